From an optimization exercise on the open Yosys and OpenROAD flow, aimed at small area; shortcuts taken in it are not production practice.
Only simulation tests tie the RTL to the original design; equivalence was not proved.
Order is by start time. A run may have started before the one above it ended, and the first run may already hold edits.
Some runs may be left out. An edit can pass the tests and still lose a function that they never use.

==> design.v <==
module vec_quad_check(
        input clk,
        input nreset,
        input enable,
        input x_in_MSB,
        input y_in_MSB,
        output [1:0] quad_out
    );
    reg [1:0] quad;    
    always @(posedge clk or negedge nreset) begin
        if (~nreset)
            quad <= 2'b00;
        else if (enable)
            quad <= {y_in_MSB,x_in_MSB};
    end
    assign quad_out = enable ? {y_in_MSB,x_in_MSB} : quad;
endmodule
module absolute_value #(
        parameter DATA_WIDTH = 16
    ) (
        input signed [DATA_WIDTH-1:0] x_in,
        input signed [DATA_WIDTH-1:0] y_in,
        output reg [DATA_WIDTH-1:0] x_out,
        output reg [DATA_WIDTH-1:0] y_out
    );
    always @* begin
        x_out = x_in[DATA_WIDTH-1] ? {1'b0,~x_in[DATA_WIDTH-2:0]+1'b1} : x_in;
        y_out = y_in[DATA_WIDTH-1] ? {1'b0,~y_in[DATA_WIDTH-2:0]+1'b1} : y_in;
    end
endmodule
module ip_upscale #(
        parameter DATA_WIDTH = 16,
        parameter CORDIC_WIDTH = 22
    ) (
	    input [DATA_WIDTH-1:0] x_in,
        input [DATA_WIDTH-1:0] y_in,
        output [CORDIC_WIDTH-1:0] x_out,
        output [CORDIC_WIDTH-1:0] y_out
    );
    assign x_out = {x_in,{CORDIC_WIDTH-DATA_WIDTH{1'b0}}};
    assign y_out = {y_in,{CORDIC_WIDTH-DATA_WIDTH{1'b0}}};
endmodule
module vec_block_first_stage #(
        parameter CORDIC_WIDTH = 22
    ) (
        input clk,
        input nreset,
        input enable,
        input signed [CORDIC_WIDTH-1:0] x_in,
        input signed [CORDIC_WIDTH-1:0] y_in,
		output signed [CORDIC_WIDTH-1:0] x_out,
		output signed [CORDIC_WIDTH-1:0] y_out,
        output reg micro_rot_o,
        output reg enable_next_stage,
        output reg vec_microRot_out_start         
    );
    reg signed [CORDIC_WIDTH-1:0] x_temp_out;
    reg signed [CORDIC_WIDTH-1:0] y_temp_out;
    assign x_out = x_temp_out;
    assign y_out = y_temp_out;
    always @(posedge clk or negedge nreset) begin
        if (~nreset) begin
            x_temp_out <= {CORDIC_WIDTH{1'b0}};
            y_temp_out <= {CORDIC_WIDTH{1'b0}};
            micro_rot_o <= 1'b0;
            enable_next_stage <= 1'b0;
            vec_microRot_out_start <= 1'b0;
        end
        else begin
            if (enable) begin
                x_temp_out <= x_in + y_in;   
                y_temp_out <= y_in - x_in;   
                micro_rot_o <= 1'b0;
                enable_next_stage <= 1'b1;
                vec_microRot_out_start <= 1'b1;
            end
            else begin
                enable_next_stage <= 1'b0;
                vec_microRot_out_start <= 1'b0;
            end
        end
    end    
endmodule
module vec_block #(
        parameter CORDIC_WIDTH = 22,
        parameter MICRO_ROT_STAGE = 1
    ) (
        input clk,
        input nreset,
        input enable,
        input signed [CORDIC_WIDTH-1:0] x_in,
        input signed [CORDIC_WIDTH-1:0] y_in,
        output signed [CORDIC_WIDTH-1:0] x_out,
        output signed [CORDIC_WIDTH-1:0] y_out,
        output reg micro_rot_o,
        output reg enable_next_stage
    );
	reg signed [CORDIC_WIDTH-1:0]	x_temp_out;
	reg signed [CORDIC_WIDTH-1:0]	y_temp_out;
	assign x_out = x_temp_out;
	assign y_out = y_temp_out;
	always @(posedge clk or negedge nreset) begin
	    if (~nreset) begin
		    x_temp_out <= {CORDIC_WIDTH{1'b0}};
			y_temp_out <= {CORDIC_WIDTH{1'b0}};
			micro_rot_o <= 1'b0;
			enable_next_stage <= 1'b0;
		end
		else begin
			if (enable) begin
			    enable_next_stage <= 1'b1;
			    if (!(y_in[CORDIC_WIDTH-1])) begin
				    x_temp_out <= x_in + {{MICRO_ROT_STAGE{y_in[CORDIC_WIDTH-1]}}, y_in[CORDIC_WIDTH-1:MICRO_ROT_STAGE]};  
					y_temp_out <= y_in - {{MICRO_ROT_STAGE{x_in[CORDIC_WIDTH-1]}}, x_in[CORDIC_WIDTH-1:MICRO_ROT_STAGE]};  
					micro_rot_o <= 1'b0;
				end
				else begin
					x_temp_out <= x_in - {{MICRO_ROT_STAGE{y_in[CORDIC_WIDTH-1]}}, y_in[CORDIC_WIDTH-1:MICRO_ROT_STAGE]}; 
					y_temp_out <= y_in + {{MICRO_ROT_STAGE{x_in[CORDIC_WIDTH-1]}}, x_in[CORDIC_WIDTH-1:MICRO_ROT_STAGE]};  
					micro_rot_o <= 1'b1;
				end
			end
			else 
				enable_next_stage <= 1'b0;
		end
	end	
endmodule
module vec_block_last_stage #(
        parameter CORDIC_WIDTH = 22,
        parameter MICRO_ROT_STAGE = 15
    ) (
        input clk,
        input nreset,
        input enable,
        input signed [CORDIC_WIDTH-1:0] x_in,
        input signed [CORDIC_WIDTH-1:0] y_in,
        output signed [CORDIC_WIDTH-1:0] x_out,
        output reg micro_rot_o,
        output reg op_valid
    );
	reg signed [CORDIC_WIDTH-1:0]	x_temp_out;
    assign x_out = x_temp_out;
    always @(posedge clk or negedge nreset) begin
        if (~nreset) begin
            x_temp_out <= {CORDIC_WIDTH{1'b0}};
            micro_rot_o <= 1'b0;
            op_valid <= 1'b0;
        end
        else begin
            if (enable) begin
                op_valid <= 1'b1;
                if (!(y_in [CORDIC_WIDTH-1])) begin
                    x_temp_out <= x_in + {{MICRO_ROT_STAGE{y_in[CORDIC_WIDTH-1]}}, y_in [CORDIC_WIDTH-1:MICRO_ROT_STAGE]};   
                    micro_rot_o <= 1'b0;
                end
                else begin
                    x_temp_out <= x_in - {{MICRO_ROT_STAGE{y_in[CORDIC_WIDTH-1]}}, y_in [CORDIC_WIDTH-1:MICRO_ROT_STAGE]};   
                    micro_rot_o <= 1'b1;
                end
            end
            else 
                op_valid <= 1'b0;
        end
    end    
endmodule
module vec_scaling #(
        parameter CORDIC_WIDTH = 22
    ) (
		input signed [CORDIC_WIDTH-1:0] x_in,
		input en,
		output reg signed [CORDIC_WIDTH-1:0] scale_out
    );
    always @* begin
	    if (en)
            scale_out = {x_in[CORDIC_WIDTH-1],x_in[CORDIC_WIDTH-1:1]} + {{4{x_in[CORDIC_WIDTH-1]}},x_in[CORDIC_WIDTH-1:4]} +
                        {{5{x_in[CORDIC_WIDTH-1]}},x_in[CORDIC_WIDTH-1:5]} + {{7{x_in[CORDIC_WIDTH-1]}},x_in[CORDIC_WIDTH-1:7]} +
                        {{8{x_in[CORDIC_WIDTH-1]}},x_in[CORDIC_WIDTH-1:8]} + {{10{x_in[CORDIC_WIDTH-1]}},x_in[CORDIC_WIDTH-1:10]} +
                        {{11{x_in[CORDIC_WIDTH-1]}},x_in[CORDIC_WIDTH-1:11]} + {{12{x_in[CORDIC_WIDTH-1]}},x_in[CORDIC_WIDTH-1:12]} +
                        {{14{x_in[CORDIC_WIDTH-1]}},x_in[CORDIC_WIDTH-1:14]};                                 
        else
            scale_out = {CORDIC_WIDTH{1'b0}};
    end
endmodule
module vec_op_downscale #(
        parameter CORDIC_WIDTH = 22,
        parameter DATA_WIDTH = 16
   ) (  
        input clk,
        input nreset,
        input enable,
	    input signed [CORDIC_WIDTH-1:0] x_in,
        output signed [DATA_WIDTH-1:0] x_out,
        output op_vld
    );
	reg signed [DATA_WIDTH-1:0] x_downscaled;
	reg enable_r;
	always @(posedge clk or negedge nreset) begin
	    if (~nreset) begin
	        x_downscaled <= {DATA_WIDTH{1'b0}};
	        enable_r <= 1'b0;
	    end
	    else begin
	        if (enable) begin   
			    x_downscaled <= x_in [CORDIC_WIDTH-1:CORDIC_WIDTH-DATA_WIDTH];
                enable_r <= 1'b1;
            end
            else
                enable_r <= 1'b0;
        end
    end
    assign x_out = x_downscaled;
    assign op_vld = enable_r;
endmodule
module vec_angle_calc #(
        parameter ANGLE_WIDTH = 16,
        parameter CORDIC_STAGES = 16
    ) (
        input clk,
        input nreset,
        input [CORDIC_STAGES-1:0] enable_in,
        input [CORDIC_STAGES-1:0] micro_rot_dir_in,
        input [1:0] quad_in,
        input quad_vld_in,
        output reg signed [ANGLE_WIDTH-1:0] angle_out
    );
    reg [ANGLE_WIDTH-1:0] atan [CORDIC_STAGES-1:0];
    always @(posedge clk) begin
        atan[0] <= 16'h2000;
        atan[1] <= 16'h12E4;
        atan[2] <= 16'h09FB;
        atan[3] <= 16'h0511;
        atan[4] <= 16'h028B;
        atan[5] <= 16'h0145;
        atan[6] <= 16'h00A2;
        atan[7] <= 16'h0051;
        atan[8] <= 16'h0028;
        atan[9] <= 16'h0014;
        atan[10] <= 16'h000A;
        atan[11] <= 16'h0005;
        atan[12] <= 16'h0002;
        atan[13] <= 16'h0001;
        atan[14] <= 16'h0000;
        atan[15] <= 16'h0000;
    end
    genvar i;
    reg signed [ANGLE_WIDTH-1:0] angle_temp [CORDIC_STAGES-2:0];  
    always @(posedge clk or negedge nreset) begin
        if (~nreset)
            angle_temp[0] <= {ANGLE_WIDTH{1'b0}};
        else if (enable_in[0])
            angle_temp[0] <= micro_rot_dir_in[0] ? -atan[0] : atan[0];
    end
    generate 
        for (i=1;i<CORDIC_STAGES-1;i=i+1) begin: gen_CVM_angle_add
            always @(posedge clk or negedge nreset) begin
                if (~nreset)
                    angle_temp[i] <= {ANGLE_WIDTH{1'b0}};
                else if (enable_in[i])
                    angle_temp[i] <= micro_rot_dir_in[i] ? angle_temp[i-1]-atan[i] :
                                                                                angle_temp[i-1]+atan[i];
            end
        end
    endgenerate
    wire signed [ANGLE_WIDTH-1:0] angle_final; 
    assign angle_final = enable_in[CORDIC_STAGES-1] && micro_rot_dir_in[CORDIC_STAGES-1] ?
                                                  angle_temp[CORDIC_STAGES-2] - atan[CORDIC_STAGES-1] :
                                                  angle_temp[CORDIC_STAGES-2] + atan[CORDIC_STAGES-1];
    wire signed [ANGLE_WIDTH-1:0] angle_final_neg;  
    assign angle_final_neg = ~angle_final[ANGLE_WIDTH-1:0] + 1'b1;
    reg [1:0] quad_r [CORDIC_STAGES-1:0];
    integer k;
    always @(posedge clk or negedge nreset) begin
        if (~nreset) 
            for (k=0;k<CORDIC_STAGES;k=k+1)
                quad_r[k] <= 2'b00;
        else begin
            if (quad_vld_in) 
                quad_r[0] <= quad_in;
            for (k=1;k<CORDIC_STAGES;k=k+1)
                quad_r[k] <= enable_in[k-1] ? quad_r[k-1] : quad_r[k];
        end
    end
    always @(posedge clk or negedge nreset) begin
        if (~nreset)
            angle_out <= {ANGLE_WIDTH{1'b0}};
        else if (enable_in[CORDIC_STAGES-1]) begin
            case (quad_r[CORDIC_STAGES-1])
                2'b00: angle_out <= angle_final;
                2'b01: angle_out <= {1'b0,angle_final_neg[ANGLE_WIDTH-2:0]}; 
                2'b11: angle_out <= {1'b1,angle_final[ANGLE_WIDTH-2:0]};
                2'b10: angle_out <= {1'b1,angle_final_neg[ANGLE_WIDTH-2:0]};            
            endcase
        end
    end
endmodule
module CORDIC_Vectoring_top1 #(
        parameter DATA_WIDTH = 16,
        parameter CORDIC_WIDTH = 22,
        parameter CORDIC_STAGES = 16,
        parameter ANGLE_WIDTH = 16
    ) (        
        input clk,
        input nreset,
        input vec_en,
        input signed [DATA_WIDTH-1:0] x_vec_in,
        input signed [DATA_WIDTH-1:0] y_vec_in,
        input angle_calc_enable_in,    
        output signed [DATA_WIDTH-1:0] x_vec_out,
        output output_valid_o,
        output [CORDIC_STAGES-1:0] micro_angle_o,
        output [1:0] quad_out,
        output vec_microRot_out_start,
        output signed [ANGLE_WIDTH-1:0] angle_out
    );
    wire [DATA_WIDTH-1:0] x_abs;	
    wire [DATA_WIDTH-1:0] y_abs;    
	wire [CORDIC_WIDTH-1:0] x_upscaled;
    wire [CORDIC_WIDTH-1:0] y_upscaled;
	wire upscaled_opvld;
	wire [CORDIC_STAGES*CORDIC_WIDTH-1:0] vect_stage_xin;   
    wire [CORDIC_STAGES*CORDIC_WIDTH-1:0] vect_stage_yin;   
    wire [CORDIC_STAGES-1:0] vect_stage_enable;             
	wire signed [CORDIC_WIDTH-1:0] x_last_stage_out;      
	wire vec_op_vld;    
	wire signed [CORDIC_WIDTH-1:0] x_scaled_o;            
    wire signed [DATA_WIDTH-1:0] x_downscale; 
    wire downscale_vld;   
    wire [CORDIC_STAGES-1:0] angle_calc_enable;
    wire angle_calc_quad_vld;    
    vec_quad_check Vec_Quad_chk(
        .clk (clk),
        .nreset (nreset),
        .enable (vec_en),
        .x_in_MSB (x_vec_in[DATA_WIDTH-1]),            
        .y_in_MSB (y_vec_in[DATA_WIDTH-1]),            
	    .quad_out (quad_out)
	);
	absolute_value #(
	   .DATA_WIDTH (DATA_WIDTH)
    ) abs (
        .x_in (x_vec_in),
        .y_in (y_vec_in),
	    .x_out (x_abs),
	    .y_out (y_abs)
	);
	ip_upscale #(
        .DATA_WIDTH (DATA_WIDTH),
        .CORDIC_WIDTH (CORDIC_WIDTH)
    ) ip_up(
        .x_in (x_abs),
        .y_in (y_abs),
        .x_out (x_upscaled),
        .y_out (y_upscaled)
    );
    assign vect_stage_enable[0] = vec_en;
    assign vect_stage_xin[CORDIC_WIDTH-1:0] = x_upscaled;
    assign vect_stage_yin[CORDIC_WIDTH-1:0] = y_upscaled;
	vec_block_first_stage #(
	    .CORDIC_WIDTH (CORDIC_WIDTH)
    ) Vec_Stage_0(
		.clk (clk),
        .nreset (nreset),
        .enable (vect_stage_enable[0]),
        .x_in (vect_stage_xin[CORDIC_WIDTH-1:0]),
        .y_in (vect_stage_yin[CORDIC_WIDTH-1:0]),
        .x_out (vect_stage_xin[2*CORDIC_WIDTH-1:CORDIC_WIDTH]),
        .y_out (vect_stage_yin[2*CORDIC_WIDTH-1:CORDIC_WIDTH]),
        .micro_rot_o (micro_angle_o[0]),
        .enable_next_stage (vect_stage_enable[1]),
        .vec_microRot_out_start (vec_microRot_out_start)
    );    	   
	genvar i;
	generate
        for (i=1;i<CORDIC_STAGES-1;i=i+1) begin: genblk_Vec_Stage_inst
	        vec_block #(
	            .CORDIC_WIDTH (CORDIC_WIDTH),
	            .MICRO_ROT_STAGE (i)
	        ) Vect_Block (
		        .clk (clk),
                .nreset (nreset),
                .enable (vect_stage_enable[i]),
                .x_in (vect_stage_xin[CORDIC_WIDTH*(i+1)-1:CORDIC_WIDTH*i]),
                .y_in (vect_stage_yin[CORDIC_WIDTH*(i+1)-1:CORDIC_WIDTH*i]),
                .x_out (vect_stage_xin[CORDIC_WIDTH*(i+2)-1:CORDIC_WIDTH*(i+1)]),
                .y_out (vect_stage_yin[CORDIC_WIDTH*(i+2)-1:CORDIC_WIDTH*(i+1)]),
                .micro_rot_o (micro_angle_o[i]),
                .enable_next_stage (vect_stage_enable[i+1])
            );
	    end
    endgenerate    
	vec_block_last_stage #(
        .CORDIC_WIDTH (CORDIC_WIDTH),
        .MICRO_ROT_STAGE (CORDIC_STAGES-1)
    ) Vec_Stage_Last(
        .clk (clk),
        .nreset (nreset),
        .enable (vect_stage_enable[CORDIC_STAGES-1]),
        .x_in (vect_stage_xin[CORDIC_WIDTH*(CORDIC_STAGES)-1:CORDIC_WIDTH*(CORDIC_STAGES-1)]),
        .y_in (vect_stage_yin[CORDIC_WIDTH*(CORDIC_STAGES)-1:CORDIC_WIDTH*(CORDIC_STAGES-1)]),
        .x_out (x_last_stage_out),
        .micro_rot_o (micro_angle_o[CORDIC_STAGES-1]),
        .op_valid (vec_op_vld)
    );           
	vec_scaling #(
        .CORDIC_WIDTH (CORDIC_WIDTH)
    ) scaling (
		.en (vec_op_vld),
		.x_in (x_last_stage_out),
		.scale_out (x_scaled_o)
	);
	vec_op_downscale #(
        .DATA_WIDTH (DATA_WIDTH),
        .CORDIC_WIDTH (CORDIC_WIDTH)
    ) op_down(
        .clk (clk),
        .nreset (nreset),
        .enable (vec_op_vld),
        .x_in (x_scaled_o),
        .x_out (x_downscale),
        .op_vld (downscale_vld)
    );
	assign angle_calc_enable = angle_calc_enable_in ? 
	           {vec_op_vld,vect_stage_enable[CORDIC_STAGES-1:1]} : {CORDIC_STAGES{1'b0}};
	assign angle_calc_quad_vld = angle_calc_enable_in ? vect_stage_enable[0] : 2'b00;
	vec_angle_calc #(
	   .ANGLE_WIDTH (ANGLE_WIDTH),
	   .CORDIC_STAGES (CORDIC_STAGES)
	) angle_calculation (
	   .clk (clk),
	   .nreset (nreset),
       .enable_in (angle_calc_enable),
       .micro_rot_dir_in (micro_angle_o),
       .quad_in (quad_out),
       .quad_vld_in (angle_calc_quad_vld),
       .angle_out (angle_out)
	);
	assign x_vec_out = x_downscale;
	assign output_valid_o = downscale_vld;		
endmodule
==> run.sh <==
#!/bin/bash
# synth_recipe.tcl (not shown) runs the flow's synth.tcl, then flattens the netlist and writes it again
# the make line also repeats each setting of config.mk as NAME=value (left out here)
make -C /OpenROAD-flow-scripts/flow DESIGN_CONFIG=/design/flow/config.mk WORK_HOME=/design/flow/orfs CLKGATE_MAP_FILE= SYNTH_SCRIPT=/design/flow/synth_recipe.tcl finish
==> config.mk <==
export PLATFORM = sky130hd
export DESIGN_NAME = CORDIC_Vectoring_top1
export DESIGN_NICKNAME = CORDIC_Vectoring_top1
export VERILOG_FILES = /design/flow/design.v
export SDC_FILE = /design/flow/constraint.sdc
export NUM_CORES = 4
export LEC_CHECK = 0
export CAP_MARGIN = 20
export CORE_MARGIN = 2
export CORE_UTILIZATION = 40
export PLACE_DENSITY = 0.6
export SLEW_MARGIN = 20
==> constraint.sdc <==
create_clock -name core_clock -period 10.0 [get_ports {clk}]
set_input_delay 2.0000 -clock core_clock [delete_from_list [all_inputs] [get_ports {clk}]]
set_output_delay 2.0000 -clock core_clock [all_outputs]
set_load 0.01 [all_outputs]
==> run notes, run 1 <==
- Cell count after placement: ~12,000
- Register clock-pin slew on the reported worst setup and hold paths: about 0.06 ns
- Largest family of logic cells by synthesized area: compound AO/OA/AOI/OAI gates
- Register bit total from synthesis: around 950
- Largest net degree at the start of global routing: about 160
- Most frequent cells in the layout: 932 x dfrtp_1, 845 x ha_1, 734 x a21oi_1
- Die area: between 200,000 and 250,000 µm²
- Fin. Hold Viols: 0
- Post-DRT Antenna Nets: 0
- Global-route wire length before repair: between 300,000 and 400,000 µm
- DRC: 0
- Final Setup Violations: 0
- Number of buffers created by CTS: between 100 and 150
- Total GRT Usage: 20.1%
- CTS tree: done
- Status: no timing/DRC/antenna violations
- Complex-gate fraction of the synthesized area: between 10% and 20%
- Layout cells sized above 1: just under 9%
- Syn_area_per_cell: about 8.9 µm²
- Clk latency of the worst-skew pair: 0.78 ns
- Initial antenna violation count: 2
- Worst Skew: roughly 0.044 ns
- Input/output buffers: 86
- Synth Cell Area: approximately 80,000 µm²
- # hold bufs at CTS: 0
- Top cells by area, synth: dfrtp_1 29%, ha_1 13%, xnor2_1 7.0%
- Max-slew violation count: 0
- Max-Slew Margin vs Limit: 30.4%
- Crit share post-route: between 50% and 60%
- Dpl hpwl: ~160,000 µm
- CP Data Required Time: roughly 8.0 ns
- Clk buf depth: 3
- Syn nets: 10,100
- Most common cell after layout, fill and taps aside: dfrtp_1
- Vias: roughly 66,000
- Synth Instances: roughly 9,100
- DRT iter0 DRCs: around 4,500
- Rows: between 150 and 200
- RSZ-0062 raised after global routing: false
- Minimum clock period: between 5 and 6 ns
- Fraction of registers with async set/reset: 100%
- Core area: about 200,000 µm²
- Layout Area Growth over Synthesis: 9.21%
- Worst Path Arrival: between 3 and 4 ns
- Htree depth: 3
- Main synth FF type: dfrtp_1
- Setup ws final: between 4 and 5 ns
- Vias in the first global route: around 64,000
- Post-Route WL: approximately 210,000 µm
- GP Congestion: 0.899
- Fin Setup TNS: 0 ns
- Clock root buffer: clkbuf_16
- I/O Pins: a little under 90
- Final Net Count: about 10,000
- Initial Util: 40.1%
- Post-CTS Resized: 0
- Die W: about 450 µm
- Mean routed wirelength per cell: 17.7 µm
- EDFF count, synth: 0
- Worst-Margin Slew: 1.03 ns
- Highest clock rate: 178 MHz
- Die span in y: approximately 450 µm
- Share of the synthesized area in the top cell type: approximately 30%
- Crit. End Element: output port
- Via density: ~5.5
- Setup Crit Path Kind: primary input to output port
- Post-CTS Setup Inserts: 0
- Ys Warns: 24
- Crit start category: primary input
- DR pass1 iterations: 6
- Setup WS pre-CTS: 3.76 ns
- Post-Synth Simple-Gate Area: ~15%
- Max_cap viols: 0
- Adder-cell share of the synthesized area: 15.9%
- Worst min-delay path category: register to register
- Mux contribution to synthesized area: under 10%
- Distinct cells, synth: a little over 80
- Post-synthesis sequential area ratio: between 20% and 30%
- CP Max Fanout: 17
- Overflow after GRT: 0
- Non-filler cells, final: around 12,000
- Cell type with the highest aggregate area in the netlist: dfrtp_1
- Post-Synth XOR/XNOR Area: 10.6%
- CTS sink count: between 900 and 1,000
final timing paths:
check	cells after the start	start	slack, ns	end
worst min-delay path	0	register	0.40	register
worst min register to register	0	register	0.40	register
min in group asynchronous	1	nreset	1.31	angle_calculation.angle_out[14]$_DFFE_PN0P_
worst max-delay path	3	y_vec_in[15]	4.37	quad_out[1]
max in group asynchronous	3	nreset	6.59	async pin
worst max register to register	17	Vec_Stage_Last.x_temp_out[14]$_DFFE_PN0P_	4.85	op_down.x_downscaled[6]$_DFFE_PN0P_
area by class of cell:
type / instances / area (µm²)
antenna: 1 / 2.50
clock buffer: 157 / 3280
clock inverter: 56 / 589
fill: 19800 / 113000
inverter: 520 / 1950
multi-input combinational: 7379 / 54200
sequential: 946 / 23700
tap: 2672 / 3340
timing repair buffer: 131 / 1240
metrics by stage:
stage                     hold WS (ns)  utilization [%]  area, µm²
after floorplan                  0.352                -      80800
after global placement           0.391             41.9      84400
after detailed placement         0.386             41.9      84400
after CTS                        0.403             43.8      88200
after global routing             0.416             43.8      88300
final                            0.404             43.8      88300
cells by family after synthesis:
logic type	count (synthesis)
compound gates	2397
xor+xnor	982
fa+ha+maj	960
buf+inv	784
flops	946
mux	519
other cells	1
simple gates	2520
metal layers:
| metal | routed length (µm) | up-vias | GRT usage, % |
|---|---|---|---|
| met5 | 0 | - | 0 |
| met3 | 7470 | 301 | 2.32 |
| met2 | 99400 | 1171 | 34.2 |
| li1 | - | 32600 | - |
| met1 | 96700 | 31500 | 26.8 |
| met4 | 6220 | 0 | 5.95 |
synth_stat cells, types with 18 or more instances:
library cell	number
a211o_1	32
a211oi_1	84
a21boi_0	34
a21o_1	266
a21oi_1	734
a31o_2	31
a31oi_1	107
and2_1	32
and3_1	100
buf_1	38
clkbuf_1	210
dfrtp_1	946
fa_1	115
ha_1	845
inv_1	517
mux2_2	452
mux2i_1	66
nand2_1	681
nand2b_1	110
nand3_1	149
nand3b_1	23
nand4_1	57
nor2_1	703
nor2b_1	111
nor3_1	297
nor3b_1	21
nor4_1	56
o211ai_1	36
o21a_1	86
o21ai_0	596
o21bai_1	84
o22ai_1	19
o31ai_1	82
o41ai_1	24
or2_2	40
or3_1	59
or4_1	18
xnor2_1	649
xor2_1	333
critical path: stages:
cell and delay (ns):
clkdlybuf4s50_1 0.81, mux2_2 0.27, clkdlybuf4s50_1 0.54
sequential cells by signal, summed over array words and instances (netlist names):
name,cells
Vec_Stage_Last.op_valid,1
angle_calculation.quad_r,32
genblk_Vec_Stage_inst.Vect_Block.y_temp_out,285
genblk_Vec_Stage_inst.Vect_Block.x_temp_out,297
op_down.enable_r,1
Vec_Stage_0.y_temp_out,15
Vec_Quad_chk.quad,2
angle_calculation.angle_out,16
Vec_Stage_0.x_temp_out,16
Vec_Stage_Last.micro_rot_o,1
genblk_Vec_Stage_inst.Vect_Block.micro_rot_o,14
op_down.x_downscaled,16
Vec_Stage_Last.x_temp_out,21
angle_calculation.angle_temp,214
genblk_Vec_Stage_inst.Vect_Block.enable_next_stage,14
Vec_Stage_0.vec_microRot_out_start,1
Power of run 1 is left out: the tool's default activity adds up to more than one toggle a clock period on the data nets, which glitch-free logic cannot reach.
==> inputs of run 2 (changes only) <==
==> design.v (replaced) <==
module CORDIC_Vectoring_top1 #(
        parameter DATA_WIDTH = 16,
        parameter CORDIC_WIDTH = 22,
        parameter CORDIC_STAGES = 16,
        parameter ANGLE_WIDTH = 16
    ) (
        input clk,
        input nreset,
        input vec_en,
        input signed [DATA_WIDTH-1:0] x_vec_in,
        input signed [DATA_WIDTH-1:0] y_vec_in,
        input angle_calc_enable_in,
        output signed [DATA_WIDTH-1:0] x_vec_out,
        output output_valid_o,
        output [CORDIC_STAGES-1:0] micro_angle_o,
        output [1:0] quad_out,
        output vec_microRot_out_start,
        output signed [ANGLE_WIDTH-1:0] angle_out
    );
    reg [17:1] vld;
    always @(posedge clk or negedge nreset)
        if (~nreset) vld <= 17'd0;
        else         vld <= {vld[16:1], vec_en};
    assign vec_microRot_out_start = vld[1];
    assign output_valid_o = vld[17];
    reg [1:0] quad;
    wire [1:0] quad_in = {y_vec_in[15], x_vec_in[15]};
    always @(posedge clk or negedge nreset)
        if (~nreset)     quad <= 2'b00;
        else if (vec_en) quad <= quad_in;
    assign quad_out = vec_en ? quad_in : quad;
    wire [14:0] xa = x_vec_in[15] ? (~x_vec_in[14:0] + 15'd1) : x_vec_in[14:0];
    wire [14:0] ya = y_vec_in[15] ? (~y_vec_in[14:0] + 15'd1) : y_vec_in[14:0];
    reg [15:0] x1h, z1h;    
    always @(posedge clk) begin
        x1h <= {1'b0, xa} + {1'b0, ya};
        z1h <= {1'b0, ya} - {1'b0, xa};
    end
    reg  [15:1] mr;                  
    wire [15:0] dprev = {mr, 1'b0};  
    wire [21:0] xs [1:16];
    wire [21:0] zs [1:15];
    assign xs[1] = {x1h, 6'd0};
    assign zs[1] = {z1h, 6'd0};
    wire [15:1] d;
    genvar k;
    generate
        for (k = 1; k <= 14; k = k + 1) begin : g_stage
            wire        dk = zs[k][21] ^ dprev[k-1];
            wire [21:0] v  = zs[k] ^ {22{zs[k][21]}};    
            wire [21:0] xsh = {{k{xs[k][21]}}, xs[k][21:k]};
            reg  [21:0] xr, zr;
            assign d[k] = dk;
            always @(posedge clk) begin
                xr <= xs[k] + (v >> k) + {21'd0, dk};
                zr <= v - xsh;
            end
            assign xs[k+1] = xr;
            assign zs[k+1] = zr;
        end
    endgenerate
    wire        d15 = zs[15][21] ^ mr[14];
    wire [21:0] v15 = zs[15] ^ {22{zs[15][21]}};
    assign d[15] = d15;
    reg [21:0] x16;
    always @(posedge clk)
        x16 <= xs[15] + (v15 >> 15) + {21'd0, d15};
    assign xs[16] = x16;
    always @(posedge clk or negedge nreset)
        if (~nreset) mr <= 15'd0;
        else begin : upd_mr
            integer i;
            for (i = 1; i <= 15; i = i + 1)
                if (vld[i]) mr[i] <= d[i];
        end
    assign micro_angle_o = {mr, 1'b0};
    wire [21:0] sc = (x16 >> 1) + (x16 >> 4) + (x16 >> 5) + (x16 >> 7) + (x16 >> 8) +
                     (x16 >> 10) + (x16 >> 11) + (x16 >> 12) + (x16 >> 14) +
                     (x16[21] ? 22'h192300 : 22'd0);
    reg [15:0] xo;
    always @(posedge clk or negedge nreset)
        if (~nreset)       xo <= 16'd0;
        else if (vld[16])  xo <= sc[21:6];
    assign x_vec_out = xo;
    wire ace = angle_calc_enable_in;
    wire [15:0] ei = ace ? vld[16:1] : 16'd0;    
    reg [1:0] qr [0:15];
    always @(posedge clk or negedge nreset)
        if (~nreset) qr[0] <= 2'b00;
        else if (ace & vec_en) qr[0] <= quad_in;
    generate
        for (k = 1; k <= 15; k = k + 1) begin : g_qr
            always @(posedge clk or negedge nreset)
                if (~nreset) qr[k] <= 2'b00;
                else if (ei[k-1]) qr[k] <= qr[k-1];
        end
    endgenerate
    reg [1:0] w0;
    always @(posedge clk or negedge nreset)
        if (~nreset) w0 <= 2'b01;
        else if (ei[0]) w0 <= {1'b1, qr[0][1] ^ qr[0][0]};
    wire [15:0] wq [0:14];
    assign wq[0] = {14'd0, w0};
    generate
        for (k = 1; k <= 13; k = k + 1) begin : g_w
            reg [k+1:0] w;
            always @(posedge clk or negedge nreset)
                if (~nreset) w <= 1;
                else if (ei[k]) w <= {wq[k-1][k:0], mr[k] ^ qr[k][1] ^ qr[k][0]};
            assign wq[k] = w;
        end
    endgenerate
    reg [14:0] w14;
    always @(posedge clk or negedge nreset)
        if (~nreset) w14 <= 15'd1;
        else if (ei[14]) w14 <= wq[13][14:0];
    localparam [16*14-1:0] ATAN = {16'h0001, 16'h0002, 16'h0005, 16'h000A, 16'h0014, 16'h0028,
                                   16'h0051, 16'h00A2, 16'h0145, 16'h028B, 16'h0511, 16'h09FB,
                                   16'h12E4, 16'h2000};
    reg [15:0] phi;
    always @* begin : dec
        integer j;
        reg p;
        phi = 16'd0;
        p = 1'b0;
        for (j = 0; j <= 13; j = j + 1) begin
            p = p | w14[14-j];
            if (p)
                phi = w14[13-j] ? phi - ATAN[16*j +: 16] : phi + ATAN[16*j +: 16];
        end
    end
    wire [1:0] qf = qr[15];
    reg [15:0] ao;
    always @(posedge clk or negedge nreset)
        if (~nreset) ao <= 16'd0;
        else if (ei[15]) ao <= {(qf == 2'b00) ? phi[15] : qf[1], phi[14:0]};
    assign angle_out = ao;
endmodule
==> run notes, run 2 <==
- Status: finished with violations
- Failing Checks: setup timing
- Cell type with the highest aggregate area in the netlist: dfxtp_1
- Crit start category: register
- Post-synthesis sequential area ratio: 32.0% (+2.7 points)
- Most common cell after layout, fill and taps aside: ha_1
- Max_cap viols: 0 (unchanged)
- Dpl hpwl: 103,000 µm (-38%)
- Share of the synthesized area in the top cell type: 22.0% (-7.3 points)
- Setup Crit Path Kind: register to register
- Most frequent cells in the layout: 678 x ha_1, 671 x inv_1, 641 x dfxtp_1
- Clk latency of the worst-skew pair: 0.70 ns (-0.08 ns)
- DRT iter0 DRCs: 1,561 (-65%)
- Largest regs: g_stage.xr: 302 flops, g_stage.zr: 287 flops, g_w.w: 117 flops
- CP Max Fanout: 5 (-12)
- Core area: 145,000 µm² (-28%)
- Slowest cell delay on critical path: 0.49 ns (-0.32 ns)
- Util after Layout: 46.8% (+3.0 points)
- Count leader, synth: ha_1
- Max-Slew Margin vs Limit: 35.1% (+4.6 points)
- RSZ-0062 raised after global routing: true
- Number of buffers created by CTS: 92 (-21%)
- Register clock-pin slew on the reported worst setup and hold paths: 0.07 ns (about the same)
- Die W: 386 µm (-15%)
- Filler cells: 13,700 (-31%)
- CTS sink count: 873 (-7.7%)
- Worst min-delay path category: register to register
- Minimum clock period: 11.74 ns (+6.11 ns)
- Hold Slack: 0.420 ns (+0.0167 ns)
- Distinct cells, synth: 85 (+2.4%)
- Layout cells sized above 1: 13.0% (+4.3 points)
- Top cells by area, synth: dfxtp_1 22%, ha_1 15%, dfrtp_1 9.3%
- Die area: 149,000 µm² (-28%)
- Worst-Margin Slew: 0.974 ns (-0.0551 ns)
- Via density: 4.93 (-11%)
- Rows: 140 (-15%)
- Initial Util: 40.1% (about the same)
- Synth Instances: 6,382 (-30%)
- Mean routed wirelength per cell: 14.2 µm (-20%)
- Max-slew violation count: 0 (unchanged)
- Input/output buffers: 86 (unchanged)
- EDFF count, synth: 0 (unchanged)
- Top cells by count, synth: 693 x ha_1, 684 x inv_1, 641 x dfxtp_1
- Highest clock rate: 85.2 MHz (-52%)
- Overflow after GRT: 0 (unchanged)
- Worst Path Arrival: 12.29 ns (+8.66 ns)
- DR pass1 iterations: 5 (-1)
- Clock root buffer: clkbuf_16
- Crit. End Element: register
- Initial antenna violation count: 1 (-1)
- Crit share post-route: 117% (+61 points)
- Fraction of registers with async set/reset: 26.6% (-73 points)
- Largest net degree at the start of global routing: 129 (-17%)
- Die span in y: 386 µm (-15%)
- Htree depth: 3 (unchanged)
- Vias: 43,400 (-34%)
- I/O Pins: 88 (unchanged)
- Main synth FF type: dfxtp_1
- Synth Cell Area: 58,300 µm² (-28%)
- Largest register FFs: 302 (+1.7%)
- Multi-input gate area: 37,700 µm² (-30%)
- Ant diodes: 0 (-1)
- Syn nets: 7,236 (-28%)
- Global-route wire length before repair: 207,000 µm (-39%)
- CTS tree: done
- Post-DRT Antenna Nets: 0 (unchanged)
- Clk buf depth: 3 (unchanged)
- Vias in the first global route: 43,200 (-33%)
- Final Net Count: 7,680 (-24%)
- Fin area: 68,000 µm² (-23%)
- Ys Warns: 2 (-92%)
- Post-Route WL: 126,000 µm (-40%)
- Register bit total from synthesis: 873 (-7.7%)
- Layout Area Growth over Synthesis: 16.7%
- Fin Setup TNS: -4.56 ns (-4.56 ns)
- Register area: 18,700 µm² (-21%)
- DP Area: 63,700 µm² (-25%)
- Reg with most FFs: g_stage.xr
- Fin. Hold Viols: 0 (unchanged)
- Total GRT Usage: 16.7% (-3.4 points)
- GP Congestion: 0.846 (-5.8%)
- Worst Skew: 0.0388 ns (-0.00487 ns)
- # hold bufs at CTS: 0 (unchanged)
- DRC: 0 (unchanged)
- Setup ws final: -1.74 ns (-6.11 ns)
- Final Setup Violations: 6 (+6)
- Syn_area_per_cell: 9.13 µm² (+2.9%)
- CP Data Required Time: 10.56 ns (+2.56 ns)
- Worst path slowest cell: or4_4
## run 2: cell types whose count changed in the layout (fill, tap and decap cells not counted), sizes merged, moves of 153 or more
cell	delta
a21oi	-397
buf	+297
dfrtp	-729
dfxtp	+641
inv	+169
mux2	-284
nand2	-339
nor2	-153
nor3	-170
o21ai	-262
xnor2	-172
## run 2: cell type report
cell class,count,share of cell area (%)
flip-flops and latches,873,27.4
multi-input cells,4743,55.5
repair buffers,430,5.15
well taps,1917,3.53
clock inverters,31,0.497
clock buffers,137,4.16
inverters,686,3.79
## run 2: worst paths after layout
check | depth (start not counted) | from | slack [ns] | endpoint
max in group asynchronous | 2 | nreset | 7.21 | qr[0][1]$_DFFE_PN0P_
min in group asynchronous | 1 | nreset | 1.40 | ao[15]$_DFFE_PN0P_
setup / recovery | 65 | w14[14]$_DFFE_PN0P_ | -1.74 | ao[15]$_DFFE_PN0P_
hold / removal | 0 | vld[7]$_DFF_PN0_ | 0.42 | vld[8]$_DFF_PN0_
hold reg to reg | 0 | vld[7]$_DFF_PN0_ | 0.42 | vld[8]$_DFF_PN0_
setup reg to reg | 65 | w14[14]$_DFFE_PN0P_ | -1.74 | ao[15]$_DFFE_PN0P_
## run 2: cells by family after synthesis
logic type / count (synthesis) / synth area share (%)
xor+xnor: 918 / 13.9
other cells: 1 / 0.00643
flops: 873 / 32.0
compound gates: 1333 / 14.7
mux: 176 / 3.39
simple gates: 1497 / 11.9
fa+ha+maj: 818 / 19.2
buf+inv: 766 / 4.94
## run 2: metal layers
metal  global-route usage, %  part of all wire [%]  vias up
met3                    2.67                   3.1      179
li1                        -                     -    22600
met2                    31.4                    51      465
met5                       0                 0.010        -
met4                    4.08                   2.2        2
met1                    19.7                    44    20200
## run 2: stage by stage
step	cells	setup slack (ns)
6_report	8817	-1.74
5_1_grt	8817	-2.37
4_1_cts	8804	-1.65
3_5_place_dp	8610	-1.86
3_3_place_gp	8610	-1.69
2_1_floorplan	6382	-1.28
## run 2: critical path, delay by kind of cell (launching register included)
family                   cells  cell delay (ns)
buffers and inverters        9             1.07
AO/OA/AOI/OAI               12             2.09
XOR/XNOR                    11             1.81
adder cells (fa/ha/maj)     11             2.96
AND/OR/NAND/NOR             20             2.73
flip-flops                   1             0.40
multiplexers                 2             0.48
## run 2: what timing repair did
action	CTS	global route
endpoints found under the hold margin	0	0
resized for setup	90	124
pin swaps	84	103
buffers inserted	26	14
setup endpoints to repair	7	10
Power of run 2 is left out for the same reason.
==> inputs of run 3 (changes only) <==
==> design.v (replaced) <==
module absolute_value (
        input [15:0] x,
        input [15:0] y,
        output [15:0] xh,
        output [15:0] zh
    );
    wire sx = x[15], sy = y[15];
    wire [14:0] ax = x[14:0] ^ {15{sx}};
    wire [14:0] ay = y[14:0] ^ {15{sy}};
    wire fix = (x == 16'h8000) ^ (y == 16'h8000);
    wire s0x_s0 = ax[0] ^ ay[0];
    wire s0x_c0 = ax[0] & ay[0];
    wire s0x_s1 = s0x_s0 ^ sx;
    wire s0x_c1 = s0x_s0 & sx;
    wire s0x_s2 = ax[1] ^ ay[1] ^ s0x_c0;
    wire s0x_c2 = (ax[1] & ay[1]) | (ax[1] & s0x_c0) | (ay[1] & s0x_c0);
    wire s0x_s3 = ax[2] ^ ay[2];
    wire s0x_c3 = ax[2] & ay[2];
    wire s0x_s4 = ax[3] ^ ay[3];
    wire s0x_c4 = ax[3] & ay[3];
    wire s0x_s5 = ax[4] ^ ay[4];
    wire s0x_c5 = ax[4] & ay[4];
    wire s0x_s6 = ax[5] ^ ay[5];
    wire s0x_c6 = ax[5] & ay[5];
    wire s0x_s7 = ax[6] ^ ay[6];
    wire s0x_c7 = ax[6] & ay[6];
    wire s0x_s8 = ax[7] ^ ay[7];
    wire s0x_c8 = ax[7] & ay[7];
    wire s0x_s9 = ax[8] ^ ay[8];
    wire s0x_c9 = ax[8] & ay[8];
    wire s0x_s10 = ax[9] ^ ay[9];
    wire s0x_c10 = ax[9] & ay[9];
    wire s0x_s11 = ax[10] ^ ay[10];
    wire s0x_c11 = ax[10] & ay[10];
    wire s0x_s12 = ax[11] ^ ay[11];
    wire s0x_c12 = ax[11] & ay[11];
    wire s0x_s13 = ax[12] ^ ay[12];
    wire s0x_c13 = ax[12] & ay[12];
    wire s0x_s14 = ax[13] ^ ay[13];
    wire s0x_c14 = ax[13] & ay[13];
    wire s0x_s15 = ax[14] ^ ay[14];
    wire s0x_c15 = ax[14] & ay[14];
    wire [15:0] xra = {s0x_c15, s0x_s15, s0x_s14, s0x_s13, s0x_s12, s0x_s11, s0x_s10, s0x_s9, s0x_s8, s0x_s7, s0x_s6, s0x_s5, s0x_s4, s0x_s3, s0x_s2, s0x_s1};
    wire [15:0] xrb = {1'b0, s0x_c14, s0x_c13, s0x_c12, s0x_c11, s0x_c10, s0x_c9, s0x_c8, s0x_c7, s0x_c6, s0x_c5, s0x_c4, s0x_c3, s0x_c2, s0x_c1, sy};
    wire [15:0] xsum = xra + xrb;
    assign xh = xsum ^ {fix, 15'd0};
    wire s0z_s0 = ay[0] ^ ~ax[0];
    wire s0z_c0 = ay[0] & ~ax[0];
    wire s0z_s1 = s0z_s0 ^ sy;
    wire s0z_c1 = s0z_s0 & sy;
    wire s0z_s2 = ay[1] ^ ~ax[1] ^ s0z_c0;
    wire s0z_c2 = (ay[1] & ~ax[1]) | (ay[1] & s0z_c0) | (~ax[1] & s0z_c0);
    wire s0z_s3 = ay[2] ^ ~ax[2];
    wire s0z_c3 = ay[2] & ~ax[2];
    wire s0z_s4 = ay[3] ^ ~ax[3];
    wire s0z_c4 = ay[3] & ~ax[3];
    wire s0z_s5 = ay[4] ^ ~ax[4];
    wire s0z_c5 = ay[4] & ~ax[4];
    wire s0z_s6 = ay[5] ^ ~ax[5];
    wire s0z_c6 = ay[5] & ~ax[5];
    wire s0z_s7 = ay[6] ^ ~ax[6];
    wire s0z_c7 = ay[6] & ~ax[6];
    wire s0z_s8 = ay[7] ^ ~ax[7];
    wire s0z_c8 = ay[7] & ~ax[7];
    wire s0z_s9 = ay[8] ^ ~ax[8];
    wire s0z_c9 = ay[8] & ~ax[8];
    wire s0z_s10 = ay[9] ^ ~ax[9];
    wire s0z_c10 = ay[9] & ~ax[9];
    wire s0z_s11 = ay[10] ^ ~ax[10];
    wire s0z_c11 = ay[10] & ~ax[10];
    wire s0z_s12 = ay[11] ^ ~ax[11];
    wire s0z_c12 = ay[11] & ~ax[11];
    wire s0z_s13 = ay[12] ^ ~ax[12];
    wire s0z_c13 = ay[12] & ~ax[12];
    wire s0z_s14 = ay[13] ^ ~ax[13];
    wire s0z_c14 = ay[13] & ~ax[13];
    wire s0z_s15 = ay[14] ^ ~ax[14];
    wire s0z_c15 = ay[14] & ~ax[14];
    wire [15:0] zra = {1'b1, s0z_s15, s0z_s14, s0z_s13, s0z_s12, s0z_s11, s0z_s10, s0z_s9, s0z_s8, s0z_s7, s0z_s6, s0z_s5, s0z_s4, s0z_s3, s0z_s2, s0z_s1};
    wire [15:0] zrb = {s0z_c15, s0z_c14, s0z_c13, s0z_c12, s0z_c11, s0z_c10, s0z_c9, s0z_c8, s0z_c7, s0z_c6, s0z_c5, s0z_c4, s0z_c3, s0z_c2, s0z_c1, ~sx};
    wire [15:0] zsum = zra + zrb;
    assign zh = zsum ^ {fix, 15'd0};
endmodule
module vec_block #(
        parameter K = 1
    ) (
        input clk,
        input [21:0] x_in,
        input [21:0] z_in,
        input dprev,
        output d,
        output reg [21:0] x_out,
        output reg [21:0] z_out
    );
    function [21:0] radd(input [21:0] a, input [21:0] b, input cin);
        integer i;
        reg c;
        begin
            c = cin;
            for (i = 0; i < 22; i = i + 1) begin
                radd[i] = a[i] ^ b[i] ^ c;
                c = (a[i] & b[i]) | (c & (a[i] ^ b[i]));
            end
        end
    endfunction
    assign d = z_in[21] ^ dprev;
    wire [21:0] v   = z_in ^ {22{z_in[21]}};
    wire [21:0] xsh = {{K{x_in[21]}}, x_in[21:K]};
    always @(posedge clk) begin
        x_out <= radd(x_in, v >> K, d);
        z_out <= radd(v, ~xsh, 1'b1);
    end
endmodule
module vec_scaling (
        input [21:0] x,
        output [15:0] y
    );
    wire sc_s0 = x[1] ^ x[4] ^ x[5];
    wire sc_c0 = (x[1] & x[4]) | (x[1] & x[5]) | (x[4] & x[5]);
    wire sc_s1 = x[7] ^ x[8];
    wire sc_c1 = x[7] & x[8];
    wire sc_s2 = x[2] ^ x[5] ^ x[6];
    wire sc_c2 = (x[2] & x[5]) | (x[2] & x[6]) | (x[5] & x[6]);
    wire sc_s3 = x[8] ^ x[9] ^ x[11];
    wire sc_c3 = (x[8] & x[9]) | (x[8] & x[11]) | (x[9] & x[11]);
    wire sc_s4 = x[12] ^ x[13];
    wire sc_c4 = x[12] & x[13];
    wire sc_s5 = x[3] ^ x[6] ^ x[7];
    wire sc_c5 = (x[3] & x[6]) | (x[3] & x[7]) | (x[6] & x[7]);
    wire sc_s6 = x[9] ^ x[10] ^ x[12];
    wire sc_c6 = (x[9] & x[10]) | (x[9] & x[12]) | (x[10] & x[12]);
    wire sc_s7 = x[13] ^ x[14] ^ x[16];
    wire sc_c7 = (x[13] & x[14]) | (x[13] & x[16]) | (x[14] & x[16]);
    wire sc_s8 = x[4] ^ x[7] ^ x[8];
    wire sc_c8 = (x[4] & x[7]) | (x[4] & x[8]) | (x[7] & x[8]);
    wire sc_s9 = x[10] ^ x[11] ^ x[13];
    wire sc_c9 = (x[10] & x[11]) | (x[10] & x[13]) | (x[11] & x[13]);
    wire sc_s10 = x[14] ^ x[15] ^ x[17];
    wire sc_c10 = (x[14] & x[15]) | (x[14] & x[17]) | (x[15] & x[17]);
    wire sc_s11 = x[5] ^ x[8] ^ x[9];
    wire sc_c11 = (x[5] & x[8]) | (x[5] & x[9]) | (x[8] & x[9]);
    wire sc_s12 = x[11] ^ x[12] ^ x[14];
    wire sc_c12 = (x[11] & x[12]) | (x[11] & x[14]) | (x[12] & x[14]);
    wire sc_s13 = x[15] ^ x[16] ^ x[18];
    wire sc_c13 = (x[15] & x[16]) | (x[15] & x[18]) | (x[16] & x[18]);
    wire sc_s14 = x[6] ^ x[9] ^ x[10];
    wire sc_c14 = (x[6] & x[9]) | (x[6] & x[10]) | (x[9] & x[10]);
    wire sc_s15 = x[12] ^ x[13] ^ x[15];
    wire sc_c15 = (x[12] & x[13]) | (x[12] & x[15]) | (x[13] & x[15]);
    wire sc_s16 = x[16] ^ x[17] ^ x[19];
    wire sc_c16 = (x[16] & x[17]) | (x[16] & x[19]) | (x[17] & x[19]);
    wire sc_s17 = x[7] ^ x[10] ^ x[11];
    wire sc_c17 = (x[7] & x[10]) | (x[7] & x[11]) | (x[10] & x[11]);
    wire sc_s18 = x[13] ^ x[14] ^ x[16];
    wire sc_c18 = (x[13] & x[14]) | (x[13] & x[16]) | (x[14] & x[16]);
    wire sc_s19 = x[17] ^ x[18] ^ x[20];
    wire sc_c19 = (x[17] & x[18]) | (x[17] & x[20]) | (x[18] & x[20]);
    wire sc_s20 = x[8] ^ x[11] ^ x[12];
    wire sc_c20 = (x[8] & x[11]) | (x[8] & x[12]) | (x[11] & x[12]);
    wire sc_s21 = x[14] ^ x[15] ^ x[17];
    wire sc_c21 = (x[14] & x[15]) | (x[14] & x[17]) | (x[15] & x[17]);
    wire sc_s22 = x[18] ^ x[19] ^ x[21];
    wire sc_c22 = (x[18] & x[19]) | (x[18] & x[21]) | (x[19] & x[21]);
    wire sc_s23 = x[9] ^ x[12] ^ x[13];
    wire sc_c23 = (x[9] & x[12]) | (x[9] & x[13]) | (x[12] & x[13]);
    wire sc_s24 = x[15] ^ x[16] ^ x[18];
    wire sc_c24 = (x[15] & x[16]) | (x[15] & x[18]) | (x[16] & x[18]);
    wire sc_s25 = x[19] ^ x[20] ^ x[21];
    wire sc_c25 = (x[19] & x[20]) | (x[19] & x[21]) | (x[20] & x[21]);
    wire sc_s26 = x[10] ^ x[13] ^ x[14];
    wire sc_c26 = (x[10] & x[13]) | (x[10] & x[14]) | (x[13] & x[14]);
    wire sc_s27 = x[16] ^ x[17] ^ x[19];
    wire sc_c27 = (x[16] & x[17]) | (x[16] & x[19]) | (x[17] & x[19]);
    wire sc_s28 = x[20] ^ x[21] ^ x[21];
    wire sc_c28 = (x[20] & x[21]) | (x[20] & x[21]) | (x[21] & x[21]);
    wire sc_s29 = x[11] ^ x[14] ^ x[15];
    wire sc_c29 = (x[11] & x[14]) | (x[11] & x[15]) | (x[14] & x[15]);
    wire sc_s30 = x[17] ^ x[18] ^ x[20];
    wire sc_c30 = (x[17] & x[18]) | (x[17] & x[20]) | (x[18] & x[20]);
    wire sc_s31 = x[12] ^ x[15] ^ x[16];
    wire sc_c31 = (x[12] & x[15]) | (x[12] & x[16]) | (x[15] & x[16]);
    wire sc_s32 = sc_s0 ^ sc_s1 ^ x[10];
    wire sc_c32 = (sc_s0 & sc_s1) | (sc_s0 & x[10]) | (sc_s1 & x[10]);
    wire sc_s33 = sc_s2 ^ sc_s3 ^ sc_s4;
    wire sc_c33 = (sc_s2 & sc_s3) | (sc_s2 & sc_s4) | (sc_s3 & sc_s4);
    wire sc_s34 = x[15] ^ sc_c0;
    wire sc_c34 = x[15] & sc_c0;
    wire sc_s35 = sc_s5 ^ sc_s6 ^ sc_s7;
    wire sc_c35 = (sc_s5 & sc_s6) | (sc_s5 & sc_s7) | (sc_s6 & sc_s7);
    wire sc_s36 = sc_c2 ^ sc_c3 ^ sc_c4;
    wire sc_c36 = (sc_c2 & sc_c3) | (sc_c2 & sc_c4) | (sc_c3 & sc_c4);
    wire sc_s37 = sc_s8 ^ sc_s9 ^ sc_s10;
    wire sc_c37 = (sc_s8 & sc_s9) | (sc_s8 & sc_s10) | (sc_s9 & sc_s10);
    wire sc_s38 = sc_c5 ^ sc_c6 ^ sc_c7;
    wire sc_c38 = (sc_c5 & sc_c6) | (sc_c5 & sc_c7) | (sc_c6 & sc_c7);
    wire sc_s39 = sc_s11 ^ sc_s12 ^ sc_s13;
    wire sc_c39 = (sc_s11 & sc_s12) | (sc_s11 & sc_s13) | (sc_s12 & sc_s13);
    wire sc_s40 = sc_c8 ^ sc_c9 ^ sc_c10;
    wire sc_c40 = (sc_c8 & sc_c9) | (sc_c8 & sc_c10) | (sc_c9 & sc_c10);
    wire sc_s41 = sc_s14 ^ sc_s15 ^ sc_s16;
    wire sc_c41 = (sc_s14 & sc_s15) | (sc_s14 & sc_s16) | (sc_s15 & sc_s16);
    wire sc_s42 = sc_c11 ^ sc_c12 ^ sc_c13;
    wire sc_c42 = (sc_c11 & sc_c12) | (sc_c11 & sc_c13) | (sc_c12 & sc_c13);
    wire sc_s43 = sc_s17 ^ sc_s18 ^ sc_s19;
    wire sc_c43 = (sc_s17 & sc_s18) | (sc_s17 & sc_s19) | (sc_s18 & sc_s19);
    wire sc_s44 = sc_c14 ^ sc_c15 ^ sc_c16;
    wire sc_c44 = (sc_c14 & sc_c15) | (sc_c14 & sc_c16) | (sc_c15 & sc_c16);
    wire sc_s45 = sc_s20 ^ sc_s21 ^ sc_s22;
    wire sc_c45 = (sc_s20 & sc_s21) | (sc_s20 & sc_s22) | (sc_s21 & sc_s22);
    wire sc_s46 = sc_c17 ^ sc_c18 ^ sc_c19;
    wire sc_c46 = (sc_c17 & sc_c18) | (sc_c17 & sc_c19) | (sc_c18 & sc_c19);
    wire sc_s47 = sc_s23 ^ sc_s24 ^ sc_s25;
    wire sc_c47 = (sc_s23 & sc_s24) | (sc_s23 & sc_s25) | (sc_s24 & sc_s25);
    wire sc_s48 = sc_c20 ^ sc_c21 ^ sc_c22;
    wire sc_c48 = (sc_c20 & sc_c21) | (sc_c20 & sc_c22) | (sc_c21 & sc_c22);
    wire sc_s49 = sc_s26 ^ sc_s27 ^ sc_s28;
    wire sc_c49 = (sc_s26 & sc_s27) | (sc_s26 & sc_s28) | (sc_s27 & sc_s28);
    wire sc_s50 = sc_c23 ^ sc_c24 ^ sc_c25;
    wire sc_c50 = (sc_c23 & sc_c24) | (sc_c23 & sc_c25) | (sc_c24 & sc_c25);
    wire sc_s51 = sc_s29 ^ sc_s30 ^ x[21];
    wire sc_c51 = (sc_s29 & sc_s30) | (sc_s29 & x[21]) | (sc_s30 & x[21]);
    wire sc_s52 = sc_c26 ^ sc_c27 ^ sc_c28;
    wire sc_c52 = (sc_c26 & sc_c27) | (sc_c26 & sc_c28) | (sc_c27 & sc_c28);
    wire sc_s53 = sc_s31 ^ x[18] ^ x[19];
    wire sc_c53 = (sc_s31 & x[18]) | (sc_s31 & x[19]) | (x[18] & x[19]);
    wire sc_s54 = x[21] ^ sc_c29 ^ sc_c30;
    wire sc_c54 = (x[21] & sc_c29) | (x[21] & sc_c30) | (sc_c29 & sc_c30);
    wire sc_s55 = x[13] ^ x[16] ^ x[17];
    wire sc_c55 = (x[13] & x[16]) | (x[13] & x[17]) | (x[16] & x[17]);
    wire sc_s56 = x[19] ^ x[20] ^ sc_c31;
    wire sc_c56 = (x[19] & x[20]) | (x[19] & sc_c31) | (x[20] & sc_c31);
    wire sc_s57 = x[14] ^ x[17] ^ x[18];
    wire sc_c57 = (x[14] & x[17]) | (x[14] & x[18]) | (x[17] & x[18]);
    wire sc_s58 = x[20] ^ x[21] ^ x[21];
    wire sc_c58 = (x[20] & x[21]) | (x[20] & x[21]) | (x[21] & x[21]);
    wire sc_s59 = x[15] ^ x[18] ^ x[19];
    wire sc_c59 = (x[15] & x[18]) | (x[15] & x[19]) | (x[18] & x[19]);
    wire sc_s60 = sc_s32 ^ x[11];
    wire sc_c60 = sc_s32 & x[11];
    wire sc_s61 = sc_s33 ^ sc_s34 ^ sc_c1;
    wire sc_c61 = (sc_s33 & sc_s34) | (sc_s33 & sc_c1) | (sc_s34 & sc_c1);
    wire sc_s62 = sc_s35 ^ sc_s36 ^ sc_c33;
    wire sc_c62 = (sc_s35 & sc_s36) | (sc_s35 & sc_c33) | (sc_s36 & sc_c33);
    wire sc_s63 = sc_s37 ^ sc_s38 ^ sc_c35;
    wire sc_c63 = (sc_s37 & sc_s38) | (sc_s37 & sc_c35) | (sc_s38 & sc_c35);
    wire sc_s64 = sc_s39 ^ sc_s40 ^ sc_c37;
    wire sc_c64 = (sc_s39 & sc_s40) | (sc_s39 & sc_c37) | (sc_s40 & sc_c37);
    wire sc_s65 = sc_s41 ^ sc_s42 ^ sc_c39;
    wire sc_c65 = (sc_s41 & sc_s42) | (sc_s41 & sc_c39) | (sc_s42 & sc_c39);
    wire sc_s66 = sc_s43 ^ sc_s44 ^ sc_c41;
    wire sc_c66 = (sc_s43 & sc_s44) | (sc_s43 & sc_c41) | (sc_s44 & sc_c41);
    wire sc_s67 = sc_s45 ^ sc_s46 ^ sc_c43;
    wire sc_c67 = (sc_s45 & sc_s46) | (sc_s45 & sc_c43) | (sc_s46 & sc_c43);
    wire sc_s68 = sc_s47 ^ sc_s48 ^ sc_c45;
    wire sc_c68 = (sc_s47 & sc_s48) | (sc_s47 & sc_c45) | (sc_s48 & sc_c45);
    wire sc_s69 = sc_s49 ^ sc_s50 ^ sc_c47;
    wire sc_c69 = (sc_s49 & sc_s50) | (sc_s49 & sc_c47) | (sc_s50 & sc_c47);
    wire sc_s70 = sc_s51 ^ sc_s52 ^ sc_c49;
    wire sc_c70 = (sc_s51 & sc_s52) | (sc_s51 & sc_c49) | (sc_s52 & sc_c49);
    wire sc_s71 = sc_s53 ^ sc_s54 ^ sc_c51;
    wire sc_c71 = (sc_s53 & sc_s54) | (sc_s53 & sc_c51) | (sc_s54 & sc_c51);
    wire sc_s72 = sc_s55 ^ sc_s56 ^ sc_c53;
    wire sc_c72 = (sc_s55 & sc_s56) | (sc_s55 & sc_c53) | (sc_s56 & sc_c53);
    wire sc_s73 = sc_s57 ^ sc_s58 ^ sc_c55;
    wire sc_c73 = (sc_s57 & sc_s58) | (sc_s57 & sc_c55) | (sc_s58 & sc_c55);
    wire sc_s74 = sc_s59 ^ x[21] ^ sc_c57;
    wire sc_c74 = (sc_s59 & x[21]) | (sc_s59 & sc_c57) | (x[21] & sc_c57);
    wire sc_s75 = x[16] ^ x[19] ^ x[20];
    wire sc_c75 = (x[16] & x[19]) | (x[16] & x[20]) | (x[19] & x[20]);
    wire sc_s76 = x[17] ^ x[20] ^ x[21];
    wire sc_c76 = (x[17] & x[20]) | (x[17] & x[21]) | (x[20] & x[21]);
    wire sc_s77 = sc_s60 ^ x[12];
    wire sc_c77 = sc_s60 & x[12];
    wire sc_s78 = sc_s61 ^ sc_c32 ^ sc_c60;
    wire sc_c78 = (sc_s61 & sc_c32) | (sc_s61 & sc_c60) | (sc_c32 & sc_c60);
    wire sc_s79 = sc_s62 ^ sc_c34 ^ sc_c61;
    wire sc_c79 = (sc_s62 & sc_c34) | (sc_s62 & sc_c61) | (sc_c34 & sc_c61);
    wire sc_s80 = sc_s63 ^ sc_c36 ^ sc_c62;
    wire sc_c80 = (sc_s63 & sc_c36) | (sc_s63 & sc_c62) | (sc_c36 & sc_c62);
    wire sc_s81 = sc_s64 ^ sc_c38 ^ sc_c63;
    wire sc_c81 = (sc_s64 & sc_c38) | (sc_s64 & sc_c63) | (sc_c38 & sc_c63);
    wire sc_s82 = sc_s65 ^ sc_c40 ^ sc_c64;
    wire sc_c82 = (sc_s65 & sc_c40) | (sc_s65 & sc_c64) | (sc_c40 & sc_c64);
    wire sc_s83 = sc_s66 ^ sc_c42 ^ sc_c65;
    wire sc_c83 = (sc_s66 & sc_c42) | (sc_s66 & sc_c65) | (sc_c42 & sc_c65);
    wire sc_s84 = sc_s67 ^ sc_c44 ^ sc_c66;
    wire sc_c84 = (sc_s67 & sc_c44) | (sc_s67 & sc_c66) | (sc_c44 & sc_c66);
    wire sc_s85 = sc_s68 ^ sc_c46 ^ sc_c67;
    wire sc_c85 = (sc_s68 & sc_c46) | (sc_s68 & sc_c67) | (sc_c46 & sc_c67);
    wire sc_s86 = sc_s69 ^ sc_c48 ^ sc_c68;
    wire sc_c86 = (sc_s69 & sc_c48) | (sc_s69 & sc_c68) | (sc_c48 & sc_c68);
    wire sc_s87 = sc_s70 ^ sc_c50 ^ sc_c69;
    wire sc_c87 = (sc_s70 & sc_c50) | (sc_s70 & sc_c69) | (sc_c50 & sc_c69);
    wire sc_s88 = sc_s71 ^ sc_c52 ^ sc_c70;
    wire sc_c88 = (sc_s71 & sc_c52) | (sc_s71 & sc_c70) | (sc_c52 & sc_c70);
    wire sc_s89 = sc_s72 ^ sc_c54 ^ sc_c71;
    wire sc_c89 = (sc_s72 & sc_c54) | (sc_s72 & sc_c71) | (sc_c54 & sc_c71);
    wire sc_s90 = sc_s73 ^ sc_c56 ^ sc_c72;
    wire sc_c90 = (sc_s73 & sc_c56) | (sc_s73 & sc_c72) | (sc_c56 & sc_c72);
    wire sc_s91 = sc_s74 ^ sc_c58 ^ sc_c73;
    wire sc_c91 = (sc_s74 & sc_c58) | (sc_s74 & sc_c73) | (sc_c58 & sc_c73);
    wire sc_s92 = sc_s75 ^ sc_c59 ^ sc_c74;
    wire sc_c92 = (sc_s75 & sc_c59) | (sc_s75 & sc_c74) | (sc_c59 & sc_c74);
    wire sc_s93 = sc_s76 ^ x[21] ^ sc_c75;
    wire sc_c93 = (sc_s76 & x[21]) | (sc_s76 & sc_c75) | (x[21] & sc_c75);
    wire sc_s94 = x[18] ^ x[21] ^ sc_c76;
    wire sc_c94 = (x[18] & x[21]) | (x[18] & sc_c76) | (x[21] & sc_c76);
    wire [21:0] ra = {1'b0, x[21], x[20], x[19], sc_s94, sc_s93, sc_s92, sc_s91, sc_s90, sc_s89, sc_s88, sc_s87, sc_s86, sc_s85, sc_s84, sc_s83, sc_s82, sc_s81, sc_s80, sc_s79, sc_s78, sc_s77};
    wire [21:0] rb = {1'b0, x[21], x[21], sc_c94, sc_c93, sc_c92, sc_c91, sc_c90, sc_c89, sc_c88, sc_c87, sc_c86, sc_c85, sc_c84, sc_c83, sc_c82, sc_c81, sc_c80, sc_c79, sc_c78, sc_c77, x[14]};
    wire [21:0] sum = ra + rb;
    assign y = sum[21:6];
endmodule
module vec_angle_calc (
        input clk,
        input nreset,
        input [15:0] ei,           
        input qvld,                
        input [1:0] quad_in,
        input [15:1] dir,          
        output reg [15:0] angle_out
    );
    genvar k;
    reg [1:0] qr [0:15];
    always @(posedge clk or negedge nreset)
        if (~nreset) qr[0] <= 2'b00;
        else if (qvld) qr[0] <= quad_in;
    generate
        for (k = 1; k <= 15; k = k + 1) begin : g_qr
            always @(posedge clk or negedge nreset)
                if (~nreset) qr[k] <= 2'b00;
                else if (ei[k-1]) qr[k] <= qr[k-1];
        end
    endgenerate
    reg [1:0] w0;
    always @(posedge clk or negedge nreset)
        if (~nreset) w0 <= 2'b01;
        else if (ei[0]) w0 <= {1'b1, qr[0][1] ^ qr[0][0]};
    wire [15:0] wq [0:13];
    assign wq[0] = {14'd0, w0};
    generate
        for (k = 1; k <= 13; k = k + 1) begin : g_w
            reg [k+1:0] w;
            always @(posedge clk or negedge nreset)
                if (~nreset) w <= 1;
                else if (ei[k]) w <= {wq[k-1][k:0], dir[k] ^ qr[k][1] ^ qr[k][0]};
            assign wq[k] = w;
        end
    endgenerate
    reg [14:0] w14;
    always @(posedge clk or negedge nreset)
        if (~nreset) w14 <= 15'd1;
        else if (ei[14]) w14 <= wq[13][14:0];
    wire [15:0] phi;
    vec_angle_decode dec (.w(w14), .phi(phi));
    wire [1:0] qf = qr[15];
    always @(posedge clk or negedge nreset)
        if (~nreset) angle_out <= 16'd0;
        else if (ei[15]) angle_out <= {(qf == 2'b00) ? phi[15] : qf[1], phi[14:0]};
endmodule
module vec_angle_decode (
        input [14:0] w,
        output [15:0] phi
    );
    wire [13:0] p, e, f;
    assign p[0] = w[14];
    assign f[0] = w[14];
    assign e[0] = p[0] & w[13];
    assign p[1] = p[0] | w[13];
    assign f[1] = ~p[0] & w[13];
    assign e[1] = p[1] & w[12];
    assign p[2] = p[1] | w[12];
    assign f[2] = ~p[1] & w[12];
    assign e[2] = p[2] & w[11];
    assign p[3] = p[2] | w[11];
    assign f[3] = ~p[2] & w[11];
    assign e[3] = p[3] & w[10];
    assign p[4] = p[3] | w[10];
    assign f[4] = ~p[3] & w[10];
    assign e[4] = p[4] & w[9];
    assign p[5] = p[4] | w[9];
    assign f[5] = ~p[4] & w[9];
    assign e[5] = p[5] & w[8];
    assign p[6] = p[5] | w[8];
    assign f[6] = ~p[5] & w[8];
    assign e[6] = p[6] & w[7];
    assign p[7] = p[6] | w[7];
    assign f[7] = ~p[6] & w[7];
    assign e[7] = p[7] & w[6];
    assign p[8] = p[7] | w[6];
    assign f[8] = ~p[7] & w[6];
    assign e[8] = p[8] & w[5];
    assign p[9] = p[8] | w[5];
    assign f[9] = ~p[8] & w[5];
    assign e[9] = p[9] & w[4];
    assign p[10] = p[9] | w[4];
    assign f[10] = ~p[9] & w[4];
    assign e[10] = p[10] & w[3];
    assign p[11] = p[10] | w[3];
    assign f[11] = ~p[10] & w[3];
    assign e[11] = p[11] & w[2];
    assign p[12] = p[11] | w[2];
    assign f[12] = ~p[11] & w[2];
    assign e[12] = p[12] & w[1];
    assign p[13] = p[12] | w[1];
    assign f[13] = ~p[12] & w[1];
    assign e[13] = p[13] & w[0];
    wire cb0 = f[0] | f[1] | f[2] | f[4] | f[6] | f[7] | f[12] | f[13];
    wire cb1 = f[3] | f[5] | f[7] | f[8] | f[9] | f[10] | f[12];
    wire cb2 = f[2] | f[5] | f[7] | f[8] | f[9];
    wire cb3 = f[2] | f[7] | f[8] | f[11];
    wire cb4 = f[2] | f[4] | f[7] | f[10];
    wire cb5 = f[3] | f[9];
    wire cb6 = f[6] | f[8];
    wire cb7 = f[5] | f[7];
    wire cb8 = f[0] | f[1] | f[4] | f[6];
    wire cb9 = f[0] | f[1] | f[3] | f[5];
    wire cb10 = f[0] | f[1] | f[2] | f[4];
    wire cb11 = f[3];
    wire cb12 = f[2];
    wire cb13 = f[1];
    wire cb14 = f[0];
    wire dc_s0 = cb1 ^ ~e[2] ^ ~e[3];
    wire dc_c0 = (cb1 & ~e[2]) | (cb1 & ~e[3]) | (~e[2] & ~e[3]);
    wire dc_s1 = ~e[4] ^ ~e[5];
    wire dc_c1 = ~e[4] & ~e[5];
    wire dc_s2 = cb2 ^ ~e[2] ^ ~e[4];
    wire dc_c2 = (cb2 & ~e[2]) | (cb2 & ~e[4]) | (~e[2] & ~e[4]);
    wire dc_s3 = ~e[6] ^ ~e[10];
    wire dc_c3 = ~e[6] & ~e[10];
    wire dc_s4 = cb3 ^ ~e[1] ^ ~e[5];
    wire dc_c4 = (cb3 & ~e[1]) | (cb3 & ~e[5]) | (~e[1] & ~e[5]);
    wire dc_s5 = cb4 ^ ~e[2];
    wire dc_c5 = cb4 & ~e[2];
    wire dc_s6 = cb5 ^ ~e[2];
    wire dc_c6 = cb5 & ~e[2];
    wire dc_s7 = cb6 ^ ~e[1];
    wire dc_c7 = cb6 & ~e[1];
    wire dc_s8 = cb7 ^ ~e[1];
    wire dc_c8 = cb7 & ~e[1];
    wire dc_s9 = cb8 ^ ~e[1];
    wire dc_c9 = cb8 & ~e[1];
    wire dc_s10 = dc_s0 ^ dc_s1 ^ ~e[7];
    wire dc_c10 = (dc_s0 & dc_s1) | (dc_s0 & ~e[7]) | (dc_s1 & ~e[7]);
    wire dc_s11 = dc_s2 ^ dc_s3 ^ ~e[12];
    wire dc_c11 = (dc_s2 & dc_s3) | (dc_s2 & ~e[12]) | (dc_s3 & ~e[12]);
    wire dc_s12 = 1'b1 ^ dc_c0;
    wire dc_c12 = 1'b1 & dc_c0;
    wire dc_s13 = dc_s4 ^ ~e[9] ^ ~e[11];
    wire dc_c13 = (dc_s4 & ~e[9]) | (dc_s4 & ~e[11]) | (~e[9] & ~e[11]);
    wire dc_s14 = 1'b1 ^ dc_c2 ^ dc_c3;
    wire dc_c14 = (1'b1 & dc_c2) | (1'b1 & dc_c3) | (dc_c2 & dc_c3);
    wire dc_s15 = dc_s5 ^ ~e[4] ^ ~e[8];
    wire dc_c15 = (dc_s5 & ~e[4]) | (dc_s5 & ~e[8]) | (~e[4] & ~e[8]);
    wire dc_s16 = ~e[10] ^ 1'b1 ^ dc_c4;
    wire dc_c16 = (~e[10] & 1'b1) | (~e[10] & dc_c4) | (1'b1 & dc_c4);
    wire dc_s17 = dc_s6 ^ ~e[3] ^ ~e[7];
    wire dc_c17 = (dc_s6 & ~e[3]) | (dc_s6 & ~e[7]) | (~e[3] & ~e[7]);
    wire dc_s18 = ~e[9] ^ 1'b1 ^ dc_c5;
    wire dc_c18 = (~e[9] & 1'b1) | (~e[9] & dc_c5) | (1'b1 & dc_c5);
    wire dc_s19 = dc_s7 ^ ~e[2] ^ ~e[6];
    wire dc_c19 = (dc_s7 & ~e[2]) | (dc_s7 & ~e[6]) | (~e[2] & ~e[6]);
    wire dc_s20 = ~e[8] ^ 1'b1 ^ dc_c6;
    wire dc_c20 = (~e[8] & 1'b1) | (~e[8] & dc_c6) | (1'b1 & dc_c6);
    wire dc_s21 = dc_s8 ^ ~e[2] ^ ~e[5];
    wire dc_c21 = (dc_s8 & ~e[2]) | (dc_s8 & ~e[5]) | (~e[2] & ~e[5]);
    wire dc_s22 = ~e[7] ^ 1'b1 ^ dc_c7;
    wire dc_c22 = (~e[7] & 1'b1) | (~e[7] & dc_c7) | (1'b1 & dc_c7);
    wire dc_s23 = dc_s9 ^ ~e[2] ^ ~e[4];
    wire dc_c23 = (dc_s9 & ~e[2]) | (dc_s9 & ~e[4]) | (~e[2] & ~e[4]);
    wire dc_s24 = ~e[6] ^ 1'b1 ^ dc_c8;
    wire dc_c24 = (~e[6] & 1'b1) | (~e[6] & dc_c8) | (1'b1 & dc_c8);
    wire dc_s25 = cb9 ^ ~e[2] ^ ~e[3];
    wire dc_c25 = (cb9 & ~e[2]) | (cb9 & ~e[3]) | (~e[2] & ~e[3]);
    wire dc_s26 = ~e[5] ^ dc_c9;
    wire dc_c26 = ~e[5] & dc_c9;
    wire dc_s27 = cb10 ^ ~e[1];
    wire dc_c27 = cb10 & ~e[1];
    wire dc_s28 = dc_s10 ^ ~e[11];
    wire dc_c28 = dc_s10 & ~e[11];
    wire dc_s29 = dc_s11 ^ dc_s12 ^ dc_c1;
    wire dc_c29 = (dc_s11 & dc_s12) | (dc_s11 & dc_c1) | (dc_s12 & dc_c1);
    wire dc_s30 = dc_s13 ^ dc_s14 ^ dc_c11;
    wire dc_c30 = (dc_s13 & dc_s14) | (dc_s13 & dc_c11) | (dc_s14 & dc_c11);
    wire dc_s31 = dc_s15 ^ dc_s16 ^ dc_c13;
    wire dc_c31 = (dc_s15 & dc_s16) | (dc_s15 & dc_c13) | (dc_s16 & dc_c13);
    wire dc_s32 = dc_s17 ^ dc_s18 ^ dc_c15;
    wire dc_c32 = (dc_s17 & dc_s18) | (dc_s17 & dc_c15) | (dc_s18 & dc_c15);
    wire dc_s33 = dc_s19 ^ dc_s20 ^ dc_c17;
    wire dc_c33 = (dc_s19 & dc_s20) | (dc_s19 & dc_c17) | (dc_s20 & dc_c17);
    wire dc_s34 = dc_s21 ^ dc_s22 ^ dc_c19;
    wire dc_c34 = (dc_s21 & dc_s22) | (dc_s21 & dc_c19) | (dc_s22 & dc_c19);
    wire dc_s35 = dc_s23 ^ dc_s24 ^ dc_c21;
    wire dc_c35 = (dc_s23 & dc_s24) | (dc_s23 & dc_c21) | (dc_s24 & dc_c21);
    wire dc_s36 = dc_s25 ^ dc_s26 ^ dc_c23;
    wire dc_c36 = (dc_s25 & dc_s26) | (dc_s25 & dc_c23) | (dc_s26 & dc_c23);
    wire dc_s37 = dc_s27 ^ ~e[4] ^ dc_c25;
    wire dc_c37 = (dc_s27 & ~e[4]) | (dc_s27 & dc_c25) | (~e[4] & dc_c25);
    wire dc_s38 = cb11 ^ ~e[3];
    wire dc_c38 = cb11 & ~e[3];
    wire dc_s39 = cb12 ^ ~e[2];
    wire dc_c39 = cb12 & ~e[2];
    wire dc_s40 = cb13 ^ ~e[1];
    wire dc_c40 = cb13 & ~e[1];
    wire dc_s41 = cb14 ^ ~e[0];
    wire dc_c41 = cb14 & ~e[0];
    wire dc_s42 = dc_s28 ^ ~e[13];
    wire dc_c42 = dc_s28 & ~e[13];
    wire dc_s43 = dc_s29 ^ dc_c10 ^ dc_c28;
    wire dc_c43 = (dc_s29 & dc_c10) | (dc_s29 & dc_c28) | (dc_c10 & dc_c28);
    wire dc_s44 = dc_s30 ^ dc_c12 ^ dc_c29;
    wire dc_c44 = (dc_s30 & dc_c12) | (dc_s30 & dc_c29) | (dc_c12 & dc_c29);
    wire dc_s45 = dc_s31 ^ dc_c14 ^ dc_c30;
    wire dc_c45 = (dc_s31 & dc_c14) | (dc_s31 & dc_c30) | (dc_c14 & dc_c30);
    wire dc_s46 = dc_s32 ^ dc_c16 ^ dc_c31;
    wire dc_c46 = (dc_s32 & dc_c16) | (dc_s32 & dc_c31) | (dc_c16 & dc_c31);
    wire dc_s47 = dc_s33 ^ dc_c18 ^ dc_c32;
    wire dc_c47 = (dc_s33 & dc_c18) | (dc_s33 & dc_c32) | (dc_c18 & dc_c32);
    wire dc_s48 = dc_s34 ^ dc_c20 ^ dc_c33;
    wire dc_c48 = (dc_s34 & dc_c20) | (dc_s34 & dc_c33) | (dc_c20 & dc_c33);
    wire dc_s49 = dc_s35 ^ dc_c22 ^ dc_c34;
    wire dc_c49 = (dc_s35 & dc_c22) | (dc_s35 & dc_c34) | (dc_c22 & dc_c34);
    wire dc_s50 = dc_s36 ^ dc_c24 ^ dc_c35;
    wire dc_c50 = (dc_s36 & dc_c24) | (dc_s36 & dc_c35) | (dc_c24 & dc_c35);
    wire dc_s51 = dc_s37 ^ dc_c26 ^ dc_c36;
    wire dc_c51 = (dc_s37 & dc_c26) | (dc_s37 & dc_c36) | (dc_c26 & dc_c36);
    wire dc_s52 = dc_s38 ^ dc_c27 ^ dc_c37;
    wire dc_c52 = (dc_s38 & dc_c27) | (dc_s38 & dc_c37) | (dc_c27 & dc_c37);
    wire dc_s53 = dc_s39 ^ 1'b1 ^ dc_c38;
    wire dc_c53 = (dc_s39 & 1'b1) | (dc_s39 & dc_c38) | (1'b1 & dc_c38);
    wire dc_s54 = dc_s40 ^ 1'b1 ^ dc_c39;
    wire dc_c54 = (dc_s40 & 1'b1) | (dc_s40 & dc_c39) | (1'b1 & dc_c39);
    wire dc_s55 = dc_s41 ^ 1'b1 ^ dc_c40;
    wire dc_c55 = (dc_s41 & 1'b1) | (dc_s41 & dc_c40) | (1'b1 & dc_c40);
    wire [15:0] ra = {dc_c41, dc_s55, dc_s54, dc_s53, dc_s52, dc_s51, dc_s50, dc_s49, dc_s48, dc_s47, dc_s46, dc_s45, dc_s44, dc_s43, dc_s42, cb0};
    wire [15:0] rb = {dc_c55, dc_c54, dc_c53, dc_c52, dc_c51, dc_c50, dc_c49, dc_c48, dc_c47, dc_c46, dc_c45, dc_c44, dc_c43, dc_c42, 1'b1, 1'b0};
    assign phi = ra + rb;
endmodule
module CORDIC_Vectoring_top1 #(
        parameter DATA_WIDTH = 16,
        parameter CORDIC_WIDTH = 22,
        parameter CORDIC_STAGES = 16,
        parameter ANGLE_WIDTH = 16
    ) (
        input clk,
        input nreset,
        input vec_en,
        input signed [DATA_WIDTH-1:0] x_vec_in,
        input signed [DATA_WIDTH-1:0] y_vec_in,
        input angle_calc_enable_in,
        output signed [DATA_WIDTH-1:0] x_vec_out,
        output output_valid_o,
        output [CORDIC_STAGES-1:0] micro_angle_o,
        output [1:0] quad_out,
        output vec_microRot_out_start,
        output signed [ANGLE_WIDTH-1:0] angle_out
    );
    function [21:0] radd(input [21:0] a, input [21:0] b, input cin);
        integer i;
        reg c;
        begin
            c = cin;
            for (i = 0; i < 22; i = i + 1) begin
                radd[i] = a[i] ^ b[i] ^ c;
                c = (a[i] & b[i]) | (c & (a[i] ^ b[i]));
            end
        end
    endfunction
    reg [17:1] vld;
    always @(posedge clk or negedge nreset)
        if (~nreset) vld <= 17'd0;
        else         vld <= {vld[16:1], vec_en};
    assign vec_microRot_out_start = vld[1];
    assign output_valid_o = vld[17];
    reg [1:0] quad;
    wire [1:0] quad_in = {y_vec_in[15], x_vec_in[15]};
    always @(posedge clk or negedge nreset)
        if (~nreset)     quad <= 2'b00;
        else if (vec_en) quad <= quad_in;
    assign quad_out = vec_en ? quad_in : quad;
    wire [15:0] x1n, z1n;
    absolute_value stage0 (.x(x_vec_in), .y(y_vec_in), .xh(x1n), .zh(z1n));
    reg [15:0] x1h, z1h;
    always @(posedge clk) begin
        x1h <= x1n;
        z1h <= z1n;
    end
    reg  [15:1] mr;                  
    wire [15:0] dprev = {mr, 1'b0};  
    wire [21:0] xs [1:15];
    wire [21:0] zs [1:15];
    wire [15:1] d;
    assign xs[1] = {x1h, 6'd0};
    assign zs[1] = {z1h, 6'd0};
    genvar k;
    generate
        for (k = 1; k <= 14; k = k + 1) begin : g_stage
            vec_block #(.K(k)) stage (
                .clk(clk), .x_in(xs[k]), .z_in(zs[k]), .dprev(dprev[k-1]),
                .d(d[k]), .x_out(xs[k+1]), .z_out(zs[k+1]));
        end
    endgenerate
    wire [21:0] v15 = zs[15] ^ {22{zs[15][21]}};
    assign d[15] = zs[15][21] ^ mr[14];
    reg [21:0] x16;
    always @(posedge clk)
        x16 <= radd(xs[15], v15 >> 15, d[15]);
    always @(posedge clk or negedge nreset)
        if (~nreset) mr <= 15'd0;
        else begin : upd_mr
            integer i;
            for (i = 1; i <= 15; i = i + 1)
                if (vld[i]) mr[i] <= d[i];
        end
    assign micro_angle_o = {mr, 1'b0};
    wire [15:0] xsc;
    vec_scaling scale (.x(x16), .y(xsc));
    reg [15:0] xo;
    always @(posedge clk or negedge nreset)
        if (~nreset)      xo <= 16'd0;
        else if (vld[16]) xo <= xsc;
    assign x_vec_out = xo;
    wire ace = angle_calc_enable_in;
    vec_angle_calc angle (
        .clk(clk), .nreset(nreset), .ei(ace ? vld[16:1] : 16'd0), .qvld(ace & vec_en),
        .quad_in(quad_in), .dir(mr), .angle_out(angle_out));
endmodule
==> run notes, run 3 <==
- Status: no timing/DRC/antenna violations
- Fin area: 50,900 µm² (-25%)
- Crit. End Element: register
- Crit start category: register
- Worst Skew: 0.0213 ns (-0.0175 ns)
- Die area: 115,000 µm² (-22%)
- Die span in y: 340 µm (-12%)
- Fin. Hold Viols: 0 (unchanged)
- Worst-Margin Slew: 0.972 ns (-0.00247 ns)
- Syn_area_per_cell: 12.2 µm² (+34%)
- Most frequent cells in the layout: 893 x inv_1, 640 x dfxtp_1, 550 x fa_1
- CTS sink count: 874 (+0.11%)
- Clock root buffer: clkbuf_16
- Highest clock rate: 104 MHz (+22%)
- Main synth FF type: dfxtp_1
- Core area: 112,000 µm² (-23%)
- Number of buffers created by CTS: 95 (+3.3%)
- Rows: 123 (-12%)
- Largest regs: g_stage.stage.x_out: 302 flops, g_stage.stage.z_out: 287 flops, angle.g_w.w: 117 flops
- Initial antenna violation count: 0 (-1)
- Crit share post-route: 96.5% (-21 points)
- Overflow after GRT: 0 (unchanged)
- Ys Warns: 17 (+15)
- Post-DRT Antenna Nets: 0 (unchanged)
- Worst r2r path cells: 23 (-65%)
- Max-slew violation count: 0 (unchanged)
- CP Max Fanout: 8 (+3)
- Input/output buffers: 86 (unchanged)
- Total GRT Usage: 13.5% (-3.3 points)
- GP Congestion: 0.827 (-2.2%)
- Largest register FFs: 302 (unchanged)
- Ant diodes: 0 (unchanged)
- Count leader, synth: inv_1
- Synth Instances: 3,690 (-42%)
- EDFF count, synth: 0 (unchanged)
- Synth Cell Area: 45,000 µm² (-23%)
- Clk buf depth: 3 (unchanged)
- Max-Slew Margin vs Limit: 34.5% (-0.52 points)
- Layout cells sized above 1: 10.1% (-2.9 points)
- Reg with most FFs: g_stage.stage.x_out
- Htree depth: 3 (unchanged)
- Non-filler cells, final: 5,396 (-39%)
- Fraction of registers with async set/reset: 26.5% (-0.030 points)
- Distinct cells, synth: 72 (-15%)
- Die W: 340 µm (-12%)
- Max_cap viols: 0 (unchanged)
- Setup Crit Path Kind: register to register
- Via density: 4.25 (-14%)
- DP Area: 47,600 µm² (-25%)
- Register clock-pin slew on the reported worst setup and hold paths: 0.06 ns (about the same)
- # hold bufs at CTS: 0 (unchanged)
- Layout Area Growth over Synthesis: 13.0%
- Share of the synthesized area in the top cell type: 28.5% (+6.5 points)
- Dpl hpwl: 59,700 µm (-42%)
- Hold depth: 0 (unchanged)
- DRC: 0 (unchanged)
- Worst Path Arrival: 10.17 ns (-2.12 ns)
- Largest net degree at the start of global routing: 110 (-15%)
- Filler cells: 10,500 (-24%)
- Minimum clock period: 9.65 ns (-2.09 ns)
- Register bit total from synthesis: 874 (+0.11%)
- Worst min-delay path category: register to register
- Post-Route WL: 73,200 µm (-42%)
- Final Net Count: 4,691 (-39%)
- Top cells by count, synth: 893 x inv_1, 642 x dfxtp_1, 559 x fa_1
- Slowest cell delay on critical path: 0.45 ns (-0.04 ns)
- DRT iter0 DRCs: 791 (-49%)
- Global-route wire length before repair: 127,000 µm (-39%)
- Most common cell after layout, fill and taps aside: inv_1
- Post-synthesis sequential area ratio: 41.5% (+9.5 points)
- Vias: 22,900 (-47%)
- Vias in the first global route: 25,700 (-41%)
- CP Data Required Time: 10.52 ns (-0.04 ns)
- Mean routed wirelength per cell: 13.6 µm (-4.7%)
- Top cells by area, synth: dfxtp_1 29%, fa_1 25%, dfrtp_1 12%
- Cell type with the highest aggregate area in the netlist: dfxtp_1
- Clk latency of the worst-skew pair: 0.65 ns (-0.05 ns)
- Multi-input gate area: 22,700 µm² (-40%)
- Worst path slowest cell: fa_1
- DR pass1 iterations: 5 (unchanged)
- Cell count after placement: 5,224 (-39%)
- Register area: 18,700 µm² (+0.11%)
- Most used cell, CP: fa_1
- RSZ-0062 raised after global routing: false
- CTS tree: done
- Crit-path cells: buf_4 -> xor2_1 -> fa_1 -> fa_1 -> fa_1 -> fa_1 -> fa_1 -> fa_1 -> fa_1 -> fa_2 -> fa_1 -> fa_1 -> fa_1 -> fa_1 -> fa_1 -> fa_1 -> fa_1 -> fa_1 -> fa_1 -> fa_1 -> fa_2 -> fa_1 -> xnor2_2
- Initial Util: 40.2% (+0.069 points)
- I/O Pins: 88 (unchanged)
- Syn nets: 4,560 (-37%)
- Final Setup Violations: 0 (-6)
==> run 3: worst max-delay path: cells and delay by family, from the launching register on <==
| kind | cells | cell delay (ns) |
|---|---|---|
| xor+xnor | 2 | 0.34 |
| fa+ha+maj | 20 | 8.65 |
| buf+inv | 1 | 0.18 |
| flops | 1 | 0.33 |
==> run 3: final cells by class <==
class                           instances  area share (%)
Inverter                              894            6.59
Clock inverter                         31           0.848
Timing Repair Buffer                  109            2.05
Tap cell                             1500            3.69
Multi-Input combinational cell       1847            44.6
Sequential cell                       874            36.7
Clock buffer                          141            5.51
==> run 3: worst paths after layout <==
| kind | startpoint | endpoint | slack (ns) |
|---|---|---|---|
| setup / recovery | g_stage[10].stage.z_out[21]$_DFF_P_ | g_stage[11].stage.z_out[21]$_DFF_P_ | 0.35 |
| hold / removal | vld[13]$_DFF_PN0_ | vld[14]$_DFF_PN0_ | 0.41 |
| setup reg to reg | g_stage[10].stage.z_out[21]$_DFF_P_ | g_stage[11].stage.z_out[21]$_DFF_P_ | 0.35 |
| hold reg to reg | vld[13]$_DFF_PN0_ | vld[14]$_DFF_PN0_ | 0.41 |
| max in group asynchronous | nreset | quad[0]$_DFF_PN0_ | 7.07 |
| min in group asynchronous | nreset | angle.angle_out[6]$_DFFE_PN0P_ | 1.38 |
==> run 3: per-stage QoR <==
step                      TNS [ns]  hold WS (ns)  setup WS (ns)  util (%)
final                            0         0.409          0.353      45.4
after global placement           0         0.402         0.0143      42.5
after detailed placement   -0.0452         0.409        -0.0452      42.5
after floorplan                  0         0.354         0.0303         -
after CTS                        0         0.413         0.0564      45.4
after global routing             0         0.433        0.00228      45.4
==> run 3: layer usage <==
layer	GRT usage, %	up-vias	part of all wire (%)
met5	0	-	0
met4	3.91	0	2.4
met3	2.58	124	3.8
met2	24.6	279	52
met1	16.1	11200	42
li1	-	11300	-
==> run 3: cell families after synthesis <==
family          Yosys count  share of synthesized area, %
mux                     169                          4.23
fa+ha+maj               834                          32.5
other cells               1                       0.00833
flops                   874                          41.5
xor+xnor                434                          8.44
compound gates          186                          2.74
buf+inv                 969                          8.20
simple gates            223                          2.43
==> run 3: what timing repair did <==
item,4_1_cts,5_1_grt
endpoints found under the setup margin,1,6
buffers inserted,0,0
gates cloned,0,0
gates resized for setup,2,12
Power of run 3 is left out for the same reason.
==> inputs of run 4 (changes only) <==
--- a/config.mk
+++ b/config.mk
@@ -5,8 +5,10 @@
 export SDC_FILE = /design/flow/constraint.sdc
 export NUM_CORES = 4
 export LEC_CHECK = 0
+export ABC_AREA = 1
 export CAP_MARGIN = 20
 export CORE_MARGIN = 2
 export CORE_UTILIZATION = 40
+export CTS_BUF_LIST = sky130_fd_sc_hd__clkbuf_8 sky130_fd_sc_hd__clkbuf_4
 export PLACE_DENSITY = 0.6
 export SLEW_MARGIN = 20
==> run notes, run 4 <==
- Highest clock rate: 103 MHz (-0.44%)
- Fin Setup TNS: 0 ns (unchanged)
- Post-synthesis sequential area ratio: 41.6% (+0.18 points)
- Worst Path Arrival: 10.34 ns (+0.17 ns)
- Initial antenna violation count: 2 (+2)
- Largest net degree at the start of global routing: 87 (-21%)
- Worst min-delay path category: register to register
- Global-route wire length before repair: 127,000 µm (+0.45%)
- Die span in y: 339 µm (-0.21%)
- Util after Layout: 45.6% (+0.18 points)
- Cell type with the highest aggregate area in the netlist: dfxtp_1
- Max-slew violation count: 0 (unchanged)
- Mean routed wirelength per cell: 12.7 µm (-6.4%)
- Crit share post-route: 96.9% (+0.43 points)
- Die W: 339 µm (-0.21%)
- Final Net Count: 5,051 (+7.7%)
- Setup Crit Path Kind: register to register
- Setup ws final: 0.310 ns (-0.0430 ns)
- Crit start category: register
- Overflow after GRT: 0 (unchanged)
- Most frequent cells in the layout: 1,028 x inv_1, 639 x dfxtp_1, 551 x fa_1
- CP Max Fanout: 2 (-6)
- Vias: 24,100 (+5.3%)
- Main synth FF type: dfxtp_1
- Htree depth: 4 (+1)
- Clk buf depth: 3 (unchanged)
- Syn nets: 4,870 (+6.8%)
- I/O Pins: 88 (unchanged)
- RSZ-0062 raised after global routing: false
- Via density: 4.17 (-1.9%)
- Total GRT Usage: 13.7% (+0.16 points)
- Register clock-pin slew on the reported worst setup and hold paths: 0.06 ns (about the same)
- Dpl hpwl: 59,100 µm (-0.94%)
- Ys Warns: 17 (unchanged)
- Input/output buffers: 86 (unchanged)
- EDFF count, synth: 0 (unchanged)
- GP Congestion: 0.828 (about the same)
- Status: no timing/DRC/antenna violations
- Syn_area_per_cell: 11.2 µm² (-8.1%)
- Layout cells sized above 1: 8.47% (-1.6 points)
- Most common cell after layout, fill and taps aside: inv_1
- Rows: 122 (-0.81%)
- Distinct cells, synth: 42 (-42%)
- Core area: 111,000 µm² (-0.95%)
- DRC: 0 (unchanged)
- Worst-Margin Slew: 0.958 ns (-0.0137 ns)
- Top cells by count, synth: 1,028 x inv_1, 642 x dfxtp_1, 559 x fa_1
- Fraction of registers with async set/reset: 26.5% (unchanged)
- Top cells by area, synth: dfxtp_1 29%, fa_1 25%, dfrtp_1 12%
- Clk latency of the worst-skew pair: 0.78 ns (+0.13 ns)
- CTS tree: done
- Max_cap viols: 0 (unchanged)
- Post-CTS Setup Inserts: 0 (unchanged)
- Clock root buffer: clkbuf_8
- Largest regs: g_stage.stage.x_out: 302 flops, g_stage.stage.z_out: 287 flops, angle.g_w.w: 117 flops
- Post-DRT Antenna Nets: 0 (unchanged)
- Minimum clock period: 9.69 ns (+0.0430 ns)
- Initial Util: 40.4% (+0.21 points)
- Final Setup Violations: 0 (unchanged)
- CP Data Required Time: 10.65 ns (+0.13 ns)
- Max-Slew Margin vs Limit: 35.9% (+1.4 points)
- Die area: 115,000 µm² (-0.42%)
- Count leader, synth: inv_1
- Share of the synthesized area in the top cell type: 28.7% (+0.12 points)
- Post-Route WL: 73,500 µm (+0.40%)
- Vias in the first global route: 26,700 (+3.8%)
- Crit. End Element: register
- Setup WS pre-CTS: -0.0735 ns (-0.0282 ns)
- Register bit total from synthesis: 874 (unchanged)
- DRT iter0 DRCs: 726 (-8.2%)
- DR pass1 iterations: 5 (unchanged)
- Number of buffers created by CTS: 147 (+55%)
- Synth Instances: 4,000 (+8.4%)
- Largest register FFs: 302 (unchanged)
- Fin. Hold Viols: 0 (unchanged)
- Worst Skew: 0.0403 ns (+0.0191 ns)
- CTS sink count: 874 (unchanged)
- Reg with most FFs: g_stage.stage.x_out
- Layout Area Growth over Synthesis: 12.9%
- Synth Cell Area: 44,800 µm² (-0.43%)
## run 4: metrics by stage
stage | hold slack, ns | instance area [µm²] | std cells
6_report | 0.416 | 50600 | 5789
5_1_grt | 0.431 | 50600 | 5788
4_1_cts | 0.418 | 50500 | 5785
3_5_place_dp | 0.411 | 47400 | 5518
3_3_place_gp | 0.409 | 47400 | 5518
2_1_floorplan | 0.352 | 44900 | 4000
## run 4: repair_timing
item	4_1_cts	5_1_grt
gates resized for setup	2	9
endpoints found under the setup margin	1	6
gates cloned	0	1
hold buffers	0	0
## run 4: critical path, stage by stage (launching register included)
cell,delay [ns]
dfxtp_1,0.32
xnor2_1,0.16
ha_1,0.16
inv_1,0.05
fa_1,0.41
fa_1,0.43
fa_1,0.43
fa_1,0.43
fa_1,0.44
fa_2,0.39
fa_2,0.39
fa_2,0.42
fa_1,0.45
fa_1,0.47
fa_1,0.46
fa_1,0.47
fa_2,0.41
fa_1,0.45
fa_1,0.46
fa_1,0.48
fa_2,0.41
fa_1,0.45
fa_1,0.46
fa_1,0.45
xnor2_1,0.13
## run 4: cell families after synthesis
logic type      count (synthesis)  share of synthesized area, %
buf+inv                      1122                          9.51
other cells                     1                       0.00836
flops                         874                          41.6
compound gates                287                          3.50
xor+xnor                      424                          8.28
simple gates                  445                          4.11
mux                            13                         0.326
fa+ha+maj                     834                          32.6
## run 4: final timing paths
path / startpoint / endpoint / slack [ns] / depth (start not counted)
worst max-delay path: g_stage[7].stage.z_out[21]$_DFF_P_ / g_stage[8].stage.z_out[21]$_DFF_P_ / 0.31 / 24
worst min-delay path: vld[3]$_DFF_PN0_ / vld[4]$_DFF_PN0_ / 0.42 / 0
worst max register to register: g_stage[7].stage.z_out[21]$_DFF_P_ / g_stage[8].stage.z_out[21]$_DFF_P_ / 0.31 / 24
worst min register to register: vld[3]$_DFF_PN0_ / vld[4]$_DFF_PN0_ / 0.42 / 0
max in group asynchronous: nreset / mr[1]$_DFFE_PN0P_ / 7.41 / 2
min in group asynchronous: nreset / angle.angle_out[6]$_DFFE_PN0P_ / 1.20 / 1
## run 4: cell type report
cell class | instances | area (µm²)
Tap cell | 1488 | 1860
Clock inverter | 22 | 153
Antenna cell | 2 | 5.00
Inverter | 1043 | 3920
Fill cell | 10300 | 60400
Clock buffer | 245 | 2970
Multi-Input combinational cell | 2004 | 21900
Sequential cell | 874 | 18700
Timing Repair Buffer | 111 | 1100
## run 4: routing by layer
metal / GRT usage, % / share of wire [%] / vias to the layer above
met5: 0 / 0 / -
met4: 4.55 / 2.2 / 0
met1: 15.9 / 43 / 11600
met3: 3.21 / 4.1 / 129
met2: 24.6 / 51 / 308
li1: - / - / 12100
Power of run 4 is left out for the same reason.
==> inputs of run 5 (changes only) <==
--- a/config.mk
+++ b/config.mk
@@ -9,6 +9,8 @@
 export CAP_MARGIN = 20
 export CORE_MARGIN = 2
 export CORE_UTILIZATION = 40
-export CTS_BUF_LIST = sky130_fd_sc_hd__clkbuf_8 sky130_fd_sc_hd__clkbuf_4
+export CTS_BUF_LIST = sky130_fd_sc_hd__clkbuf_4
+export CTS_CLUSTER_DIAMETER = 40
+export CTS_CLUSTER_SIZE = 10
 export PLACE_DENSITY = 0.6
 export SLEW_MARGIN = 20
==> run notes, run 5 <==
- Global-route track usage on met3: 3.36% (+0.16 points)
- Top cells by count, synth: 1,028 x inv_1, 642 x dfxtp_1, 559 x fa_1
- Ys Warns: 17 (unchanged)
- Most used cell, CP: fa_1
- DRT iter0 DRCs: 754 (+3.9%)
- Number of buffers created by CTS: 130 (-12%)
- Crit start category: register
- Main synth FF type: dfxtp_1
- Max-Slew Margin vs Limit: 34.3% (-1.6 points)
- Synth Instances: 4,000 (unchanged)
- Final Setup Violations: 0 (unchanged)
- Top delay family on crit path: adder cells
- Max-slew violation count: 0 (unchanged)
- Share of the synthesized area in the top cell type: 28.7% (unchanged)
- Top cells by area, synth: dfxtp_1 29%, fa_1 25%, dfrtp_1 12%
- Non-filler cells, final: 5,755 (-0.59%)
- Htree depth: 4 (unchanged)
- Layout Area Growth over Synthesis: 10.3%
- Die area: 115,000 µm² (unchanged)
- Die W: 339 µm (unchanged)
- CTS sink count: 874 (unchanged)
- Total GRT Usage: 13.6% (-0.060 points)
- Crit. End Element: register
- Status: no timing/DRC/antenna violations
- Worst-Margin Slew: 0.982 ns (+0.0240 ns)
- Synth Cell Area: 44,800 µm² (unchanged)
- Dpl hpwl: 59,100 µm (unchanged)
- Met1 usage: 15.8% (-0.15 points)
- Worst Path Arrival: 10.58 ns (+0.24 ns)
- Count leader, synth: inv_1
- Global route hottest layer: met2
- Setup Crit Path Kind: register to register
- Most frequent cells in the layout: 1,028 x inv_1, 638 x dfxtp_1, 552 x fa_1
- Input/output buffers: 86 (unchanged)
- CP bufs+invs: 1 (unchanged)
- Distinct cells, synth: 42 (unchanged)
- Crit share post-route: 96.8% (-0.14 points)
- GP Congestion: 0.828 (unchanged)
- Overflow after GRT: 0 (unchanged)
- Cell type with the highest aggregate area in the netlist: dfxtp_1
- Largest register FFs: 302 (unchanged)
- Vias in the first global route: 26,400 (-1.2%)
- Final Net Count: 5,034 (-0.34%)
- CP Max Fanout: 1 (-1)
- Die span in y: 339 µm (unchanged)
- Register bit total from synthesis: 874 (unchanged)
- Clk buf depth: 3 (unchanged)
- Max_cap viols: 0 (unchanged)
- Highest clock rate: 103 MHz (+0.14%)
- Fin Setup TNS: 0 ns (unchanged)
- Initial antenna violation count: 3 (+1)
- Fraction of registers with async set/reset: 26.5% (unchanged)
- Worst path slowest cell: fa_1
- Via density: 4.18 (+0.22%)
- Syn nets: 4,870 (unchanged)
- Worst min-delay path category: register to register
- Met2 usage: 24.5% (-0.12 points)
- Most common cell after layout, fill and taps aside: inv_1
- Slowest cell delay on critical path: 0.48 ns (about the same)
- Crit-path cells: xnor2_1 -> ha_1 -> inv_1 -> fa_1 -> fa_1 -> fa_1 -> fa_1 -> fa_1 -> fa_2 -> fa_2 -> fa_2 -> fa_1 -> fa_1 -> fa_1 -> fa_1 -> fa_2 -> fa_1 -> fa_1 -> fa_1 -> fa_2 -> fa_1 -> fa_1 -> fa_1 -> xnor2_1
- Core area: 111,000 µm² (unchanged)
- Worst Skew: 0.0745 ns (+0.0342 ns)
- Post-synthesis sequential area ratio: 41.6% (unchanged)
- CP Data Required Time: 10.90 ns (+0.25 ns)
- Post-DRT Antenna Nets: 0 (unchanged)
- Layout cells sized above 1: 7.14% (-1.3 points)
- Global-route wire length before repair: 126,000 µm (-0.76%)
- CTS tree: done
- Reg with most FFs: g_stage.stage.x_out
- I/O Pins: 88 (unchanged)
- DRC: 0 (unchanged)
- Vias: 24,000 (-0.37%)
- Syn_area_per_cell: 11.2 µm² (unchanged)
- Post-Route WL: 72,800 µm (-0.95%)
- Clk latency of the worst-skew pair: 1.04 ns (+0.26 ns)
- EDFF count, synth: 0 (unchanged)
- Post-CTS Setup Inserts: 0 (unchanged)
- Minimum clock period: 9.68 ns (-0.0139 ns)
- Mean routed wirelength per cell: 12.7 µm (-0.37%)
- Rows: 122 (unchanged)
- Largest net degree at the start of global routing: 87 (unchanged)
- Cell count after placement: 5,518 (unchanged)
- Initial Util: 40.4% (unchanged)
- Largest regs: g_stage.stage.x_out: 302 flops, g_stage.stage.z_out: 287 flops, angle.g_w.w: 117 flops
- DR pass1 iterations: 5 (unchanged)
- Fin. Hold Viols: 0 (unchanged)
- Clock root buffer: clkbuf_4
- Register clock-pin slew on the reported worst setup and hold paths: 0.12 ns (+0.06 ns)
-- run 5: per-layer routing --
metal  vias to the layer above  share of wire, %
met3                       117               4.2
met4                         0               2.1
met5                         -                 0
li1                      12100                 -
met2                       273                51
met1                     11600                42
-- run 5: logic make-up (layout without fill, tap and decap cells) --
group | count (synthesis) | after routing | share of synthesized area [%]
and+or+nand+nor | 445 | 445 | 4.11
other | 1 | 9 | 0.00836
buffers and inverters | 1122 | 1381 | 9.51
muxes | 13 | 13 | 0.326
xor gates and xnor gates | 424 | 424 | 8.28
AOI/OAI and AO/OA | 287 | 287 | 3.50
adders and majority gates | 834 | 834 | 32.6
DFF | 874 | 874 | 41.6
-- run 5: worst paths after layout --
check                                                   from                                 end  slack (ns)  cells past startpoint
max                        g_stage[7].stage.z_out[0]$_DFF_P_  g_stage[8].stage.z_out[21]$_DFF_P_        0.32                     24
min                                         vld[4]$_DFF_PN0_                    vld[5]$_DFF_PN0_        0.38                      0
max reg2reg                g_stage[7].stage.z_out[0]$_DFF_P_  g_stage[8].stage.z_out[21]$_DFF_P_        0.32                     24
min reg2reg                                 vld[4]$_DFF_PN0_                    vld[5]$_DFF_PN0_        0.38                      0
max in group asynchronous                             nreset       angle.g_w[4].w[4]$_DFFE_PN0P_        7.68                      2
min in group asynchronous                             nreset                   xo[7]$_DFFE_PN0P_        0.97                      1
-- run 5: through the flow --
step / utilization (%) / cell area (µm²) / setup WS (ns) / hold WS, ns
2_1_floorplan: - / 44900 / 0.0542 / 0.352
3_3_place_gp: 42.7 / 47400 / -0.00185 / 0.409
3_5_place_dp: 42.7 / 47400 / -0.0735 / 0.411
4_1_cts: 44.5 / 49400 / 0.00526 / 0.374
5_1_grt: 44.6 / 49500 / -0.0212 / 0.407
6_report: 44.6 / 49500 / 0.324 / 0.379
-- run 5: worst reg2reg max path, cell delays in order, from the launching register on --
cell and delay (ns):
dfxtp_1 0.32, xnor2_1 0.14, ha_1 0.16, inv_1 0.05, fa_1 0.41, fa_1 0.43
fa_1 0.44, fa_1 0.43, fa_1 0.44, fa_2 0.39, fa_2 0.39, fa_2 0.41
fa_1 0.45, fa_1 0.47, fa_1 0.46, fa_1 0.48, fa_2 0.41, fa_1 0.45
fa_1 0.46, fa_1 0.48, fa_2 0.41, fa_1 0.45, fa_1 0.46, fa_1 0.45
xnor2_1 0.13
-- run 5: area by class of cell --
class,count,area [µm²]
multi-input cells,2004,21900
clock buffers,155,1160
repair buffers,111,1100
clock inverters,72,807
fillers,10500,61500
inverters,1043,3920
diodes,8,20.0
flip-flops and latches,874,18700
well taps,1488,1860
-- run 5: timing repair --
| action | in CTS | in global routing |
|---|---|---|
| setup endpoints to repair | 1 | 7 |
| cloned | 0 | 1 |
| hold buffers | 0 | 0 |
| resized for setup | 1 | 11 |
| hold endpoints to repair | 0 | 0 |
Power of run 5 is left out for the same reason.
==> inputs of run 6 (changes only) <==
--- a/config.mk
+++ b/config.mk
@@ -9,8 +9,8 @@
 export CAP_MARGIN = 20
 export CORE_MARGIN = 2
 export CORE_UTILIZATION = 40
-export CTS_BUF_LIST = sky130_fd_sc_hd__clkbuf_4
-export CTS_CLUSTER_DIAMETER = 40
-export CTS_CLUSTER_SIZE = 10
+export CTS_BUF_LIST = sky130_fd_sc_hd__clkbuf_8
+export CTS_CLUSTER_DIAMETER = 50
+export CTS_CLUSTER_SIZE = 18
 export PLACE_DENSITY = 0.6
 export SLEW_MARGIN = 20
==> run notes, run 6 <==
- Register bit total from synthesis: 874 (unchanged)
- Fraction of registers with async set/reset: 26.5% (unchanged)
- # hold bufs at CTS: 0 (unchanged)
- Main synth FF type: dfxtp_1
- R2R setup slack: 0.30 ns (-0.02 ns)
- CP Data Required Time: 10.60 ns (-0.30 ns)
- DRC: 0 (unchanged)
- Total GRT Usage: 13.4% (-0.24 points)
- Hold depth: 0 (unchanged)
- Crit share post-route: 97.0% (+0.20 points)
- DRT iter0 DRCs: 781 (+3.6%)
- Register clock-pin slew on the reported worst setup and hold paths: 0.11 ns (about the same)
- Minimum clock period: 9.70 ns (+0.0197 ns)
- Crit. End Element: register
- Initial Util: 40.4% (unchanged)
- Top cells by count, synth: 1,028 x inv_1, 642 x dfxtp_1, 559 x fa_1
- Max-slew violation count: 0 (unchanged)
- Largest regs: g_stage.stage.x_out: 302 flops, g_stage.stage.z_out: 287 flops, angle.g_w.w: 117 flops
- Crit start category: register
- Worst Skew: 0.0402 ns (-0.0343 ns)
- Number of buffers created by CTS: 91 (-30%)
- Core area: 111,000 µm² (unchanged)
- Most frequent cells in the layout: 1,029 x inv_1, 638 x dfxtp_1, 551 x fa_1
- Ys Warns: 17 (unchanged)
- Fin. Hold Viols: 0 (unchanged)
- GP Congestion: 0.828 (unchanged)
- Dpl hpwl: 59,100 µm (unchanged)
- Syn_area_per_cell: 11.2 µm² (unchanged)
- Distinct cells, synth: 42 (unchanged)
- Final Net Count: 4,995 (-0.77%)
- Clk latency of the worst-skew pair: 0.73 ns (-0.31 ns)
- DR pass1 iterations: 5 (unchanged)
- Rows: 122 (unchanged)
- Input/output buffers: 86 (unchanged)
- Global-route wire length before repair: 126,000 µm (-0.64%)
- EDFF count, synth: 0 (unchanged)
- Synth Instances: 4,000 (unchanged)
- Worst r2r src: g_stage[7].stage.z_out[21]$_DFF_P_
- Vias in the first global route: 26,100 (-1.1%)
- Overflow after GRT: 0 (unchanged)
- Die area: 115,000 µm² (unchanged)
- Post-synthesis sequential area ratio: 41.6% (unchanged)
- Layout cells sized above 1: 6.38% (-0.76 points)
- Layout Area Growth over Synthesis: 10.9%
- Worst hold path startpoint: vld[13]$_DFF_PN0_
- Htree depth: 3 (-1)
- CTS tree: done
- Post-DRT Antenna Nets: 0 (unchanged)
- Post-Route WL: 72,300 µm (-0.64%)
- Post-CTS Setup Inserts: 0 (unchanged)
- Share of the synthesized area in the top cell type: 28.7% (unchanged)
- Syn nets: 4,870 (unchanged)
- Worst min-delay path category: register to register
- Clk buf depth: 3 (unchanged)
- Final Setup Violations: 0 (unchanged)
- Mean routed wirelength per cell: 12.7 µm (+0.46%)
- RSZ-0062 raised after global routing: false
- Top cells by area, synth: dfxtp_1 29%, fa_1 25%, dfrtp_1 12%
- Via density: 4.17 (about the same)
- Most common cell after layout, fill and taps aside: inv_1
- Setup Crit Path Kind: register to register
- Die span in y: 339 µm (unchanged)
- Largest net degree at the start of global routing: 87 (unchanged)
- Worst r2r path cells: 24 (unchanged)
- Fin Setup TNS: 0 ns (unchanged)
- I/O Pins: 88 (unchanged)
- Worst Path Arrival: 10.30 ns (-0.28 ns)
- CTS sink count: 874 (unchanged)
- Clock root buffer: clkbuf_8
- Status: no timing/DRC/antenna violations
- Max-Slew Margin vs Limit: 35.1% (+0.74 points)
- Max_cap viols: 0 (unchanged)
- Initial antenna violation count: 2 (-1)
- Worst-Margin Slew: 0.971 ns (-0.0110 ns)
- Die W: 339 µm (unchanged)
- Worst reg2reg endpoint: g_stage[8].stage.z_out[21]$_DFF_P_
- Count leader, synth: inv_1
- Cell type with the highest aggregate area in the netlist: dfxtp_1
- Highest clock rate: 103 MHz (-0.20%)
- Reg with most FFs: g_stage.stage.x_out
- CP Max Fanout: 2 (+1)
- Vias: 23,800 (-1.1%)
- Synth Cell Area: 44,800 µm² (unchanged)
- Largest register FFs: 302 (unchanged)
- Worst Hold Path EP: vld[14]$_DFF_PN0_
## run 6: worst max-delay path by stage
| stage | from | end | slack [ns] |
|---|---|---|---|
| floorplan | g_stage[7].stage.z_out[21]$_DFF_P_ | g_stage[8].stage.z_out[21]$_DFF_P_ | 0.05 |
| global placement | g_stage[7].stage.z_out[21]$_DFF_P_ | g_stage[8].stage.z_out[21]$_DFF_P_ | -0.002 |
| detailed placement | g_stage[7].stage.z_out[21]$_DFF_P_ | g_stage[8].stage.z_out[21]$_DFF_P_ | -0.07 |
| CTS | g_stage[7].stage.z_out[21]$_DFF_P_ | g_stage[8].stage.z_out[21]$_DFF_P_ | 0.05 |
| global route | g_stage[3].stage.z_out[21]$_DFF_P_ | g_stage[4].stage.z_out[21]$_DFF_P_ | 0.007 |
| finish | g_stage[7].stage.z_out[21]$_DFF_P_ | g_stage[8].stage.z_out[21]$_DFF_P_ | 0.30 |
## run 6: metrics by stage
step / hold slack [ns] / cell area, µm² / utilization, % / setup slack, ns / cells
floorplan: 0.352 / 44900 / - / 0.0542 / 4000
global placement: 0.409 / 47400 / 42.7 / -0.00185 / 5518
detailed placement: 0.411 / 47400 / 42.7 / -0.0735 / 5518
CTS: 0.396 / 49600 / 44.7 / 0.0516 / 5689
global route: 0.437 / 49700 / 44.8 / 0.00655 / 5692
finish: 0.413 / 49700 / 44.8 / 0.304 / 5692
## run 6: final cells by class
| type | instances | area, µm² |
|---|---|---|
| fill | 10400 | 61300 |
| multi-input combinational | 2004 | 21900 |
| sequential | 874 | 18700 |
| inverter | 1043 | 3920 |
| tap | 1488 | 1860 |
| clock buffer | 96 | 1320 |
| timing repair buffer | 111 | 1100 |
| clock inverter | 75 | 907 |
| antenna | 1 | 2.50 |
## run 6: worst max-delay path: stages, from the launching register on
cell	delay, ns
dfxtp_1	0.34
xnor2_1	0.16
ha_1	0.16
inv_1	0.05
fa_1	0.41
fa_1	0.44
fa_1	0.43
fa_1	0.43
fa_1	0.44
fa_2	0.39
fa_2	0.39
fa_2	0.42
fa_1	0.45
fa_1	0.47
fa_1	0.47
fa_2	0.42
fa_2	0.40
fa_1	0.45
fa_1	0.46
fa_1	0.47
fa_2	0.41
fa_1	0.45
fa_1	0.46
fa_1	0.45
xnor2_1	0.13
## run 6: repair_timing
item / in CTS / in global routing
endpoints found under the setup margin: 2 / 7
gates resized for setup: 3 / 10
cloned: 0 / 1
## run 6: cells by family after synthesis
| group | Yosys count | share of synthesized area, % |
|---|---|---|
| simple gates | 445 | 4.11 |
| flops | 874 | 41.6 |
| other cells | 1 | 0.00836 |
| mux | 13 | 0.326 |
| compound gates | 287 | 3.50 |
| fa+ha+maj | 834 | 32.6 |
| buf+inv | 1122 | 9.51 |
| xor+xnor | 424 | 8.28 |
## run 6: layer usage
metal | wire [µm] | track usage, % | vias up
met4 | 1650 | 3.51 | 0
met1 | 31000 | 15.9 | 11500
met2 | 37200 | 24.5 | 216
met3 | 2470 | 2.59 | 110
met5 | 0 | 0 | -
li1 | - | - | 11900
Power of run 6 is left out for the same reason.
==> inputs of run 7 (changes only) <==
==> flow/run.sh (new file) <==
#!/bin/bash
# Standard synthesis, then a re-optimisation of its combinational logic around the
# full adders (netopt.py + resynth.ys), then the standard layout flow.
set -euo pipefail
LIB=$FLOW_HOME/platforms/sky130hd/lib/sky130_fd_sc_hd__tt_025C_1v80.lib
R=orfs/results/sky130hd/CORDIC_Vectoring_top1/base
bash standard.sh synth > standard_synth.log 2>&1
cp $R/1_2_yosys.v standard_1_2_yosys.v
python3 flow/netopt.py $LIB standard_1_2_yosys.v netopt.v > netopt.log 2>&1
sed -e "s#LIBFILE#$LIB#g" -e "s#FLOWHOME#$FLOW_HOME#g" flow/resynth.ys > resynth.ys
yosys -s resynth.ys > resynth.log 2>&1
cp resynth.v $R/1_2_yosys.v
touch $R/1_2_yosys.v
rm -f $R/1_synth.odb
bash standard.sh synth > standard_synth2.log 2>&1
bash standard.sh > standard_finish.log 2>&1
==> flow/netopt.py (new file) <==
#!/usr/bin/env python3
"""Rewrite a mapped Yosys netlist for re-synthesis of its combinational glue:
keeps flip-flops, full/half adders and tie cells as instances, turns every other
cell into an assign from its liberty function, and flips the polarity of full
adders (FA(~a,~b,~c) = ~FA(a,b,c)) where that removes inverters between adders,
flip-flops and ports.  Usage: netopt.py LIB IN.v OUT.v"""
import re, sys, collections

lib_path, in_path, out_path = sys.argv[1:4]

# ---- liberty: output pin functions
lib = open(lib_path).read()
funcs = {}
for m in re.finditer(r'\n\s*cell\s*\(\s*"?(\w+)"?\s*\)\s*\{', lib):
    start = m.end(); depth = 1; i = start
    while depth:
        c = lib[i]
        if c == '{': depth += 1
        elif c == '}': depth -= 1
        i += 1
    body = lib[start:i]
    outs = {}
    for pm in re.finditer(r'\n\s*pin\s*\(\s*"?(\w+)"?\s*\)\s*\{', body):
        s2 = pm.end(); d = 1; j = s2
        while d:
            c = body[j]
            if c == '{': d += 1
            elif c == '}': d -= 1
            j += 1
        pb = body[s2:j]
        if re.search(r'direction\s*:\s*"?output', pb):
            f = re.search(r'\n\s*function\s*:\s*"([^"]*)"', pb)
            if f: outs[pm.group(1)] = f.group(1)
    funcs[m.group(1)] = outs

KEEP = re.compile(r'sky130_fd_sc_hd__(df|edf|sdf|fa_|ha_|conb|dl)')

txt = open(in_path).read()
mod_start = txt.index('module ')
hdr_end = txt.index(';', mod_start) + 1
header = txt[mod_start:hdr_end]
body = txt[hdr_end:txt.rindex('endmodule')]

port_decl = []
for m in re.finditer(r'^\s*(input|output|inout)\b[^;]*;', body, re.M):
    port_decl.append(m.group(0).strip())

NET = r'(\\\S+\s|[A-Za-z_][\w$]*(?:\s*\[\d+\])?|\d+\'[bh][0-9a-fA-Fxz]+)'
insts = []
for m in re.finditer(r'^\s*(sky130_fd_sc_hd__\w+)\s+(\\\S+\s|\S+)\s*\((.*?)\);', body, re.M | re.S):
    pins = {p: n.strip() for p, n in re.findall(r'\.(\w+)\(\s*' + NET + r'\s*\)', m.group(3))}
    insts.append([m.group(1), m.group(2).strip(), pins])
assigns = re.findall(r'^\s*assign\s+(.*?)\s*=\s*(.*?);', body, re.M)

def norm(n):
    n = n.strip()
    return n

# drivers / loads
driver = {}
loads = collections.defaultdict(list)
for idx, (t, name, pins) in enumerate(insts):
    outs = funcs.get(t, {})
    for p, n in pins.items():
        if p in outs or p in ('Q', 'Q_N', 'HI', 'LO', 'SUM', 'COUT'):
            driver[n] = (idx, p)
        else:
            loads[n].append((idx, p))

def is_inv(t):
    return re.match(r'sky130_fd_sc_hd__(clk)?inv_\d+$', t) is not None
def is_fa(t):
    return t.startswith('sky130_fd_sc_hd__fa_')
def kept(t):
    return KEEP.match(t) is not None

# ---- FA flip optimisation
# edges between kept cells / ports through inverter-only chains: (drv, load, parity)
edges = []
def walk(net, parity, src):
    for (li, lp) in loads.get(net, []):
        t = insts[li][0]
        if is_inv(t):
            walk(insts[li][2]['Y'], parity ^ 1, src)
        elif kept(t):
            edges.append((src, li, parity))
for idx, (t, name, pins) in enumerate(insts):
    if kept(t):
        for p in ('Q', 'SUM', 'COUT'):
            if p in pins:
                walk(pins[p], 0, idx)
flip = collections.defaultdict(int)
fa_ids = [i for i, x in enumerate(insts) if is_fa(x[0])]
adj = collections.defaultdict(list)
for (a, b, p) in edges:
    adj[a].append((b, p)); adj[b].append((a, p))
def cost_local(i):
    return sum((p ^ flip[i] ^ flip[j]) for (j, p) in adj[i] if j != i)
changed = True; it = 0
while changed and it < 50:
    changed = False; it += 1
    for i in fa_ids:
        c0 = cost_local(i); flip[i] ^= 1; c1 = cost_local(i)
        if c1 < c0: changed = True
        else: flip[i] ^= 1
tot = sum((p ^ flip[a] ^ flip[b]) for (a, b, p) in edges)
sys.stderr.write("netopt: %d FA, %d flipped, %d edges, inverting edges %d -> %d\n" % (
    len(fa_ids), sum(flip[i] for i in fa_ids), len(edges), sum(p for (_, _, p) in edges), tot))

# ---- write
out = [header]
out += ['  ' + d for d in port_decl]
nets = set()
for t, name, pins in insts:
    nets.update(pins.values())
for a, b in assigns:
    nets.add(a.strip()); nets.add(b.strip())
portnames = set()
for d in port_decl:
    for w in re.sub(r'^(input|output|inout)\s*(\[\d+:\d+\])?', '', d).rstrip(';').split(','):
        portnames.add(w.strip())
def base(n):
    return re.sub(r'\s*\[\d+\]$', '', n) if not n.startswith('\\') else n
decl = set()
for n in nets:
    if "'" in n: continue
    b = base(n)
    if b in portnames: continue
    decl.add(n if n.startswith('\\') else b)
for n in sorted(decl):
    out.append('  wire %s ;' % n if n.startswith('\\') else '  wire %s;' % n)
k = 0
def tok_sub(fn, pins):
    def rep(m):
        return '(' + pins[m.group(0)] + ' )'
    e = re.sub(r'[A-Za-z_]\w*', rep, fn)
    return e.replace('!', '~')
for idx, (t, name, pins) in enumerate(insts):
    if kept(t):
        pins = dict(pins)
        if is_fa(t) and flip[idx]:
            for p in ('A', 'B', 'CIN'):
                nn = '\\nopt_i%d ' % k; k += 1
                out.append('  wire %s;' % nn)
                out.append('  assign %s = ~%s ;' % (nn, pins[p]))
                pins[p] = nn
            for p in ('SUM', 'COUT'):
                nn = '\\nopt_o%d ' % k; k += 1
                out.append('  wire %s;' % nn)
                out.append('  assign %s = ~%s ;' % (pins[p], nn))
                pins[p] = nn
        out.append('  %s %s (%s);' % (t, name if not name.startswith('\\') else name + ' ',
                   ', '.join('.%s(%s )' % (p, n) for p, n in pins.items())))
    else:
        for p, fn in funcs[t].items():
            if p in pins:
                out.append('  assign %s = %s;' % (pins[p] + ' ' if pins[p].startswith('\\') else pins[p],
                                                  tok_sub(fn, pins)))
for a, b in assigns:
    out.append('  assign %s = %s;' % (a, b))
out.append('endmodule')
open(out_path, 'w').write('\n'.join(out) + '\n')
==> flow/resynth.ys (new file) <==
# Re-synthesis of the combinational glue of the standard synthesis netlist
# (netopt.v, written by netopt.py). Flip-flops, adders and tie cells stay as they are.
read_liberty -lib LIBFILE
read_verilog netopt.v
hierarchy -top CORDIC_Vectoring_top1
proc
opt -purge
techmap
opt -fast -purge
abc -script FLOWHOME/scripts/abc_area.script -liberty LIBFILE -dont_use sky130_fd_sc_hd__probe_p_8 -dont_use sky130_fd_sc_hd__probec_p_8 -dont_use sky130_fd_sc_hd__lpflow_bleeder_1 -dont_use sky130_fd_sc_hd__lpflow_clkbufkapwr_1 -dont_use sky130_fd_sc_hd__lpflow_clkbufkapwr_16 -dont_use sky130_fd_sc_hd__lpflow_clkbufkapwr_2 -dont_use sky130_fd_sc_hd__lpflow_clkbufkapwr_4 -dont_use sky130_fd_sc_hd__lpflow_clkbufkapwr_8 -dont_use sky130_fd_sc_hd__lpflow_clkinvkapwr_1 -dont_use sky130_fd_sc_hd__lpflow_clkinvkapwr_16 -dont_use sky130_fd_sc_hd__lpflow_clkinvkapwr_2 -dont_use sky130_fd_sc_hd__lpflow_clkinvkapwr_4 -dont_use sky130_fd_sc_hd__lpflow_clkinvkapwr_8 -dont_use sky130_fd_sc_hd__lpflow_decapkapwr_12 -dont_use sky130_fd_sc_hd__lpflow_decapkapwr_3 -dont_use sky130_fd_sc_hd__lpflow_decapkapwr_4 -dont_use sky130_fd_sc_hd__lpflow_decapkapwr_6 -dont_use sky130_fd_sc_hd__lpflow_decapkapwr_8 -dont_use sky130_fd_sc_hd__lpflow_inputiso0n_1 -dont_use sky130_fd_sc_hd__lpflow_inputiso0p_1 -dont_use sky130_fd_sc_hd__lpflow_inputiso1n_1 -dont_use sky130_fd_sc_hd__lpflow_inputiso1p_1 -dont_use sky130_fd_sc_hd__lpflow_inputisolatch_1 -dont_use sky130_fd_sc_hd__lpflow_isobufsrc_1 -dont_use sky130_fd_sc_hd__lpflow_isobufsrc_16 -dont_use sky130_fd_sc_hd__lpflow_isobufsrc_2 -dont_use sky130_fd_sc_hd__lpflow_isobufsrc_4 -dont_use sky130_fd_sc_hd__lpflow_isobufsrc_8 -dont_use sky130_fd_sc_hd__lpflow_isobufsrckapwr_16 -dont_use sky130_fd_sc_hd__lpflow_lsbuf_lh_hl_isowell_tap_1 -dont_use sky130_fd_sc_hd__lpflow_lsbuf_lh_hl_isowell_tap_2 -dont_use sky130_fd_sc_hd__lpflow_lsbuf_lh_hl_isowell_tap_4 -dont_use sky130_fd_sc_hd__lpflow_lsbuf_lh_isowell_4 -dont_use sky130_fd_sc_hd__lpflow_lsbuf_lh_isowell_tap_1 -dont_use sky130_fd_sc_hd__lpflow_lsbuf_lh_isowell_tap_2 -dont_use sky130_fd_sc_hd__lpflow_lsbuf_lh_isowell_tap_4  -D 10000
setundef -zero
splitnets
opt_clean -purge
hilomap -singleton -hicell sky130_fd_sc_hd__conb_1 HI -locell sky130_fd_sc_hd__conb_1 LO
insbuf -buf sky130_fd_sc_hd__buf_4 A X
opt_clean -purge
tee -o resynth_stat.txt stat -liberty LIBFILE
write_verilog -noattr -nohex -nodec resynth.v
==> standard.sh (new file) <==
#!/bin/bash
# synth_recipe.tcl (not shown) runs the flow's synth.tcl, then flattens the netlist and writes it again
# the make line also repeats each setting of config.mk as NAME=value (left out here)
make -C /OpenROAD-flow-scripts/flow DESIGN_CONFIG=/design/flow/config.mk WORK_HOME=/design/flow/orfs CLKGATE_MAP_FILE= SYNTH_SCRIPT=/design/flow/synth_recipe.tcl "${@:-finish}"
removed: run.sh
==> run notes, run 7 <==
- Rows: 119 (-2.5%)
- Filler cells: 9,685 (-6.9%)
- Setup WS pre-CTS: -0.0831 ns (-0.00963 ns)
- Die W: 330 µm (-2.5%)
- Max_cap viols: 0 (unchanged)
- Clk buf depth: 3 (unchanged)
- Register clock-pin slew on the reported worst setup and hold paths: 0.09 ns (-0.02 ns)
- Crit. End Element: register
- CTS sink count: 874 (unchanged)
- Largest regs: g_stage.stage.x_out: 302 flops, g_stage.stage.z_out: 287 flops, angle.g_w.w: 117 flops
- Crit start category: register
- Post-Route WL: 73,900 µm (+2.2%)
- Dpl hpwl: 60,800 µm (+2.9%)
- Layout cells sized above 1: 7.30% (+0.92 points)
- Clock root buffer: clkbuf_8
- Util after Layout: 45.1% (+0.26 points)
- I/O Pins: 88 (unchanged)
- Crit share post-route: 96.1% (-0.83 points)
- Post-DRT Antenna Nets: 0 (unchanged)
- Highest clock rate: 104 MHz (+0.86%)
- Worst hold path startpoint: vld[8]$_DFF_PN0_
- Max-slew violation count: 0 (unchanged)
- Number of buffers created by CTS: 94 (+3.3%)
- Core area: 105,000 µm² (-5.0%)
- Largest register FFs: 302 (unchanged)
- Post-CTS Resized: 2 (-1)
- Global-route wire length before repair: 122,000 µm (-2.5%)
- Most frequent cells in the layout: 636 x dfxtp_1, 547 x fa_1, 489 x nand2_1
- Syn nets: 4,331 (-11%)
- CP Data Required Time: 10.63 ns (+0.03 ns)
- DRC: 0 (unchanged)
- Vias in the first global route: 24,400 (-6.4%)
- Slowest cell delay on critical path: 0.45 ns (-0.02 ns)
- Cell count after placement: 4,926 (-11%)
- Die area: 109,000 µm² (-5.0%)
- Worst r2r src: g_stage[10].stage.z_out[21]$_DFF_P_
- Minimum clock period: 9.61 ns (-0.0831 ns)
- # hold bufs at CTS: 0 (unchanged)
- Status: no timing/DRC/antenna violations
- Worst min-delay path category: register to register
- Worst Hold Path EP: vld[9]$_DFF_PN0_
- Fin Setup TNS: 0 ns (unchanged)
- Worst Path Arrival: 10.24 ns (-0.06 ns)
- Worst-Margin Slew: 0.959 ns (-0.0118 ns)
- R2R setup slack: 0.39 ns (+0.08 ns)
- Post-CTS Setup Inserts: 0 (unchanged)
- DRT iter0 DRCs: 710 (-9.1%)
- Fin. Hold Viols: 0 (unchanged)
- RSZ-0062 raised after global routing: false
- Max-Slew Margin vs Limit: 35.9% (+0.79 points)
- Setup Crit Path Kind: register to register
- CTS tree: done
- GP Congestion: 0.874 (+5.5%)
- CP Max Fanout: 3 (+1)
- Initial Util: 40.4% (about the same)
- Synth Instances: 3,461 (-13%)
- Final Setup Violations: 0 (unchanged)
- Input/output buffers: 86 (unchanged)
- Most common cell after layout, fill and taps aside: dfxtp_1
- Via density: 4.30 (+3.0%)
- Largest net degree at the start of global routing: 108 (+24%)
- Most used cell, CP: fa_1
- Ys Warns: 17 (unchanged)
- Setup ws final: 0.387 ns (+0.0831 ns)
- Hold depth: 0 (unchanged)
- Syn_area_per_cell: 12.3 µm² (+9.8%)
- CP bufs+invs: 1 (unchanged)
- Worst Skew: 0.0503 ns (+0.0101 ns)
- Final Net Count: 4,501 (-9.9%)
- Vias: 21,900 (-7.6%)
- Htree depth: 3 (unchanged)
- Worst r2r path cells: 24 (unchanged)
- Mean routed wirelength per cell: 14.5 µm (+14%)
- Layout Area Growth over Synthesis: 11.5%
- Crit-path cells: xnor2_1 -> ha_1 -> inv_1 -> fa_1 -> fa_1 -> fa_1 -> fa_1 -> fa_1 -> fa_1 -> fa_1 -> fa_1 -> fa_1 -> fa_1 -> fa_1 -> fa_1 -> fa_1 -> fa_1 -> fa_1 -> fa_1 -> fa_1 -> fa_1 -> fa_1 -> fa_1 -> xnor2_1
- Total GRT Usage: 14.3% (+0.94 points)
- DR pass1 iterations: 16 (+11)
- Worst path slowest cell: fa_1
- Top delay family on crit path: adder cells
- Die span in y: 330 µm (-2.5%)
- Reg with most FFs: g_stage.stage.x_out
- Synth Cell Area: 42,600 µm² (-5.0%)
- Non-filler cells, final: 5,104 (-10%)
- Worst reg2reg endpoint: g_stage[11].stage.z_out[21]$_DFF_P_
- Initial antenna violation count: 1 (-1)
- Overflow after GRT: 0 (unchanged)
- Clk latency of the worst-skew pair: 0.74 ns (about the same)
## run 7: per-stage QoR
step | area, µm² | hold WS [ns]
5_1_grt | 47500 | 0.433
3_5_place_dp | 45200 | 0.412
3_3_place_gp | 45200 | 0.410
6_report | 47500 | 0.408
2_1_floorplan | 42600 | 0.382
4_1_cts | 47500 | 0.403
## run 7: worst max-delay path by stage
stage / start / end / slack [ns] / cells past startpoint
global placement: g_stage[7].stage.z_out[21]$_DFF_P_ / g_stage[8].stage.z_out[21]$_DFF_P_ / -0.01 / 24
detailed placement: g_stage[7].stage.z_out[21]$_DFF_P_ / g_stage[8].stage.z_out[21]$_DFF_P_ / -0.08 / 23
global route: g_stage[12].stage.z_out[21]$_DFF_P_ / g_stage[13].stage.z_out[21]$_DFF_P_ / 0.03 / 24
finish: g_stage[10].stage.z_out[21]$_DFF_P_ / g_stage[11].stage.z_out[21]$_DFF_P_ / 0.39 / 24
floorplan: g_stage[8].stage.z_out[21]$_DFF_P_ / g_stage[9].stage.z_out[21]$_DFF_P_ / 0.09 / 24
CTS: g_stage[7].stage.z_out[21]$_DFF_P_ / g_stage[8].stage.z_out[21]$_DFF_P_ / 0.03 / 23
## run 7: final cells by class
| cell class | count | area (µm²) | share of cell area [%] |
|---|---|---|---|
| Antenna cell | 1 | 2.50 | 0.00527 |
| Clock buffer | 105 | 1450 | 3.04 |
| Clock inverter | 72 | 820 | 1.73 |
| Inverter | 465 | 1750 | 3.67 |
| Multi-Input combinational cell | 2085 | 22000 | 46.3 |
| Sequential cell | 874 | 18700 | 39.3 |
| Tap cell | 1391 | 1740 | 3.66 |
| Timing Repair Buffer | 111 | 1060 | 2.23 |
## run 7: layer usage
layer / track usage, % / share of wire [%] / routed length, µm / up-vias
met2: 27.7 / 55 / 40500 / 274
li1: - / - / - / 11000
met1: 15.2 / 38 / 27800 / 10600
met3: 2.60 / 3.9 / 2860 / 130
met5: 0 / 0 / 0 / -
met4: 5.68 / 3.7 / 2710 / 0
Power of run 7 is left out for the same reason.
==> inputs of run 8 (changes only) <==
--- a/design.v
+++ b/design.v
@@ -40,9 +40,55 @@
     wire s0x_c14 = ax[13] & ay[13];
     wire s0x_s15 = ax[14] ^ ay[14];
     wire s0x_c15 = ax[14] & ay[14];
-    wire [15:0] xra = {s0x_c15, s0x_s15, s0x_s14, s0x_s13, s0x_s12, s0x_s11, s0x_s10, s0x_s9, s0x_s8, s0x_s7, s0x_s6, s0x_s5, s0x_s4, s0x_s3, s0x_s2, s0x_s1};
-    wire [15:0] xrb = {1'b0, s0x_c14, s0x_c13, s0x_c12, s0x_c11, s0x_c10, s0x_c9, s0x_c8, s0x_c7, s0x_c6, s0x_c5, s0x_c4, s0x_c3, s0x_c2, s0x_c1, sy};
-    wire [15:0] xsum = xra + xrb;
+    wire s0x_s16 = s0x_s1 ^ sy;
+    wire s0x_c16 = s0x_s1 & sy;
+    wire s0x_s17 = s0x_s2 ^ s0x_c1 ^ s0x_c16;
+    wire s0x_c17 = (s0x_s2 & s0x_c1) | (s0x_s2 & s0x_c16) | (s0x_c1 & s0x_c16);
+    wire s0x_s18 = s0x_s3 ^ s0x_c2 ^ s0x_c17;
+    wire s0x_c18 = (s0x_s3 & s0x_c2) | (s0x_s3 & s0x_c17) | (s0x_c2 & s0x_c17);
+    wire s0x_s19 = s0x_s4 ^ s0x_c3 ^ s0x_c18;
+    wire s0x_c19 = (s0x_s4 & s0x_c3) | (s0x_s4 & s0x_c18) | (s0x_c3 & s0x_c18);
+    wire s0x_s20 = s0x_s5 ^ s0x_c4 ^ s0x_c19;
+    wire s0x_c20 = (s0x_s5 & s0x_c4) | (s0x_s5 & s0x_c19) | (s0x_c4 & s0x_c19);
+    wire s0x_s21 = s0x_s6 ^ s0x_c5 ^ s0x_c20;
+    wire s0x_c21 = (s0x_s6 & s0x_c5) | (s0x_s6 & s0x_c20) | (s0x_c5 & s0x_c20);
+    wire s0x_s22 = s0x_s7 ^ s0x_c6 ^ s0x_c21;
+    wire s0x_c22 = (s0x_s7 & s0x_c6) | (s0x_s7 & s0x_c21) | (s0x_c6 & s0x_c21);
+    wire s0x_s23 = s0x_s8 ^ s0x_c7 ^ s0x_c22;
+    wire s0x_c23 = (s0x_s8 & s0x_c7) | (s0x_s8 & s0x_c22) | (s0x_c7 & s0x_c22);
+    wire s0x_s24 = s0x_s9 ^ s0x_c8;
+    wire s0x_c24 = s0x_s9 & s0x_c8;
+    wire s0x_r25 = s0x_s24 ^ s0x_c23;
+    wire s0x_t25 = s0x_s24;
+    wire s0x_s26 = s0x_s10 ^ s0x_c9 ^ s0x_c24;
+    wire s0x_c26 = (s0x_s10 & s0x_c9) | (s0x_s10 & s0x_c24) | (s0x_c9 & s0x_c24);
+    wire s0x_r27 = s0x_s26 ^ (s0x_c23 & s0x_t25);
+    wire s0x_t27 = s0x_t25 & s0x_s26;
+    wire s0x_s28 = s0x_s11 ^ s0x_c10 ^ s0x_c26;
+    wire s0x_c28 = (s0x_s11 & s0x_c10) | (s0x_s11 & s0x_c26) | (s0x_c10 & s0x_c26);
+    wire s0x_r29 = s0x_s28 ^ (s0x_c23 & s0x_t27);
+    wire s0x_t29 = s0x_t27 & s0x_s28;
+    wire s0x_s30 = s0x_s12 ^ s0x_c11 ^ s0x_c28;
+    wire s0x_c30 = (s0x_s12 & s0x_c11) | (s0x_s12 & s0x_c28) | (s0x_c11 & s0x_c28);
+    wire s0x_r31 = s0x_s30 ^ (s0x_c23 & s0x_t29);
+    wire s0x_t31 = s0x_t29 & s0x_s30;
+    wire s0x_s32 = s0x_s13 ^ s0x_c12 ^ s0x_c30;
+    wire s0x_c32 = (s0x_s13 & s0x_c12) | (s0x_s13 & s0x_c30) | (s0x_c12 & s0x_c30);
+    wire s0x_r33 = s0x_s32 ^ (s0x_c23 & s0x_t31);
+    wire s0x_t33 = s0x_t31 & s0x_s32;
+    wire s0x_s34 = s0x_s14 ^ s0x_c13 ^ s0x_c32;
+    wire s0x_c34 = (s0x_s14 & s0x_c13) | (s0x_s14 & s0x_c32) | (s0x_c13 & s0x_c32);
+    wire s0x_r35 = s0x_s34 ^ (s0x_c23 & s0x_t33);
+    wire s0x_t35 = s0x_t33 & s0x_s34;
+    wire s0x_s36 = s0x_s15 ^ s0x_c14 ^ s0x_c34;
+    wire s0x_c36 = (s0x_s15 & s0x_c14) | (s0x_s15 & s0x_c34) | (s0x_c14 & s0x_c34);
+    wire s0x_r37 = s0x_s36 ^ (s0x_c23 & s0x_t35);
+    wire s0x_t37 = s0x_t35 & s0x_s36;
+    wire s0x_s38 = s0x_c15 ^ 1'b0 ^ s0x_c36;
+    wire s0x_c38 = (s0x_c15 & 1'b0) | (s0x_c15 & s0x_c36) | (1'b0 & s0x_c36);
+    wire s0x_r39 = s0x_s38 ^ (s0x_c23 & s0x_t37);
+    wire s0x_t39 = s0x_t37 & s0x_s38;
+    wire [15:0] xsum = {s0x_r39, s0x_r37, s0x_r35, s0x_r33, s0x_r31, s0x_r29, s0x_r27, s0x_r25, s0x_s23, s0x_s22, s0x_s21, s0x_s20, s0x_s19, s0x_s18, s0x_s17, s0x_s16};
     assign xh = xsum ^ {fix, 15'd0};
     wire s0z_s0 = ay[0] ^ ~ax[0];
     wire s0z_c0 = ay[0] & ~ax[0];
@@ -76,9 +122,55 @@
     wire s0z_c14 = ay[13] & ~ax[13];
     wire s0z_s15 = ay[14] ^ ~ax[14];
     wire s0z_c15 = ay[14] & ~ax[14];
-    wire [15:0] zra = {1'b1, s0z_s15, s0z_s14, s0z_s13, s0z_s12, s0z_s11, s0z_s10, s0z_s9, s0z_s8, s0z_s7, s0z_s6, s0z_s5, s0z_s4, s0z_s3, s0z_s2, s0z_s1};
-    wire [15:0] zrb = {s0z_c15, s0z_c14, s0z_c13, s0z_c12, s0z_c11, s0z_c10, s0z_c9, s0z_c8, s0z_c7, s0z_c6, s0z_c5, s0z_c4, s0z_c3, s0z_c2, s0z_c1, ~sx};
-    wire [15:0] zsum = zra + zrb;
+    wire s0z_s16 = s0z_s1 ^ ~sx;
+    wire s0z_c16 = s0z_s1 & ~sx;
+    wire s0z_s17 = s0z_s2 ^ s0z_c1 ^ s0z_c16;
+    wire s0z_c17 = (s0z_s2 & s0z_c1) | (s0z_s2 & s0z_c16) | (s0z_c1 & s0z_c16);
+    wire s0z_s18 = s0z_s3 ^ s0z_c2 ^ s0z_c17;
+    wire s0z_c18 = (s0z_s3 & s0z_c2) | (s0z_s3 & s0z_c17) | (s0z_c2 & s0z_c17);
+    wire s0z_s19 = s0z_s4 ^ s0z_c3 ^ s0z_c18;
+    wire s0z_c19 = (s0z_s4 & s0z_c3) | (s0z_s4 & s0z_c18) | (s0z_c3 & s0z_c18);
+    wire s0z_s20 = s0z_s5 ^ s0z_c4 ^ s0z_c19;
+    wire s0z_c20 = (s0z_s5 & s0z_c4) | (s0z_s5 & s0z_c19) | (s0z_c4 & s0z_c19);
+    wire s0z_s21 = s0z_s6 ^ s0z_c5 ^ s0z_c20;
+    wire s0z_c21 = (s0z_s6 & s0z_c5) | (s0z_s6 & s0z_c20) | (s0z_c5 & s0z_c20);
+    wire s0z_s22 = s0z_s7 ^ s0z_c6 ^ s0z_c21;
+    wire s0z_c22 = (s0z_s7 & s0z_c6) | (s0z_s7 & s0z_c21) | (s0z_c6 & s0z_c21);
+    wire s0z_s23 = s0z_s8 ^ s0z_c7 ^ s0z_c22;
+    wire s0z_c23 = (s0z_s8 & s0z_c7) | (s0z_s8 & s0z_c22) | (s0z_c7 & s0z_c22);
+    wire s0z_s24 = s0z_s9 ^ s0z_c8;
+    wire s0z_c24 = s0z_s9 & s0z_c8;
+    wire s0z_r25 = s0z_s24 ^ s0z_c23;
+    wire s0z_t25 = s0z_s24;
+    wire s0z_s26 = s0z_s10 ^ s0z_c9 ^ s0z_c24;
+    wire s0z_c26 = (s0z_s10 & s0z_c9) | (s0z_s10 & s0z_c24) | (s0z_c9 & s0z_c24);
+    wire s0z_r27 = s0z_s26 ^ (s0z_c23 & s0z_t25);
+    wire s0z_t27 = s0z_t25 & s0z_s26;
+    wire s0z_s28 = s0z_s11 ^ s0z_c10 ^ s0z_c26;
+    wire s0z_c28 = (s0z_s11 & s0z_c10) | (s0z_s11 & s0z_c26) | (s0z_c10 & s0z_c26);
+    wire s0z_r29 = s0z_s28 ^ (s0z_c23 & s0z_t27);
+    wire s0z_t29 = s0z_t27 & s0z_s28;
+    wire s0z_s30 = s0z_s12 ^ s0z_c11 ^ s0z_c28;
+    wire s0z_c30 = (s0z_s12 & s0z_c11) | (s0z_s12 & s0z_c28) | (s0z_c11 & s0z_c28);
+    wire s0z_r31 = s0z_s30 ^ (s0z_c23 & s0z_t29);
+    wire s0z_t31 = s0z_t29 & s0z_s30;
+    wire s0z_s32 = s0z_s13 ^ s0z_c12 ^ s0z_c30;
+    wire s0z_c32 = (s0z_s13 & s0z_c12) | (s0z_s13 & s0z_c30) | (s0z_c12 & s0z_c30);
+    wire s0z_r33 = s0z_s32 ^ (s0z_c23 & s0z_t31);
+    wire s0z_t33 = s0z_t31 & s0z_s32;
+    wire s0z_s34 = s0z_s14 ^ s0z_c13 ^ s0z_c32;
+    wire s0z_c34 = (s0z_s14 & s0z_c13) | (s0z_s14 & s0z_c32) | (s0z_c13 & s0z_c32);
+    wire s0z_r35 = s0z_s34 ^ (s0z_c23 & s0z_t33);
+    wire s0z_t35 = s0z_t33 & s0z_s34;
+    wire s0z_s36 = s0z_s15 ^ s0z_c14 ^ s0z_c34;
+    wire s0z_c36 = (s0z_s15 & s0z_c14) | (s0z_s15 & s0z_c34) | (s0z_c14 & s0z_c34);
+    wire s0z_r37 = s0z_s36 ^ (s0z_c23 & s0z_t35);
+    wire s0z_t37 = s0z_t35 & s0z_s36;
+    wire s0z_s38 = 1'b1 ^ s0z_c15 ^ s0z_c36;
+    wire s0z_c38 = (1'b1 & s0z_c15) | (1'b1 & s0z_c36) | (s0z_c15 & s0z_c36);
+    wire s0z_r39 = s0z_s38 ^ (s0z_c23 & s0z_t37);
+    wire s0z_t39 = s0z_t37 & s0z_s38;
+    wire [15:0] zsum = {s0z_r39, s0z_r37, s0z_r35, s0z_r33, s0z_r31, s0z_r29, s0z_r27, s0z_r25, s0z_s23, s0z_s22, s0z_s21, s0z_s20, s0z_s19, s0z_s18, s0z_s17, s0z_s16};
     assign zh = zsum ^ {fix, 15'd0};
 endmodule
 module vec_block #(
@@ -305,9 +397,75 @@
     wire sc_c93 = (sc_s76 & x[21]) | (sc_s76 & sc_c75) | (x[21] & sc_c75);
     wire sc_s94 = x[18] ^ x[21] ^ sc_c76;
     wire sc_c94 = (x[18] & x[21]) | (x[18] & sc_c76) | (x[21] & sc_c76);
-    wire [21:0] ra = {1'b0, x[21], x[20], x[19], sc_s94, sc_s93, sc_s92, sc_s91, sc_s90, sc_s89, sc_s88, sc_s87, sc_s86, sc_s85, sc_s84, sc_s83, sc_s82, sc_s81, sc_s80, sc_s79, sc_s78, sc_s77};
-    wire [21:0] rb = {1'b0, x[21], x[21], sc_c94, sc_c93, sc_c92, sc_c91, sc_c90, sc_c89, sc_c88, sc_c87, sc_c86, sc_c85, sc_c84, sc_c83, sc_c82, sc_c81, sc_c80, sc_c79, sc_c78, sc_c77, x[14]};
-    wire [21:0] sum = ra + rb;
+    wire sc_s95 = sc_s77 ^ x[14];
+    wire sc_c95 = sc_s77 & x[14];
+    wire sc_s96 = sc_s78 ^ sc_c77 ^ sc_c95;
+    wire sc_c96 = (sc_s78 & sc_c77) | (sc_s78 & sc_c95) | (sc_c77 & sc_c95);
+    wire sc_s97 = sc_s79 ^ sc_c78 ^ sc_c96;
+    wire sc_c97 = (sc_s79 & sc_c78) | (sc_s79 & sc_c96) | (sc_c78 & sc_c96);
+    wire sc_s98 = sc_s80 ^ sc_c79 ^ sc_c97;
+    wire sc_c98 = (sc_s80 & sc_c79) | (sc_s80 & sc_c97) | (sc_c79 & sc_c97);
+    wire sc_s99 = sc_s81 ^ sc_c80 ^ sc_c98;
+    wire sc_c99 = (sc_s81 & sc_c80) | (sc_s81 & sc_c98) | (sc_c80 & sc_c98);
+    wire sc_s100 = sc_s82 ^ sc_c81 ^ sc_c99;
+    wire sc_c100 = (sc_s82 & sc_c81) | (sc_s82 & sc_c99) | (sc_c81 & sc_c99);
+    wire sc_s101 = sc_s83 ^ sc_c82 ^ sc_c100;
+    wire sc_c101 = (sc_s83 & sc_c82) | (sc_s83 & sc_c100) | (sc_c82 & sc_c100);
+    wire sc_s102 = sc_s84 ^ sc_c83 ^ sc_c101;
+    wire sc_c102 = (sc_s84 & sc_c83) | (sc_s84 & sc_c101) | (sc_c83 & sc_c101);
+    wire sc_s103 = sc_s85 ^ sc_c84 ^ sc_c102;
+    wire sc_c103 = (sc_s85 & sc_c84) | (sc_s85 & sc_c102) | (sc_c84 & sc_c102);
+    wire sc_s104 = sc_s86 ^ sc_c85 ^ sc_c103;
+    wire sc_c104 = (sc_s86 & sc_c85) | (sc_s86 & sc_c103) | (sc_c85 & sc_c103);
+    wire sc_s105 = sc_s87 ^ sc_c86;
+    wire sc_c105 = sc_s87 & sc_c86;
+    wire sc_r106 = sc_s105 ^ sc_c104;
+    wire sc_t106 = sc_s105;
+    wire sc_s107 = sc_s88 ^ sc_c87 ^ sc_c105;
+    wire sc_c107 = (sc_s88 & sc_c87) | (sc_s88 & sc_c105) | (sc_c87 & sc_c105);
+    wire sc_r108 = sc_s107 ^ (sc_c104 & sc_t106);
+    wire sc_t108 = sc_t106 & sc_s107;
+    wire sc_s109 = sc_s89 ^ sc_c88 ^ sc_c107;
+    wire sc_c109 = (sc_s89 & sc_c88) | (sc_s89 & sc_c107) | (sc_c88 & sc_c107);
+    wire sc_r110 = sc_s109 ^ (sc_c104 & sc_t108);
+    wire sc_t110 = sc_t108 & sc_s109;
+    wire sc_s111 = sc_s90 ^ sc_c89 ^ sc_c109;
+    wire sc_c111 = (sc_s90 & sc_c89) | (sc_s90 & sc_c109) | (sc_c89 & sc_c109);
+    wire sc_r112 = sc_s111 ^ (sc_c104 & sc_t110);
+    wire sc_t112 = sc_t110 & sc_s111;
+    wire sc_s113 = sc_s91 ^ sc_c90 ^ sc_c111;
+    wire sc_c113 = (sc_s91 & sc_c90) | (sc_s91 & sc_c111) | (sc_c90 & sc_c111);
+    wire sc_r114 = sc_s113 ^ (sc_c104 & sc_t112);
+    wire sc_t114 = sc_t112 & sc_s113;
+    wire sc_s115 = sc_s92 ^ sc_c91 ^ sc_c113;
+    wire sc_c115 = (sc_s92 & sc_c91) | (sc_s92 & sc_c113) | (sc_c91 & sc_c113);
+    wire sc_r116 = sc_s115 ^ (sc_c104 & sc_t114);
+    wire sc_t116 = sc_t114 & sc_s115;
+    wire sc_s117 = sc_s93 ^ sc_c92 ^ sc_c115;
+    wire sc_c117 = (sc_s93 & sc_c92) | (sc_s93 & sc_c115) | (sc_c92 & sc_c115);
+    wire sc_r118 = sc_s117 ^ (sc_c104 & sc_t116);
+    wire sc_t118 = sc_t116 & sc_s117;
+    wire sc_s119 = sc_s94 ^ sc_c93 ^ sc_c117;
+    wire sc_c119 = (sc_s94 & sc_c93) | (sc_s94 & sc_c117) | (sc_c93 & sc_c117);
+    wire sc_r120 = sc_s119 ^ (sc_c104 & sc_t118);
+    wire sc_t120 = sc_t118 & sc_s119;
+    wire sc_s121 = x[19] ^ sc_c94 ^ sc_c119;
+    wire sc_c121 = (x[19] & sc_c94) | (x[19] & sc_c119) | (sc_c94 & sc_c119);
+    wire sc_r122 = sc_s121 ^ (sc_c104 & sc_t120);
+    wire sc_t122 = sc_t120 & sc_s121;
+    wire sc_s123 = x[20] ^ x[21] ^ sc_c121;
+    wire sc_c123 = (x[20] & x[21]) | (x[20] & sc_c121) | (x[21] & sc_c121);
+    wire sc_r124 = sc_s123 ^ (sc_c104 & sc_t122);
+    wire sc_t124 = sc_t122 & sc_s123;
+    wire sc_s125 = x[21] ^ x[21] ^ sc_c123;
+    wire sc_c125 = (x[21] & x[21]) | (x[21] & sc_c123) | (x[21] & sc_c123);
+    wire sc_r126 = sc_s125 ^ (sc_c104 & sc_t124);
+    wire sc_t126 = sc_t124 & sc_s125;
+    wire sc_s127 = 1'b0 ^ 1'b0 ^ sc_c125;
+    wire sc_c127 = (1'b0 & 1'b0) | (1'b0 & sc_c125) | (1'b0 & sc_c125);
+    wire sc_r128 = sc_s127 ^ (sc_c104 & sc_t126);
+    wire sc_t128 = sc_t126 & sc_s127;
+    wire [21:0] sum = {sc_r128, sc_r126, sc_r124, sc_r122, sc_r120, sc_r118, sc_r116, sc_r114, sc_r112, sc_r110, sc_r108, sc_r106, sc_s104, sc_s103, sc_s102, sc_s101, sc_s100, sc_s99, sc_s98, sc_s97, sc_s96, sc_s95};
     assign y = sum[21:6];
 endmodule
 module vec_angle_calc (
@@ -531,9 +689,56 @@
     wire dc_c54 = (dc_s40 & 1'b1) | (dc_s40 & dc_c39) | (1'b1 & dc_c39);
     wire dc_s55 = dc_s41 ^ 1'b1 ^ dc_c40;
     wire dc_c55 = (dc_s41 & 1'b1) | (dc_s41 & dc_c40) | (1'b1 & dc_c40);
-    wire [15:0] ra = {dc_c41, dc_s55, dc_s54, dc_s53, dc_s52, dc_s51, dc_s50, dc_s49, dc_s48, dc_s47, dc_s46, dc_s45, dc_s44, dc_s43, dc_s42, cb0};
-    wire [15:0] rb = {dc_c55, dc_c54, dc_c53, dc_c52, dc_c51, dc_c50, dc_c49, dc_c48, dc_c47, dc_c46, dc_c45, dc_c44, dc_c43, dc_c42, 1'b1, 1'b0};
-    assign phi = ra + rb;
+    wire dc_s56 = cb0 ^ 1'b0;
+    wire dc_c56 = cb0 & 1'b0;
+    wire dc_s57 = dc_s42 ^ 1'b1 ^ dc_c56;
+    wire dc_c57 = (dc_s42 & 1'b1) | (dc_s42 & dc_c56) | (1'b1 & dc_c56);
+    wire dc_s58 = dc_s43 ^ dc_c42 ^ dc_c57;
+    wire dc_c58 = (dc_s43 & dc_c42) | (dc_s43 & dc_c57) | (dc_c42 & dc_c57);
+    wire dc_s59 = dc_s44 ^ dc_c43 ^ dc_c58;
+    wire dc_c59 = (dc_s44 & dc_c43) | (dc_s44 & dc_c58) | (dc_c43 & dc_c58);
+    wire dc_s60 = dc_s45 ^ dc_c44 ^ dc_c59;
+    wire dc_c60 = (dc_s45 & dc_c44) | (dc_s45 & dc_c59) | (dc_c44 & dc_c59);
+    wire dc_s61 = dc_s46 ^ dc_c45 ^ dc_c60;
+    wire dc_c61 = (dc_s46 & dc_c45) | (dc_s46 & dc_c60) | (dc_c45 & dc_c60);
+    wire dc_s62 = dc_s47 ^ dc_c46 ^ dc_c61;
+    wire dc_c62 = (dc_s47 & dc_c46) | (dc_s47 & dc_c61) | (dc_c46 & dc_c61);
+    wire dc_s63 = dc_s48 ^ dc_c47 ^ dc_c62;
+    wire dc_c63 = (dc_s48 & dc_c47) | (dc_s48 & dc_c62) | (dc_c47 & dc_c62);
+    wire dc_s64 = dc_s49 ^ dc_c48;
+    wire dc_c64 = dc_s49 & dc_c48;
+    wire dc_r65 = dc_s64 ^ dc_c63;
+    wire dc_t65 = dc_s64;
+    wire dc_s66 = dc_s50 ^ dc_c49 ^ dc_c64;
+    wire dc_c66 = (dc_s50 & dc_c49) | (dc_s50 & dc_c64) | (dc_c49 & dc_c64);
+    wire dc_r67 = dc_s66 ^ (dc_c63 & dc_t65);
+    wire dc_t67 = dc_t65 & dc_s66;
+    wire dc_s68 = dc_s51 ^ dc_c50 ^ dc_c66;
+    wire dc_c68 = (dc_s51 & dc_c50) | (dc_s51 & dc_c66) | (dc_c50 & dc_c66);
+    wire dc_r69 = dc_s68 ^ (dc_c63 & dc_t67);
+    wire dc_t69 = dc_t67 & dc_s68;
+    wire dc_s70 = dc_s52 ^ dc_c51 ^ dc_c68;
+    wire dc_c70 = (dc_s52 & dc_c51) | (dc_s52 & dc_c68) | (dc_c51 & dc_c68);
+    wire dc_r71 = dc_s70 ^ (dc_c63 & dc_t69);
+    wire dc_t71 = dc_t69 & dc_s70;
+    wire dc_s72 = dc_s53 ^ dc_c52 ^ dc_c70;
+    wire dc_c72 = (dc_s53 & dc_c52) | (dc_s53 & dc_c70) | (dc_c52 & dc_c70);
+    wire dc_r73 = dc_s72 ^ (dc_c63 & dc_t71);
+    wire dc_t73 = dc_t71 & dc_s72;
+    wire dc_s74 = dc_s54 ^ dc_c53 ^ dc_c72;
+    wire dc_c74 = (dc_s54 & dc_c53) | (dc_s54 & dc_c72) | (dc_c53 & dc_c72);
+    wire dc_r75 = dc_s74 ^ (dc_c63 & dc_t73);
+    wire dc_t75 = dc_t73 & dc_s74;
+    wire dc_s76 = dc_s55 ^ dc_c54 ^ dc_c74;
+    wire dc_c76 = (dc_s55 & dc_c54) | (dc_s55 & dc_c74) | (dc_c54 & dc_c74);
+    wire dc_r77 = dc_s76 ^ (dc_c63 & dc_t75);
+    wire dc_t77 = dc_t75 & dc_s76;
+    wire dc_s78 = dc_c41 ^ dc_c55 ^ dc_c76;
+    wire dc_c78 = (dc_c41 & dc_c55) | (dc_c41 & dc_c76) | (dc_c55 & dc_c76);
+    wire dc_r79 = dc_s78 ^ (dc_c63 & dc_t77);
+    wire dc_t79 = dc_t77 & dc_s78;
+    wire [15:0] sum = {dc_r79, dc_r77, dc_r75, dc_r73, dc_r71, dc_r69, dc_r67, dc_r65, dc_s63, dc_s62, dc_s61, dc_s60, dc_s59, dc_s58, dc_s57, dc_s56};
+    assign phi = sum;
 endmodule
 module CORDIC_Vectoring_top1 #(
         parameter DATA_WIDTH = 16,
--- a/config.mk
+++ b/config.mk
@@ -9,8 +9,8 @@
 export CAP_MARGIN = 20
 export CORE_MARGIN = 2
 export CORE_UTILIZATION = 40
-export CTS_BUF_LIST = sky130_fd_sc_hd__clkbuf_8
-export CTS_CLUSTER_DIAMETER = 50
-export CTS_CLUSTER_SIZE = 18
+export CTS_BUF_LIST = sky130_fd_sc_hd__clkbuf_4
+export CTS_CLUSTER_DIAMETER = 40
+export CTS_CLUSTER_SIZE = 10
 export PLACE_DENSITY = 0.6
 export SLEW_MARGIN = 20
==> run notes, run 8 <==
- R2R setup slack: 0.40 ns (about the same)
- Mean routed wirelength per cell: 13.7 µm (-5.4%)
- Layout cells sized above 1: 8.03% (+0.73 points)
- Worst-Margin Slew: 1.04 ns (+0.0770 ns)
- Final Setup Violations: 0 (unchanged)
- Top delay family on crit path: adder cells
- Global-route wire length before repair: 116,000 µm (-5.1%)
- Largest register FFs: 302 (unchanged)
- Worst Path Arrival: 10.51 ns (+0.27 ns)
- Overflow after GRT: 0 (unchanged)
- Met1 usage: 14.1% (-1.1 points)
- CP Data Required Time: 10.90 ns (+0.27 ns)
- Max-Slew Margin vs Limit: 30.7% (-5.1 points)
- Die area: 108,000 µm² (-1.3%)
- Clk latency of the worst-skew pair: 1.03 ns (+0.29 ns)
- Clock root buffer: clkbuf_4
- Initial Util: 40.4% (about the same)
- RSZ-0062 raised after global routing: false
- DRC: 0 (unchanged)
- Crit share post-route: 96.0% (-0.11 points)
- CTS sink count: 874 (unchanged)
- CP bufs+invs: 1 (unchanged)
- CP Max Fanout: 3 (unchanged)
- Worst min-delay path category: register to register
- Initial antenna violation count: 2 (+1)
- Worst Skew: 0.0961 ns (+0.0459 ns)
- Syn_area_per_cell: 12.8 µm² (+4.1%)
- Reg with most FFs: g_stage.stage.x_out
- Vias in the first global route: 24,000 (-1.7%)
- Highest clock rate: 104 MHz (+0.11%)
- Status: no timing/DRC/antenna violations
- Die W: 328 µm (-0.65%)
- Crit-path cells: xnor2_1 -> ha_1 -> inv_1 -> fa_1 -> fa_1 -> fa_1 -> fa_1 -> fa_1 -> fa_1 -> fa_1 -> fa_1 -> fa_1 -> fa_1 -> fa_1 -> fa_1 -> fa_1 -> fa_1 -> fa_1 -> fa_1 -> fa_1 -> fa_1 -> fa_1 -> fa_1 -> xnor2_1
- Die span in y: 328 µm (-0.65%)
- Clk buf depth: 3 (unchanged)
- Crit. End Element: register
- Cell count after placement: 4,728 (-4.0%)
- Post-CTS Setup Inserts: 0 (unchanged)
- Worst reg2reg endpoint: g_stage[12].stage.z_out[21]$_DFF_P_
- Global route hottest layer: met2
- Worst setup path start: g_stage[11].stage.z_out[21]$_DFF_P_
- GP Congestion: 0.831 (-4.9%)
- Max_cap viols: 0 (unchanged)
- Number of buffers created by CTS: 131 (+39%)
- Htree depth: 4 (+1)
- DRT iter0 DRCs: 638 (-10%)
- Ys Warns: 17 (unchanged)
- Setup Crit Path Kind: register to register
- Post-Route WL: 68,000 µm (-8.0%)
- Max-slew violation count: 0 (unchanged)
- Most common cell after layout, fill and taps aside: dfxtp_1
- Core area: 104,000 µm² (-1.4%)
- Synth Instances: 3,282 (-5.2%)
- Met2 usage: 26.5% (-1.2 points)
- Hold depth: 0 (unchanged)
- Fin Setup TNS: 0 ns (unchanged)
- DR pass1 iterations: 5 (-11)
- I/O Pins: 88 (unchanged)
- Vias: 21,000 (-4.1%)
- Via density: 4.24 (-1.4%)
- Most frequent cells in the layout: 639 x dfxtp_1, 606 x fa_1, 477 x nand2_1
- Slowest cell delay on critical path: 0.44 ns (about the same)
- Minimum clock period: 9.60 ns (-0.0109 ns)
- Most used cell, CP: fa_1
- WP depth: 24 (unchanged)
- Register clock-pin slew on the reported worst setup and hold paths: 0.10 ns (about the same)
- Final Net Count: 4,348 (-3.4%)
- Crit start category: register
- Fin. Hold Viols: 0 (unchanged)
- Layout Area Growth over Synthesis: 10.7%
- # hold bufs at CTS: 0 (unchanged)
- Input/output buffers: 86 (unchanged)
- Global-route track usage on met3: 3.10% (+0.50 points)
- Worst path slowest cell: fa_1
- Critical path endpoint: g_stage[12].stage.z_out[21]$_DFF_P_
- CTS tree: done
- Fin area: 46,500 µm² (-2.0%)
- Dpl hpwl: 55,000 µm (-9.6%)
- Syn nets: 4,149 (-4.2%)
- Post-DRT Antenna Nets: 0 (unchanged)
- Largest net degree at the start of global routing: 161 (+49%)
- Worst r2r path cells: 24 (unchanged)
- Largest regs: g_stage.stage.x_out: 302 flops, g_stage.stage.z_out: 287 flops, angle.g_w.w: 117 flops
- Rows: 118 (-0.84%)
- Synth Cell Area: 42,000 µm² (-1.3%)
- Worst r2r src: g_stage[11].stage.z_out[21]$_DFF_P_
- Non-filler cells, final: 4,965 (-2.7%)
- Total GRT Usage: 13.5% (-0.78 points)
- DP Area: 44,600 µm² (-1.4%)
[run 8: worst reg2reg max path, stage by stage, from the launching register on]
cell     delay (ns)
dfxtp_1        0.42
xnor2_1        0.15
ha_1           0.16
inv_1          0.05
fa_1           0.42
fa_1           0.43
fa_1           0.42
fa_1           0.44
fa_1           0.43
fa_1           0.43
fa_1           0.43
fa_1           0.43
fa_1           0.44
fa_1           0.43
fa_1           0.43
fa_1           0.43
fa_1           0.42
fa_1           0.44
fa_1           0.43
fa_1           0.43
fa_1           0.43
fa_1           0.43
fa_1           0.43
fa_1           0.42
xnor2_1        0.13
[run 8: how the worst min path moves through the flow]
stage	from	to	slack, ns
after global routing	vld[5]$_DFF_PN0_	vld[6]$_DFF_PN0_	0.43
after detailed placement	vld[6]$_DFF_PN0_	vld[7]$_DFF_PN0_	0.41
after CTS	vld[14]$_DFF_PN0_	vld[15]$_DFF_PN0_	0.41
after global placement	vld[3]$_DFF_PN0_	vld[4]$_DFF_PN0_	0.40
after floorplan	vld[3]$_DFF_PN0_	vld[4]$_DFF_PN0_	0.38
final	vld[14]$_DFF_PN0_	vld[15]$_DFF_PN0_	0.41
[run 8: final cells by class]
| cell class | instances | area (µm²) |
|---|---|---|
| Antenna cell | 9 | 22.5 |
| Clock inverter | 77 | 811 |
| Timing Repair Buffer | 103 | 1010 |
| Multi-Input combinational cell | 1955 | 21600 |
| Clock buffer | 151 | 1130 |
| Fill cell | 9652 | 57400 |
| Tap cell | 1380 | 1730 |
| Inverter | 416 | 1570 |
| Sequential cell | 874 | 18700 |
[run 8: stage by stage]
stage	utilization (%)	hold slack [ns]	setup WS (ns)
after floorplan	-	0.382	0.0881
after CTS	44.7	0.405	0.234
final	44.8	0.407	0.398
after global routing	44.8	0.429	0.00382
after global placement	42.9	0.405	0.277
after detailed placement	42.9	0.407	0.255
[run 8: what timing repair did]
action,4_1_cts,5_1_grt
setup endpoints to repair,0,3
resized for setup,0,5
endpoints found under the hold margin,0,0
[run 8: layer usage]
| layer | vias up | share of wire (%) |
|---|---|---|
| li1 | 10400 | - |
| met1 | 10200 | 38 |
| met2 | 271 | 56 |
| met3 | 130 | 3.9 |
| met4 | 0 | 2.4 |
| met5 | - | 0 |
Power of run 8 is left out for the same reason.
==> inputs of run 9 (changes only) <==
==> design.v: back to that of run 3 <==
==> run.sh (new file) <==
#!/bin/bash
# synth_recipe.tcl (not shown) runs the flow's synth.tcl, then flattens the netlist and writes it again
# the make line also repeats each setting of config.mk as NAME=value (left out here)
make -C /OpenROAD-flow-scripts/flow DESIGN_CONFIG=/design/flow/config.mk WORK_HOME=/design/flow/orfs CLKGATE_MAP_FILE= SYNTH_SCRIPT=/design/flow/synth_recipe.tcl finish
--- a/config.mk
+++ b/config.mk
@@ -6,11 +6,11 @@
 export NUM_CORES = 4
 export LEC_CHECK = 0
 export ABC_AREA = 1
-export CAP_MARGIN = 20
+export CAP_MARGIN = 0
 export CORE_MARGIN = 2
 export CORE_UTILIZATION = 40
 export CTS_BUF_LIST = sky130_fd_sc_hd__clkbuf_4
 export CTS_CLUSTER_DIAMETER = 40
 export CTS_CLUSTER_SIZE = 10
 export PLACE_DENSITY = 0.6
-export SLEW_MARGIN = 20
+export SLEW_MARGIN = 0
removed: flow/run.sh
removed: flow/netopt.py
removed: flow/resynth.ys
removed: standard.sh
==> run notes, run 9 <==
- EDFF count, synth: 0
- Distinct cells, synth: between 40 and 50
- Vias in the first global route: 26,400 (+9.9%)
- Die area: 115,000 µm² (+6.6%)
- Most frequent cells in the layout: 1,028 x inv_1, 638 x dfxtp_1, 552 x fa_1
- Final Net Count: 5,033 (+16%)
- Worst-Margin Slew: 0.976 ns (-0.0600 ns)
- Fin. Hold Viols: 0 (unchanged)
- Worst Path Arrival: 10.58 ns (+0.07 ns)
- Crit. End Element: register
- DRT iter0 DRCs: 763 (+20%)
- Total GRT Usage: 13.6% (+0.070 points)
- Most used cell, CP: fa_1
- GP Congestion: 0.828 (-0.37%)
- CTS sink count: 874 (unchanged)
- Core area: 111,000 µm² (+6.8%)
- Cell type with the highest aggregate area in the netlist: dfxtp_1
- Share of the synthesized area in the top cell type: approximately 29%
- Setup WS pre-CTS: -0.0735 ns (-0.329 ns)
- Count leader, synth: inv_1
- Synth Cell Area: 44,800 µm² (+6.7%)
- Layout Area Growth over Synthesis: 10.3%
- Initial antenna violation count: 3 (+1)
- Crit start category: register
- Worst Skew: 0.0723 ns (-0.0238 ns)
- Most common cell after layout, fill and taps aside: inv_1
- Max_cap viols: 0 (unchanged)
- Synth Instances: 4,000 (+22%)
- Syn_area_per_cell: 11.2 µm² (-12%)
- Syn nets: 4,870 (+17%)
- Hold depth: 0 (unchanged)
- Fraction of registers with async set/reset: between 20% and 30%
- Vias: 24,000 (+14%)
- Post-Route WL: 72,800 µm (+7.1%)
- DR pass1 iterations: 7 (+2)
- CP Max Fanout: 1 (-2)
- CTS tree: done
- Overflow after GRT: 0 (unchanged)
- Layout cells sized above 1: 7.12% (-0.91 points)
- Global-route wire length before repair: 126,000 µm (+8.8%)
- Slowest cell delay on critical path: 0.47 ns (+0.03 ns)
- Largest net degree at the start of global routing: 87 (-46%)
- CP bufs+invs: 1 (unchanged)
- Clk buf depth: 3 (unchanged)
- Register clock-pin slew on the reported worst setup and hold paths: 0.11 ns (about the same)
- R2R setup slack: 0.33 ns (-0.07 ns)
- Htree depth: 4 (unchanged)
- Ys Warns: 17 (unchanged)
- Top cells by area, synth: dfxtp_1 29%, fa_1 25%, dfrtp_1 12%
- Dpl hpwl: 59,100 µm (+7.5%)
- Status: no timing/DRC/antenna violations
- Initial Util: 40.4% (about the same)
- DRC: 0 (unchanged)
- Crit share post-route: 96.7% (+0.72 points)
- I/O Pins: 88 (unchanged)
- Setup ws final: 0.326 ns (-0.0723 ns)
- Final Setup Violations: 0 (unchanged)
- Die W: 339 µm (+3.2%)
- Top cells by count, synth: 1,028 x inv_1, 642 x dfxtp_1, 559 x fa_1
- Post-synthesis sequential area ratio: roughly two fifths
- Max-slew violation count: 0 (unchanged)
- Input/output buffers: 86 (unchanged)
- Crit-path cells: xnor2_1 -> ha_1 -> inv_1 -> fa_1 -> fa_1 -> fa_1 -> fa_1 -> fa_1 -> fa_2 -> fa_2 -> fa_2 -> fa_1 -> fa_1 -> fa_1 -> fa_1 -> fa_2 -> fa_1 -> fa_1 -> fa_1 -> fa_2 -> fa_1 -> fa_1 -> fa_1 -> xnor2_1
- # hold bufs at CTS: 0 (unchanged)
- Reg with most FFs: g_stage.stage.x_out
- Minimum clock period: 9.67 ns (+0.0723 ns)
- Cell count after placement: 5,518 (+17%)
- Clock root buffer: clkbuf_4
- Die span in y: 339 µm (+3.2%)
- Setup Crit Path Kind: register to register
- Max-Slew Margin vs Limit: 34.7% (+4.0 points)
- Main synth FF type: dfxtp_1
- Post-CTS Setup Inserts: 0 (unchanged)
- Worst r2r path cells: 24 (unchanged)
- Clk latency of the worst-skew pair: 1.04 ns (about the same)
- Number of buffers created by CTS: 130 (-0.76%)
- Worst min-delay path category: register to register
- Non-filler cells, final: 5,754 (+16%)
- Mean routed wirelength per cell: 12.7 µm (-7.6%)
- Top delay family on crit path: adder cells
- Worst path slowest cell: fa_1
- CP Data Required Time: 10.90 ns (about the same)
- WP depth: 24 (unchanged)
- Register bit total from synthesis: around 870
- Via density: 4.18 (-1.4%)
- Highest clock rate: 103 MHz (-0.75%)
- Rows: 122 (+3.4%)
- Largest regs: g_stage.stage.x_out: 302 flops, g_stage.stage.z_out: 287 flops, angle.g_w.w: 117 flops
- Post-DRT Antenna Nets: 0 (unchanged)
- Largest register FFs: 302 (unchanged)
==> run 9: per-stage QoR <==
stage               TNS (ns)  utilization (%)  hold WS [ns]  area [µm²]
finish                     0             44.6         0.382       49500
global route         -0.0212             44.6         0.407       49400
detailed placement   -0.0735             42.7         0.411       47400
global placement    -0.00185             42.7         0.409       47400
floorplan                  0                -         0.352       44900
CTS                        0             44.5         0.374       49400
==> run 9: final timing paths <==
path | startpoint | endpoint
max | g_stage[7].stage.z_out[0]$_DFF_P_ | g_stage[8].stage.z_out[21]$_DFF_P_
min | vld[4]$_DFF_PN0_ | vld[5]$_DFF_PN0_
max reg2reg | g_stage[7].stage.z_out[0]$_DFF_P_ | g_stage[8].stage.z_out[21]$_DFF_P_
min reg2reg | vld[4]$_DFF_PN0_ | vld[5]$_DFF_PN0_
max in group asynchronous | nreset | mr[6]$_DFFE_PN0P_
min in group asynchronous | nreset | xo[7]$_DFFE_PN0P_
==> run 9: final cells by class <==
cell class | count | area (µm²)
tap | 1488 | 1860
fill | 10500 | 61500
clock buffer | 155 | 1160
timing repair buffer | 110 | 1080
multi-input combinational | 2004 | 21900
inverter | 1043 | 3920
clock inverter | 72 | 807
antenna | 8 | 20.0
sequential | 874 | 18700
==> run 9: metal layers <==
metal / up-vias / routed length (µm) / GRT usage [%]
li1: 12100 / - / -
met1: 11600 / 30900 / 15.8
met2: 266 / 37300 / 24.5
met3: 117 / 3110 / 3.36
met4: 0 / 1510 / 4.47
met5: - / 0 / 0
==> run 9: kinds of logic after synthesis <==
| kind of cell | after synthesis | share of synthesized area (%) |
|---|---|---|
| xor gates and xnor gates | 424 | 8.28 |
| muxes | 13 | 0.326 |
| AOI/OAI and AO/OA | 287 | 3.50 |
| buffers and inverters | 1122 | 9.51 |
| and+or+nand+nor | 445 | 4.11 |
| adders and majority gates | 834 | 32.6 |
| other | 1 | 0.00836 |
| DFF | 874 | 41.6 |
==> run 9: timing repair <==
| action | in CTS | in global routing |
|---|---|---|
| resized for setup | 1 | 11 |
| cloned | 0 | 1 |
| setup endpoints to repair | 1 | 7 |
| endpoints found under the hold margin | 0 | 0 |
Power of run 9 is left out for the same reason.
==> inputs of run 10 (changes only) <==
==> design.v: back to that of run 8 <==
==> flow/run.sh (new file) <==
#!/bin/bash
# Standard synthesis, then a re-optimisation of its combinational logic around the
# full adders (netopt.py + resynth.ys), then the standard layout flow.
set -euo pipefail
LIB=$FLOW_HOME/platforms/sky130hd/lib/sky130_fd_sc_hd__tt_025C_1v80.lib
R=orfs/results/sky130hd/CORDIC_Vectoring_top1/base
bash standard.sh synth > standard_synth.log 2>&1
cp $R/1_2_yosys.v standard_1_2_yosys.v
python3 flow/netopt.py $LIB standard_1_2_yosys.v netopt.v > netopt.log 2>&1
sed -e "s#LIBFILE#$LIB#g" -e "s#FLOWHOME#$FLOW_HOME#g" -e "s#FLOWDIR#$PWD/flow#g" flow/resynth.ys > resynth.ys
yosys -s resynth.ys > resynth.log 2>&1
cp resynth.v $R/1_2_yosys.v
touch $R/1_2_yosys.v
rm -f $R/1_synth.odb
bash standard.sh synth > standard_synth2.log 2>&1
bash standard.sh BUFFER_PORTS_ARGS="-buffer_cell sky130_fd_sc_hd__buf_1" finish > standard_finish.log 2>&1
==> flow/abc_amap.script (new file) <==
strash; dch; amap; topo
==> flow/netopt.py: back to that of run 7 <==
==> flow/resynth.ys (new file) <==
# Re-synthesis of the combinational glue of the standard synthesis netlist
# (netopt.v, written by netopt.py). Flip-flops, adders and tie cells stay as they are.
read_liberty -lib LIBFILE
read_verilog netopt.v
hierarchy -top CORDIC_Vectoring_top1
proc
opt -purge
techmap
opt -fast -purge
abc -script FLOWDIR/abc_amap.script -liberty LIBFILE -dont_use sky130_fd_sc_hd__probe_p_8 -dont_use sky130_fd_sc_hd__probec_p_8 -dont_use sky130_fd_sc_hd__lpflow_bleeder_1 -dont_use sky130_fd_sc_hd__lpflow_clkbufkapwr_1 -dont_use sky130_fd_sc_hd__lpflow_clkbufkapwr_16 -dont_use sky130_fd_sc_hd__lpflow_clkbufkapwr_2 -dont_use sky130_fd_sc_hd__lpflow_clkbufkapwr_4 -dont_use sky130_fd_sc_hd__lpflow_clkbufkapwr_8 -dont_use sky130_fd_sc_hd__lpflow_clkinvkapwr_1 -dont_use sky130_fd_sc_hd__lpflow_clkinvkapwr_16 -dont_use sky130_fd_sc_hd__lpflow_clkinvkapwr_2 -dont_use sky130_fd_sc_hd__lpflow_clkinvkapwr_4 -dont_use sky130_fd_sc_hd__lpflow_clkinvkapwr_8 -dont_use sky130_fd_sc_hd__lpflow_decapkapwr_12 -dont_use sky130_fd_sc_hd__lpflow_decapkapwr_3 -dont_use sky130_fd_sc_hd__lpflow_decapkapwr_4 -dont_use sky130_fd_sc_hd__lpflow_decapkapwr_6 -dont_use sky130_fd_sc_hd__lpflow_decapkapwr_8 -dont_use sky130_fd_sc_hd__lpflow_inputiso0n_1 -dont_use sky130_fd_sc_hd__lpflow_inputiso0p_1 -dont_use sky130_fd_sc_hd__lpflow_inputiso1n_1 -dont_use sky130_fd_sc_hd__lpflow_inputiso1p_1 -dont_use sky130_fd_sc_hd__lpflow_inputisolatch_1 -dont_use sky130_fd_sc_hd__lpflow_isobufsrc_1 -dont_use sky130_fd_sc_hd__lpflow_isobufsrc_16 -dont_use sky130_fd_sc_hd__lpflow_isobufsrc_2 -dont_use sky130_fd_sc_hd__lpflow_isobufsrc_4 -dont_use sky130_fd_sc_hd__lpflow_isobufsrc_8 -dont_use sky130_fd_sc_hd__lpflow_isobufsrckapwr_16 -dont_use sky130_fd_sc_hd__lpflow_lsbuf_lh_hl_isowell_tap_1 -dont_use sky130_fd_sc_hd__lpflow_lsbuf_lh_hl_isowell_tap_2 -dont_use sky130_fd_sc_hd__lpflow_lsbuf_lh_hl_isowell_tap_4 -dont_use sky130_fd_sc_hd__lpflow_lsbuf_lh_isowell_4 -dont_use sky130_fd_sc_hd__lpflow_lsbuf_lh_isowell_tap_1 -dont_use sky130_fd_sc_hd__lpflow_lsbuf_lh_isowell_tap_2 -dont_use sky130_fd_sc_hd__lpflow_lsbuf_lh_isowell_tap_4  -D 10000
setundef -zero
splitnets
opt_clean -purge
hilomap -singleton -hicell sky130_fd_sc_hd__conb_1 HI -locell sky130_fd_sc_hd__conb_1 LO
insbuf -buf sky130_fd_sc_hd__buf_4 A X
opt_clean -purge
tee -o resynth_stat.txt stat -liberty LIBFILE
write_verilog -noattr -nohex -nodec resynth.v
==> standard.sh (new file) <==
#!/bin/bash
# synth_recipe.tcl (not shown) runs the flow's synth.tcl, then flattens the netlist and writes it again
# the make line also repeats each setting of config.mk as NAME=value (left out here)
make -C /OpenROAD-flow-scripts/flow DESIGN_CONFIG=/design/flow/config.mk WORK_HOME=/design/flow/orfs CLKGATE_MAP_FILE= SYNTH_SCRIPT=/design/flow/synth_recipe.tcl "${@:-finish}"
--- a/config.mk
+++ b/config.mk
@@ -6,11 +6,11 @@
 export NUM_CORES = 4
 export LEC_CHECK = 0
 export ABC_AREA = 1
-export CAP_MARGIN = 0
+export CAP_MARGIN = 20
 export CORE_MARGIN = 2
 export CORE_UTILIZATION = 40
 export CTS_BUF_LIST = sky130_fd_sc_hd__clkbuf_4
 export CTS_CLUSTER_DIAMETER = 40
 export CTS_CLUSTER_SIZE = 10
 export PLACE_DENSITY = 0.6
-export SLEW_MARGIN = 0
+export SLEW_MARGIN = 20
removed: run.sh
==> run notes, run 10 <==
- Largest regs: g_stage.stage.x_out: 302 flops, g_stage.stage.z_out: 287 flops, angle.g_w.w: 117 flops
- Filler cells: 9,644 (-8.1%)
- CTS sink count: 874 (unchanged)
- Dpl hpwl: 60,900 µm (+3.0%)
- Worst Path Arrival: 10.47 ns (-0.11 ns)
- Cell count after placement: 4,937 (-11%)
- DRT iter0 DRCs: 874 (+15%)
- Rows: 118 (-3.3%)
- Most frequent cells in the layout: 633 x dfxtp_1, 592 x fa_1, 531 x clkinv_1
- Crit share post-route: 96.5% (-0.24 points)
- CTS tree: done
- Largest register FFs: 302 (unchanged)
- Initial Util: 40.3% (-0.16 points)
- Total GRT Usage: 14.6% (+1.0 points)
- Post-CTS Setup Inserts: 0 (unchanged)
- Vias in the first global route: 25,000 (-5.2%)
- Input/output buffers: 86 (unchanged)
- Crit. End Element: register
- Max_cap viols: 0 (unchanged)
- Worst min-delay path category: register to register
- Crit start category: register
- Minimum clock period: 9.65 ns (-0.0238 ns)
- M1 wire length: 30,400 µm (-1.6%)
- Highest clock rate: 104 MHz (+0.25%)
- Layout Area Growth over Synthesis: 9.56%
- Worst Skew: 0.0889 ns (+0.0166 ns)
- Register area: 18,700 µm² (about the same)
- CP Max Fanout: 3 (+2)
- Largest net degree at the start of global routing: 68 (-22%)
- Synth Instances: 3,452 (-14%)
- Final Setup Violations: 0 (unchanged)
- Overflow after GRT: 0 (unchanged)
- Die span in y: 326 µm (-3.6%)
- Die area: 107,000 µm² (-7.2%)
- Routed length on met2: 38,900 µm (+4.3%)
- Max-slew violation count: 0 (unchanged)
- Clock root buffer: clkbuf_4
- Metal3 WL: 3090 µm (-0.45%)
- Non-filler cells, final: 5,152 (-10%)
- RSZ-0062 raised after global routing: false
- Via density: 4.51 (+8.0%)
- Initial antenna violation count: 2 (-1)
- I/O Pins: 88 (unchanged)
- DR pass1 iterations: 4 (-3)
- Fin. Hold Viols: 0 (unchanged)
- Ys Warns: 17 (unchanged)
- Register clock-pin slew on the reported worst setup and hold paths: 0.11 ns (about the same)
- Top Metal Used: met4
- Number of buffers created by CTS: 120 (-7.7%)
- DRC: 0 (unchanged)
- Worst-Margin Slew: 1.02 ns (+0.0438 ns)
- Clk latency of the worst-skew pair: 0.97 ns (-0.07 ns)
- Syn_area_per_cell: 12.1 µm² (+7.5%)
- Post-Route WL: 74,300 µm (+2.1%)
- Mean routed wirelength per cell: 14.4 µm (+14%)
- Die W: 326 µm (-3.6%)
- Max-Slew Margin vs Limit: 31.8% (-3.0 points)
- GP Congestion: 0.860 (+3.9%)
- Most common cell after layout, fill and taps aside: dfxtp_1
- Core area: 103,000 µm² (-6.9%)
- Final Net Count: 4,546 (-9.7%)
- Post-DRT Antenna Nets: 0 (unchanged)
- Reg with most FFs: g_stage.stage.x_out
- Synth Cell Area: 41,600 µm² (-7.2%)
- Layout cells sized above 1: 7.59% (+0.48 points)
- Vias: 23,200 (-3.3%)
- Clk buf depth: 3 (unchanged)
- Status: no timing/DRC/antenna violations
- Multi-input gate area: 20,900 µm² (-4.8%)
- Global-route wire length before repair: 125,000 µm (-0.78%)
- Htree depth: 3 (-1)
- Syn nets: 4,319 (-11%)
- Setup Crit Path Kind: register to register
- CP Data Required Time: 10.82 ns (-0.08 ns)
run 10: repair_timing:
| action | in CTS | in global routing |
|---|---|---|
| hold buffers | 0 | 0 |
| gates resized for setup | 0 | 25 |
| setup endpoints to repair | 0 | 14 |
run 10: final cells by class:
type | instances | share of cell area [%]
clock buffers | 154 | 2.54
repair buffers | 119 | 1.26
flip-flops and latches | 874 | 41.0
multi-input cells | 2033 | 45.8
inverters | 531 | 4.40
clock inverters | 56 | 1.18
diodes | 5 | 0.0275
well taps | 1380 | 3.79
run 10: through the flow:
step | setup slack (ns) | instance area [µm²] | hold WS [ns] | setup TNS [ns] | utilization [%]
detailed placement | 0.178 | 43800 | 0.366 | 0 | 42.4
global route | 0.00313 | 45600 | 0.365 | 0 | 44.1
global placement | 0.260 | 43800 | 0.367 | 0 | 42.4
floorplan | -0.0803 | 41600 | 0.361 | -0.0803 | -
CTS | 0.172 | 45500 | 0.368 | 0 | 44.0
finish | 0.349 | 45600 | 0.377 | 0 | 44.1
run 10: path summary, 6_finish.rpt:
path,start,endpoint,slack (ns),cells after the start
min in group asynchronous,nreset,xo[14]$_DFFE_PN0P_,1.11,1
setup reg to reg,g_stage[9].stage.z_out[21]$_DFF_P_,g_stage[10].stage.z_out[21]$_DFF_P_,0.35,27
max in group asynchronous,nreset,angle.g_w[7].w[4]$_DFFE_PN0P_,6.84,3
hold reg to reg,vld[6]$_DFF_PN0_,vld[7]$_DFF_PN0_,0.38,0
setup / recovery,g_stage[9].stage.z_out[21]$_DFF_P_,g_stage[10].stage.z_out[21]$_DFF_P_,0.35,27
hold / removal,vld[6]$_DFF_PN0_,vld[7]$_DFF_PN0_,0.38,0
run 10: worst max-delay path: stages, from the launching register on:
cell	delay (ns)
dfxtp_2	0.33
clkinv_2	0.05
nor2_1	0.04
a21oi_1	0.14
ha_1	0.18
clkinv_1	0.08
fa_1	0.42
fa_1	0.44
fa_1	0.43
fa_1	0.43
fa_1	0.43
fa_1	0.43
fa_1	0.45
fa_1	0.43
fa_1	0.44
fa_2	0.39
fa_1	0.43
fa_1	0.43
fa_1	0.42
fa_1	0.42
fa_1	0.42
fa_1	0.43
fa_1	0.43
fa_1	0.43
fa_1	0.42
fa_1	0.42
nor2_1	0.11
a21oi_1	0.06
run 10: per-layer routing:
| metal | vias to the layer above | global-route usage [%] |
|---|---|---|
| met5 | - | 0 |
| met4 | 0 | 4.26 |
| met3 | 147 | 3.21 |
| met2 | 287 | 26.7 |
| met1 | 11100 | 17.2 |
| li1 | 11700 | - |
Power of run 10 is left out for the same reason.
==> inputs of run 11 (changes only) <==
--- a/config.mk
+++ b/config.mk
@@ -8,9 +8,9 @@
 export ABC_AREA = 1
 export CAP_MARGIN = 20
 export CORE_MARGIN = 2
-export CORE_UTILIZATION = 40
+export CORE_UTILIZATION = 55
 export CTS_BUF_LIST = sky130_fd_sc_hd__clkbuf_4
 export CTS_CLUSTER_DIAMETER = 40
 export CTS_CLUSTER_SIZE = 10
-export PLACE_DENSITY = 0.6
+export PLACE_DENSITY = 0.75
 export SLEW_MARGIN = 20
==> run notes, run 11 <==
- Worst Path Arrival: 10.50 ns (+0.03 ns)
- CP Data Required Time: 10.85 ns (+0.03 ns)
- DR pass1 iterations: 7 (+3)
- Max-slew violation count: 0 (unchanged)
- Die span in y: 279 µm (-15%)
- Top delay family on crit path: adder cells
- GP Congestion: 0.908 (+5.6%)
- Worst min-delay path category: register to register
- Slowest cell delay on critical path: 0.44 ns (about the same)
- Reg with most FFs: g_stage.stage.x_out
- Syn nets: 4,319 (unchanged)
- Max-Slew Margin vs Limit: 34.4% (+2.7 points)
- Largest net degree at the start of global routing: 196 (+190%)
- Max_cap viols: 0 (unchanged)
- CP Max Fanout: 5 (+2)
- Total GRT Usage: 19.9% (+5.3 points)
- Crit. End Element: register
- Initial antenna violation count: 3 (+1)
- Layout cells sized above 1: 7.20% (-0.39 points)
- Most common cell after layout, fill and taps aside: dfxtp_1
- CP bufs+invs: 2 (unchanged)
- Most used cell, CP: fa_1
- Largest register FFs: 302 (unchanged)
- CTS sink count: 874 (unchanged)
- Vias: 23,800 (+2.3%)
- Non-filler cells, final: 4,723 (-8.3%)
- Post-Route WL: 72,500 µm (-2.4%)
- Final Net Count: 4,538 (-0.18%)
- Number of buffers created by CTS: 115 (-4.2%)
- Fin. Hold Viols: 0 (unchanged)
- Clk latency of the worst-skew pair: 0.96 ns (about the same)
- Cell count after placement: 4,521 (-8.4%)
- Multi-input gate area: 20,900 µm² (+0.11%)
- Highest clock rate: 104 MHz (about the same)
- Register area: 18,700 µm² (about the same)
- Rows: 100 (-15%)
- # hold bufs at CTS: 0 (unchanged)
- Overflow after GRT: 0 (unchanged)
- Synth Cell Area: 41,600 µm² (unchanged)
- Layout Area Growth over Synthesis: 8.14%
- Input/output buffers: 86 (unchanged)
- Via density: 5.03 (+12%)
- CTS tree: done
- Minimum clock period: 9.65 ns (+0.000594 ns)
- Crit start category: register
- Filler cells: 5,768 (-40%)
- Most frequent cells in the layout: 635 x dfxtp_1, 587 x fa_1, 532 x clkinv_1
- Die area: 77,900 µm² (-27%)
- Synth Instances: 3,452 (unchanged)
- Core area: 74,700 µm² (-28%)
- I/O Pins: 88 (unchanged)
- Htree depth: 3 (unchanged)
- Register clock-pin slew on the reported worst setup and hold paths: 0.11 ns (about the same)
- Mean routed wirelength per cell: 15.4 µm (+6.4%)
- Setup Crit Path Kind: register to register
- Clk buf depth: 3 (unchanged)
- Worst-Margin Slew: 0.983 ns (-0.0365 ns)
- Worst path slowest cell: fa_1
- Crit share post-route: 96.5% (about the same)
- Vias in the first global route: 25,400 (+1.6%)
- Syn_area_per_cell: 12.1 µm² (unchanged)
- Initial Util: 55.7% (+15 points)
- DRT iter0 DRCs: 1,059 (+21%)
- Largest regs: g_stage.stage.x_out: 302 flops, g_stage.stage.z_out: 287 flops, angle.g_w.w: 117 flops
- Worst hold path startpoint: vld[12]$_DFF_PN0_
- Die W: 279 µm (-15%)
- Worst setup path start: g_stage[2].stage.z_out[21]$_DFF_P_
- Global-route wire length before repair: 124,000 µm (-0.99%)
- Ys Warns: 17 (unchanged)
- Dpl hpwl: 58,400 µm (-4.0%)
- Clock root buffer: clkbuf_4
- Worst Skew: 0.0984 ns (+0.00948 ns)
- Post-DRT Antenna Nets: 0 (unchanged)
- DRC: 0 (unchanged)
- Final Setup Violations: 0 (unchanged)
- Worst r2r src: g_stage[2].stage.z_out[21]$_DFF_P_
- Status: no timing/DRC/antenna violations
run 11: layout make-up:
type	count	area share (%)
multi-input combinational	2033	46.4
timing repair buffer	116	1.25
clock buffer	146	2.44
antenna	6	0.0334
clock inverter	48	1.14
tap	969	2.70
sequential	874	41.5
inverter	531	4.46
run 11: stage by stage:
| stage | util, % | setup WS [ns] | area (µm²) | hold slack, ns | setup TNS, ns |
|---|---|---|---|---|---|
| 3_3_place_gp | 57.9 | 0.294 | 43300 | 0.366 | 0 |
| 2_1_floorplan | - | -0.0803 | 41600 | 0.361 | -0.0803 |
| 3_5_place_dp | 57.9 | 0.0195 | 43300 | 0.367 | 0 |
| 5_1_grt | 60.2 | -0.0366 | 45000 | 0.391 | -0.0366 |
| 4_1_cts | 60.1 | 0.0309 | 44900 | 0.378 | 0 |
| 6_report | 60.2 | 0.349 | 45000 | 0.383 | 0 |
run 11: routing by layer:
metal	vias to the layer above	track usage (%)	share of wire (%)
met5	-	0	0
met2	386	35.9	52
met3	146	3.66	4.3
li1	11700	-	-
met1	11600	24.7	41
met4	0	5.33	2.4
run 11: timing repair:
| action | CTS | global route |
|---|---|---|
| gates cloned | 0 | 0 |
| setup buffers | 0 | 2 |
| setup endpoints to repair | 1 | 14 |
| resized for setup | 2 | 28 |
run 11: worst paths after layout:
check | endpoint | slack (ns) | cells after the start
worst min register to register | vld[13]$_DFF_PN0_ | 0.38 | 0
worst max-delay path | g_stage[3].stage.z_out[21]$_DFF_P_ | 0.35 | 26
worst min-delay path | vld[13]$_DFF_PN0_ | 0.38 | 0
worst max register to register | g_stage[3].stage.z_out[21]$_DFF_P_ | 0.35 | 26
min in group asynchronous | xo[4]$_DFFE_PN0P_ | 1.09 | 1
max in group asynchronous | vld[12]$_DFF_PN0_ | 7.54 | 2
run 11: worst register-to-register path: cells and delay by family, from the launching register on:
kind                       cells  cell delay, ns
AOI/OAI and AO/OA              2            0.34
buffers and inverters          2            0.18
and+or+nand+nor                1            0.07
DFF                            1            0.35
adders and majority gates     21            8.58
Power of run 11 is left out for the same reason.
==> inputs of run 12 (changes only) <==
--- a/flow/run.sh
+++ b/flow/run.sh
@@ -13,4 +13,4 @@
 touch $R/1_2_yosys.v
 rm -f $R/1_synth.odb
 bash standard.sh synth > standard_synth2.log 2>&1
-bash standard.sh BUFFER_PORTS_ARGS="-buffer_cell sky130_fd_sc_hd__buf_1" finish > standard_finish.log 2>&1
+bash standard.sh BUFFER_PORTS_ARGS="-buffer_cell sky130_fd_sc_hd__buf_1" CTS_ARGS="-sink_clustering_enable -repair_clock_nets -sink_clustering_size 10 -sink_clustering_max_diameter 40 -buf_list sky130_fd_sc_hd__clkbuf_4 -dont_use_dummy_load" finish > standard_finish.log 2>&1
--- a/config.mk
+++ b/config.mk
@@ -8,9 +8,9 @@
 export ABC_AREA = 1
 export CAP_MARGIN = 20
 export CORE_MARGIN = 2
-export CORE_UTILIZATION = 55
+export CORE_UTILIZATION = 40
 export CTS_BUF_LIST = sky130_fd_sc_hd__clkbuf_4
 export CTS_CLUSTER_DIAMETER = 40
 export CTS_CLUSTER_SIZE = 10
-export PLACE_DENSITY = 0.75
+export PLACE_DENSITY = 0.6
 export SLEW_MARGIN = 20
==> run notes, run 12 <==
- Max-Slew Margin vs Limit: 30.9% (-3.5 points)
- R2R setup slack: 0.31 ns (-0.04 ns)
- Die area: 107,000 µm² (+37%)
- Clk buf depth: 3 (unchanged)
- Input/output buffers: 86 (unchanged)
- Fin. Hold Viols: 0 (unchanged)
- GP Congestion: 0.860 (-5.3%)
- Reg with most FFs: g_stage.stage.x_out
- Max_cap viols: 0 (unchanged)
- CTS sink count: 874 (unchanged)
- Global-route wire length before repair: 125,000 µm (+0.47%)
- Highest clock rate: 103 MHz (-0.41%)
- Worst min-delay path category: register to register
- Ys Warns: 17 (unchanged)
- WP depth: 27 (+3.8%)
- Crit start category: register
- Most frequent cells in the layout: 634 x dfxtp_1, 594 x fa_1, 522 x clkinv_1
- Syn_area_per_cell: 12.1 µm² (unchanged)
- Top Metal Used: met4
- Layout cells sized above 1: 5.49% (-1.7 points)
- Post-DRT Antenna Nets: 0 (unchanged)
- Rows: 118 (+18%)
- CP Data Required Time: 10.81 ns (-0.04 ns)
- Overflow after GRT: 0 (unchanged)
- Metal3 WL: 3030 µm (-3.4%)
- Worst Hold Path EP: vld[11]$_DFF_PN0_
- Total GRT Usage: 14.6% (-5.4 points)
- Vias: 23,100 (-2.8%)
- DRC: 0 (unchanged)
- Minimum clock period: 9.69 ns (+0.0401 ns)
- Dpl hpwl: 60,900 µm (+4.2%)
- Top delay family on crit path: adder cells
- Mean routed wirelength per cell: 14.6 µm (-4.9%)
- Crit. End Element: register
- Largest net degree at the start of global routing: 68 (-65%)
- Htree depth: 3 (unchanged)
- Slowest cell delay on critical path: 0.45 ns (about the same)
- Largest register FFs: 302 (unchanged)
- Post-CTS Setup Inserts: 0 (unchanged)
- I/O Pins: 88 (unchanged)
- Final Setup Violations: 0 (unchanged)
- Post-Route WL: 73,900 µm (+2.0%)
- Via density: 4.56 (-9.3%)
- Die W: 326 µm (+17%)
- Die span in y: 326 µm (+17%)
- Non-filler cells, final: 5,062 (+7.2%)
- Initial antenna violation count: 2 (-1)
- M1 wire length: 30,200 µm (+1.5%)
- Worst r2r src: g_stage[9].stage.z_out[21]$_DFF_P_
- Worst Skew: 0.123 ns (+0.0251 ns)
- Filler cells: 9,690 (+68%)
- Crit share post-route: 96.9% (+0.40 points)
- Worst path slowest cell: fa_1
- Setup Crit Path Kind: register to register
- Register clock-pin slew on the reported worst setup and hold paths: 0.11 ns (about the same)
- DR pass1 iterations: 5 (-2)
- Synth Cell Area: 41,600 µm² (unchanged)
- Most common cell after layout, fill and taps aside: dfxtp_1
- Initial Util: 40.3% (-15 points)
- Worst r2r path cells: 27 (+3.8%)
- Synth Instances: 3,452 (unchanged)
- Clock root buffer: clkbuf_4
- Worst reg2reg endpoint: g_stage[10].stage.z_out[21]$_DFF_P_
- Status: no timing/DRC/antenna violations
- CP Max Fanout: 3 (-2)
- Largest regs: g_stage.stage.x_out: 302 flops, g_stage.stage.z_out: 287 flops, angle.g_w.w: 117 flops
- Cell count after placement: 4,937 (+9.2%)
- Worst-Margin Slew: 1.03 ns (+0.0487 ns)
- Final Net Count: 4,546 (+0.18%)
- DRT iter0 DRCs: 810 (-24%)
- Max-slew violation count: 0 (unchanged)
- Core area: 103,000 µm² (+38%)
- Syn nets: 4,319 (unchanged)
- Routed length on met2: 38,600 µm (+2.1%)
- CTS tree: done
- CP bufs+invs: 2 (unchanged)
- Layout Area Growth over Synthesis: 7.64%
- Worst hold path startpoint: vld[10]$_DFF_PN0_
- Most used cell, CP: fa_1
- Hold depth: 0 (unchanged)
- Clk latency of the worst-skew pair: 0.96 ns (about the same)
- Worst Path Arrival: 10.50 ns (about the same)
- Number of buffers created by CTS: 120 (+4.3%)
- Vias in the first global route: 24,900 (-2.2%)
[run 12: final cells by class]
| type | instances | area [µm²] | area share, % |
|---|---|---|---|
| tap | 1380 | 1730 | 3.86 |
| clock buffer | 120 | 901 | 2.01 |
| sequential | 874 | 18700 | 41.7 |
| multi-input combinational | 2033 | 20900 | 46.6 |
| timing repair buffer | 119 | 574 | 1.28 |
| antenna | 5 | 12.5 | 0.0279 |
| inverter | 531 | 2000 | 4.48 |
[run 12: per-layer routing]
layer | global-route usage (%) | vias to the layer above
met5 | 0 | -
met4 | 4.30 | 0
met3 | 3.24 | 146
met2 | 26.6 | 277
met1 | 17.1 | 11100
li1 | - | 11600
[run 12: metrics by stage]
step / area, µm² / utilization, % / setup TNS (ns) / hold WS (ns) / setup slack, ns
after detailed placement: 43800 / 42.4 / 0 / 0.366 / 0.178
after CTS: 44700 / 43.3 / 0 / 0.372 / 0.161
after floorplan: 41600 / - / -0.0803 / 0.361 / -0.0803
after global routing: 44800 / 43.3 / -0.000461 / 0.371 / -0.000461
final: 44800 / 43.3 / 0 / 0.365 / 0.309
after global placement: 43800 / 42.4 / 0 / 0.367 / 0.260
[run 12: how the worst max path moves through the flow]
stage	from	end	slack, ns
final	g_stage[9].stage.z_out[21]$_DFF_P_	g_stage[10].stage.z_out[21]$_DFF_P_	0.31
after global routing	g_stage[12].stage.z_out[21]$_DFF_P_	g_stage[13].stage.z_out[21]$_DFF_P_	-0.0005
after CTS	g_stage[10].stage.z_out[21]$_DFF_P_	g_stage[11].stage.z_out[21]$_DFF_P_	0.16
after detailed placement	g_stage[12].stage.z_out[21]$_DFF_P_	g_stage[13].stage.z_out[21]$_DFF_P_	0.18
after global placement	g_stage[10].stage.z_out[21]$_DFF_P_	g_stage[11].stage.z_out[21]$_DFF_P_	0.26
after floorplan	g_stage[12].stage.z_out[21]$_DFF_P_	g_stage[13].stage.z_out[21]$_DFF_P_	-0.08
[run 12: what timing repair did]
item                       CTS  global route
gates resized for setup      0            22
hold buffers                 0             0
setup endpoints to repair    0            12
[run 12: worst register-to-register path: stages, from the launching register on]
cell and delay (ns):
dfxtp_2 0.33, clkinv_2 0.05, nor2_1 0.04, a21oi_1 0.14, ha_1 0.18, clkinv_1 0.08, fa_1 0.42, fa_1 0.44
fa_1 0.43, fa_1 0.43, fa_1 0.43, fa_1 0.43, fa_1 0.45, fa_1 0.43, fa_1 0.43, fa_1 0.45
fa_1 0.43, fa_1 0.43, fa_1 0.42, fa_1 0.42, fa_1 0.42, fa_1 0.43, fa_1 0.43, fa_1 0.43
fa_1 0.42, fa_1 0.42, nor2_1 0.11, a21oi_1 0.06
Power of run 12 is left out for the same reason.
==> inputs of run 13 (changes only) <==
--- a/flow/run.sh
+++ b/flow/run.sh
@@ -13,4 +13,4 @@
 touch $R/1_2_yosys.v
 rm -f $R/1_synth.odb
 bash standard.sh synth > standard_synth2.log 2>&1
-bash standard.sh BUFFER_PORTS_ARGS="-buffer_cell sky130_fd_sc_hd__buf_1" CTS_ARGS="-sink_clustering_enable -repair_clock_nets -sink_clustering_size 10 -sink_clustering_max_diameter 40 -buf_list sky130_fd_sc_hd__clkbuf_4 -dont_use_dummy_load" finish > standard_finish.log 2>&1
+bash standard.sh BUFFER_PORTS_ARGS="-buffer_cell sky130_fd_sc_hd__buf_1" CTS_ARGS="-sink_clustering_enable -repair_clock_nets -sink_clustering_size 16 -sink_clustering_max_diameter 50 -buf_list sky130_fd_sc_hd__clkbuf_8 -dont_use_dummy_load" finish > standard_finish.log 2>&1
--- a/flow/resynth.ys
+++ b/flow/resynth.ys
@@ -12,7 +12,7 @@
 splitnets
 opt_clean -purge
 hilomap -singleton -hicell sky130_fd_sc_hd__conb_1 HI -locell sky130_fd_sc_hd__conb_1 LO
-insbuf -buf sky130_fd_sc_hd__buf_4 A X
+insbuf -buf sky130_fd_sc_hd__buf_1 A X
 opt_clean -purge
 tee -o resynth_stat.txt stat -liberty LIBFILE
 write_verilog -noattr -nohex -nodec resynth.v
==> run notes, run 13 <==
- Status: no timing/DRC/antenna violations
- Die span in y: 326 µm (about the same)
- Setup ws final: 0.405 ns (+0.0968 ns)
- Hold depth: 0 (unchanged)
- Worst r2r src: g_stage[5].stage.z_out[21]$_DFF_P_
- DRT iter0 DRCs: 921 (+14%)
- Post-DRT Antenna Nets: 0 (unchanged)
- Total GRT Usage: 14.5% (-0.029 points)
- Setup Crit Path Kind: register to register
- Worst-Margin Slew: 0.999 ns (-0.0331 ns)
- Most frequent cells in the layout: 635 x dfxtp_1, 587 x fa_1, 522 x clkinv_1
- Rows: 118 (unchanged)
- Die W: 326 µm (about the same)
- Worst min-delay path category: register to register
- Worst hold path startpoint: vld[13]$_DFF_PN0_
- Overflow after GRT: 0 (unchanged)
- CTS sink count: 874 (unchanged)
- Register clock-pin slew on the reported worst setup and hold paths: 0.10 ns (about the same)
- Global-route wire length before repair: 125,000 µm (+0.13%)
- Initial antenna violation count: 0 (-2)
- Vias in the first global route: 24,700 (-0.41%)
- Clk latency of the worst-skew pair: 0.73 ns (-0.23 ns)
- Worst r2r path cells: 26 (-3.7%)
- Worst Skew: 0.106 ns (-0.0176 ns)
- Max-Slew Margin vs Limit: 33.1% (+2.2 points)
- Setup WS pre-CTS: 0.133 ns (-0.0459 ns)
- CTS tree: done
- DRC: 0 (unchanged)
- Max_cap viols: 0 (unchanged)
- Layout Area Growth over Synthesis: 8.68%
- Final Net Count: 4,517 (-0.64%)
- Clock root buffer: clkbuf_8
- Crit start category: register
- Crit share post-route: 95.9% (-0.97 points)
- Input/output buffers: 86 (unchanged)
- Number of buffers created by CTS: 93 (-23%)
- Largest net degree at the start of global routing: 170 (+150%)
- Max-slew violation count: 0 (unchanged)
- Ys Warns: 17 (unchanged)
- Fin area: 45,200 µm² (+0.84%)
- I/O Pins: 88 (unchanged)
- CP Data Required Time: 10.53 ns (-0.28 ns)
- Crit. End Element: register
- Post-CTS Setup Inserts: 0 (unchanged)
- Highest clock rate: 104 MHz (+1.0%)
- Die area: 106,000 µm² (-0.13%)
- Syn nets: 4,319 (unchanged)
- Dpl hpwl: 60,000 µm (-1.4%)
- Util after Layout: 43.8% (+0.43 points)
- Fin Setup TNS: 0 ns (unchanged)
- Largest register FFs: 302 (unchanged)
- Worst Path Arrival: 10.13 ns (-0.37 ns)
- Core area: 103,000 µm² (-0.14%)
- Clk buf depth: 3 (unchanged)
- Mean routed wirelength per cell: 14.5 µm (-0.43%)
- Fin. Hold Viols: 0 (unchanged)
- Register area: 18,700 µm² (about the same)
- GP Congestion: 0.839 (-2.5%)
- Minimum clock period: 9.59 ns (-0.0968 ns)
- Most common cell after layout, fill and taps aside: dfxtp_1
- Synth Instances: 3,452 (unchanged)
- Htree depth: 3 (unchanged)
- Final Setup Violations: 0 (unchanged)
- Layout cells sized above 1: 4.88% (-0.61 points)
- Ant diodes: 0 (-5)
- Reg with most FFs: g_stage.stage.x_out
- CP Max Fanout: 4 (+1)
- Vias: 22,800 (-1.3%)
- Multi-input gate area: 20,900 µm² (about the same)
- DP Area: 43,800 µm² (about the same)
- Largest regs: g_stage.stage.x_out: 302 flops, g_stage.stage.z_out: 287 flops, angle.g_w.w: 117 flops
- Worst setup path start: g_stage[5].stage.z_out[21]$_DFF_P_
- Synth Cell Area: 41,500 µm² (-0.13%)
- Initial Util: 40.3% (about the same)
- Syn_area_per_cell: 12.0 µm² (-0.13%)
- Filler cells: 9,576 (-1.2%)
- Post-Route WL: 73,100 µm (-1.1%)
- Via density: 4.54 (-0.59%)
- DR pass1 iterations: 5 (unchanged)
[run 13: repair_timing]
| item | 4_1_cts | 5_1_grt |
|---|---|---|
| setup endpoints to repair | 0 | 13 |
| hold endpoints to repair | 0 | 0 |
| hold buffers | 0 | 0 |
| gates resized for setup | 0 | 27 |
[run 13: worst paths after layout]
path | end | slack [ns]
min reg2reg | vld[14]$_DFF_PN0_ | 0.38
min in group asynchronous | angle.qr[13][0]$_DFFE_PN0P_ | 1.46
max in group asynchronous | angle.g_w[7].w[5]$_DFFE_PN0P_ | 7.08
max | g_stage[6].stage.z_out[21]$_DFF_P_ | 0.41
max reg2reg | g_stage[6].stage.z_out[21]$_DFF_P_ | 0.41
min | vld[14]$_DFF_PN0_ | 0.38
[run 13: metal layers]
metal	global-route usage [%]	vias to the layer above	part of all wire (%)
li1	-	11500	-
met1	17.3	10900	41
met2	26.7	242	53
met3	2.75	125	3.6
met4	4.06	0	2.6
met5	0	-	0
[run 13: metrics by stage]
step	hold slack [ns]	instances
global route	0.396	5028
finish	0.375	5028
floorplan	0.361	3452
CTS	0.376	5028
global placement	0.367	4935
detailed placement	0.365	4935
[run 13: critical path: stages, from the launching register on]
cell and delay [ns]:
dfxtp_2 0.37, clkinv_2 0.09, a21oi_1 0.14, ha_1 0.16, clkinv_1 0.07, fa_1 0.42, fa_2 0.38, fa_1 0.43
fa_1 0.43, fa_1 0.43, fa_1 0.43, fa_1 0.43, fa_1 0.42, fa_1 0.42, fa_1 0.43, fa_1 0.43
fa_1 0.43, fa_1 0.42, fa_1 0.42, fa_1 0.42, fa_1 0.42, fa_1 0.43, fa_1 0.44, fa_2 0.40
fa_1 0.42, nor2_1 0.10, a21oi_1 0.05
[run 13: layout make-up]
type | count | share of cell area [%]
multi-input combinational | 2033 | 46.2
sequential | 874 | 41.4
timing repair buffer | 117 | 1.27
clock buffer | 93 | 2.83
inverter | 531 | 4.44
tap | 1380 | 3.82
Power of run 13 is left out for the same reason.
==> inputs of run 14 (changes only) <==
--- a/flow/run.sh
+++ b/flow/run.sh
@@ -13,4 +13,4 @@
 touch $R/1_2_yosys.v
 rm -f $R/1_synth.odb
 bash standard.sh synth > standard_synth2.log 2>&1
-bash standard.sh BUFFER_PORTS_ARGS="-buffer_cell sky130_fd_sc_hd__buf_1" CTS_ARGS="-sink_clustering_enable -repair_clock_nets -sink_clustering_size 16 -sink_clustering_max_diameter 50 -buf_list sky130_fd_sc_hd__clkbuf_8 -dont_use_dummy_load" finish > standard_finish.log 2>&1
+bash standard.sh BUFFER_PORTS_ARGS="-buffer_cell sky130_fd_sc_hd__buf_1" CTS_ARGS="-sink_clustering_enable -repair_clock_nets -sink_clustering_size 8 -sink_clustering_max_diameter 36 -buf_list {sky130_fd_sc_hd__clkbuf_2 sky130_fd_sc_hd__clkbuf_4} -dont_use_dummy_load" finish > standard_finish.log 2>&1
--- a/flow/resynth.ys
+++ b/flow/resynth.ys
@@ -12,7 +12,7 @@
 splitnets
 opt_clean -purge
 hilomap -singleton -hicell sky130_fd_sc_hd__conb_1 HI -locell sky130_fd_sc_hd__conb_1 LO
-insbuf -buf sky130_fd_sc_hd__buf_1 A X
+insbuf -buf sky130_fd_sc_hd__buf_4 A X
 opt_clean -purge
 tee -o resynth_stat.txt stat -liberty LIBFILE
 write_verilog -noattr -nohex -nodec resynth.v
==> run notes, run 14 <==
- Status: no timing/DRC/antenna violations
- Vias: 23,200 (+1.5%)
- Initial Util: 40.3% (about the same)
- Synth Instances: 3,452 (unchanged)
- Worst setup path start: g_stage[9].stage.z_out[21]$_DFF_P_
- Post-Route WL: 74,200 µm (+1.5%)
- Number of buffers created by CTS: 144 (+55%)
- Mean routed wirelength per cell: 14.6 µm (+0.32%)
- Post-DRT Antenna Nets: 0 (unchanged)
- DR pass1 iterations: 5 (unchanged)
- Post-CTS Resized: 0 (unchanged)
- Die span in y: 326 µm (about the same)
- Global-route wire length before repair: 125,000 µm (+0.48%)
- Largest net degree at the start of global routing: 68 (-60%)
- Filler cells: 9,667 (+0.95%)
- Max-Slew Margin vs Limit: 31.8% (-1.4 points)
- Post-CTS Setup Inserts: 0 (unchanged)
- Worst min-delay path category: register to register
- Worst-Margin Slew: 1.02 ns (+0.0207 ns)
- Worst path slowest cell: fa_1
- Slowest cell delay on critical path: 0.45 ns (about the same)
- Ys Warns: 17 (unchanged)
- Register clock-pin slew on the reported worst setup and hold paths: 0.09 ns (about the same)
- Fin. Hold Viols: 0 (unchanged)
- Max-slew violation count: 0 (unchanged)
- Clock root buffer: clkbuf_4
- CP Data Required Time: 10.87 ns (+0.34 ns)
- Synth Cell Area: 41,600 µm² (+0.13%)
- Dpl hpwl: 60,900 µm (+1.4%)
- RSZ-0062 raised after global routing: false
- Setup Crit Path Kind: register to register
- Total GRT Usage: 14.7% (+0.20 points)
- Via density: 4.55 (+0.33%)
- Final Net Count: 4,570 (+1.2%)
- Die area: 107,000 µm² (+0.13%)
- Worst r2r src: g_stage[9].stage.z_out[21]$_DFF_P_
- Max_cap viols: 0 (unchanged)
- Worst hold path startpoint: vld[6]$_DFF_PN0_
- Layout cells sized above 1: 6.16% (+1.3 points)
- Register area: 18,700 µm² (about the same)
- Syn_area_per_cell: 12.1 µm² (+0.13%)
- Htree depth: 4 (+1)
- DRC: 0 (unchanged)
- Worst Skew: 0.0940 ns (-0.0119 ns)
- Layout Area Growth over Synthesis: 8.09%
- Largest register FFs: 302 (unchanged)
- Clk buf depth: 3 (unchanged)
- Highest clock rate: 104 MHz (-0.61%)
- Most used cell, CP: fa_1
- CTS tree: done
- Hold Slack: 0.373 ns (-0.00172 ns)
- Vias in the first global route: 25,100 (+1.4%)
- Worst Path Arrival: 10.53 ns (+0.40 ns)
- Core area: 103,000 µm² (+0.14%)
- Reg with most FFs: g_stage.stage.x_out
- Die W: 326 µm (about the same)
- # hold bufs at CTS: 0 (unchanged)
- Rows: 118 (unchanged)
- Syn nets: 4,319 (unchanged)
- Most common cell after layout, fill and taps aside: dfxtp_1
- Clk latency of the worst-skew pair: 1.01 ns (+0.28 ns)
- Crit start category: register
- Initial antenna violation count: 2 (+2)
- Multi-input gate area: 20,900 µm² (about the same)
- Crit. End Element: register
- Minimum clock period: 9.65 ns (+0.0589 ns)
- CTS sink count: 874 (unchanged)
- Final Setup Violations: 0 (unchanged)
- I/O Pins: 88 (unchanged)
- Input/output buffers: 86 (unchanged)
- Crit share post-route: 96.5% (+0.59 points)
- DRT iter0 DRCs: 751 (-18%)
- Largest regs: g_stage.stage.x_out: 302 flops, g_stage.stage.z_out: 287 flops, angle.g_w.w: 117 flops
- GP Congestion: 0.860 (+2.6%)
- Most frequent cells in the layout: 635 x dfxtp_1, 591 x fa_1, 522 x clkinv_1
- Overflow after GRT: 0 (unchanged)
- CP Max Fanout: 3 (-1)
## run 14: metrics by stage
stage                     TNS (ns)  util (%)  cells  worst slack, ns  area [µm²]
after global placement           0      42.4   4937            0.260       43800
after global routing             0      43.5   5083           0.0146       45000
after CTS                        0      43.4   5081           0.0893       44900
after detailed placement         0      42.4   4937            0.178       43800
final                            0      43.5   5087            0.347       45000
after floorplan            -0.0803         -   3452          -0.0803       41600
## run 14: worst paths after layout
path                                                       end  slack [ns]  depth (start not counted)
max                        g_stage[10].stage.z_out[21]$_DFF_P_        0.35                         27
min                                           vld[7]$_DFF_PN0_        0.37                          0
max reg2reg                g_stage[10].stage.z_out[21]$_DFF_P_        0.35                         27
min reg2reg                                   vld[7]$_DFF_PN0_        0.37                          0
max in group asynchronous        angle.g_w[6].w[4]$_DFFE_PN0P_        6.82                          3
min in group asynchronous                    xo[5]$_DFFE_PN0P_        1.10                          1
## run 14: area by class of cell
class,count,area share [%]
Clock buffer,144,2.40
Antenna cell,6,0.0334
Sequential cell,874,41.6
Inverter,531,4.46
Timing Repair Buffer,119,1.28
Multi-Input combinational cell,2033,46.4
Tap cell,1380,3.84
## run 14: critical path: cells and delay by family, from the launching register on
family	cells	cell delay, ns
simple gates	2	0.15
buf+inv	2	0.13
compound gates	2	0.20
flops	1	0.33
fa+ha+maj	21	8.72
## run 14: routing by layer
| layer | track usage, % | share of wire (%) | vias to the layer above |
|---|---|---|---|
| met5 | 0 | 0 | - |
| met4 | 5.00 | 2.5 | 0 |
| met3 | 3.59 | 4.4 | 149 |
| met2 | 26.6 | 52 | 293 |
| met1 | 17.0 | 41 | 11000 |
| li1 | - | - | 11700 |
Power of run 14 is left out for the same reason.
==> inputs of run 15 (changes only) <==
--- a/flow/run.sh
+++ b/flow/run.sh
@@ -13,4 +13,4 @@
 touch $R/1_2_yosys.v
 rm -f $R/1_synth.odb
 bash standard.sh synth > standard_synth2.log 2>&1
-bash standard.sh BUFFER_PORTS_ARGS="-buffer_cell sky130_fd_sc_hd__buf_1" CTS_ARGS="-sink_clustering_enable -repair_clock_nets -sink_clustering_size 8 -sink_clustering_max_diameter 36 -buf_list {sky130_fd_sc_hd__clkbuf_2 sky130_fd_sc_hd__clkbuf_4} -dont_use_dummy_load" finish > standard_finish.log 2>&1
+bash standard.sh BUFFER_PORTS_ARGS="-buffer_cell sky130_fd_sc_hd__buf_1" CTS_ARGS="-sink_clustering_enable -repair_clock_nets -sink_clustering_size 10 -sink_clustering_max_diameter 40 -buf_list sky130_fd_sc_hd__clkbuf_4 -dont_use_dummy_load" finish > standard_finish.log 2>&1
==> flow/abc_amap.script (replaced) <==
strash; dch -f; amap -m; topo
--- a/flow/resynth.ys
+++ b/flow/resynth.ys
@@ -12,7 +12,7 @@
 splitnets
 opt_clean -purge
 hilomap -singleton -hicell sky130_fd_sc_hd__conb_1 HI -locell sky130_fd_sc_hd__conb_1 LO
-insbuf -buf sky130_fd_sc_hd__buf_4 A X
+insbuf -buf sky130_fd_sc_hd__buf_1 A X
 opt_clean -purge
 tee -o resynth_stat.txt stat -liberty LIBFILE
 write_verilog -noattr -nohex -nodec resynth.v
==> run notes, run 15 <==
- Status: no timing/DRC/antenna violations
- Largest net degree at the start of global routing: 83 (+22%)
- I/O Pins: 88 (unchanged)
- Clk buf depth: 3 (unchanged)
- Syn nets: 4,203 (-2.7%)
- Post-CTS Setup Inserts: 0 (unchanged)
- Final Net Count: 4,426 (-3.2%)
- Filler cells: 9,547 (-1.2%)
- Most used cell, CP: fa_1
- Global-route wire length before repair: 123,000 µm (-2.2%)
- Max-slew violation count: 0 (unchanged)
- Layout cells sized above 1: 5.85% (-0.31 points)
- Largest register FFs: 302 (unchanged)
- Initial antenna violation count: 4 (+2)
- Via density: 4.59 (+0.84%)
- Worst-Margin Slew: 1.09 ns (+0.0657 ns)
- Slowest cell delay on critical path: 0.45 ns (about the same)
- Synth Cell Area: 41,400 µm² (-0.52%)
- Crit start category: register
- Register clock-pin slew on the reported worst setup and hold paths: 0.10 ns (about the same)
- Initial Util: 40.5% (+0.25 points)
- Post-DRT Antenna Nets: 0 (unchanged)
- Vias in the first global route: 24,500 (-2.5%)
- Setup Crit Path Kind: register to register
- Mean routed wirelength per cell: 14.5 µm (-0.75%)
- Setup WS pre-CTS: 0.171 ns (-0.00762 ns)
- GP Congestion: 0.829 (-3.7%)
- Most common cell after layout, fill and taps aside: dfxtp_1
- Worst Path Arrival: 10.42 ns (-0.11 ns)
- Worst Skew: 0.116 ns (+0.0219 ns)
- DRC: 0 (unchanged)
- Max_cap viols: 0 (unchanged)
- Minimum clock period: 9.58 ns (-0.0710 ns)
- Post-Route WL: 71,300 µm (-3.9%)
- Reg with most FFs: g_stage.stage.x_out
- Dpl hpwl: 58,500 µm (-4.0%)
- Worst path slowest cell: fa_1
- RSZ-0062 raised after global routing: false
- Die span in y: 326 µm (-0.26%)
- Syn_area_per_cell: 12.4 µm² (+2.9%)
- DRT iter0 DRCs: 758 (+0.93%)
- Clock root buffer: clkbuf_4
- Setup ws final: 0.418 ns (+0.0710 ns)
- Ys Warns: 17 (unchanged)
- Synth Instances: 3,336 (-3.4%)
- Layout Area Growth over Synthesis: 7.75%
- Die W: 326 µm (-0.26%)
- Overflow after GRT: 0 (unchanged)
- Highest clock rate: 104 MHz (+0.74%)
- Worst min-delay path category: register to register
- CTS sink count: 874 (unchanged)
- CTS tree: done
- Crit. End Element: register
- Crit share post-route: 95.8% (-0.71 points)
- Largest regs: g_stage.stage.x_out: 302 flops, g_stage.stage.z_out: 287 flops, angle.g_w.w: 117 flops
- Most frequent cells in the layout: 635 x dfxtp_1, 582 x fa_1, 401 x clkinv_1
- Core area: 102,000 µm² (-1.1%)
- Final Setup Violations: 0 (unchanged)
- Max-Slew Margin vs Limit: 26.9% (-4.9 points)
- Htree depth: 3 (-1)
- Vias: 22,600 (-2.3%)
- CP Data Required Time: 10.84 ns (-0.03 ns)
- Number of buffers created by CTS: 119 (-17%)
- Input/output buffers: 86 (unchanged)
- DR pass1 iterations: 5 (unchanged)
- Fin. Hold Viols: 0 (unchanged)
- Multi-input gate area: 21,200 µm² (+1.5%)
- Register area: 18,700 µm² (unchanged)
- Die area: 106,000 µm² (-0.51%)
- CP Max Fanout: 4 (+1)
- Total GRT Usage: 14.4% (-0.38 points)
- Clk latency of the worst-skew pair: 0.97 ns (-0.04 ns)
- Rows: 117 (-0.85%)
-- run 15: cell type report --
class,instances,area share [%]
antenna,2,0.0112
clock buffer,119,2.00
timing repair buffer,116,1.25
inverter,410,3.48
tap,1368,3.84
sequential,874,41.9
multi-input combinational,2038,47.5
-- run 15: worst max-delay path, delay by kind of cell, from the launching register on --
| kind | cells | cell delay (ns) |
|---|---|---|
| adder cells (fa/ha/maj) | 21 | 8.70 |
| AO/OA/AOI/OAI | 2 | 0.16 |
| AND/OR/NAND/NOR | 2 | 0.16 |
| flip-flops | 1 | 0.32 |
| buffers and inverters | 2 | 0.15 |
-- run 15: final timing paths --
kind                                                        to                           startpoint  cells past startpoint  slack [ns]
min                                           vld[9]$_DFF_PN0_                     vld[8]$_DFF_PN0_                      0        0.37
min in group asynchronous       angle.g_w[13].w[9]$_DFFE_PN0P_                               nreset                      1        0.95
max                        g_stage[11].stage.z_out[21]$_DFF_P_  g_stage[10].stage.z_out[21]$_DFF_P_                     27        0.42
min reg2reg                                   vld[9]$_DFF_PN0_                     vld[8]$_DFF_PN0_                      0        0.37
max in group asynchronous           angle.qr[8][0]$_DFFE_PN0P_                               nreset                      3        7.17
max reg2reg                g_stage[11].stage.z_out[21]$_DFF_P_  g_stage[10].stage.z_out[21]$_DFF_P_                     27        0.42
-- run 15: per-layer routing --
| layer | share of wire, % | global-route usage, % | vias to the layer above | wire length [µm] |
|---|---|---|---|---|
| met3 | 3.8 | 2.73 | 158 | 2730 |
| met5 | 0.015 | 0 | - | 11 |
| met1 | 41 | 16.8 | 10800 | 29400 |
| met2 | 52 | 26.1 | 309 | 36800 |
| met4 | 3.4 | 5.21 | 2 | 2410 |
| li1 | - | - | 11400 | - |
-- run 15: metrics by stage --
stage               instances  hold slack, ns  utilization [%]  area [µm²]  setup TNS [ns]
floorplan                3336           0.361                -       41400         -0.0702
global placement         4806           0.369             42.7       43600               0
detailed placement       4806           0.368             42.7       43600               0
CTS                      4925           0.350             43.6       44500               0
global route             4927           0.369             43.6       44600               0
finish                   4927           0.371             43.6       44600               0
-- run 15: repair_timing --
action / 4_1_cts / 5_1_grt
setup endpoints to repair: 0 / 15
gates resized for setup: 0 / 33
hold buffers: 0 / 0
hold endpoints to repair: 0 / 0
Power of run 15 is left out for the same reason.
==> inputs of run 16 (changes only) <==
--- a/flow/netopt.py
+++ b/flow/netopt.py
@@ -1,6 +1,6 @@
 #!/usr/bin/env python3
 """Rewrite a mapped Yosys netlist for re-synthesis of its combinational glue:
-keeps flip-flops, full/half adders and tie cells as instances, turns every other
+keeps flip-flops, full adders and tie cells as instances (half adders are re-mapped), turns every other
 cell into an assign from its liberty function, and flips the polarity of full
 adders (FA(~a,~b,~c) = ~FA(a,b,c)) where that removes inverters between adders,
 flip-flops and ports.  Usage: netopt.py LIB IN.v OUT.v"""
@@ -33,7 +33,7 @@
             if f: outs[pm.group(1)] = f.group(1)
     funcs[m.group(1)] = outs
 
-KEEP = re.compile(r'sky130_fd_sc_hd__(df|edf|sdf|fa_|ha_|conb|dl)')
+KEEP = re.compile(r'sky130_fd_sc_hd__(df|edf|sdf|fa_|conb|dl)')
 
 txt = open(in_path).read()
 mod_start = txt.index('module ')
==> run notes, run 16 <==
- Vias in the first global route: 24,900 (+1.9%)
- Die area: 104,000 µm² (-1.7%)
- Synth Instances: 3,588 (+7.6%)
- Minimum clock period: 9.64 ns (+0.0528 ns)
- Core area: 100,000 µm² (-1.7%)
- Worst Skew: 0.116 ns (-0.000397 ns)
- Filler cells: 9,509 (-0.40%)
- Total GRT Usage: 14.9% (+0.55 points)
- Global-route wire length before repair: 124,000 µm (+0.89%)
- Initial antenna violation count: 5 (+1)
- Post-CTS Setup Inserts: 0 (unchanged)
- Largest register FFs: 302 (unchanged)
- Rows: 116 (-0.85%)
- Final Net Count: 4,451 (+0.56%)
- Overflow after GRT: 0 (unchanged)
- Syn nets: 4,231 (+0.67%)
- Crit start category: register
- Die span in y: 323 µm (-0.84%)
- DR pass1 iterations: 7 (+2)
- Final Setup Violations: 0 (unchanged)
- Hold Slack: 0.388 ns (+0.0167 ns)
- Max-slew violation count: 0 (unchanged)
- Via density: 4.59 (about the same)
- Fin. Hold Viols: 0 (unchanged)
- DRT iter0 DRCs: 987 (+30%)
- Layout Area Growth over Synthesis: 7.78% (about the same)
- Htree depth: 3 (unchanged)
- Worst Path Arrival: 10.44 ns (+0.02 ns)
- Worst min-delay path category: register to register
- Status: no timing/DRC/antenna violations
- Synth Cell Area: 40,700 µm² (-1.7%)
- Syn_area_per_cell: 11.3 µm² (-8.6%)
- Setup Crit Path Kind: register to register
- Largest net degree at the start of global routing: 83 (unchanged)
- Input/output buffers: 86 (unchanged)
- Worst-Margin Slew: 1.09 ns (+0.00887 ns)
- Most frequent cells in the layout: 637 x dfxtp_1, 601 x fa_1, 459 x nor2_1
- Die W: 323 µm (-0.84%)
- CTS sink count: 874 (unchanged)
- Most common cell after layout, fill and taps aside: dfxtp_1
- R2R setup slack: 0.36 ns (-0.05 ns)
- GP Congestion: 0.864 (+4.3%)
- DRC: 0 (unchanged)
- Dpl hpwl: 59,800 µm (+2.3%)
- Ys Warns: 17 (unchanged)
- Util after Layout: 43.7% (about the same)
- Max_cap viols: 0 (unchanged)
- Reg with most FFs: g_stage.stage.x_out
- Post-Route WL: 73,000 µm (+2.3%)
- CTS tree: done
- # hold bufs at CTS: 0 (unchanged)
- CP Max Fanout: 5 (+1)
- Crit. End Element: register
- Crit share post-route: 96.4% (+0.53 points)
- CP Data Required Time: 10.80 ns (-0.04 ns)
- Fin Setup TNS: 0 ns (unchanged)
- Mean routed wirelength per cell: 14.1 µm (-2.4%)
- Number of buffers created by CTS: 120 (+0.84%)
- Vias: 23,700 (+4.9%)
- Post-DRT Antenna Nets: 0 (unchanged)
- Max-Slew Margin vs Limit: 26.3% (-0.60 points)
- Highest clock rate: 104 MHz (-0.55%)
- Initial Util: 40.5% (about the same)
- Clock root buffer: clkbuf_4
- Layout cells sized above 1: 5.02% (-0.83 points)
- Clk latency of the worst-skew pair: 0.96 ns (about the same)
- Post-CTS Resized: 0 (unchanged)
- Register clock-pin slew on the reported worst setup and hold paths: 0.10 ns (about the same)
- I/O Pins: 88 (unchanged)
- Largest regs: g_stage.stage.x_out: 302 flops, g_stage.stage.z_out: 287 flops, angle.g_w.w: 117 flops
- Clk buf depth: 3 (unchanged)
run 16: path summary, 6_finish.rpt:
| check | start | endpoint | cells after the start |
|---|---|---|---|
| min in group asynchronous | nreset | angle.w14[12]$_DFFE_PN0P_ | 1 |
| max | g_stage[11].stage.z_out[21]$_DFF_P_ | g_stage[12].stage.z_out[21]$_DFF_P_ | 25 |
| min | vld[15]$_DFF_PN0_ | vld[16]$_DFF_PN0_ | 0 |
| max reg2reg | g_stage[11].stage.z_out[21]$_DFF_P_ | g_stage[12].stage.z_out[21]$_DFF_P_ | 25 |
| max in group asynchronous | nreset | angle.qr[11][0]$_DFFE_PN0P_ | 3 |
| min reg2reg | vld[15]$_DFF_PN0_ | vld[16]$_DFF_PN0_ | 0 |
run 16: metrics by stage:
| stage | instance area, µm² | instances | setup WS (ns) |
|---|---|---|---|
| floorplan | 40700 | 3588 | 0.00612 |
| global placement | 42900 | 5043 | 0.261 |
| detailed placement | 42900 | 5043 | 0.173 |
| CTS | 43800 | 5163 | 0.127 |
| global route | 43800 | 5165 | -0.0153 |
| finish | 43800 | 5166 | 0.365 |
run 16: area by class of cell:
| class | count | area (µm²) | area share, % |
|---|---|---|---|
| tap | 1357 | 1700 | 3.87 |
| multi-input combinational | 2266 | 20400 | 46.5 |
| antenna | 3 | 7.51 | 0.0171 |
| clock buffer | 120 | 901 | 2.05 |
| inverter | 431 | 1630 | 3.71 |
| sequential | 874 | 18700 | 42.6 |
| timing repair buffer | 115 | 559 | 1.28 |
run 16: per-layer routing:
| layer | track usage, % | vias to the layer above | routed length, µm |
|---|---|---|---|
| met3 | 2.60 | 154 | 2710 |
| met2 | 27.2 | 328 | 37500 |
| met5 | 0 | - | 0 |
| li1 | - | 12100 | - |
| met4 | 5.48 | 0 | 2360 |
| met1 | 17.5 | 11200 | 30400 |
run 16: critical path, cell delays in order, from the launching register on:
cell      delay (ns)
dfxtp_2         0.38
clkinv_2        0.07
a21oi_1         0.15
nand2_1         0.10
fa_1            0.43
fa_1            0.44
fa_1            0.44
fa_1            0.42
fa_1            0.44
fa_1            0.44
fa_1            0.45
fa_1            0.43
fa_1            0.43
fa_1            0.43
fa_1            0.45
fa_2            0.39
fa_1            0.42
fa_1            0.43
fa_1            0.44
fa_1            0.43
fa_1            0.43
fa_1            0.43
fa_1            0.44
fa_1            0.42
nor2_1          0.11
a21oi_1         0.05
Power of run 16 is left out for the same reason.

## separate check: timing with driven ports
How much do the figures lean on ideal ports? The routed layouts below were timed once more, with nothing changed but the port constraints.
Step 1, drivers: a clkbuf_16 drives clk and a buf_2 each remaining input, both assumed.
Step 2 adds t to the input delays and takes it off the output delays; t is the mean of the earliest and latest rising clock arrival at the registers after step 1. Input paths then give back, and output paths get back, about the clock's delay inside the block.
Three values: ideal ports, drivers, drivers and shift; two values: the first two.
run | shift t [ns] | setup slack, ns | worst hold slack (ns) | slew at the worst register clock pin (ns) | worst slew at a driven data input, ns
run 1 | 0.841 | 4.374 / 4.348 / 3.691 | 0.404 / 0.404 / 0.404 | 0.07 / 0.07 | 0.06
run 2 | 0.754 | -1.737 / -1.737 / -1.737 | 0.420 / 0.420 / 0.420 | 0.07 / 0.07 | 0.06
run 3 | 0.706 | 0.353 / 0.353 / 0.353 | 0.409 / 0.409 / 0.409 | 0.06 / 0.06 | 0.05
run 4 | 0.832 | 0.310 / 0.310 / 0.310 | 0.416 / 0.416 / 0.416 | 0.06 / 0.06 | 0.05
run 5 | 1.067 | 0.324 / 0.324 / 0.324 | 0.379 / 0.379 / 0.379 | 0.12 / 0.12 | 0.05
run 6 | 0.780 | 0.304 / 0.304 / 0.304 | 0.413 / 0.413 / 0.413 | 0.11 / 0.11 | 0.05
run 7 | 0.784 | 0.387 / 0.387 / 0.387 | 0.408 / 0.408 / 0.408 | 0.10 / 0.10 | 0.06
run 8 | 1.048 | 0.398 / 0.398 / 0.398 | 0.407 / 0.407 / 0.407 | 0.11 / 0.11 | 0.05
run 9 | 1.069 | 0.326 / 0.326 / 0.326 | 0.382 / 0.382 / 0.382 | 0.11 / 0.11 | 0.05
run 10 | 0.992 | 0.349 / 0.349 / 0.349 | 0.377 / 0.377 / 0.377 | 0.11 / 0.11 | 0.06
run 11 | 0.976 | 0.349 / 0.349 / 0.349 | 0.383 / 0.383 / 0.383 | 0.11 / 0.11 | 0.04
run 12 | 0.964 | 0.309 / 0.309 / 0.309 | 0.365 / 0.365 / 0.365 | 0.11 / 0.11 | 0.06
run 13 | 0.738 | 0.405 / 0.405 / 0.405 | 0.375 / 0.375 / 0.375 | 0.10 / 0.10 | 0.07
run 14 | 1.028 | 0.347 / 0.347 / 0.347 | 0.373 / 0.373 / 0.373 | 0.09 / 0.09 | 0.06
run 15 | 0.955 | 0.418 / 0.418 / 0.418 | 0.371 / 0.371 / 0.371 | 0.11 / 0.11 | 0.04
run 16 | 0.961 | 0.365 / 0.365 / 0.365 | 0.388 / 0.388 / 0.388 | 0.11 / 0.11 | 0.05
The setup slack of run 1, which loses most, moves by -0.026 ns with the drivers and by -0.683 ns with both steps.
